From an optimization exercise on the open Yosys and OpenROAD flow, aimed at small area and a short achievable clock period; shortcuts taken in it are not production practice.
Where RTL was checked, it was by simulation tests only, not by an equivalence proof against the original.
Runs are listed by start time; runs that overlapped did not see each other's results, and the first one shown may already differ from the original design.
Some runs may be left out. An edit can pass the tests and still lose a function that they never use.
The RTL of runs 2 to 4, 6 and 8 to 14 was laid out without a check of its function.
Power and IR drop assume default switching activity.

==> design/flow/design.v <==
module axi_addr #(
        parameter AW = 32,
        parameter DW = 32
    )(
    input  [AW-1 : 0] i_last_addr,
    input  [2 : 0]    i_size,
    input  [1 : 0]    i_burst,
    input  [7 : 0]    i_len,
    output reg [AW-1 : 0] o_next_addr
    );
    localparam DSZ = $clog2(DW) - 3;  
    localparam FIXED     = 2'b00,
               INCREMENT = 2'b01,
               WRAP      = 2'b10;
    reg [AW-1 : 0] wrap_mask, increment;
    always @(*) begin
        increment = 0;
        if (i_burst != FIXED) begin
            if (DSZ == 0) begin
                increment = 1;
            end
            else if (DSZ == 1) begin
                increment = i_size[0] ? 2 : 1;
            end
            else if (DSZ == 2) begin
                increment = i_size[1] ? 4 : (i_size[0] ? 2 : 1);
            end
            else if (DSZ == 3) begin
                case (i_size[1 : 0])
                    2'b00: increment = 1;
                    2'b01: increment = 2;
                    2'b10: increment = 4;
                    2'b11: increment = 8;
                endcase
            end
            else begin
                increment = (1 << i_size);
            end
        end
    end
    always @(*) begin
        wrap_mask = 'b0;
        if (i_burst == WRAP) begin
            if (i_len == 1) begin
                wrap_mask = (1 << (i_size + 1));
            end
            else if (i_len == 3) begin
                wrap_mask = (1 << (i_size + 2));
            end
            else if (i_len == 7) begin
                wrap_mask = (1 << (i_size + 3));
            end
            else if (i_len == 15) begin
                wrap_mask = (1 << (i_size + 4));
            end
            wrap_mask = wrap_mask - 1;
            if (AW > 12) begin
                wrap_mask[(AW-1) : ((AW >12) ? 12 : (AW-1))] = 'b0;
            end
        end
    end
    always @(*) begin
        o_next_addr = i_last_addr + increment;
        if (i_burst != FIXED) begin
            if (DSZ < 2) begin
                o_next_addr = i_size[0];
            end
            else if (DSZ < 4) begin
                case(i_size[1 : 0]) 
                    2'b00: o_next_addr        = o_next_addr;
                    2'b01: o_next_addr[0]     = 1'b0;
                    2'b10: o_next_addr[1 : 0] = 'b0;
                    2'b11: o_next_addr[2 : 0] = 'b0;
                endcase
            end
            else begin
                case(i_size) 
                    3'b000: o_next_addr        = o_next_addr;
                    3'b001: o_next_addr[0]     = 1'b0;
                    3'b010: o_next_addr[1 : 0] = 'b0;
                    3'b011: o_next_addr[2 : 0] = 'b0;
                    3'b100: o_next_addr[3 : 0] = 'b0;
                    3'b101: o_next_addr[4 : 0] = 'b0;
                    3'b110: o_next_addr[5 : 0] = 'b0;
                    3'b111: o_next_addr[6 : 0] = 'b0;
                endcase
            end
        end
        if (i_burst[1]) begin
            o_next_addr = (i_last_addr & ~wrap_mask) | (o_next_addr & wrap_mask);
        end
        if (AW > 12) begin
            o_next_addr[(AW-1) : ((AW >12) ? 12 : (AW-1))] = i_last_addr[(AW-1) : ((AW >12) ? 12 : (AW-1))];
        end
    end
endmodule
module axi_slave #(
    parameter AXI_ID_WD   = 2,
    parameter AXI_DATA_WD = 32,
    parameter AXI_ADDR_WD = 32,
    parameter AXI_STRB_WD = 4
    )(
    input                      S_AXI_ACLK,
    input                      S_AXI_ARESETN,
    input  [AXI_ADDR_WD-1 : 0] S_AXI_AWADDR,
    input  [AXI_ID_WD-1   : 0] S_AXI_AWID,
    input  [1 : 0]             S_AXI_AWBURST,
    input  [2 : 0]             S_AXI_AWSIZE,
    input  [7 : 0]             S_AXI_AWLEN,
    input                      S_AXI_AWVALID,
    output                     S_AXI_AWREADY,
    input  [AXI_DATA_WD-1 : 0] S_AXI_WDATA,
    input  [AXI_STRB_WD-1 : 0] S_AXI_WSTRB,
    input                      S_AXI_WLAST,
    input                      S_AXI_WVALID,
    output                     S_AXI_WREADY,
    output [AXI_ID_WD-1   : 0] S_AXI_BID,
    output [1 : 0]             S_AXI_BRESP,
    output                     S_AXI_BVALID,
    input                      S_AXI_BREADY,
    input  [AXI_ADDR_WD-1 : 0] S_AXI_ARADDR,
    input  [AXI_ID_WD-1   : 0] S_AXI_ARID,
    input  [1 : 0]             S_AXI_ARBURST,
    input  [2 : 0]             S_AXI_ARSIZE,
    input  [7 : 0]             S_AXI_ARLEN,
    input                      S_AXI_ARVALID,
    output                     S_AXI_ARREADY,
    output [AXI_DATA_WD-1 : 0] S_AXI_RDATA,
    output                     S_AXI_RLAST,
    output [AXI_ID_WD-1   : 0] S_AXI_RID,
    output [1 : 0]             S_AXI_RRESP,
    output                     S_AXI_RVALID,
    input                      S_AXI_RREADY
    );
    localparam IW = AXI_ID_WD,
               DW = AXI_DATA_WD,
               AW = AXI_ADDR_WD,
               SW = AXI_STRB_WD;
    localparam DW_BYTE = DW >> 3;
    localparam DEPTH   = 1 << 8;
    reg [7 : 0] bank0 [63 : 0];
    reg [7 : 0] bank1 [63 : 0];
    reg [7 : 0] bank2 [63 : 0];
    reg [7 : 0] bank3 [63 : 0];
    reg [AW-1 : 0] awaddr;
    reg [IW-1 : 0] awid;
    reg [1 : 0]    awburst;
    reg [2 : 0]    awsize;
    reg [7 : 0]    awlen;
    reg [AW-1 : 0] araddr;
    reg [IW-1 : 0] arid;
    reg [1 : 0]    arburst;
    reg [2 : 0]    arsize;
    reg [7 : 0]    arlen;
    reg            axi_awready;
    reg            axi_wready;
    reg [IW-1 : 0] axi_bid;
    reg            axi_bvalid;
    reg            axi_arready;
    reg [DW-1 : 0] axi_rdata;
    reg            axi_rlast;
    reg [IW-1 : 0] axi_rid;
    reg            axi_rvalid;
    reg         bvalid_r;
    reg [7 : 0] cur_rlen;
    wire [AW-1 : 0] next_wr_addr;
    wire [AW-1 : 0] next_rd_addr;
    wire awfire = S_AXI_AWVALID  && S_AXI_AWREADY;
    wire wfire  = S_AXI_WVALID   && S_AXI_WREADY;
    wire arfire = S_AXI_ARVALID  && S_AXI_ARREADY;
    wire rfire  = S_AXI_RVALID   && S_AXI_RREADY;
    wire b_pend = S_AXI_BVALID   && !S_AXI_BREADY;
    wire r_pend = S_AXI_RVALID   && !S_AXI_RREADY;
    always @(posedge S_AXI_ACLK) begin
        if (S_AXI_AWREADY) begin
            awaddr  <= S_AXI_AWADDR;
            awid    <= S_AXI_AWID;
            awburst <= S_AXI_AWBURST;
            awlen   <= S_AXI_AWLEN;
            awsize  <= S_AXI_AWSIZE;
        end
        else if (wfire) begin
            awaddr <= next_wr_addr;
        end
    end
    always @(posedge S_AXI_ACLK) begin
        if (!S_AXI_ARESETN) begin
            axi_awready <= 1'b1;
            axi_wready  <= 1'b0;
        end
        else if (awfire) begin
            axi_awready <= 1'b0;
            axi_wready  <= 1'b1;
        end
        else if (wfire) begin
            axi_awready <= S_AXI_WLAST && !b_pend;
            axi_wready  <= !S_AXI_WLAST;
        end
        else if (!S_AXI_AWREADY) begin
            if (axi_wready) begin
                axi_awready <= 1'b0;
            end
            else if (b_pend) begin
                axi_awready <= 1'b0;
            end
            else begin
                axi_awready <= 1'b1;
            end
        end
    end
    always @(posedge S_AXI_ACLK) begin
        if (!b_pend) begin
            axi_bid <= awid;
        end
    end
    always @(posedge S_AXI_ACLK) begin
        if (!S_AXI_ARESETN) begin
            axi_bvalid <= 1'b0;
        end
        else if (wfire && S_AXI_WLAST) begin
            axi_bvalid <= 1'b1;
        end
        else if (S_AXI_BREADY) begin
            axi_bvalid <= bvalid_r;
        end
    end
    always @(posedge S_AXI_ACLK) begin
        if (!S_AXI_ARESETN) begin
            bvalid_r <= 1'b0;
        end
        else if (b_pend && wfire && S_AXI_WLAST) begin
            bvalid_r <= 1'b1;
        end
        else if (S_AXI_BREADY) begin
            bvalid_r <= 1'b0;
        end
    end
    wire [1 : 0] wl0 = 2'd0 - awaddr[1 : 0];
    wire [1 : 0] wl1 = 2'd1 - awaddr[1 : 0];
    wire [1 : 0] wl2 = 2'd2 - awaddr[1 : 0];
    wire [1 : 0] wl3 = 2'd3 - awaddr[1 : 0];
    wire [5 : 0] wrow = awaddr[7 : 2];
    wire [5 : 0] wr0 = wrow + (awaddr[1 : 0] > 2'd0);
    wire [5 : 0] wr1 = wrow + (awaddr[1 : 0] > 2'd1);
    wire [5 : 0] wr2 = wrow + (awaddr[1 : 0] > 2'd2);
    wire [5 : 0] wr3 = wrow;
    always @(posedge S_AXI_ACLK) begin
        if (wfire && S_AXI_WSTRB[wl0]) bank0[wr0] <= S_AXI_WDATA[{wl0, 3'b000} +: 8];
        if (wfire && S_AXI_WSTRB[wl1]) bank1[wr1] <= S_AXI_WDATA[{wl1, 3'b000} +: 8];
        if (wfire && S_AXI_WSTRB[wl2]) bank2[wr2] <= S_AXI_WDATA[{wl2, 3'b000} +: 8];
        if (wfire && S_AXI_WSTRB[wl3]) bank3[wr3] <= S_AXI_WDATA[{wl3, 3'b000} +: 8];
    end
    axi_addr #( 
        .AW(AW),
        .DW(DW)
    ) get_next_wr_addr(
        .i_last_addr(awaddr),
        .i_burst(awburst),
        .i_size(awsize),
        .i_len(awlen),
        .o_next_addr(next_wr_addr)
    );
    assign S_AXI_AWREADY = axi_awready;
    assign S_AXI_WREADY  = axi_wready;
    assign S_AXI_BRESP   = 2'b00;
    assign S_AXI_BVALID  = axi_bvalid;
    assign S_AXI_BID     = axi_bid;
    always @(posedge S_AXI_ACLK) begin
        if (arfire) begin
            araddr  <= S_AXI_ARADDR;
            arid    <= S_AXI_ARID;
            arburst <= S_AXI_ARBURST;
            arlen   <= S_AXI_ARLEN;
            arsize  <= S_AXI_ARSIZE;
        end
        else if (rfire) begin
            araddr <= next_rd_addr;
        end
    end
    always @(posedge S_AXI_ACLK) begin
        if (!S_AXI_ARESETN) begin
            cur_rlen <= 'b0;
        end
        else if (arfire) begin
            cur_rlen <= S_AXI_ARLEN;
        end
        else if (rfire) begin
            cur_rlen <= cur_rlen - 1'b1;
        end
    end
    always @(posedge S_AXI_ACLK) begin
        if (!S_AXI_ARESETN) begin
            axi_arready <= 1'b1;
        end
        else if (arfire) begin
            axi_arready <= 1'b0;
        end
        else if (rfire) begin
            axi_arready <= (cur_rlen == 0);
        end
    end
    always @(posedge S_AXI_ACLK) begin
        if (!S_AXI_ARESETN) begin
            axi_rvalid <= 1'b0;
        end
        else if (arfire) begin
            axi_rvalid <= 1'b1;
        end
        else if (rfire) begin
            axi_rvalid <= (cur_rlen > 0);
        end
    end
    always @(posedge S_AXI_ACLK) begin
        if (!S_AXI_ARESETN) begin
            axi_rlast <= 1'b0;
        end
        else if (arfire) begin
            axi_rlast <= (S_AXI_ARLEN == 'b0);
        end
        else if (rfire) begin
            axi_rlast <= (cur_rlen == 'b1);
        end
    end
    always @(posedge S_AXI_ACLK) begin
        if (arfire) begin
            axi_rid <= S_AXI_ARID;
        end
    end
    axi_addr #( 
        .AW(AW),
        .DW(DW)
    ) get_next_rd_addr(
        .i_last_addr(araddr),
        .i_burst(arburst),
        .i_size(arsize),
        .i_len(arlen),
        .o_next_addr(next_rd_addr)
    );
    wire [5 : 0] rrow = araddr[7 : 2];
    wire [7 : 0] rb0 = bank0[rrow + (araddr[1 : 0] > 2'd0)];
    wire [7 : 0] rb1 = bank1[rrow + (araddr[1 : 0] > 2'd1)];
    wire [7 : 0] rb2 = bank2[rrow + (araddr[1 : 0] > 2'd2)];
    wire [7 : 0] rb3 = bank3[rrow];
    wire [31 : 0] rall = {rb3, rb2, rb1, rb0};
    wire [63 : 0] rdup = {rall, rall};
    always @(*) begin
        axi_rdata = rdup[{araddr[1 : 0], 3'b000} +: 32];
    end
    assign S_AXI_ARREADY = axi_arready;
    assign S_AXI_RVALID  = axi_rvalid;
    assign S_AXI_RDATA   = axi_rdata;
    assign S_AXI_RLAST   = axi_rlast;
    assign S_AXI_RID     = axi_rid;
    assign S_AXI_RRESP   = 2'b00;
endmodule
==> design/flow/run.sh <==
#!/bin/bash
# synth_recipe.tcl (not shown) runs the flow's synth.tcl, then flattens the netlist and writes it again
# the make line also repeats each setting of config.mk as NAME=value (left out here)
make -C /OpenROAD-flow-scripts/flow DESIGN_CONFIG=/design/flow/config.mk WORK_HOME=/design/flow/orfs CLKGATE_MAP_FILE= SYNTH_SCRIPT=/design/flow/synth_recipe.tcl finish
==> design/flow/config.mk <==
export PLATFORM = sky130hd
export DESIGN_NAME = axi_slave
export DESIGN_NICKNAME = axi_slave
export VERILOG_FILES = /design/flow/design.v
export SDC_FILE = /design/flow/constraint.sdc
export NUM_CORES = 4
export LEC_CHECK = 0
export CAP_MARGIN = 20
export CELL_PAD_IN_SITES_DETAIL_PLACEMENT = 2
export CELL_PAD_IN_SITES_GLOBAL_PLACEMENT = 4
export CORE_MARGIN = 2
export CORE_UTILIZATION = 30
export PLACE_DENSITY = 0.5
export SLEW_MARGIN = 20
==> design/flow/constraint.sdc <==
create_clock -name core_clock -period 10.0 [get_ports {S_AXI_ACLK}]
set_input_delay 2.0000 -clock core_clock [delete_from_list [all_inputs] [get_ports {S_AXI_ACLK}]]
set_output_delay 2.0000 -clock core_clock [all_outputs]
set_load 0.01 [all_outputs]
==> results of run 1 <==
==> worst paths after layout <==
| path | endpoint | cells after the start |
|---|---|---|
| max reg2reg | bank2[58][1] | 7 |
| min reg2reg | axi_bid[1] | 0 |
| max | S_AXI_RDATA[25] | 13 |
| min | axi_bid[1] | 0 |
==> worst reg2reg max path, delay by kind of cell (launching register included) <==
family / cells / cell delay, ps
AND/OR/NAND/NOR: 3 / 2200
AO/OA/AOI/OAI: 1 / 450
buffers and inverters: 2 / 650
adder cells (fa/ha/maj): 1 / 970
flip-flops: 1 / 320
==> sequential cells by signal, indices dropped and copies added, names as in the netlist, 3 cells and up, named ones only <==
register,cells
bank1,512
awlen,8
bank2,512
arlen,8
bank3,512
bank0,512
arsize,3
awsize,3
cur_rlen,8
araddr,6
==> cells in the mapped netlist (3+ instances only) <==
| cell | n | area [um^2] |
|---|---|---|
| edfxtp_1 | 2096 | 62900 |
| mux4_2 | 688 | 15500 |
| nor2_1 | 339 | 1270 |
| clkbuf_1 | 131 | 492 |
| nand2_1 | 110 | 413 |
| a21oi_1 | 63 | 315 |
| mux2i_1 | 60 | 601 |
| nand3_1 | 41 | 205 |
| buf_2 | 40 | 200 |
| ha_1 | 32 | 400 |
| inv_1 | 32 | 120 |
| buf_1 | 30 | 113 |
| xnor2_1 | 28 | 245 |
| o21ai_0 | 27 | 135 |
| nor3_1 | 24 | 120 |
| dfxtp_1 | 21 | 420 |
| xor2_1 | 20 | 175 |
| a22oi_1 | 17 | 128 |
| mux2_2 | 14 | 158 |
| nor2b_1 | 13 | 81.3 |
| nand3b_1 | 11 | 82.6 |
| a21o_1 | 9 | 67.6 |
| and3_1 | 9 | 56.3 |
| nand2b_1 | 9 | 56.3 |
| or3_1 | 9 | 56.3 |
| a31oi_1 | 8 | 50.1 |
| a211oi_1 | 7 | 52.6 |
| nand4_1 | 7 | 43.8 |
| nor4_1 | 7 | 43.8 |
| o211ai_1 | 7 | 52.6 |
| a311oi_1 | 5 | 43.8 |
| or2_2 | 5 | 31.3 |
| and4_1 | 4 | 35.0 |
| buf_4 | 4 | 30.0 |
| nor3b_1 | 4 | 30.0 |
| o31ai_1 | 4 | 30.0 |
| o32a_1 | 4 | 40.0 |
| a32oi_1 | 3 | 26.3 |
| inv_2 | 3 | 11.3 |
| nor4_2 | 3 | 37.5 |
| o22ai_1 | 3 | 18.8 |
| o32ai_1 | 3 | 26.3 |
==> metal layers <==
| metal | GRT usage (%) | vias to the layer above | share of wire (%) |
|---|---|---|---|
| met1 | 25.8 | 22700 | 46 |
| met5 | 0 | - | 0.0049 |
| met4 | 3.95 | 2 | 2.0 |
| li1 | - | 17400 | - |
| met3 | 2.14 | 279 | 2.8 |
| met2 | 30.7 | 592 | 49 |
==> layout make-up <==
class	instances	area (um^2)	share of cell area, %
sequential	2117	63400	63.7
multi-input combinational	1641	21200	21.4
clock buffer	314	6390	6.42
tap	3743	4680	4.71
timing repair buffer	254	2460	2.47
clock inverter	133	1190	1.20
inverter	36	135	0.136
antenna	3	7.51	0.00755
==> through the flow <==
step / cells / hold WS, ps / setup WS, ps
floorplan: 4000 / 400 / 4030
global placement: 7791 / 402 / 2150
detailed placement: 7791 / 406 / 2180
CTS: 8238 / 425 / 1160
global route: 8240 / 437 / 1080
finish: 8241 / 422 / 1210
==> logic make-up (layout without fill, tap and decap cells) <==
logic type                 after synthesis  count (layout)  synth area share [%]
buffers and inverters                  242             737                  1.15
and+or+nand+nor                        612             612                  3.20
other                                    1               7               0.00439
xor gates and xnor gates                48              48                 0.492
muxes                                  762             762                  19.0
adders and majority gates               34              34                 0.516
AOI/OAI and AO/OA                      181             181                  1.40
DFF                                   2117            2117                  74.2
==> power by group through the flow <==
stage / Combinational [mW] / Sequential [mW] / Clock [mW]
CTS: 5.29 / 10.4 / 8.97
floorplan: 2.82 / 10.5 / 0
global route: 5.41 / 10.4 / 9.29
global placement: 5.23 / 10.5 / 0
detailed placement: 5.29 / 10.5 / 0
finish: 5.07 / 10.4 / 8.67
==> impl_metrics.toml, run 1 <==
[status]
status = "timing/DRC/antenna clean"

[sta]
max_freq_ghz = 0.114
final-max-slew-violation-count = 0
finalHoldViolations = 0
worstMarginPinSlew_ps = 1110
fin_crit_sh_pct = 87.9
tns_ps = 0
setup-violations-final = 0
fin_crit_ps = 8790
skew_ps = 25.1
slew-limit-headroom_pct = 25.5
rsz0062_at_grt = "no"

[power_and_ir_drop]
p_int_mw = 17.2
power.share.clock_pct = 36.0
p_per_area_nw_per_um2 = 242
pwr-share-seq_pct = 43.0
leakage_nw = 30.4
p_switching_mw = 6.85
totalPowerFinal_mw = 24.1
netSwitchingFraction_pct = 28.4
ir_drop_uv = 131
comb_power_share_pct = 21.0

[drt]
drtIter0Drc = 3126
drc = 0
viasPerCell = 4.97
drt-total-wl_um = 264000
postRouteAntennaNets = 0
vias = 41000
routedWlPerCell_um = 32.1
dr.pass1.iters = 5

[synthesis]
ys_ff_latch = 2117
ys.flop_type = "edfxtp_1"
yosysSeqAreaShare_pct = 74.2
syn_area_per_cell_um2 = 21.4
synthArstFlopShare_pct = 0
netlist_instances = 3997
synth_edf_count = 2096
synth_warnings = 2
yosys.cell_types.count = 74
syn_area_um2 = 85400

[final_layout]
area_growth_pct = 16.5
nets = 4467
postLayoutCoreUtil_pct = 35.2
fin_area_um2 = 99500
final_cell_mix = "edfxtp_1, mux4_2, nor2_1"
mostFrequentLayoutCell = "edfxtp_1"
post_route_cells_drive_above_1_share_pct = 26.5
fillCellCount = 27100

[global_route]
antenna_found_initial = 21
grt.overflow.total = 0
grt_max_degree = 65
grt_pass1_vias = 45400
grt_usage_pct = 18.4
grt_first_pass_wirelength_um = 373000

[clocking]
holdBufCountCts = 0
cts_made_buffers = 245
clk_latency_ps = 900
cts_setup_buffers = 0
cts_root_buf = "clkbuf_16"
cts_tree = "yes"
path_clk_slew_ps = 60
cts_sinks = 2117
clk_path_buf_depth = 4
htree_levels = 4
cts_resized = 0

[worst_setup_path]
critPathMaxFanout = 33
cp_top_family = "multiplexers"
r2r_slack_ps = 5020
worstSetupEndpointType = "output port"
start_kind = "flop"
path_class = "flop to output port"
arrival_ps = 6790
slowest_stage = "mux2i_1"
crit_required_ps = 8000
max_stage_delay_ps = 810
path_cells = "buf_4 -> inv_2 -> buf_4 -> nor2_1 -> ha_4 -> buf_12 -> buf_12 -> mux4_2 -> mux4_2 -> mux4_2 -> mux2i_1 -> a21oi_1 -> clkdlybuf4s50_1"
crit_buf_inv = 6
cpMostUsedCell = "mux4_2"

[placed_design]
gp_congestion = 0.721
io_buffers = 131
dpl-instance-area_um2 = 91900
hpwl_um = 171000

[flow_run]
cap_violations = 0

[floorplan]
rows = 195
initial_core_util_pct = 30.2
coreArea_um2 = 283000
fp.dieW_um = 537
ios = 184
dieArea_um2 = 289000
die_h_um = 537

[min_path]
hold_path_class = "flop to flop"
hold_start = "awid[1]"
==> inputs of run 2 (changes only) <==
==> design/flow/design.v (replaced) <==
module axi_addr (
    input      [7 : 0] i_last_addr,
    input      [2 : 0] i_size,
    input      [1 : 0] i_burst,
    input      [7 : 0] i_len,
    output reg [7 : 0] o_next_addr
    );
    localparam FIXED = 2'b00,
               WRAP  = 2'b10;
    reg [7 : 0] wrap_mask, increment;
    always @(*) begin
        increment = 8'd0;
        if (i_burst != FIXED)
            increment = i_size[1] ? 8'd4 : (i_size[0] ? 8'd2 : 8'd1);
    end
    always @(*) begin
        wrap_mask = 8'd0;
        if (i_burst == WRAP) begin
            if (i_len == 1)       wrap_mask = (1 << (i_size + 1));
            else if (i_len == 3)  wrap_mask = (1 << (i_size + 2));
            else if (i_len == 7)  wrap_mask = (1 << (i_size + 3));
            else if (i_len == 15) wrap_mask = (1 << (i_size + 4));
            wrap_mask = wrap_mask - 1'b1;
        end
    end
    always @(*) begin
        o_next_addr = i_last_addr + increment;
        if (i_burst != FIXED) begin
            case (i_size[1 : 0])
                2'b00: o_next_addr        = o_next_addr;
                2'b01: o_next_addr[0]     = 1'b0;
                2'b10: o_next_addr[1 : 0] = 2'b0;
                2'b11: o_next_addr[2 : 0] = 3'b0;
            endcase
        end
        if (i_burst[1])
            o_next_addr = (i_last_addr & ~wrap_mask) | (o_next_addr & wrap_mask);
    end
endmodule
module axi_slave #(
    parameter AXI_ID_WD   = 2,
    parameter AXI_DATA_WD = 32,
    parameter AXI_ADDR_WD = 32,
    parameter AXI_STRB_WD = 4
    )(
    input                      S_AXI_ACLK,
    input                      S_AXI_ARESETN,
    input  [AXI_ADDR_WD-1 : 0] S_AXI_AWADDR,
    input  [AXI_ID_WD-1   : 0] S_AXI_AWID,
    input  [1 : 0]             S_AXI_AWBURST,
    input  [2 : 0]             S_AXI_AWSIZE,
    input  [7 : 0]             S_AXI_AWLEN,
    input                      S_AXI_AWVALID,
    output                     S_AXI_AWREADY,
    input  [AXI_DATA_WD-1 : 0] S_AXI_WDATA,
    input  [AXI_STRB_WD-1 : 0] S_AXI_WSTRB,
    input                      S_AXI_WLAST,
    input                      S_AXI_WVALID,
    output                     S_AXI_WREADY,
    output [AXI_ID_WD-1   : 0] S_AXI_BID,
    output [1 : 0]             S_AXI_BRESP,
    output                     S_AXI_BVALID,
    input                      S_AXI_BREADY,
    input  [AXI_ADDR_WD-1 : 0] S_AXI_ARADDR,
    input  [AXI_ID_WD-1   : 0] S_AXI_ARID,
    input  [1 : 0]             S_AXI_ARBURST,
    input  [2 : 0]             S_AXI_ARSIZE,
    input  [7 : 0]             S_AXI_ARLEN,
    input                      S_AXI_ARVALID,
    output                     S_AXI_ARREADY,
    output [AXI_DATA_WD-1 : 0] S_AXI_RDATA,
    output                     S_AXI_RLAST,
    output [AXI_ID_WD-1   : 0] S_AXI_RID,
    output [1 : 0]             S_AXI_RRESP,
    output                     S_AXI_RVALID,
    input                      S_AXI_RREADY
    );
    localparam IW = AXI_ID_WD;
    reg [7 : 0] awaddr;
    reg [IW-1 : 0] awid;
    reg [1 : 0] awburst;
    reg [2 : 0] awsize;
    reg [7 : 0] awlen;
    reg [7 : 0] araddr;
    reg [1 : 0] arburst;
    reg [2 : 0] arsize;
    reg [7 : 0] arlen;
    reg            axi_awready;
    reg            axi_wready;
    reg [IW-1 : 0] axi_bid;
    reg            axi_bvalid;
    reg            bvalid_r;
    reg            axi_arready;
    reg [31 : 0]   axi_rdata;
    reg            axi_rlast;
    reg [IW-1 : 0] axi_rid;
    reg            axi_rvalid;
    reg [7 : 0]    cur_rlen;
    wire [7 : 0] next_wr_addr;
    wire [7 : 0] next_rd_addr;
    wire awfire = S_AXI_AWVALID && axi_awready;
    wire wfire  = S_AXI_WVALID  && axi_wready;
    wire arfire = S_AXI_ARVALID && axi_arready;
    wire rfire  = axi_rvalid    && S_AXI_RREADY;
    wire b_pend = axi_bvalid    && !S_AXI_BREADY;
    always @(posedge S_AXI_ACLK) begin
        if (axi_awready) begin
            awaddr  <= S_AXI_AWADDR[7 : 0];
            awid    <= S_AXI_AWID;
            awburst <= S_AXI_AWBURST;
            awlen   <= S_AXI_AWLEN;
            awsize  <= S_AXI_AWSIZE;
        end
        else if (wfire) begin
            awaddr <= next_wr_addr;
        end
    end
    always @(posedge S_AXI_ACLK) begin
        if (!S_AXI_ARESETN) begin
            axi_awready <= 1'b1;
            axi_wready  <= 1'b0;
        end
        else if (awfire) begin
            axi_awready <= 1'b0;
            axi_wready  <= 1'b1;
        end
        else if (wfire) begin
            axi_awready <= S_AXI_WLAST && !b_pend;
            axi_wready  <= !S_AXI_WLAST;
        end
        else if (!axi_awready) begin
            axi_awready <= !axi_wready && !b_pend;
        end
    end
    always @(posedge S_AXI_ACLK) begin
        if (!b_pend)
            axi_bid <= awid;
    end
    always @(posedge S_AXI_ACLK) begin
        if (!S_AXI_ARESETN)
            axi_bvalid <= 1'b0;
        else if (wfire && S_AXI_WLAST)
            axi_bvalid <= 1'b1;
        else if (S_AXI_BREADY)
            axi_bvalid <= bvalid_r;
    end
    always @(posedge S_AXI_ACLK) begin
        if (!S_AXI_ARESETN)
            bvalid_r <= 1'b0;
        else if (b_pend && wfire && S_AXI_WLAST)
            bvalid_r <= 1'b1;
        else if (S_AXI_BREADY)
            bvalid_r <= 1'b0;
    end
    axi_addr get_next_wr_addr (
        .i_last_addr(awaddr),
        .i_burst(awburst),
        .i_size(awsize),
        .i_len(awlen),
        .o_next_addr(next_wr_addr)
    );
    assign S_AXI_AWREADY = axi_awready;
    assign S_AXI_WREADY  = axi_wready;
    assign S_AXI_BRESP   = 2'b00;
    assign S_AXI_BVALID  = axi_bvalid;
    assign S_AXI_BID     = axi_bid;
    always @(posedge S_AXI_ACLK) begin
        if (arfire) begin
            arburst <= S_AXI_ARBURST;
            arlen   <= S_AXI_ARLEN;
            arsize  <= S_AXI_ARSIZE;
        end
    end
    always @(posedge S_AXI_ACLK) begin
        if (arfire)
            axi_rid <= S_AXI_ARID;
    end
    always @(posedge S_AXI_ACLK) begin
        if (!S_AXI_ARESETN)
            cur_rlen <= 8'd0;
        else if (arfire)
            cur_rlen <= S_AXI_ARLEN;
        else if (rfire)
            cur_rlen <= cur_rlen - 1'b1;
    end
    always @(posedge S_AXI_ACLK) begin
        if (!S_AXI_ARESETN)
            axi_arready <= 1'b1;
        else if (arfire)
            axi_arready <= 1'b0;
        else if (rfire)
            axi_arready <= (cur_rlen == 8'd0);
    end
    always @(posedge S_AXI_ACLK) begin
        if (!S_AXI_ARESETN)
            axi_rvalid <= 1'b0;
        else if (arfire)
            axi_rvalid <= 1'b1;
        else if (rfire)
            axi_rvalid <= (cur_rlen != 8'd0);
    end
    always @(posedge S_AXI_ACLK) begin
        if (!S_AXI_ARESETN)
            axi_rlast <= 1'b0;
        else if (arfire)
            axi_rlast <= (S_AXI_ARLEN == 8'd0);
        else if (rfire)
            axi_rlast <= (cur_rlen == 8'd1);
    end
    axi_addr get_next_rd_addr (
        .i_last_addr(araddr),
        .i_burst(arburst),
        .i_size(arsize),
        .i_len(arlen),
        .o_next_addr(next_rd_addr)
    );
    wire [7 : 0] araddr_nx = arfire ? S_AXI_ARADDR[7 : 0] :
                             rfire  ? next_rd_addr : araddr;
    always @(posedge S_AXI_ACLK) begin
        araddr <= araddr_nx;
    end
    wire [5 : 0] ar_row_in  = S_AXI_ARADDR[7 : 2];
    wire [5 : 0] ar_row_in1 = S_AXI_ARADDR[7 : 2] + 1'b1;
    wire [7 : 0] ar_int     = rfire ? next_rd_addr : araddr;
    wire [5 : 0] ar_row_int1 = ar_int[7 : 2] + 1'b1;
    wire [31 : 0] bank_nx;
    genvar b, r;
    generate
        for (b = 0; b < 4; b = b + 1) begin : g_bank
            wire [1 : 0] wl   = b - awaddr[1 : 0];
            wire [5 : 0] wrow = awaddr[7 : 2] + (awaddr[1 : 0] > b);
            wire         wen  = wfire && S_AXI_WSTRB[wl];
            wire [7 : 0] wdat = S_AXI_WDATA[{wl, 3'b000} +: 8];
            wire [5 : 0] rrow = arfire ? ((S_AXI_ARADDR[1 : 0] > b) ? ar_row_in1 : ar_row_in)
                                       : ((ar_int[1 : 0] > b) ? ar_row_int1 : ar_int[7 : 2]);
            wire [511 : 0] q;
            reg  [7 : 0]   rd;
            integer k;
            for (r = 0; r < 64; r = r + 1) begin : g_row
                reg [7 : 0] m;
                always @(posedge S_AXI_ACLK) begin
                    if (wen && wrow == r)
                        m <= wdat;
                end
                assign q[r*8 +: 8] = m;
            end
            always @(*) begin
                rd = 8'd0;
                for (k = 0; k < 64; k = k + 1)
                    rd = rd | (q[k*8 +: 8] & {8{rrow == k}});
            end
            assign bank_nx[b*8 +: 8] = (wen && wrow == rrow) ? wdat : rd;
        end
    endgenerate
    wire [1 : 0]  rsh  = araddr_nx[1 : 0];
    wire [63 : 0] bdup = {bank_nx, bank_nx};
    always @(posedge S_AXI_ACLK) begin
        axi_rdata <= bdup[{rsh, 3'b000} +: 32];
    end
    assign S_AXI_ARREADY = axi_arready;
    assign S_AXI_RVALID  = axi_rvalid;
    assign S_AXI_RDATA   = axi_rdata;
    assign S_AXI_RLAST   = axi_rlast;
    assign S_AXI_RID     = axi_rid;
    assign S_AXI_RRESP   = 2'b00;
endmodule
==> run 2 against run 1 <==
- synthesized cell count grew 50%
- die area rose by 3.4%
- critical path depth increased by 13
- register-to-register slack got worse by 3900 ps
- final area rose by 5.6%
- clock power rose by 1%
- critical path type is now flop to flop
- global-route usage up 9.8 points
- via count rose by 49%
- first-iteration DRC count grew 97%
- largest cell class unchanged
==> impl_metrics.toml, run 2 <==
[clocking]
htree_levels = 4
cts_root_buf = "clkbuf_16"
cts_setup_buffers = 0
cts_resized = 0
path_clk_slew_ps = 60
clk_path_buf_depth = 4
cts_tree = "yes"
holdBufCountCts = 0
clk_latency_ps = 930
cts_sinks = 2143
cts_made_buffers = 245

[synthesis]
synthTopCellsByArea = "edfxtp_1, a22oi_1, nor2_1, nand2_1, a222oi_1"
ys.flop_type = "edfxtp_1"
syn_area_per_cell_um2 = 14.8
yosys.cell_types.count = 119
netlist_instances = 5977
yosys.area_share.adder_pct = 0.470
synth_edf_count = 2088
ys_ff_latch = 2143
synth_warnings = 2
yosysSeqAreaShare_pct = 72.3
synth-xor-area-share_pct = 1.03
syn_area_um2 = 88300
synth_compound_area_share_pct = 13.7
yosysMostFrequentCell = "edfxtp_1"
synthArstFlopShare_pct = 0
synth_top_family_by_area = "compound AO/OA/AOI/OAI gates"
synth_commonest_cells = "edfxtp_1, nor2_1, nand2_1"
synthSimpleGateAreaFrac_pct = 8.54
yosys.area.top_type = "edfxtp_1"
synth_mux_area_share_pct = 2.00
netlist.area_leader.share_pct = 71.0

[placed_design]
post-place-ws_ps = 669
dp.cells = 10100
gp_congestion = 0.840
hpwl_um = 288000
io_buffers = 131

[power_and_ir_drop]
leakage_nw = 32.9
p_per_area_nw_per_um2 = 239
ir_drop_uv = 164

[final_layout]
postLayoutCoreUtil_pct = 35.8
regArea_um2 = 63800
mostFrequentLayoutCell = "edfxtp_1"
fillCellCount = 29600
final_cell_mix = "edfxtp_1, buf_4, nand2_1"
regMostFlops = "g_bank.g_row.m"
largest_reg_flops = 2048
post_route_cells_drive_above_1_share_pct = 16.1
area_growth_pct = 19.0
multi_input_area_um2 = 23700
reg_top3 = "g_bank.g_row.m (2048), axi_rdata (32)"
instances_no_fill = 10600
nets = 6607

[sta]
tns_ps = 0
slew-limit-headroom_pct = 21.2
skew_ps = 62.0
whs_ps = 422
rsz0062_at_grt = "no"
max_freq_ghz = 0.112
finalHoldViolations = 0
fin_crit_ps = 8900
worstMarginPinSlew_ps = 1180
worst_slack_ps = 1100
fin_crit_sh_pct = 89.0
setup-violations-final = 0
final-max-slew-violation-count = 0

[worst_setup_path]
critPathMaxFanout = 14
crit_required_ps = 10770
cpMostUsedCell = "buf_4"
worstSetupEndpointType = "flop"
start_kind = "flop"
max_stage_delay_ps = 770
slowest_stage = "a2111oi_0"
path_class = "flop to flop"
arrival_ps = 9660

[flow_run]
cap_violations = 0

[global_route]
grt_usage_pct = 28.1
grt.overflow.total = 0
grt_first_pass_wirelength_um = 580000
grt_max_degree = 68
grt_pass1_vias = 63500
antenna_found_initial = 18

[floorplan]
rows = 199
dieArea_um2 = 299000
initial_core_util_pct = 30.1
die_h_um = 546
coreArea_um2 = 293000
fp.dieW_um = 546
ios = 184

[min_path]
hold_path_class = "flop to flop"

[drt]
viasPerCell = 5.80
drtIter0Drc = 6150
drt-total-wl_um = 429000
routedWlPerCell_um = 40.7
drc = 0
postRouteAntennaNets = 0
dr.pass1.iters = 9
vias = 61200

[status]
status = "timing/DRC/antenna clean"
[run 2: cell count changes after synthesis, sizes merged, moves of 143 or more]
cell | previous run | this run
nand2 | 110 | 426
mux4 | 688 | 32
a22oi | 17 | 297
a21oi | 63 | 206
a222oi | 0 | 156
nand3 | 41 | 231
[run 2: cells by family (layout without fill, tap and decap cells)]
kind of cell,after synthesis,in the layout
muxes,131,131
DFF,2143,2143
AOI/OAI and AO/OA,1572,1572
other,1,10
adders and majority gates,32,32
and+or+nand+nor,1581,1581
buffers and inverters,417,1072
xor gates and xnor gates,100,100
[run 2: worst max-delay path: cells and delay by family (launching register included)]
family	cells	cell delay (ps)
AO/OA/AOI/OAI	11	4450
adder cells (fa/ha/maj)	2	770
buffers and inverters	4	950
flip-flops	1	530
multiplexers	1	120
AND/OR/NAND/NOR	8	1890
[run 2: cell type report]
class / count / area share, %
tap: 3919 / 4.67
inverter: 43 / 0.156
antenna: 6 / 0.0143
multi-input combinational: 3420 / 22.6
sequential: 2143 / 60.7
clock buffer: 307 / 6.10
clock inverter: 138 / 1.07
timing repair buffer: 584 / 4.68
[run 2: layer usage]
layer | routed length [um] | GRT usage (%) | up-vias
met1 | 189000 | 38.2 | 33800
met5 | 0 | 0 | -
met3 | 17200 | 2.50 | 442
li1 | - | - | 25300
met2 | 212000 | 48.3 | 1683
met4 | 10900 | 6.87 | 0
[run 2: power by group]
part           total, mW  switching (mW)  leakage (nW)  internal [mW]
combinational       5.83            4.34          9.98           1.49
clock               8.77            3.85          3.67           4.92
sequential          10.5          0.0754          19.3           10.4
[run 2: path summary, 6_finish.rpt]
kind,from,to,slack (ps),cells past startpoint
max,arsize[1],axi_rdata[18],1100,26
min,awid[0],axi_bid[0],420,0
max reg2reg,arsize[1],axi_rdata[18],1100,26
min reg2reg,awid[0],axi_bid[0],420,0
[run 2: metrics by stage]
stage | area (um^2) | power (mW)
after detailed placement | 97500 | 16.5
after CTS | 105000 | 25.3
after global routing | 105000 | 25.8
final | 105000 | 25.1
after global placement | 97300 | 16.5
after floorplan | 88300 | 13.1
==> inputs of run 3 (changes only) <==
--- a/design/flow/design.v
+++ b/design/flow/design.v
@@ -1,3 +1,2 @@
-module axi_addr (
-    input      [7 : 0] i_last_addr,
+module axi_addr_mask (
     input      [2 : 0] i_size,
@@ -5,35 +4,46 @@
     input      [7 : 0] i_len,
-    output reg [7 : 0] o_next_addr
+    output             o_nf,
+    output     [1 : 0] o_sz,
+    output reg [7 : 0] o_mask
     );
-    localparam FIXED = 2'b00,
-               WRAP  = 2'b10;
-    reg [7 : 0] wrap_mask, increment;
+    reg [7 : 0] wrap_mask;
     always @(*) begin
-        increment = 8'd0;
-        if (i_burst != FIXED)
-            increment = i_size[1] ? 8'd4 : (i_size[0] ? 8'd2 : 8'd1);
+        wrap_mask = 8'd0;
+        if (i_len == 1)       wrap_mask = (1 << (i_size + 1));
+        else if (i_len == 3)  wrap_mask = (1 << (i_size + 2));
+        else if (i_len == 7)  wrap_mask = (1 << (i_size + 3));
+        else if (i_len == 15) wrap_mask = (1 << (i_size + 4));
+        wrap_mask = wrap_mask - 1'b1;
     end
     always @(*) begin
-        wrap_mask = 8'd0;
-        if (i_burst == WRAP) begin
-            if (i_len == 1)       wrap_mask = (1 << (i_size + 1));
-            else if (i_len == 3)  wrap_mask = (1 << (i_size + 2));
-            else if (i_len == 7)  wrap_mask = (1 << (i_size + 3));
-            else if (i_len == 15) wrap_mask = (1 << (i_size + 4));
-            wrap_mask = wrap_mask - 1'b1;
-        end
+        case (i_burst)
+            2'b10:   o_mask = wrap_mask;
+            2'b11:   o_mask = 8'h00;
+            default: o_mask = 8'hff;
+        endcase
     end
+    assign o_nf = (i_burst != 2'b00);
+    assign o_sz = i_size[1 : 0];
+endmodule
+module axi_addr (
+    input      [7 : 0] i_last_addr,
+    input              i_nf,
+    input      [1 : 0] i_sz,
+    input      [7 : 0] i_mask,
+    output     [7 : 0] o_next_addr
+    );
+    wire [7 : 0] inc = !i_nf ? 8'd0 : i_sz[1] ? 8'd4 : i_sz[0] ? 8'd2 : 8'd1;
+    reg  [7 : 0] sum;
     always @(*) begin
-        o_next_addr = i_last_addr + increment;
-        if (i_burst != FIXED) begin
-            case (i_size[1 : 0])
-                2'b00: o_next_addr        = o_next_addr;
-                2'b01: o_next_addr[0]     = 1'b0;
-                2'b10: o_next_addr[1 : 0] = 2'b0;
-                2'b11: o_next_addr[2 : 0] = 3'b0;
+        sum = i_last_addr + inc;
+        if (i_nf) begin
+            case (i_sz)
+                2'b00: sum        = sum;
+                2'b01: sum[0]     = 1'b0;
+                2'b10: sum[1 : 0] = 2'b0;
+                2'b11: sum[2 : 0] = 3'b0;
             endcase
         end
-        if (i_burst[1])
-            o_next_addr = (i_last_addr & ~wrap_mask) | (o_next_addr & wrap_mask);
     end
+    assign o_next_addr = (i_last_addr & ~i_mask) | (sum & i_mask);
 endmodule
@@ -78,11 +88,2 @@
     localparam IW = AXI_ID_WD;
-    reg [7 : 0] awaddr;
-    reg [IW-1 : 0] awid;
-    reg [1 : 0] awburst;
-    reg [2 : 0] awsize;
-    reg [7 : 0] awlen;
-    reg [7 : 0] araddr;
-    reg [1 : 0] arburst;
-    reg [2 : 0] arsize;
-    reg [7 : 0] arlen;
     reg            axi_awready;
@@ -98,4 +99,2 @@
     reg [7 : 0]    cur_rlen;
-    wire [7 : 0] next_wr_addr;
-    wire [7 : 0] next_rd_addr;
     wire awfire = S_AXI_AWVALID && axi_awready;
@@ -105,2 +104,26 @@
     wire b_pend = axi_bvalid    && !S_AXI_BREADY;
+    reg [7 : 0]    awaddr;
+    reg [IW-1 : 0] awid;
+    reg            aw_nf;
+    reg [1 : 0]    aw_sz;
+    reg [7 : 0]    aw_mask;
+    wire           aw_nf_in;
+    wire [1 : 0]   aw_sz_in;
+    wire [7 : 0]   aw_mask_in;
+    wire [7 : 0]   next_wr_addr;
+    axi_addr_mask get_wr_mask (
+        .i_size(S_AXI_AWSIZE),
+        .i_burst(S_AXI_AWBURST),
+        .i_len(S_AXI_AWLEN),
+        .o_nf(aw_nf_in),
+        .o_sz(aw_sz_in),
+        .o_mask(aw_mask_in)
+    );
+    axi_addr get_next_wr_addr (
+        .i_last_addr(awaddr),
+        .i_nf(aw_nf),
+        .i_sz(aw_sz),
+        .i_mask(aw_mask),
+        .o_next_addr(next_wr_addr)
+    );
     always @(posedge S_AXI_ACLK) begin
@@ -109,5 +132,5 @@
             awid    <= S_AXI_AWID;
-            awburst <= S_AXI_AWBURST;
-            awlen   <= S_AXI_AWLEN;
-            awsize  <= S_AXI_AWSIZE;
+            aw_nf   <= aw_nf_in;
+            aw_sz   <= aw_sz_in;
+            aw_mask <= aw_mask_in;
         end
@@ -154,9 +177,2 @@
     end
-    axi_addr get_next_wr_addr (
-        .i_last_addr(awaddr),
-        .i_burst(awburst),
-        .i_size(awsize),
-        .i_len(awlen),
-        .o_next_addr(next_wr_addr)
-    );
     assign S_AXI_AWREADY = axi_awready;
@@ -166,7 +182,40 @@
     assign S_AXI_BID     = axi_bid;
+    reg [7 : 0]  araddr;
+    reg [7 : 0]  rnext;
+    reg          ar_nf;
+    reg [1 : 0]  ar_sz;
+    reg [7 : 0]  ar_mask;
+    wire         ar_nf_in;
+    wire [1 : 0] ar_sz_in;
+    wire [7 : 0] ar_mask_in;
+    wire [7 : 0] rnext_in;
+    wire [7 : 0] rnext_nx;
+    axi_addr_mask get_rd_mask (
+        .i_size(S_AXI_ARSIZE),
+        .i_burst(S_AXI_ARBURST),
+        .i_len(S_AXI_ARLEN),
+        .o_nf(ar_nf_in),
+        .o_sz(ar_sz_in),
+        .o_mask(ar_mask_in)
+    );
+    axi_addr get_next_rd_addr_in (
+        .i_last_addr(S_AXI_ARADDR[7 : 0]),
+        .i_nf(ar_nf_in),
+        .i_sz(ar_sz_in),
+        .i_mask(ar_mask_in),
+        .o_next_addr(rnext_in)
+    );
+    axi_addr get_next_rd_addr (
+        .i_last_addr(rnext),
+        .i_nf(ar_nf),
+        .i_sz(ar_sz),
+        .i_mask(ar_mask),
+        .o_next_addr(rnext_nx)
+    );
     always @(posedge S_AXI_ACLK) begin
         if (arfire) begin
-            arburst <= S_AXI_ARBURST;
-            arlen   <= S_AXI_ARLEN;
-            arsize  <= S_AXI_ARSIZE;
+            ar_nf   <= ar_nf_in;
+            ar_sz   <= ar_sz_in;
+            ar_mask <= ar_mask_in;
+            axi_rid <= S_AXI_ARID;
         end
@@ -174,4 +223,10 @@
     always @(posedge S_AXI_ACLK) begin
-        if (arfire)
-            axi_rid <= S_AXI_ARID;
+        if (arfire) begin
+            araddr <= S_AXI_ARADDR[7 : 0];
+            rnext  <= rnext_in;
+        end
+        else if (rfire) begin
+            araddr <= rnext;
+            rnext  <= rnext_nx;
+        end
     end
@@ -209,20 +264,11 @@
     end
-    axi_addr get_next_rd_addr (
-        .i_last_addr(araddr),
-        .i_burst(arburst),
-        .i_size(arsize),
-        .i_len(arlen),
-        .o_next_addr(next_rd_addr)
-    );
-    wire [7 : 0] araddr_nx = arfire ? S_AXI_ARADDR[7 : 0] :
-                             rfire  ? next_rd_addr : araddr;
-    always @(posedge S_AXI_ACLK) begin
-        araddr <= araddr_nx;
-    end
-    wire [5 : 0] ar_row_in  = S_AXI_ARADDR[7 : 2];
-    wire [5 : 0] ar_row_in1 = S_AXI_ARADDR[7 : 2] + 1'b1;
-    wire [7 : 0] ar_int     = rfire ? next_rd_addr : araddr;
-    wire [5 : 0] ar_row_int1 = ar_int[7 : 2] + 1'b1;
+    wire [5 : 0] row_in  = S_AXI_ARADDR[7 : 2];
+    wire [5 : 0] row_in1 = S_AXI_ARADDR[7 : 2] + 1'b1;
+    wire [5 : 0] row_a   = araddr[7 : 2];
+    wire [5 : 0] row_a1  = araddr[7 : 2] + 1'b1;
+    wire [5 : 0] row_n   = rnext[7 : 2];
+    wire [5 : 0] row_n1  = rnext[7 : 2] + 1'b1;
+    wire [1 : 0] rsh = arfire ? S_AXI_ARADDR[1 : 0] : rfire ? rnext[1 : 0] : araddr[1 : 0];
     wire [31 : 0] bank_nx;
-    genvar b, r;
+    genvar b, r, j;
     generate
@@ -233,7 +279,11 @@
             wire [7 : 0] wdat = S_AXI_WDATA[{wl, 3'b000} +: 8];
-            wire [5 : 0] rrow = arfire ? ((S_AXI_ARADDR[1 : 0] > b) ? ar_row_in1 : ar_row_in)
-                                       : ((ar_int[1 : 0] > b) ? ar_row_int1 : ar_int[7 : 2]);
+            wire [5 : 0] rrow = arfire ? ((S_AXI_ARADDR[1 : 0] > b) ? row_in1 : row_in)
+                              : rfire  ? ((rnext[1 : 0] > b) ? row_n1 : row_n)
+                                       : ((araddr[1 : 0] > b) ? row_a1 : row_a);
+            wire [7 : 0] whi = 8'd1 << wrow[5 : 3];
+            wire [7 : 0] wlo = 8'd1 << wrow[2 : 0];
+            wire [7 : 0] rhi = 8'd1 << rrow[5 : 3];
+            wire [7 : 0] rlo = 8'd1 << rrow[2 : 0];
+            wire [63 : 0] rsel;
             wire [511 : 0] q;
-            reg  [7 : 0]   rd;
-            integer k;
             for (r = 0; r < 64; r = r + 1) begin : g_row
@@ -241,3 +291,3 @@
                 always @(posedge S_AXI_ACLK) begin
-                    if (wen && wrow == r)
+                    if (wen && whi[r / 8] && wlo[r % 8])
                         m <= wdat;
@@ -245,12 +295,16 @@
                 assign q[r*8 +: 8] = m;
+                assign rsel[r] = rhi[r / 8] & rlo[r % 8];
             end
-            always @(*) begin
-                rd = 8'd0;
-                for (k = 0; k < 64; k = k + 1)
-                    rd = rd | (q[k*8 +: 8] & {8{rrow == k}});
+            wire [7 : 0] rd;
+            for (j = 0; j < 8; j = j + 1) begin : g_bit
+                wire [63 : 0] col;
+                for (r = 0; r < 64; r = r + 1) begin : g_col
+                    assign col[r] = q[r*8 + j];
+                end
+                mux64_oh u_mux (.d(col), .s(rsel), .y(rd[j]));
             end
-            assign bank_nx[b*8 +: 8] = (wen && wrow == rrow) ? wdat : rd;
+            wire hit = wen && (wrow == rrow);
+            assign bank_nx[b*8 +: 8] = hit ? wdat : rd;
         end
     endgenerate
-    wire [1 : 0]  rsh  = araddr_nx[1 : 0];
     wire [63 : 0] bdup = {bank_nx, bank_nx};
@@ -266 +320,52 @@
 endmodule
+module mux64_oh (
+    input  [63 : 0] d,
+    input  [63 : 0] s,
+    output          y
+    );
+    wire [21 : 0] g;
+    genvar i;
+    generate
+        for (i = 0; i < 21; i = i + 1) begin : g_aoi
+            aoi222 u (.a(d[3*i +: 3]), .s(s[3*i +: 3]), .y(g[i]));
+        end
+    endgenerate
+    nand2_c u_l (.a(d[63]), .b(s[63]), .y(g[21]));
+    wire [5 : 0] h;
+    nand4_c u_h0 (.a(g[3 : 0]),   .y(h[0]));
+    nand4_c u_h1 (.a(g[7 : 4]),   .y(h[1]));
+    nand4_c u_h2 (.a(g[11 : 8]),  .y(h[2]));
+    nand4_c u_h3 (.a(g[15 : 12]), .y(h[3]));
+    nand4_c u_h4 (.a(g[19 : 16]), .y(h[4]));
+    nand2_c u_h5 (.a(g[20]), .b(g[21]), .y(h[5]));
+    wire [1 : 0] k;
+    nor3_c u_k0 (.a(h[2 : 0]), .y(k[0]));
+    nor3_c u_k1 (.a(h[5 : 3]), .y(k[1]));
+    nand2_c u_y (.a(k[0]), .b(k[1]), .y(y));
+endmodule
+module aoi222 (
+    input  [2 : 0] a,
+    input  [2 : 0] s,
+    output         y
+    );
+    assign y = !((a[0] & s[0]) | (a[1] & s[1]) | (a[2] & s[2]));
+endmodule
+module nand2_c (
+    input  a,
+    input  b,
+    output y
+    );
+    assign y = !(a & b);
+endmodule
+module nand4_c (
+    input  [3 : 0] a,
+    output         y
+    );
+    assign y = !(&a);
+endmodule
+module nor3_c (
+    input  [2 : 0] a,
+    output         y
+    );
+    assign y = !(|a);
+endmodule
--- a/design/flow/config.mk
+++ b/design/flow/config.mk
@@ -11,4 +11,7 @@
 export CORE_MARGIN = 2
-export CORE_UTILIZATION = 30
-export PLACE_DENSITY = 0.5
+export CORE_UTILIZATION = 40
+export PLACE_DENSITY = 0.6
+export SETUP_SLACK_MARGIN = 5
 export SLEW_MARGIN = 20
+export SYNTH_HIERARCHICAL = 1
+export SYNTH_MINIMUM_KEEP_SIZE = 0
==> run 3 against run 2 <==
- still clean
- combinational power is 29% lower
- first-iteration DRC count rose by 3.7%
- synthesized area is 5.0% lower
- via count is 14% lower
- critical endpoint is now axi_rdata[8]
==> impl_metrics.toml, run 3 <==
[worst_setup_path]
slowest_stage = "a222oi_1"
critPathMaxFanout = 7
cpMostUsedCell = "nand3_4"
crit_required_ps = 10720
max_stage_delay_ps = 580
start_kind = "input pin"
path_cells = "clkdlybuf4s15_1 -> buf_6 -> nand2_4 -> or4_4 -> nand3_4 -> nand3_4 -> and2_4 -> nand2b_4 -> nor2_4 -> a222oi_1 -> nand4_1 -> nor3_4 -> nand2_2 -> nand2b_1 -> o221ai_1 -> o22ai_1"
arrival_ps = 5900
crit_buf_inv = 2
rr_endpoint = "axi_rdata[21]"
timing.rr.start = "araddr[4]"
r2r_slack_ps = 5120
ff2ff_path_depth = 14
path_class = "input pin to flop"
cp_top_family = "simple AND/OR/NAND/NOR gates"
worstSetupEndpointType = "flop"

[global_route]
grt_usage_pct = 26.9
grt_max_degree = 68
grt_first_pass_wirelength_um = 413000
antenna_found_initial = 9
top_usage_layer = "met2"
grt_use_met1_pct = 35.3
grt_use_met2_pct = 47.2
grt_pass1_vias = 55500
grt.overflow.total = 0
use_met3_pct = 3.46

[power_and_ir_drop]
power.share.clock_pct = 36.0
netSwitchingFraction_pct = 29.4
p_per_area_nw_per_um2 = 233
leakage_nw = 31.3
pwr-share-seq_pct = 46.2
p_switching_mw = 6.84
ir_drop_uv = 195
p_int_mw = 16.5
comb_power_share_pct = 17.8

[drt]
viasPerCell = 6.24
dr.pass1.iters = 10
vias = 52900
postRouteAntennaNets = 0
routedWlPerCell_um = 34.4
drtIter0Drc = 6377
drt-total-wl_um = 292000
drc = 0

[clocking]
cts_tree = "yes"
cts_root_buf = "clkbuf_16"
clk_latency_ps = 890
htree_levels = 4
path_clk_slew_ps = 60
cts_made_buffers = 225
cts_sinks = 2147
clk_path_buf_depth = 3

[synthesis]
netlist_instances = 5009
yosysMostFrequentCell = "edfxtp_1"
synthTopCellsByArea = "edfxtp_1, a222oi_1, nor2_1, nand4_1, nand2_1"
netlist.area_leader.share_pct = 75.2
synth_compound_area_share_pct = 10.8
synth_warnings = 9
synthSimpleGateAreaFrac_pct = 9.04
synthArstFlopShare_pct = 0
yosys.area_share.adder_pct = 0.579
synth_top_family_by_area = "compound AO/OA/AOI/OAI gates"
synth-xor-area-share_pct = 0.895
synth_edf_count = 2100
synth_mux_area_share_pct = 1.44
ys.flop_type = "edfxtp_1"
syn_area_um2 = 83900
yosys.cell_types.count = 92
synth_commonest_cells = "edfxtp_1, a222oi_1, nor2_1"
yosysSeqAreaShare_pct = 76.3
syn_area_per_cell_um2 = 16.8
yosys.area.top_type = "edfxtp_1"
ys_ff_latch = 2147

[final_layout]
nets = 5646
postLayoutCoreUtil_pct = 47.8
reg_top3 = "g_bank.g_row.m (2048), axi_rdata (32)"
fillCellCount = 19100
largest_reg_flops = 2048
area_growth_pct = 19.2
post_route_cells_drive_above_1_share_pct = 19.6
mostFrequentLayoutCell = "edfxtp_1"
final_cell_mix = "edfxtp_1, a222oi_1, nor2_1"
regMostFlops = "g_bank.g_row.m"
regArea_um2 = 64000
multi_input_area_um2 = 21400

[sta]
tns_ps = 0
finalHoldViolations = 0
slew-limit-headroom_pct = 25.0
max_freq_ghz = 0.193
worstMarginPinSlew_ps = 1120
fin_crit_ps = 5180
skew_ps = 50.7
fin_crit_sh_pct = 51.8
final-max-slew-violation-count = 0
setup-violations-final = 0
rsz0062_at_grt = "yes"

[placed_design]
hpwl_um = 186000
io_buffers = 131
gp_congestion = 0.781

[floorplan]
ios = 184
fp.dieW_um = 462
initial_core_util_pct = 40.1
die_h_um = 462
coreArea_um2 = 209000
dieArea_um2 = 213000
rows = 168

[min_path]
hold_start = "awid[0]"
hold_path_class = "flop to flop"
min_to = "axi_bid[0]"
hold_depth = 0

[status]
status = "timing/DRC/antenna clean"

[flow_run]
cap_violations = 0
==> run 3: cell types whose count changed after synthesis, sizes merged, moves of 105 or more <==
| cell | change |
|---|---|
| a21oi | -188 |
| a222oi | +516 |
| a22o | -105 |
| a22oi | -295 |
| clkbuf | -191 |
| nand2 | -135 |
| nand3 | -140 |
| nand4 | +138 |
| nor2 | +163 |
==> run 3: area by class of cell <==
cell class,instances,area share [%]
Clock inverter,163,1.62
Antenna cell,2,0.00500
Inverter,39,0.171
Tap cell,2805,3.51
Multi-Input combinational cell,2705,21.4
Clock buffer,261,5.77
Sequential cell,2147,64.0
Timing Repair inverter,3,0.0263
Timing Repair Buffer,350,3.53
==> run 3: Yosys stat by module, one instance, submodules excluded, excerpt <==
module	flip-flops and latches	cells	copies in the design	cell area, um^2
nor3_c	0	1	64	10.0
axi_addr_mask	0	108	2	781
nand4_c	0	1	160	6.26
axi_slave	2147	3693	1	72800
axi_addr	0	36	3	275
nand2_c	0	1	96	3.75
aoi222	0	1	672	10.0
==> run 3: routing by layer <==
metal | share of wire [%] | vias up
li1 | - | 22500
met1 | 40 | 28300
met2 | 51 | 1709
met3 | 5.6 | 380
met4 | 2.6 | 6
met5 | 0.012 | -
==> run 3: worst register-to-register path, stage by stage, from the launching register on <==
cell,delay (ps)
edfxtp_1,690
nand3_1,370
or4_1,650
a21oi_4,290
or3_4,240
nor2_4,50
nand3_4,190
nor2_4,110
a222oi_1,590
nand4_1,380
nor3_4,320
nand2_2,160
a311o_1,300
o2111a_2,160
mux2_4,270
==> run 3: cell families (layout without fill, tap and decap cells) <==
kind of cell    Yosys count  in the layout
flops                  2147           2147
fa+ha+maj                37             37
compound gates          985            985
other cells               1              6
xor+xnor                 84             84
buf+inv                 160            816
simple gates           1522           1522
mux                      73             73
==> run 3: worst max path at each step <==
stage	slack, ps	start	cells past startpoint	to
after floorplan	5000	S_AXI_ARADDR[4]	17	axi_rdata[20]
final	4820	S_AXI_ARADDR[5]	16	axi_rdata[8]
after global routing	4840	S_AXI_ARADDR[2]	16	axi_rdata[3]
after global placement	1610	S_AXI_ARVALID	16	axi_rdata[3]
after CTS	4910	S_AXI_ARADDR[3]	18	axi_rdata[19]
after detailed placement	1630	S_AXI_RREADY	15	axi_rdata[21]
==> run 3: repair_timing <==
item / 4_1_cts / 5_1_grt
hold buffers: 0 / 0
pin swaps: 187 / 159
setup buffers: 93 / 50
endpoints found under the setup margin: 68 / 40
endpoints found under the hold margin: 0 / 0
gates resized for setup: 461 / 195
cloned: 6 / 2
==> run 3: power groups by stage <==
| stage | logic [mW] | clock network (mW) | registers [mW] |
|---|---|---|---|
| final | 4.16 | 8.38 | 10.8 |
| after CTS | 4.03 | 8.55 | 10.8 |
| after global placement | 3.49 | 0 | 11.0 |
| after detailed placement | 3.60 | 0 | 11.0 |
| after global routing | 4.37 | 8.83 | 10.8 |
| after floorplan | 1.67 | 0 | 10.8 |
==> run 3: per-stage QoR <==
stage	cells	hold WS [ps]	setup slack, ps	power (mW)	instance area [um^2]
6_report	8475	426	4820	23.3	100000
3_3_place_gp	7897	401	1610	14.5	88700
4_1_cts	8421	422	4910	23.3	98800
2_1_floorplan	5012	400	5000	12.5	83900
5_1_grt	8474	437	4840	24.0	100000
3_5_place_dp	7898	407	1630	14.6	88700
==> inputs of run 4 (changes only) <==
--- a/design/flow/config.mk
+++ b/design/flow/config.mk
@@ -13,3 +13,2 @@
 export PLACE_DENSITY = 0.6
-export SETUP_SLACK_MARGIN = 5
 export SLEW_MARGIN = 20
==> run 4 against run 3 <==
- synthesized area stayed put
- utilization shrank 2.0 points
- still clean on timing, DRC and antenna
- global-route usage fell by 0.36 points
- highest routed layer unchanged
==> impl_metrics.toml, run 4 <==
[placed_design]
post-place-ws_ps = 1340
gp_congestion = 0.796
io_buffers = 131
hpwl_um = 186000

[drt]
drt-total-wl_um = 287000
drtIter0Drc = 6370
postRouteAntennaNets = 0
wl_met3_um = 12800
routedWlPerCell_um = 34.6
wirelength_met1_um = 119000
dr.pass1.iters = 14
vias = 51500
viasPerCell = 6.20
drc = 0
top_layer = "met5"
routed-wl-met2_um = 148000

[sta]
rsz0062_at_grt = "no"
final-max-slew-violation-count = 0
worstMarginPinSlew_ps = 1120
worst_slack_ps = 2280
finalHoldViolations = 0
tns_ps = 0
max_freq_ghz = 0.129
fin_crit_sh_pct = 77.2
skew_ps = 62.7
slew-limit-headroom_pct = 25.1
setup-violations-final = 0
whs_ps = 425
fin_crit_ps = 7720

[final_layout]
area_growth_pct = 14.1
reg_top3 = "g_bank.g_row.m (2048), axi_rdata (32)"
largest_reg_flops = 2048
mostFrequentLayoutCell = "edfxtp_1"
final_cell_mix = "edfxtp_1, a222oi_1, nor2_1"
regMostFlops = "g_bank.g_row.m"
nets = 5492
post_route_cells_drive_above_1_share_pct = 10.1

[floorplan]
rows = 168
coreArea_um2 = 209000
die_h_um = 462
dieArea_um2 = 213000
fp.dieW_um = 462
initial_core_util_pct = 40.1
ios = 184

[worst_setup_path]
path_class = "input pin to flop"
start_kind = "input pin"
arrival_ps = 8460
crit_required_ps = 10740
critPathMaxFanout = 29
worstSetupEndpointType = "flop"
ff2ff_path_depth = 16

[min_path]
hold_path_class = "flop to flop"
hold_depth = 0

[synthesis]
yosysSeqAreaShare_pct = 76.3
syn_area_um2 = 83900
synth_compound_area_share_pct = 10.8
synth_mux_area_share_pct = 1.44
ys_ff_latch = 2147
syn_area_per_cell_um2 = 16.8
yosys.cell_types.count = 92
ys.flop_type = "edfxtp_1"
synthSimpleGateAreaFrac_pct = 9.04
synthTopCellsByArea = "edfxtp_1, a222oi_1, nor2_1, nand4_1, nand2_1"
netlist_instances = 5009
synth_warnings = 9
synth-xor-area-share_pct = 0.895
synthArstFlopShare_pct = 0
synth_commonest_cells = "edfxtp_1, a222oi_1, nor2_1"
yosys.area.top_type = "edfxtp_1"
synth_top_family_by_area = "compound AO/OA/AOI/OAI gates"
yosys.area_share.adder_pct = 0.579
yosysMostFrequentCell = "edfxtp_1"
synth_edf_count = 2100
netlist.area_leader.share_pct = 75.2

[global_route]
antenna_found_initial = 11
grt.overflow.total = 0
grt_pass1_vias = 54700
grt_usage_pct = 26.6
grt_max_degree = 68
grt_first_pass_wirelength_um = 407000

[flow_run]
cap_violations = 0

[clocking]
clk_latency_ps = 870
path_clk_slew_ps = 60
holdBufCountCts = 0
cts_made_buffers = 223
cts_tree = "yes"
cts_sinks = 2147
clk_path_buf_depth = 3
htree_levels = 4
cts_setup_buffers = 0
cts_resized = 0
cts_root_buf = "clkbuf_16"

[power_and_ir_drop]
ir_drop_uv = 182
p_per_area_nw_per_um2 = 235
leakage_nw = 29.6

[status]
status = "timing/DRC/antenna clean"
-- run 4: cell counts after synthesis --
Identical to the previous run, type by type.
-- run 4: layout make-up --
class | count | area, um^2
multi-input combinational | 2705 | 19200
clock buffer | 272 | 5820
tap | 2805 | 3510
sequential | 2147 | 64000
fill | 19500 | 113000
antenna | 3 | 7.51
clock inverter | 137 | 1290
inverter | 39 | 151
timing repair buffer | 201 | 1840
-- run 4: modules after synthesis, one instance, submodules excluded, excerpt --
module / cells / copies in the design / cell area [um^2] / flip-flops and latches
axi_addr: 36 / 3 / 275 / 0
nor3_c: 1 / 64 / 10.0 / 0
axi_addr_mask: 108 / 2 / 781 / 0
nand2_c: 1 / 96 / 3.75 / 0
nand4_c: 1 / 160 / 6.26 / 0
axi_slave: 3693 / 1 / 72800 / 2147
-- run 4: kinds of logic after synthesis --
kind of cell             after synthesis
AO/OA/AOI/OAI                        985
adder cells (fa/ha/maj)               37
multiplexers                          73
other                                  1
XOR/XNOR                              84
buffers and inverters                160
flip-flops                          2147
AND/OR/NAND/NOR                     1522
-- run 4: per-stage QoR --
stage               total power [mW]  cells  utilization (%)  instance area (um^2)
finish                          22.5   8309             45.8                 95800
global route                    23.1   8308             45.8                 95800
CTS                             22.7   8306             45.8                 95800
detailed placement              14.6   7897             42.4                 88700
global placement                14.5   7897             42.4                 88700
floorplan                       12.5   5012                -                 83900
-- run 4: path summary, 6_finish.rpt --
kind | from | endpoint | slack [ps]
max reg2reg | axi_arready | axi_rdata[5] | 3470
min reg2reg | awid[1] | axi_bid[1] | 430
min | awid[1] | axi_bid[1] | 430
max | S_AXI_ARVALID | axi_rdata[5] | 2280
-- run 4: power breakdown --
group	internal, mW	leakage, nW	switching, mW	total [mW]
logic	0.843	6.87	2.76	3.60
clock network	4.62	3.46	3.55	8.17
registers	10.6	19.3	0.173	10.7
total	16.0	29.6	6.48	22.5
-- run 4: worst max-delay path, cell delays in order --
cell and delay, ps:
clkdlybuf4s50_1 680, nand2_2 110, inv_2 500, nor2_1 310, buf_4 270, a221oi_1 880
nor2_1 190, nand2_1 710, nor2_1 370, a222oi_1 590, nand4_1 370, nor3_2 560
nand2_1 190, nor2_1 140, o31ai_1 90, o211a_1 170, mux2_2 280
-- run 4: layer usage --
layer,vias to the layer above,GRT usage [%]
li1,22200,-
met1,27500,34.6
met2,1483,46.9
met3,341,3.34
met4,8,6.57
met5,-,0
==> inputs of run 5 (changes only) <==
--- a/design/flow/design.v
+++ b/design/flow/design.v
@@ -8,17 +8,9 @@
     );
-    reg [7 : 0] wrap_mask;
+    wire len_ok = (i_len[7 : 4] == 4'd0) && i_len[0] &&
+                  (i_len[1] || !i_len[2]) && (i_len[2] || !i_len[3]);
+    wire [3 : 0] p = i_size + i_len[0] + i_len[1] + i_len[2] + i_len[3];
+    integer i;
     always @(*) begin
-        wrap_mask = 8'd0;
-        if (i_len == 1)       wrap_mask = (1 << (i_size + 1));
-        else if (i_len == 3)  wrap_mask = (1 << (i_size + 2));
-        else if (i_len == 7)  wrap_mask = (1 << (i_size + 3));
-        else if (i_len == 15) wrap_mask = (1 << (i_size + 4));
-        wrap_mask = wrap_mask - 1'b1;
-    end
-    always @(*) begin
-        case (i_burst)
-            2'b10:   o_mask = wrap_mask;
-            2'b11:   o_mask = 8'h00;
-            default: o_mask = 8'hff;
-        endcase
+        for (i = 0; i < 8; i = i + 1)
+            o_mask[i] = (i_burst == 2'b10) ? (!len_ok || p > i) : !i_burst[0] ? 1'b1 : !i_burst[1];
     end
@@ -215,3 +207,3 @@
     always @(posedge S_AXI_ACLK) begin
-        if (arfire) begin
+        if (axi_arready) begin
             ar_nf   <= ar_nf_in;
@@ -223,3 +215,3 @@
     always @(posedge S_AXI_ACLK) begin
-        if (arfire) begin
+        if (axi_arready) begin
             araddr <= S_AXI_ARADDR[7 : 0];
@@ -227,3 +219,3 @@
         end
-        else if (rfire) begin
+        else if (S_AXI_RREADY) begin
             araddr <= rnext;
@@ -235,3 +227,3 @@
             cur_rlen <= 8'd0;
-        else if (arfire)
+        else if (axi_arready)
             cur_rlen <= S_AXI_ARLEN;
@@ -259,3 +251,3 @@
             axi_rlast <= 1'b0;
-        else if (arfire)
+        else if (axi_arready)
             axi_rlast <= (S_AXI_ARLEN == 8'd0);
@@ -270,3 +262,3 @@
     wire [5 : 0] row_n1  = rnext[7 : 2] + 1'b1;
-    wire [1 : 0] rsh = arfire ? S_AXI_ARADDR[1 : 0] : rfire ? rnext[1 : 0] : araddr[1 : 0];
+    wire [1 : 0] rsh = axi_arready ? S_AXI_ARADDR[1 : 0] : S_AXI_RREADY ? rnext[1 : 0] : araddr[1 : 0];
     wire [31 : 0] bank_nx;
@@ -279,4 +271,4 @@
             wire [7 : 0] wdat = S_AXI_WDATA[{wl, 3'b000} +: 8];
-            wire [5 : 0] rrow = arfire ? ((S_AXI_ARADDR[1 : 0] > b) ? row_in1 : row_in)
-                              : rfire  ? ((rnext[1 : 0] > b) ? row_n1 : row_n)
+            wire [5 : 0] rrow = axi_arready  ? ((S_AXI_ARADDR[1 : 0] > b) ? row_in1 : row_in)
+                              : S_AXI_RREADY ? ((rnext[1 : 0] > b) ? row_n1 : row_n)
                                        : ((araddr[1 : 0] > b) ? row_a1 : row_a);
--- a/design/flow/config.mk
+++ b/design/flow/config.mk
@@ -13,2 +13,3 @@
 export PLACE_DENSITY = 0.6
+export SETUP_SLACK_MARGIN = 5
 export SLEW_MARGIN = 20
==> run 5 against run 4 <==
- non-clock buffer count up 167
- clock skew fell by 7.2 ps
- via count is 1.6% lower
- routed wire length increased by 0.17%
- synthesized cell count down 4.9%
- critical path depth did not move
- total power is 1.9% higher
- die area down 1.6%
- clock power shrank 2%
- largest power group unchanged
==> impl_metrics.toml, run 5 <==
[power_and_ir_drop]
pwr-share-seq_pct = 47.0
p_per_area_nw_per_um2 = 233
p_int_mw = 16.2
leakage_nw = 30.6
netSwitchingFraction_pct = 29.2
comb_power_share_pct = 18.0
p_switching_mw = 6.69
power.share.clock_pct = 35.0
ir_drop_uv = 183

[drt]
drtIter0Drc = 6575
routedWlPerCell_um = 35.3
drc = 0
drt-total-wl_um = 288000
postRouteAntennaNets = 0
dr.pass1.iters = 13
vias = 50700
viasPerCell = 6.23

[global_route]
grt_pass1_vias = 53700
grt_usage_pct = 26.8
grt_max_degree = 78
grt.overflow.total = 0
grt_first_pass_wirelength_um = 404000
antenna_found_initial = 8

[floorplan]
initial_core_util_pct = 40.3
ios = 184
rows = 166
die_h_um = 458
fp.dieW_um = 458
dieArea_um2 = 210000
coreArea_um2 = 205000

[clocking]
cts_tree = "yes"
cts_root_buf = "clkbuf_16"
cts_sinks = 2147
cts_made_buffers = 224
clk_path_buf_depth = 3
path_clk_slew_ps = 60
clk_latency_ps = 860
holdBufCountCts = 0
htree_levels = 4

[final_layout]
fin_area_um2 = 98300
post_route_cells_drive_above_1_share_pct = 19.7
reg_top3 = "g_bank.g_row.m (2048), axi_rdata (32)"
mostFrequentLayoutCell = "edfxtp_1"
nets = 5432
regMostFlops = "g_bank.g_row.m"
regArea_um2 = 64000
final_cell_mix = "edfxtp_1, a222oi_1, nor2_1"
area_growth_pct = 19.1
multi_input_area_um2 = 20000
largest_reg_flops = 2048
fillCellCount = 18700

[worst_setup_path]
arrival_ps = 6100
start_kind = "input pin"
path_class = "input pin to flop"
ff2ff_path_depth = 15
r2r_slack_ps = 4700
critPathMaxFanout = 5
rr_endpoint = "axi_rdata[29]"
crit_required_ps = 10720
timing.rr.start = "rnext[4]"
worstSetupEndpointType = "flop"

[sta]
rsz0062_at_grt = "yes"
fin_crit_sh_pct = 53.8
max_freq_ghz = 0.186
final-max-slew-violation-count = 0
fin_crit_ps = 5380
tns_ps = 0
setup-violations-final = 0
slew-limit-headroom_pct = 21.6
finalHoldViolations = 0
skew_ps = 55.5
worstMarginPinSlew_ps = 1170

[placed_design]
io_buffers = 131
gp_congestion = 0.790
dpl-instance-area_um2 = 87300
hpwl_um = 185000

[synthesis]
ys.flop_type = "edfxtp_1"
synthTopCellsByArea = "edfxtp_1, a222oi_1, nor2_1, nand4_1, dfxtp_1"
ys_ff_latch = 2147
netlist.area_leader.share_pct = 76.4
synthArstFlopShare_pct = 0
yosys.cell_types.count = 81
netlist_instances = 4764
syn_area_per_cell_um2 = 17.3
syn_area_um2 = 82500
synth_commonest_cells = "edfxtp_1, a222oi_1, nor2_1"
synth_edf_count = 2100
yosysSeqAreaShare_pct = 77.5
yosys.area.top_type = "edfxtp_1"
synth_warnings = 9
yosysMostFrequentCell = "edfxtp_1"

[min_path]
hold_path_class = "flop to flop"
hold_start = "awid[1]"
min_to = "axi_bid[1]"
hold_depth = 0

[flow_run]
cap_violations = 0

[status]
status = "timing/DRC/antenna clean"
==> run 5: cell count changes after synthesis, moves of 14 or more <==
cell	change
inv_1	+17
mux2i_1	+31
o311a_1	+14
nand4_1	-44
buf_2	-14
o22ai_1	-16
o31ai_1	-20
nand3_1	-31
xor2_1	-19
and3_1	-18
nor2_1	-59
nand2_1	-43
a21oi_1	+29
==> run 5: area by class of cell <==
type / instances / area share, %
clock buffers: 291 / 6.08
multi-input cells: 2461 / 20.4
flip-flops and latches: 2147 / 65.1
inverters: 59 / 0.238
diodes: 7 / 0.0178
clock inverters: 122 / 1.03
repair buffers: 368 / 3.69
well taps: 2688 / 3.42
==> run 5: cell families (layout without fill, tap and decap cells) <==
group,after synthesis,in the layout,share of synthesized area (%)
simple gates,1282,1282,7.58
other cells,1,11,0.00454
buf+inv,159,840,0.896
fa+ha+maj,33,33,0.582
flops,2147,2147,77.5
xor+xnor,76,76,0.806
compound gates,952,952,10.7
mux,114,114,1.92
==> run 5: layer usage <==
| layer | share of wire [%] | GRT usage, % |
|---|---|---|
| met4 | 2.8 | 7.60 |
| met3 | 4.5 | 2.95 |
| met5 | 0 | 0 |
| met2 | 51 | 47.1 |
| met1 | 41 | 35.2 |
==> run 5: worst max-delay path by stage <==
stage | slack [ps] | from | to | depth (start not counted)
finish | 4620 | S_AXI_ARADDR[2] | axi_rdata[29] | 17
global route | 4670 | S_AXI_ARADDR[2] | axi_rdata[12] | 19
CTS | 4800 | S_AXI_ARADDR[2] | axi_rdata[14] | 18
detailed placement | 1860 | S_AXI_RREADY | axi_rdata[1] | 13
global placement | 1860 | S_AXI_RREADY | axi_rdata[6] | 13
floorplan | 5000 | S_AXI_RREADY | axi_rdata[7] | 14
==> run 5: what timing repair did <==
item	CTS	global route
endpoints found under the setup margin	32	32
gates resized for setup	514	139
buffers inserted	113	55
gates cloned	2	0
pin swaps	207	111
==> run 5: Yosys stat by module (local to each module, per instance), a selection <==
module | flip-flops and latches | copies in the design | cell area [um^2] | cells inside
axi_addr_mask | 0 | 2 | 273 | 36
nor3_c | 0 | 64 | 10.0 | 1
axi_addr | 0 | 3 | 275 | 36
nand2_c | 0 | 96 | 3.75 | 1
axi_slave | 2147 | 1 | 72400 | 3592
aoi222 | 0 | 672 | 10.0 | 1
nand4_c | 0 | 160 | 6.26 | 1
==> run 5: power by group through the flow <==
stage / sequential, mW / combinational, mW / clock [mW]
finish: 10.8 / 4.13 / 8.03
global route: 10.8 / 4.31 / 8.47
CTS: 10.8 / 3.97 / 8.18
detailed placement: 11.0 / 3.50 / 0
global placement: 11.0 / 3.41 / 0
floorplan: 10.9 / 1.58 / 0
==> run 5: critical path: stages <==
cell,delay (ps)
buf_8,70
buf_12,120
nand3_4,130
nor3_4,160
mux2i_2,300
a211oi_4,80
buf_12,160
buf_6,120
or3b_4,330
nor2_4,90
a222oi_1,570
nand4_1,470
nor3_4,520
nand2_2,140
o31a_1,210
o311a_1,330
a221o_1,270
==> run 5: per-stage QoR <==
| stage | total power, mW | hold WS, ps | setup slack, ps | util, % | instances |
|---|---|---|---|---|---|
| after floorplan | 12.4 | 400 | 5000 | - | 4767 |
| final | 22.9 | 432 | 4620 | 48.0 | 8143 |
| after detailed placement | 14.5 | 416 | 1860 | 42.6 | 7551 |
| after global routing | 23.5 | 439 | 4670 | 48.0 | 8139 |
| after global placement | 14.4 | 402 | 1860 | 42.6 | 7551 |
| after CTS | 22.9 | 430 | 4800 | 47.5 | 8079 |
==> inputs of run 6 (changes only) <==
--- a/design/flow/design.v
+++ b/design/flow/design.v
@@ -256,11 +256,17 @@
     end
-    wire [5 : 0] row_in  = S_AXI_ARADDR[7 : 2];
-    wire [5 : 0] row_in1 = S_AXI_ARADDR[7 : 2] + 1'b1;
-    wire [5 : 0] row_a   = araddr[7 : 2];
-    wire [5 : 0] row_a1  = araddr[7 : 2] + 1'b1;
-    wire [5 : 0] row_n   = rnext[7 : 2];
-    wire [5 : 0] row_n1  = rnext[7 : 2] + 1'b1;
-    wire [1 : 0] rsh = axi_arready ? S_AXI_ARADDR[1 : 0] : S_AXI_RREADY ? rnext[1 : 0] : araddr[1 : 0];
-    wire [31 : 0] bank_nx;
-    genvar b, r, j;
+    wire [3 : 0] sh_in, sh_a, sh_n;
+    wire [3 : 0] sh = axi_arready ? sh_in : S_AXI_RREADY ? sh_n : sh_a;
+    assign sh_in = 4'd1 << S_AXI_ARADDR[1 : 0];
+    assign sh_a  = 4'd1 << araddr[1 : 0];
+    assign sh_n  = 4'd1 << rnext[1 : 0];
+    wire [31 : 0] rd_all;
+    wire [3 : 0]  hit;
+    wire [31 : 0] wdat_all;
+    wire [31 : 0] i_hi, i_lo;
+    row_dec u_idec (.a(S_AXI_ARADDR[7 : 0]), .hi(i_hi), .lo(i_lo));
+    wire [23 : 0] w_rows, a_rows, n_rows;
+    bank_rows u_wrows (.a(awaddr), .rows(w_rows));
+    bank_rows u_arows (.a(araddr), .rows(a_rows));
+    bank_rows u_nrows (.a(rnext),  .rows(n_rows));
+    genvar b, r, j, i;
     generate
@@ -268,12 +274,12 @@
             wire [1 : 0] wl   = b - awaddr[1 : 0];
-            wire [5 : 0] wrow = awaddr[7 : 2] + (awaddr[1 : 0] > b);
             wire         wen  = wfire && S_AXI_WSTRB[wl];
             wire [7 : 0] wdat = S_AXI_WDATA[{wl, 3'b000} +: 8];
-            wire [5 : 0] rrow = axi_arready  ? ((S_AXI_ARADDR[1 : 0] > b) ? row_in1 : row_in)
-                              : S_AXI_RREADY ? ((rnext[1 : 0] > b) ? row_n1 : row_n)
-                                       : ((araddr[1 : 0] > b) ? row_a1 : row_a);
-            wire [7 : 0] whi = 8'd1 << wrow[5 : 3];
-            wire [7 : 0] wlo = 8'd1 << wrow[2 : 0];
-            wire [7 : 0] rhi = 8'd1 << rrow[5 : 3];
-            wire [7 : 0] rlo = 8'd1 << rrow[2 : 0];
+            wire [5 : 0] wrow  = w_rows[b*6 +: 6];
+            wire [5 : 0] irow  = S_AXI_RREADY ? n_rows[b*6 +: 6] : a_rows[b*6 +: 6];
+            wire [7 : 0] whi   = 8'd1 << wrow[5 : 3];
+            wire [7 : 0] wlo   = 8'd1 << wrow[2 : 0];
+            wire [7 : 0] hi_r  = 8'd1 << irow[5 : 3];
+            wire [7 : 0] lo_r  = 8'd1 << irow[2 : 0];
+            wire [7 : 0] rhi = axi_arready ? i_hi[b*8 +: 8] : hi_r;
+            wire [7 : 0] rlo = axi_arready ? i_lo[b*8 +: 8] : lo_r;
             wire [63 : 0] rsel;
@@ -289,3 +295,2 @@
             end
-            wire [7 : 0] rd;
             for (j = 0; j < 8; j = j + 1) begin : g_bit
@@ -295,12 +300,25 @@
                 end
-                mux64_oh u_mux (.d(col), .s(rsel), .y(rd[j]));
+                mux64_oh u_mux (.d(col), .s(rsel), .y(rd_all[b*8 + j]));
+            end
+            assign hit[b] = wen && (|(whi & rhi)) && (|(wlo & rlo));
+            assign wdat_all[b*8 +: 8] = wdat;
+        end
+        for (i = 0; i < 4; i = i + 1) begin : g_lane
+            wire [3 : 0] rot;
+            for (b = 0; b < 4; b = b + 1) begin : g_rot
+                assign rot[b] = sh[(b - i) & 3];
+            end
+            wire [3 : 0] gm = rot & ~hit;
+            wire [3 : 0] gw = rot & hit;
+            for (j = 0; j < 8; j = j + 1) begin : g_bit
+                wire wb = |(gw & {wdat_all[24 + j], wdat_all[16 + j], wdat_all[8 + j], wdat_all[j]});
+                wire y;
+                lane_sel u_sel (.g(gm), .d({rd_all[24 + j], rd_all[16 + j], rd_all[8 + j], rd_all[j]}),
+                                .wb_n(!wb), .y(y));
+                always @(posedge S_AXI_ACLK) begin
+                    axi_rdata[i*8 + j] <= y;
+                end
             end
-            wire hit = wen && (wrow == rrow);
-            assign bank_nx[b*8 +: 8] = hit ? wdat : rd;
         end
     endgenerate
-    wire [63 : 0] bdup = {bank_nx, bank_nx};
-    always @(posedge S_AXI_ACLK) begin
-        axi_rdata <= bdup[{rsh, 3'b000} +: 32];
-    end
     assign S_AXI_ARREADY = axi_arready;
@@ -312,2 +330,56 @@
 endmodule
+module row_dec (
+    input  [7 : 0]  a,
+    output [31 : 0] hi,
+    output [31 : 0] lo
+    );
+    wire [7 : 0] lo0 = 8'd1 << a[4 : 2];
+    wire [7 : 0] hi0 = 8'd1 << a[7 : 5];
+    wire [7 : 0] lo1 = {lo0[6 : 0], lo0[7]};
+    wire [7 : 0] hi1 = {hi0[6 : 0], hi0[7]};
+    genvar b;
+    generate
+        for (b = 0; b < 4; b = b + 1) begin : g_b
+            wire c     = (a[1 : 0] > b);
+            wire carry = c && lo0[7];
+            assign lo[b*8 +: 8] = c     ? lo1 : lo0;
+            assign hi[b*8 +: 8] = carry ? hi1 : hi0;
+        end
+    endgenerate
+endmodule
+module bank_rows (
+    input  [7 : 0]  a,
+    output [23 : 0] rows
+    );
+    genvar b;
+    generate
+        for (b = 0; b < 4; b = b + 1) begin : g_b
+            assign rows[b*6 +: 6] = a[7 : 2] + (a[1 : 0] > b);
+        end
+    endgenerate
+endmodule
+module lane_sel (
+    input  [3 : 0] g,
+    input  [3 : 0] d,
+    input          wb_n,
+    output         y
+    );
+    wire n0, n1;
+    aoi22 u0 (.a(d[1 : 0]), .s(g[1 : 0]), .y(n0));
+    aoi22 u1 (.a(d[3 : 2]), .s(g[3 : 2]), .y(n1));
+    nand3_c u2 (.a({n0, n1, wb_n}), .y(y));
+endmodule
+module aoi22 (
+    input  [1 : 0] a,
+    input  [1 : 0] s,
+    output         y
+    );
+    assign y = !((a[0] & s[0]) | (a[1] & s[1]));
+endmodule
+module nand3_c (
+    input  [2 : 0] a,
+    output         y
+    );
+    assign y = !(&a);
+endmodule
 module mux64_oh (
==> design/flow/flow/run.sh (new file) <==
#!/bin/bash
set -euo pipefail
bash standard.sh SETUP_SLACK_MARGIN=6.5 finish > flow_make.log 2>&1
==> design/flow/standard.sh (new file) <==
#!/bin/bash
# synth_recipe.tcl (not shown) runs the flow's synth.tcl, then flattens the netlist and writes it again
# the make line also repeats each setting of config.mk as NAME=value (left out here)
make -C /OpenROAD-flow-scripts/flow DESIGN_CONFIG=/design/flow/config.mk WORK_HOME=/design/flow/orfs CLKGATE_MAP_FILE= SYNTH_SCRIPT=/design/flow/synth_recipe.tcl "${@:-finish}"
removed: design/flow/run.sh
==> run 6 against run 5 <==
- non-clock buffer count increased by 197
- sequential share of layout area decreased by 4.2 points
- register-to-register slack better by 820 ps
- critical path depth shrank 2
- final area grew 7.0%
- synthesized area increased by 2.8%
- clock power down 1%
- clock skew grew 10 ps
- combinational power barely moved
- critical path type unchanged
==> impl_metrics.toml, run 6 <==
[drt]
postRouteAntennaNets = 0
wl_met3_um = 16600
routedWlPerCell_um = 35.3
viasPerCell = 6.27
routed-wl-met2_um = 157000
vias = 55100
drc = 0
wirelength_met1_um = 130000
top_layer = "met4"
drtIter0Drc = 7399
dr.pass1.iters = 10
drt-total-wl_um = 310000

[worst_setup_path]
crit_buf_inv = 4
start_kind = "input pin"
worstSetupEndpointType = "flop"
path_cells = "buf_12 -> buf_12 -> o2111ai_4 -> xor2_2 -> buf_4 -> nor2_4 -> a22oi_2 -> buf_6 -> nor2_2 -> a222oi_1 -> nand4_1 -> nor3_4 -> nand2_4 -> a22oi_2 -> nand3_2"
path_class = "input pin to flop"
max_stage_delay_ps = 570
critPathMaxFanout = 8
crit_required_ps = 10680
slowest_stage = "a222oi_1"
cp_top_family = "compound AO/OA/AOI/OAI gates"
arrival_ps = 5290

[power_and_ir_drop]
power.share.clock_pct = 34.9
comb_power_share_pct = 18.1
ir_drop_uv = 191
p_int_mw = 16.0
pwr-share-seq_pct = 47.0
p_per_area_nw_per_um2 = 216
p_switching_mw = 6.75
leakage_nw = 32.8
netSwitchingFraction_pct = 29.7

[synthesis]
synth_commonest_cells = "edfxtp_1, a222oi_1, nor2_1"
synth_edf_count = 2100
synthTopCellsByArea = "edfxtp_1, a222oi_1, nor2_1, nand4_1, dfxtp_1"
syn_area_um2 = 84800
yosys.area.top_type = "edfxtp_1"
syn_area_per_cell_um2 = 16.6
synth-xor-area-share_pct = 0.898
yosysMostFrequentCell = "edfxtp_1"
ys_ff_latch = 2147
yosys.cell_types.count = 107
netlist.area_leader.share_pct = 74.3
synth_mux_area_share_pct = 1.59
synth_top_family_by_area = "compound AO/OA/AOI/OAI gates"
synthSimpleGateAreaFrac_pct = 8.16
synth_warnings = 9
ys.flop_type = "edfxtp_1"
yosysSeqAreaShare_pct = 75.5
yosys.area_share.adder_pct = 0.670
synth_compound_area_share_pct = 11.9
netlist_instances = 5120
synthArstFlopShare_pct = 0

[sta]
skew_ps = 65.7
tns_ps = 0
final-max-slew-violation-count = 0
rsz0062_at_grt = "yes"
fin_crit_ps = 4610
finalHoldViolations = 0
setup-violations-final = 0
fin_crit_sh_pct = 46.1
max_freq_ghz = 0.217
worstMarginPinSlew_ps = 1360
slew-limit-headroom_pct = 9.07
whs_ps = 432

[final_layout]
largest_reg_flops = 2048
postLayoutCoreUtil_pct = 49.7
final_cell_mix = "edfxtp_1, a222oi_1, nor2_4"
fillCellCount = 19100
reg_top3 = "g_bank.g_row.m (2048), axi_rdata (32)"
nets = 5955
post_route_cells_drive_above_1_share_pct = 29.4
mostFrequentLayoutCell = "edfxtp_1"
instances_no_fill = 8788
area_growth_pct = 24.0
regMostFlops = "g_bank.g_row.m"

[floorplan]
fp.dieW_um = 464
coreArea_um2 = 211000
dieArea_um2 = 216000
ios = 184
die_h_um = 464
rows = 169
initial_core_util_pct = 40.1

[placed_design]
gp_congestion = 0.800
io_buffers = 131
dp.cells = 8051
hpwl_um = 195000

[clocking]
clk_latency_ps = 870
htree_levels = 4
path_clk_slew_ps = 60
cts_root_buf = "clkbuf_16"
cts_sinks = 2147
cts_tree = "yes"
holdBufCountCts = 0
clk_path_buf_depth = 3
cts_made_buffers = 223

[status]
status = "timing/DRC/antenna clean"

[flow_run]
cap_violations = 0

[global_route]
grt_first_pass_wirelength_um = 441000
antenna_found_initial = 13
grt_max_degree = 112
grt_usage_pct = 28.3
grt.overflow.total = 0
grt_pass1_vias = 58100

[min_path]
hold_path_class = "flop to flop"
## run 6: cell types whose count changed after synthesis, moves of 16 or more
cell / delta
mux2_2: +17
inv_1: +34
o32ai_1: +22
nand3_1: +47
buf_4: +23
nor2_1: +31
o221ai_1: -17
o22ai_1: +27
mux4_2: -24
a22oi_2: +64
nand3b_1: +19
a22oi_1: +51
a221oi_1: +16
## run 6: layer usage
layer / vias to the layer above / track usage, %
li1: 23300 / -
met1: 29500 / 38.7
met4: 0 / 6.01
met5: - / 0
met2: 1903 / 48.6
met3: 377 / 3.24
## run 6: repair_timing
action                      CTS  global route
setup endpoints to repair  2415          1409
cloned                       11             1
setup buffers               259            49
pin swaps                   349           138
resized for setup          1094           120
## run 6: path summary, 6_finish.rpt
check                                startpoint            end  slack, ps  cells after the start
worst max register to register         rnext[1]  axi_rdata[21]       5520                     17
worst min register to register          awid[1]     axi_bid[1]        430                      0
worst max-delay path            S_AXI_ARADDR[1]  axi_rdata[21]       5390                     15
worst min-delay path                    awid[1]     axi_bid[1]        430                      0
## run 6: layout make-up
cell class              instances  area, um^2  area share (%)
inverters                      97         429           0.408
flip-flops and latches       2147       64100            61.0
clock buffers                 284        5890            5.60
clock inverters               126         938           0.892
well taps                    2821        3530            3.36
diodes                          5        12.5          0.0119
multi-input cells            2743       24200            23.1
repair buffers                565        6000            5.70
## run 6: per-stage QoR
stage	setup slack (ps)	power, mW	area [um^2]
finish	5390	22.7	105000
detailed placement	2230	14.3	91000
global placement	2330	14.2	91000
global route	5370	23.3	105000
floorplan	5480	12.5	86100
CTS	5510	22.8	104000
## run 6: cells by family (layout without fill, tap and decap cells)
family                     count (synthesis)  in the layout
muxes                                    118            118
adders and majority gates                 40             40
buffers and inverters                    235           1072
and+or+nand+nor                         1397           1397
other                                      1              9
DFF                                     2147           2147
xor gates and xnor gates                  87             87
AOI/OAI and AO/OA                       1095           1097
## run 6: per-module statistics from Yosys (local to each module, per instance), excerpt
module	cell area, um^2	cells	flops+latches	times used
axi_slave	72000	3602	2147	1
row_dec	793	133	0	1
bank_rows	313	39	0	3
axi_addr	275	36	0	3
axi_addr_mask	273	36	0	2
aoi22	12.5	1	0	64
aoi222	10.0	1	0	672
nor3_c	10.0	1	0	64
nand4_c	6.26	1	0	160
nand3_c	5.00	1	0	32
nand2_c	3.75	1	0	96
## run 6: power groups by stage
| stage | Combinational, mW | Sequential (mW) | Clock [mW] |
|---|---|---|---|
| floorplan | 1.72 | 10.7 | 0 |
| global placement | 3.41 | 10.8 | 0 |
| detailed placement | 3.51 | 10.8 | 0 |
| CTS | 4.05 | 10.7 | 8.06 |
| global route | 4.31 | 10.7 | 8.38 |
| finish | 4.11 | 10.7 | 7.92 |
==> inputs of run 7 (changes only) <==
--- a/design/flow/design.v
+++ b/design/flow/design.v
@@ -284,3 +284,2 @@
             wire [7 : 0] rlo = axi_arready ? i_lo[b*8 +: 8] : lo_r;
-            wire [63 : 0] rsel;
             wire [511 : 0] q;
@@ -293,3 +292,2 @@
                 assign q[r*8 +: 8] = m;
-                assign rsel[r] = rhi[r / 8] & rlo[r % 8];
             end
@@ -300,3 +298,3 @@
                 end
-                mux64_oh u_mux (.d(col), .s(rsel), .y(rd_all[b*8 + j]));
+                mux64_oh u_mux (.d(col), .hi(rhi), .lo(rlo), .y(rd_all[b*8 + j]));
             end
@@ -366,19 +364,3 @@
     );
-    wire n0, n1;
-    aoi22 u0 (.a(d[1 : 0]), .s(g[1 : 0]), .y(n0));
-    aoi22 u1 (.a(d[3 : 2]), .s(g[3 : 2]), .y(n1));
-    nand3_c u2 (.a({n0, n1, wb_n}), .y(y));
-endmodule
-module aoi22 (
-    input  [1 : 0] a,
-    input  [1 : 0] s,
-    output         y
-    );
-    assign y = !((a[0] & s[0]) | (a[1] & s[1]));
-endmodule
-module nand3_c (
-    input  [2 : 0] a,
-    output         y
-    );
-    assign y = !(&a);
+    assign y = (|(g & d)) | !wb_n;
 endmodule
@@ -386,50 +368,21 @@
     input  [63 : 0] d,
-    input  [63 : 0] s,
+    input  [7 : 0]  hi,
+    input  [7 : 0]  lo,
     output          y
     );
-    wire [21 : 0] g;
+    wire [7 : 0] g;
     genvar i;
     generate
-        for (i = 0; i < 21; i = i + 1) begin : g_aoi
-            aoi222 u (.a(d[3*i +: 3]), .s(s[3*i +: 3]), .y(g[i]));
+        for (i = 0; i < 8; i = i + 1) begin : g_grp
+            mux8_oh u (.d(d[8*i +: 8]), .s(lo), .y(g[i]));
         end
     endgenerate
-    nand2_c u_l (.a(d[63]), .b(s[63]), .y(g[21]));
-    wire [5 : 0] h;
-    nand4_c u_h0 (.a(g[3 : 0]),   .y(h[0]));
-    nand4_c u_h1 (.a(g[7 : 4]),   .y(h[1]));
-    nand4_c u_h2 (.a(g[11 : 8]),  .y(h[2]));
-    nand4_c u_h3 (.a(g[15 : 12]), .y(h[3]));
-    nand4_c u_h4 (.a(g[19 : 16]), .y(h[4]));
-    nand2_c u_h5 (.a(g[20]), .b(g[21]), .y(h[5]));
-    wire [1 : 0] k;
-    nor3_c u_k0 (.a(h[2 : 0]), .y(k[0]));
-    nor3_c u_k1 (.a(h[5 : 3]), .y(k[1]));
-    nand2_c u_y (.a(k[0]), .b(k[1]), .y(y));
-endmodule
-module aoi222 (
-    input  [2 : 0] a,
-    input  [2 : 0] s,
-    output         y
-    );
-    assign y = !((a[0] & s[0]) | (a[1] & s[1]) | (a[2] & s[2]));
-endmodule
-module nand2_c (
-    input  a,
-    input  b,
-    output y
-    );
-    assign y = !(a & b);
-endmodule
-module nand4_c (
-    input  [3 : 0] a,
-    output         y
-    );
-    assign y = !(&a);
+    mux8_oh u_hi (.d(g), .s(hi), .y(y));
 endmodule
-module nor3_c (
-    input  [2 : 0] a,
+module mux8_oh (
+    input  [7 : 0] d,
+    input  [7 : 0] s,
     output         y
     );
-    assign y = !(|a);
+    assign y = |(d & s);
 endmodule
--- a/design/flow/config.mk
+++ b/design/flow/config.mk
@@ -17 +17,2 @@
 export SYNTH_MINIMUM_KEEP_SIZE = 0
+export TNS_END_PERCENT = 20
==> run 7 against run 6 <==
- worst setup slack better by 210 ps
- still clean
- total power is 6.4% higher
- highest routed layer unchanged
- clock power is 4.8% higher
- sequential cell count stayed put
- sequential share of layout area is 1.7 points lower
==> impl_metrics.toml, run 7 <==
[synthesis]
netlist_instances = 5341
syn_area_per_cell_um2 = 16.0
synth_warnings = 9
yosys.area.top_type = "edfxtp_1"
ys.flop_type = "edfxtp_1"
synthTopCellsByArea = "edfxtp_1, a22oi_1, nand4_1, nor2_1, dfxtp_1"
synthArstFlopShare_pct = 0
syn_area_um2 = 85400
netlist.area_leader.share_pct = 73.9
synth_commonest_cells = "edfxtp_1, a22oi_1, nor2_1"
synth_edf_count = 2100
ys_ff_latch = 2147
yosys.cell_types.count = 97
yosysMostFrequentCell = "edfxtp_1"
yosysSeqAreaShare_pct = 75.0

[worst_setup_path]
path_class = "input pin to flop"
rr_endpoint = "axi_rdata[2]"
crit_required_ps = 10720
worstSetupEndpointType = "flop"
slowest_stage = "a222oi_1"
ff2ff_path_depth = 18
start_kind = "input pin"
timing.rr.start = "rnext[1]"
path_cells = "buf_16 -> nand3b_1 -> buf_4 -> o21ai_4 -> nand2_2 -> o31ai_4 -> buf_12 -> buf_4 -> buf_16 -> a22oi_2 -> nand4_1 -> a22oi_2 -> nand4_1 -> buf_6 -> a222oi_1 -> nand3_2"
arrival_ps = 5120
critPathMaxFanout = 14
max_stage_delay_ps = 400
r2r_slack_ps = 5670

[final_layout]
reg_top3 = "g_bank.g_row.m (2048), axi_rdata (32)"
fillCellCount = 19000
largest_reg_flops = 2048
final_cell_mix = "edfxtp_1, a22oi_1, nand4_1"
mostFrequentLayoutCell = "edfxtp_1"
multi_input_area_um2 = 25400
regArea_um2 = 64000
area_growth_pct = 26.4
post_route_cells_drive_above_1_share_pct = 27.0
nets = 6222
regMostFlops = "g_bank.g_row.m"

[global_route]
grt_first_pass_wirelength_um = 465000
grt_max_degree = 69
grt_usage_pct = 30.0
grt_pass1_vias = 59900
antenna_found_initial = 3
grt.overflow.total = 0

[floorplan]
dieArea_um2 = 217000
coreArea_um2 = 212000
rows = 169
initial_core_util_pct = 40.3
fp.dieW_um = 466
die_h_um = 466
ios = 184

[flow_run]
cap_violations = 0

[sta]
whs_ps = 419
fin_crit_ps = 4400
finalHoldViolations = 0
fin_crit_sh_pct = 44.0
tns_ps = 0
max_freq_ghz = 0.227
final-max-slew-violation-count = 0
slew-limit-headroom_pct = 16.8
skew_ps = 36.6
rsz0062_at_grt = "yes"
setup-violations-final = 0
worstMarginPinSlew_ps = 1250

[drt]
routedWlPerCell_um = 37.9
postRouteAntennaNets = 0
viasPerCell = 6.33
vias = 57400
dr.pass1.iters = 8
drc = 0
drt-total-wl_um = 343000
drtIter0Drc = 5591

[clocking]
clk_latency_ps = 880
path_clk_slew_ps = 60
htree_levels = 4
cts_tree = "yes"
cts_sinks = 2147
cts_root_buf = "clkbuf_16"
holdBufCountCts = 0
cts_made_buffers = 225
clk_path_buf_depth = 3

[power_and_ir_drop]
leakage_nw = 33.2
p_per_area_nw_per_um2 = 224
ir_drop_uv = 201

[min_path]
hold_path_class = "flop to flop"
min_to = "axi_bid[0]"
hold_start = "awid[0]"
hold_depth = 0

[placed_design]
hpwl_um = 188000
io_buffers = 131
gp_congestion = 0.820

[status]
status = "timing/DRC/antenna clean"
[run 7: worst max path at each step]
stage,cells past startpoint,to,startpoint
3_3_place_gp,14,axi_rdata[2],S_AXI_ARADDR[2]
3_5_place_dp,14,axi_rdata[2],S_AXI_ARADDR[4]
6_report,16,axi_rdata[2],S_AXI_ARADDR[3]
4_1_cts,14,axi_rdata[5],S_AXI_ARADDR[1]
2_1_floorplan,15,axi_rdata[26],S_AXI_ARADDR[2]
5_1_grt,17,axi_rdata[2],S_AXI_ARADDR[4]
[run 7: critical path: cells and delay by family]
kind            cells  cell delay (ps)
simple gates        5              880
buf+inv             6             1060
compound gates      5             1140
[run 7: modules after synthesis, one instance, submodules excluded, a selection]
module	flip-flops and latches	cell area, um^2	cells	times used
mux8_oh	0	36.3	5	288
axi_slave	2147	71200	3375	1
bank_rows	0	313	39	3
row_dec	0	793	133	1
axi_addr	0	275	36	3
lane_sel	0	18.8	3	32
axi_addr_mask	0	273	36	2
[run 7: cells by family (layout without fill, tap and decap cells)]
family,after synthesis,in the layout,share of synthesized area (%)
compound gates,1548,1558,13.6
flops,2147,2147,75.0
mux,105,105,1.45
fa+ha+maj,40,40,0.665
other cells,1,9,0.00439
xor+xnor,83,83,0.851
simple gates,1193,1196,7.19
buf+inv,224,1100,1.25
[run 7: per-stage QoR]
stage,instances,worst slack (ps),area (um^2),utilization [%],total power [mW]
2_1_floorplan,5344,5170,85700,-,12.7
3_3_place_gp,8267,2640,90700,42.7,14.7
3_5_place_dp,8267,2590,90700,42.7,14.8
4_1_cts,8930,5800,105000,49.4,23.8
5_1_grt,9055,5570,108000,50.9,24.8
6_report,9059,5600,108000,50.9,24.2
[run 7: repair_timing]
item                                    4_1_cts  5_1_grt
cloned                                       45       23
resized for setup                          1022      342
pin swaps                                   235      181
setup buffers                               202       99
endpoints found under the setup margin     2239     2401
[run 7: where the power goes]
| group | switching (mW) | internal, mW | total, mW |
|---|---|---|---|
| sequential | 0.0877 | 10.5 | 10.6 |
| combinational | 3.71 | 1.59 | 5.30 |
| clock | 3.67 | 4.64 | 8.30 |
| total | 7.46 | 16.7 | 24.2 |
[run 7: metal layers]
layer / vias to the layer above / wire (um) / part of all wire (%) / global-route usage, %
met4: 0 / 14500 / 4.2 / 10.3
met5: - / 0 / 0 / 0
met2: 2040 / 172000 / 50 / 51.5
met3: 557 / 18800 / 5.5 / 3.60
li1: 23900 / - / - / -
met1: 30900 / 138000 / 40 / 39.3
[run 7: area by class of cell]
cell class                 instances  share of cell area, %
antenna                            5                 0.0116
tap                             2821                   3.27
multi-input combinational       2986                   23.5
timing repair buffer             602                   7.05
sequential                      2147                   59.3
clock buffer                     291                   5.55
clock inverter                   125                   1.00
inverter                          82                  0.320
==> inputs of run 8 (changes only) <==
--- a/design/flow/design.v
+++ b/design/flow/design.v
@@ -174,3 +174,3 @@
     assign S_AXI_BID     = axi_bid;
-    reg [7 : 0]  araddr;
+    reg [7 : 0]  araddr;    
     reg [7 : 0]  rnext;
@@ -214,2 +214,7 @@
     end
+    wire [23 : 0] in_rows, nin_rows, nnx_rows;
+    reg  [23 : 0] arow, nrow;
+    bank_rows u_in_rows  (.a(S_AXI_ARADDR[7 : 0]), .rows(in_rows));
+    bank_rows u_nin_rows (.a(rnext_in),            .rows(nin_rows));
+    bank_rows u_nnx_rows (.a(rnext_nx),            .rows(nnx_rows));
     always @(posedge S_AXI_ACLK) begin
@@ -218,2 +223,4 @@
             rnext  <= rnext_in;
+            arow   <= in_rows;
+            nrow   <= nin_rows;
         end
@@ -222,2 +229,4 @@
             rnext  <= rnext_nx;
+            arow   <= nrow;
+            nrow   <= nnx_rows;
         end
@@ -264,8 +273,6 @@
     wire [31 : 0] wdat_all;
-    wire [31 : 0] i_hi, i_lo;
-    row_dec u_idec (.a(S_AXI_ARADDR[7 : 0]), .hi(i_hi), .lo(i_lo));
-    wire [23 : 0] w_rows, a_rows, n_rows;
+    wire [7 : 0] in_p = axi_arready ? 8'd1 << S_AXI_ARADDR[4 : 2] : 8'd0;
+    wire [7 : 0] in_q = axi_arready ? 8'd1 << S_AXI_ARADDR[7 : 5] : 8'd0;
+    wire [23 : 0] w_rows;
     bank_rows u_wrows (.a(awaddr), .rows(w_rows));
-    bank_rows u_arows (.a(araddr), .rows(a_rows));
-    bank_rows u_nrows (.a(rnext),  .rows(n_rows));
     genvar b, r, j, i;
@@ -277,9 +284,12 @@
             wire [5 : 0] wrow  = w_rows[b*6 +: 6];
-            wire [5 : 0] irow  = S_AXI_RREADY ? n_rows[b*6 +: 6] : a_rows[b*6 +: 6];
+            wire [5 : 0] irow  = S_AXI_RREADY ? nrow[b*6 +: 6] : arow[b*6 +: 6];
             wire [7 : 0] whi   = 8'd1 << wrow[5 : 3];
             wire [7 : 0] wlo   = 8'd1 << wrow[2 : 0];
-            wire [7 : 0] hi_r  = 8'd1 << irow[5 : 3];
-            wire [7 : 0] lo_r  = 8'd1 << irow[2 : 0];
-            wire [7 : 0] rhi = axi_arready ? i_hi[b*8 +: 8] : hi_r;
-            wire [7 : 0] rlo = axi_arready ? i_lo[b*8 +: 8] : lo_r;
+            wire [7 : 0] hi_r  = axi_arready ? 8'd0 : 8'd1 << irow[5 : 3];
+            wire [7 : 0] lo_r  = axi_arready ? 8'd0 : 8'd1 << irow[2 : 0];
+            wire [7 : 0] rhi, rlo;
+            line_sel #(.B(b)) u_lines (
+                .a_lo(S_AXI_ARADDR[1 : 0]), .p(in_p), .q(in_q),
+                .lo_r(lo_r), .hi_r(hi_r), .lo(rlo), .hi(rhi)
+            );
             wire [511 : 0] q;
@@ -328,21 +338,2 @@
 endmodule
-module row_dec (
-    input  [7 : 0]  a,
-    output [31 : 0] hi,
-    output [31 : 0] lo
-    );
-    wire [7 : 0] lo0 = 8'd1 << a[4 : 2];
-    wire [7 : 0] hi0 = 8'd1 << a[7 : 5];
-    wire [7 : 0] lo1 = {lo0[6 : 0], lo0[7]};
-    wire [7 : 0] hi1 = {hi0[6 : 0], hi0[7]};
-    genvar b;
-    generate
-        for (b = 0; b < 4; b = b + 1) begin : g_b
-            wire c     = (a[1 : 0] > b);
-            wire carry = c && lo0[7];
-            assign lo[b*8 +: 8] = c     ? lo1 : lo0;
-            assign hi[b*8 +: 8] = carry ? hi1 : hi0;
-        end
-    endgenerate
-endmodule
 module bank_rows (
@@ -364,3 +355,31 @@
     );
-    assign y = (|(g & d)) | !wb_n;
+    wire n0, n1;
+    aoi22 u0 (.a(d[1 : 0]), .s(g[1 : 0]), .y(n0));
+    aoi22 u1 (.a(d[3 : 2]), .s(g[3 : 2]), .y(n1));
+    assign y = !(n0 & n1 & wb_n);
+endmodule
+module aoi22 (
+    input  [1 : 0] a,
+    input  [1 : 0] s,
+    output         y
+    );
+    assign y = !((a[0] & s[0]) | (a[1] & s[1]));
+endmodule
+module line_sel #(
+    parameter B = 0
+    )(
+    input  [1 : 0] a_lo,
+    input  [7 : 0] p,
+    input  [7 : 0] q,
+    input  [7 : 0] lo_r,
+    input  [7 : 0] hi_r,
+    output [7 : 0] lo,
+    output [7 : 0] hi
+    );
+    wire c     = (a_lo > B);
+    wire carry = c && p[7];
+    wire [7 : 0] lo_in = c     ? {p[6 : 0], p[7]} : p;
+    wire [7 : 0] hi_in = carry ? {q[6 : 0], q[7]} : q;
+    assign lo = lo_in | lo_r;
+    assign hi = hi_in | hi_r;
 endmodule
==> run 8 against run 7 <==
- still clean on timing, DRC and antenna
- via count grew 0.30%
- count of clock-buffer cells in the layout grew 6
- die area grew 1.4%
- critical endpoint is now nrow[17]
- largest power group unchanged
==> impl_metrics.toml, run 8 <==
[final_layout]
area_growth_pct = 28.7
final_cell_mix = "edfxtp_1, a22oi_1, a22oi_2"
multi_input_area_um2 = 25600
regArea_um2 = 65300
regMostFlops = "g_bank.g_row.m"
post_route_cells_drive_above_1_share_pct = 29.8
largest_reg_flops = 2048
mostFrequentLayoutCell = "edfxtp_1"
fin_area_um2 = 111000
nets = 6355
fillCellCount = 19200
instances_no_fill = 9212
reg_top3 = "g_bank.g_row.m (2048), axi_rdata (32)"
postLayoutCoreUtil_pct = 51.9

[sta]
fin_crit_sh_pct = 46.0
max_freq_ghz = 0.218
rsz0062_at_grt = "yes"
whs_ps = 428
setup-violations-final = 0
slew-limit-headroom_pct = 24.9
skew_ps = 80.7
finalHoldViolations = 0
fin_crit_ps = 4600
final-max-slew-violation-count = 0
worst_slack_ps = 5400
worstMarginPinSlew_ps = 1130
tns_ps = 0

[placed_design]
io_buffers = 131
hpwl_um = 191000
post-place-ws_ps = 2650
dpl-instance-area_um2 = 92400
gp_congestion = 0.796
dp.cells = 8312

[global_route]
grt_max_degree = 69
grt.overflow.total = 0
grt_first_pass_wirelength_um = 477000
grt_pass1_vias = 60800
antenna_found_initial = 7
grt_usage_pct = 30.3

[floorplan]
dieArea_um2 = 220000
ios = 184
rows = 170
die_h_um = 469
initial_core_util_pct = 40.3
coreArea_um2 = 215000
fp.dieW_um = 469

[clocking]
cts_tree = "yes"
htree_levels = 4
cts_root_buf = "clkbuf_16"
holdBufCountCts = 0
cts_sinks = 2189
cts_made_buffers = 231
clk_path_buf_depth = 3
clk_latency_ps = 900
path_clk_slew_ps = 70

[synthesis]
synth_commonest_cells = "edfxtp_1, a22oi_1, nor2_1"
netlist.area_leader.share_pct = 74.3
netlist_instances = 5329
syn_area_um2 = 86600
ys.flop_type = "edfxtp_1"
synth_edf_count = 2142
synth_warnings = 9
syn_area_per_cell_um2 = 16.3
yosys.cell_types.count = 79
synthArstFlopShare_pct = 0
synthTopCellsByArea = "edfxtp_1, a22oi_1, nand4_1, nor2_1, dfxtp_1"
yosysMostFrequentCell = "edfxtp_1"
ys_ff_latch = 2189
yosys.area.top_type = "edfxtp_1"
yosysSeqAreaShare_pct = 75.3

[worst_setup_path]
arrival_ps = 5200
path_class = "input pin to flop"
crit_required_ps = 10600
critPathMaxFanout = 4
worstSetupEndpointType = "flop"
start_kind = "input pin"

[drt]
viasPerCell = 6.25
vias = 57600
routedWlPerCell_um = 37.4
drc = 0
dr.pass1.iters = 5
drtIter0Drc = 5116
drt-total-wl_um = 345000
postRouteAntennaNets = 0

[power_and_ir_drop]
leakage_nw = 34.9
ir_drop_uv = 184
totalPowerFinal_mw = 24.1
p_per_area_nw_per_um2 = 216

[status]
status = "timing/DRC/antenna clean"

[flow_run]
cap_violations = 0

[min_path]
hold_path_class = "flop to flop"
[run 8: cell count changes after synthesis, sizes merged, moves of 32 or more]
cell,previous run,this run
a222oi,32,0
nor2,354,425
edfxtp,2100,2142
a22o,47,1
nand2,218,140
a22oi,1155,1219
[run 8: path summary, 6_finish.rpt]
check                   from       endpoint  slack, ps  depth (start not counted)
min reg2reg          awid[0]     axi_bid[0]        430                          0
min                  awid[0]     axi_bid[0]        430                          0
max          S_AXI_ARSIZE[0]       nrow[17]       5400                         16
max reg2reg        awaddr[2]  axi_rdata[15]       5680                         14
[run 8: cell type report]
| type | instances | share of cell area, % |
|---|---|---|
| multi-input cells | 2951 | 23.0 |
| inverters | 80 | 0.269 |
| repair buffers | 718 | 8.42 |
| diodes | 3 | 0.00673 |
| clock buffers | 297 | 5.52 |
| well taps | 2838 | 3.19 |
| flip-flops and latches | 2189 | 58.6 |
| clock inverters | 136 | 1.07 |
[run 8: Yosys stat by module, one instance, submodules excluded, a selection]
module,cells,flops+latches,cell area [um^2],copies in the design
mux8_oh,5,0,36.3,288
aoi22,1,0,12.5,64
axi_addr_mask,36,0,273,2
lane_sel,1,0,5.00,32
axi_slave,3312,2189,71600,1
bank_rows,40,0,314,4
axi_addr,36,0,275,3
[run 8: kinds of logic (layout without fill, tap and decap cells)]
group	after synthesis	count (layout)	synth area share, %
mux	122	122	1.76
compound gates	1516	1524	13.3
fa+ha+maj	46	46	0.742
buf+inv	203	1231	1.17
xor+xnor	73	73	0.738
flops	2189	2189	75.3
simple gates	1179	1182	6.90
other cells	1	7	0.00433
[run 8: critical path, stage by stage]
cell     delay, ps
buf_12         100
fa_1           540
inv_2           40
fa_2           330
inv_2           80
fa_2           250
xor2_4         240
nand3_2        130
a31oi_4        210
and4_4         240
o21ai_4         70
xnor2_4        250
and3_4         240
nand3_4         70
xnor2_2        140
mux2_4         260
[run 8: power breakdown]
group          switching (mW)  internal (mW)
registers               0.241           10.6
logic                    3.18           1.54
clock network            3.76           4.72
[run 8: per-layer routing]
layer  up-vias  wire [um]  GRT usage (%)
li1      24000          -              -
met2      1781     175000           52.6
met3       463      16300           3.52
met4         0      11800           8.85
met5         -          0              0
met1     31300     142000           39.9
[run 8: what timing repair did]
action	in CTS	in global routing
cloned	62	13
gates resized for setup	988	355
setup endpoints to repair	2273	2136
pin swaps	361	273
buffers inserted	297	89
==> inputs of run 9 (changes only) <==
==> design/flow/flow/run.sh (replaced) <==
#!/bin/bash
set -euo pipefail
bash standard.sh SETUP_SLACK_MARGIN=6.5 "BUFFER_PORTS_ARGS=-buffer_cell sky130_fd_sc_hd__buf_2" finish > flow_make.log 2>&1
--- a/design/flow/config.mk
+++ b/design/flow/config.mk
@@ -12,2 +12,4 @@
 export CORE_UTILIZATION = 40
+export CTS_CLUSTER_DIAMETER = 70
+export CTS_CLUSTER_SIZE = 24
 export PLACE_DENSITY = 0.6
==> run 9 against run 8 <==
- fmax decreased by 0.31%
- count of clock-buffer cells in the layout shrank 143
- non-clock buffer count down 59
- via count shrank 2.7%
- global-route usage is 0.67 points lower
- utilization shrank 2.1 points
- synthesized cell count unchanged
- largest cell class unchanged
==> impl_metrics.toml, run 9 <==
[status]
status = "timing/DRC/antenna clean"

[synthesis]
yosys.area.top_type = "edfxtp_1"
synth_mux_area_share_pct = 1.76
ys.flop_type = "edfxtp_1"
synth_commonest_cells = "edfxtp_1, a22oi_1, nor2_1"
syn_area_per_cell_um2 = 16.3
synthTopCellsByArea = "edfxtp_1, a22oi_1, nand4_1, nor2_1, dfxtp_1"
yosysMostFrequentCell = "edfxtp_1"
synthArstFlopShare_pct = 0
ys_ff_latch = 2189
syn_area_um2 = 86600
synth_top_family_by_area = "compound AO/OA/AOI/OAI gates"
synth_warnings = 9
yosys.cell_types.count = 79
netlist.area_leader.share_pct = 74.3
synth-xor-area-share_pct = 0.738
synth_compound_area_share_pct = 13.3
synthSimpleGateAreaFrac_pct = 6.90
synth_edf_count = 2142
netlist_instances = 5329
yosysSeqAreaShare_pct = 75.3
yosys.area_share.adder_pct = 0.742

[clocking]
cts_made_buffers = 144
clk_latency_ps = 860
holdBufCountCts = 0
cts_root_buf = "clkbuf_16"
cts_sinks = 2189
htree_levels = 4
clk_path_buf_depth = 3
cts_tree = "yes"
path_clk_slew_ps = 70

[min_path]
hold_depth = 0
hold_start = "awid[1]"
hold_path_class = "flop to flop"
min_to = "axi_bid[1]"

[final_layout]
nets = 6217
largest_reg_flops = 2048
mostFrequentLayoutCell = "edfxtp_1"
reg_top3 = "g_bank.g_row.m (2048), axi_rdata (32)"
area_growth_pct = 23.4
post_route_cells_drive_above_1_share_pct = 28.9
final_cell_mix = "edfxtp_1, a22oi_1, nand4_1"
regMostFlops = "g_bank.g_row.m"

[drt]
routedWlPerCell_um = 37.0
postRouteAntennaNets = 0
vias = 56000
drc = 0
drt-total-wl_um = 333000
dr.pass1.iters = 5
viasPerCell = 6.23
drtIter0Drc = 5275

[floorplan]
ios = 184
rows = 170
fp.dieW_um = 469
initial_core_util_pct = 40.3
coreArea_um2 = 215000
dieArea_um2 = 220000
die_h_um = 469

[flow_run]
cap_violations = 0

[worst_setup_path]
critPathMaxFanout = 4
rr_endpoint = "axi_rdata[20]"
slowest_stage = "fa_2"
cpMostUsedCell = "fa_2"
timing.rr.start = "axi_arready"
path_cells = "buf_12 -> fa_2 -> inv_2 -> fa_2 -> inv_2 -> fa_2 -> xor2_4 -> nor2_4 -> a31oi_4 -> nand2b_1 -> o22ai_4 -> and2_4 -> ha_4 -> ha_4 -> nand2_2 -> xnor2_1 -> mux2_4"
r2r_slack_ps = 5850
max_stage_delay_ps = 570
worstSetupEndpointType = "flop"
path_class = "input pin to flop"
arrival_ps = 5190
ff2ff_path_depth = 13
crit_required_ps = 10580
start_kind = "input pin"

[sta]
tns_ps = 0
finalHoldViolations = 0
fin_crit_sh_pct = 46.1
worstMarginPinSlew_ps = 1360
setup-violations-final = 0
rsz0062_at_grt = "yes"
final-max-slew-violation-count = 0
fin_crit_ps = 4610
max_freq_ghz = 0.217
slew-limit-headroom_pct = 9.24
skew_ps = 50.0
worst_slack_ps = 5390

[placed_design]
post-place-ws_ps = 2620
gp_congestion = 0.785
hpwl_um = 190000
io_buffers = 131

[global_route]
grt_usage_pct = 29.6
grt_max_degree = 69
grt.overflow.total = 0
antenna_found_initial = 15
grt_first_pass_wirelength_um = 466000
grt_pass1_vias = 59000

[power_and_ir_drop]
p_per_area_nw_per_um2 = 205
ir_drop_uv = 206
leakage_nw = 33.3
[run 9: cell families (layout without fill, tap and decap cells)]
kind of cell,count (synthesis),count (layout)
AO/OA/AOI/OAI,1516,1530
adder cells (fa/ha/maj),46,46
AND/OR/NAND/NOR,1179,1184
buffers and inverters,203,999
other,1,6
XOR/XNOR,73,73
multiplexers,122,122
flip-flops,2189,2189
[run 9: layout make-up]
cell class              count  area, um^2
diodes                      2        5.00
well taps                2838        3550
clock inverters           106        1160
multi-input cells        2959       25100
inverters                  80         300
fillers                 19500      108000
flip-flops and latches   2189       65300
repair buffers            659        7810
clock buffers             154        3700
[run 9: worst max path at each step]
stage | from | depth (start not counted) | to
2_1_floorplan | S_AXI_RREADY | 13 | axi_rdata[25]
3_3_place_gp | S_AXI_RREADY | 14 | axi_rdata[31]
4_1_cts | S_AXI_ARLEN[0] | 17 | nrow[17]
6_report | S_AXI_ARSIZE[0] | 17 | nrow[16]
3_5_place_dp | S_AXI_RREADY | 14 | axi_rdata[7]
5_1_grt | S_AXI_ARSIZE[0] | 17 | nrow[5]
[run 9: critical path, delay by kind of cell]
kind                       cells  cell delay (ps)
adders and majority gates      5             1450
and+or+nand+nor                4              490
AOI/OAI and AO/OA              2              420
xor gates and xnor gates       2              360
muxes                          1              250
buffers and inverters          3              220
[run 9: layer usage]
layer	wire length, um	GRT usage, %
met5	0	0
met4	9690	7.95
met3	15300	3.14
met2	170000	51.7
met1	138000	39.3
[run 9: timing repair]
item	4_1_cts	5_1_grt
resized for setup	865	276
endpoints found under the hold margin	0	0
buffers inserted	275	72
gates cloned	69	1
pin swaps	328	202
setup endpoints to repair	2187	2143
[run 9: modules after synthesis, one instance, submodules excluded, a selection]
module,flops+latches,cell area (um^2)
axi_slave,2189,71600
bank_rows,0,314
axi_addr,0,275
axi_addr_mask,0,273
mux8_oh,0,36.3
aoi22,0,12.5
lane_sel,0,5.00
[run 9: power breakdown]
part / internal [mW] / total (mW) / switching (mW)
clock network: 2.98 / 6.52 / 3.53
registers: 10.6 / 10.9 / 0.248
logic: 1.41 / 4.50 / 3.08
[run 9: stage by stage]
stage	utilization (%)	hold slack, ps	total power [mW]	cells	instance area (um^2)
6_report	49.7	433	21.9	8987	107000
5_1_grt	49.7	449	22.5	8987	107000
4_1_cts	48.7	434	21.8	8911	105000
3_5_place_dp	42.7	412	14.6	8307	91600
3_3_place_gp	42.7	401	14.4	8307	91600
2_1_floorplan	-	400	12.7	5332	87100
==> inputs of run 10 (changes only) <==
--- a/design/flow/design.v
+++ b/design/flow/design.v
@@ -10,7 +10,9 @@
                   (i_len[1] || !i_len[2]) && (i_len[2] || !i_len[3]);
-    wire [3 : 0] p = i_size + i_len[0] + i_len[1] + i_len[2] + i_len[3];
-    integer i;
+    wire [7 : 0] wrap = ({4'd0, i_len[3 : 0]} << i_size) | ~(8'hff << i_size);
     always @(*) begin
-        for (i = 0; i < 8; i = i + 1)
-            o_mask[i] = (i_burst == 2'b10) ? (!len_ok || p > i) : !i_burst[0] ? 1'b1 : !i_burst[1];
+        case (i_burst)
+            2'b10:   o_mask = len_ok ? wrap : 8'hff;
+            2'b11:   o_mask = 8'h00;
+            default: o_mask = 8'hff;
+        endcase
     end
@@ -275,2 +277,4 @@
     wire [7 : 0] in_q = axi_arready ? 8'd1 << S_AXI_ARADDR[7 : 5] : 8'd0;
+    wire sel_a = !axi_arready && !S_AXI_RREADY;
+    wire sel_n = !axi_arready && S_AXI_RREADY;
     wire [23 : 0] w_rows;
@@ -284,7 +288,10 @@
             wire [5 : 0] wrow  = w_rows[b*6 +: 6];
-            wire [5 : 0] irow  = S_AXI_RREADY ? nrow[b*6 +: 6] : arow[b*6 +: 6];
+            wire [5 : 0] arow_b = arow[b*6 +: 6];
+            wire [5 : 0] nrow_b = nrow[b*6 +: 6];
             wire [7 : 0] whi   = 8'd1 << wrow[5 : 3];
             wire [7 : 0] wlo   = 8'd1 << wrow[2 : 0];
-            wire [7 : 0] hi_r  = axi_arready ? 8'd0 : 8'd1 << irow[5 : 3];
-            wire [7 : 0] lo_r  = axi_arready ? 8'd0 : 8'd1 << irow[2 : 0];
+            wire [7 : 0] hi_a  = 8'd1 << arow_b[5 : 3];
+            wire [7 : 0] lo_a  = 8'd1 << arow_b[2 : 0];
+            wire [7 : 0] hi_n  = 8'd1 << nrow_b[5 : 3];
+            wire [7 : 0] lo_n  = 8'd1 << nrow_b[2 : 0];
             wire [7 : 0] rhi, rlo;
@@ -292,3 +299,5 @@
                 .a_lo(S_AXI_ARADDR[1 : 0]), .p(in_p), .q(in_q),
-                .lo_r(lo_r), .hi_r(hi_r), .lo(rlo), .hi(rhi)
+                .sel_a(sel_a), .lo_a(lo_a), .hi_a(hi_a),
+                .sel_n(sel_n), .lo_n(lo_n), .hi_n(hi_n),
+                .lo(rlo), .hi(rhi)
             );
@@ -373,4 +382,8 @@
     input  [7 : 0] q,
-    input  [7 : 0] lo_r,
-    input  [7 : 0] hi_r,
+    input          sel_a,
+    input  [7 : 0] lo_a,
+    input  [7 : 0] hi_a,
+    input          sel_n,
+    input  [7 : 0] lo_n,
+    input  [7 : 0] hi_n,
     output [7 : 0] lo,
@@ -382,4 +395,4 @@
     wire [7 : 0] hi_in = carry ? {q[6 : 0], q[7]} : q;
-    assign lo = lo_in | lo_r;
-    assign hi = hi_in | hi_r;
+    assign lo = lo_in | (lo_a & {8{sel_a}}) | (lo_n & {8{sel_n}});
+    assign hi = hi_in | (hi_a & {8{sel_a}}) | (hi_n & {8{sel_n}});
 endmodule
==> run 10 against run 9 <==
- still clean
- routed wire length is 1.7% higher
- synthesized cell count down 0.73%
- non-clock buffer count shrank 35
- global-route usage hardly changed
- sequential share of layout area rose by 0.25 points
- fmax increased by 5.8%
- sequential power hardly changed
- critical path type unchanged
==> impl_metrics.toml, run 10 <==
[global_route]
grt.overflow.total = 0
grt_pass1_vias = 59600
grt_max_degree = 66
use_met3_pct = 4.30
grt_usage_pct = 29.6
grt_use_met1_pct = 41.2
top_usage_layer = "met2"
grt_first_pass_wirelength_um = 470000
antenna_found_initial = 25
grt_use_met2_pct = 48.6

[drt]
drt-total-wl_um = 338000
vias = 57400
postRouteAntennaNets = 0
viasPerCell = 6.43
dr.pass1.iters = 6
drtIter0Drc = 5959
routedWlPerCell_um = 37.9
drc = 0

[final_layout]
nets = 6123
post_route_cells_drive_above_1_share_pct = 28.0
mostFrequentLayoutCell = "edfxtp_1"
fillCellCount = 19700
reg_top3 = "g_bank.g_row.m (2048), axi_rdata (32)"
instances_no_fill = 8923
largest_reg_flops = 2048
area_growth_pct = 21.5
final_cell_mix = "edfxtp_1, a22oi_1, nand4_1"
regMostFlops = "g_bank.g_row.m"
postLayoutCoreUtil_pct = 49.0

[worst_setup_path]
slowest_stage = "a211o_4"
start_kind = "input pin"
arrival_ps = 5030
max_stage_delay_ps = 380
cp_top_family = "compound AO/OA/AOI/OAI gates"
r2r_slack_ps = 5970
rr_endpoint = "axi_rdata[14]"
cpMostUsedCell = "buf_6"
timing.rr.start = "axi_arready"
worstSetupEndpointType = "flop"
crit_required_ps = 10670
critPathMaxFanout = 7
path_class = "input pin to flop"
crit_buf_inv = 7
path_cells = "buf_6 -> buf_12 -> nand2_8 -> nor3_4 -> buf_6 -> buf_6 -> and3_4 -> a211o_4 -> buf_12 -> buf_16 -> a22oi_1 -> nand4_1 -> a22oi_2 -> nand4_1 -> buf_6 -> a22oi_2 -> nand3_1"
ff2ff_path_depth = 15

[power_and_ir_drop]
totalPowerFinal_mw = 22.1
p_per_area_nw_per_um2 = 207
leakage_nw = 33.1
ir_drop_uv = 182

[floorplan]
ios = 184
rows = 171
die_h_um = 472
initial_core_util_pct = 40.3
dieArea_um2 = 223000
fp.dieW_um = 472
coreArea_um2 = 217000

[synthesis]
synthArstFlopShare_pct = 0
netlist_instances = 5290
synth_warnings = 9
yosys.cell_types.count = 84
ys.flop_type = "edfxtp_1"
yosys.area.top_type = "edfxtp_1"
netlist.area_leader.share_pct = 73.5
synth_commonest_cells = "edfxtp_1, a22oi_1, nor2_1"
syn_area_um2 = 87600
yosysMostFrequentCell = "edfxtp_1"
syn_area_per_cell_um2 = 16.6
ys_ff_latch = 2189
synth_edf_count = 2142
synthTopCellsByArea = "edfxtp_1, a22oi_1, nand4_1, nor2_1, dfxtp_1"
yosysSeqAreaShare_pct = 74.5

[clocking]
cts_sinks = 2189
cts_root_buf = "clkbuf_16"
htree_levels = 4
path_clk_slew_ps = 80
cts_made_buffers = 144
clk_latency_ps = 840
cts_tree = "yes"
clk_path_buf_depth = 3

[placed_design]
dp.cells = 8258
io_buffers = 131
gp_congestion = 0.793
hpwl_um = 188000

[sta]
slew-limit-headroom_pct = 26.6
final-max-slew-violation-count = 0
fin_crit_sh_pct = 43.6
fin_crit_ps = 4360
rsz0062_at_grt = "yes"
max_freq_ghz = 0.229
finalHoldViolations = 0
skew_ps = 48.4
tns_ps = 0
setup-violations-final = 0
worstMarginPinSlew_ps = 1100

[status]
status = "timing/DRC/antenna clean"

[flow_run]
cap_violations = 0

[min_path]
min_to = "axi_bid[0]"
hold_path_class = "flop to flop"
hold_depth = 0
hold_start = "awid[0]"
-- run 10: cell count changes in the layout (fill, tap and decap cells not counted), sizes merged, moves of 26 or more --
cell	previous run	this run
buf	634	594
a22oi	1219	1252
inv	125	89
a31oi	43	12
a211o	46	20
and3b	0	36
nor3b	12	51
nand2	140	102
nor2	425	335
-- run 10: layout make-up --
cell class,instances,area [um^2],area share [%]
Sequential cell,2189,65300,61.3
Multi-Input combinational cell,2938,25300,23.8
Timing Repair Buffer,624,7010,6.58
Clock buffer,157,3760,3.53
Tap cell,2854,3570,3.36
Clock inverter,103,1240,1.17
Inverter,45,185,0.174
Timing Repair inverter,5,57.6,0.0541
Antenna cell,8,20.0,0.0188
-- run 10: per-stage QoR --
stage	hold WS (ps)	worst slack, ps	area (um^2)
detailed placement	406	2530	92900
global route	448	5630	106000
CTS	425	5810	105000
finish	423	5640	106000
floorplan	400	4730	88800
global placement	405	2590	92900
-- run 10: timing repair --
item / in CTS / in global routing
resized for setup: 652 / 182
endpoints found under the setup margin: 1833 / 1901
pin swaps: 240 / 119
setup buffers: 275 / 52
cloned: 59 / 11
hold buffers: 0 / 0
-- run 10: worst max path at each step --
stage / start / endpoint / slack (ps) / depth (start not counted)
4_1_cts: S_AXI_RREADY / axi_rdata[5] / 5810 / 17
2_1_floorplan: S_AXI_RREADY / axi_rdata[24] / 4730 / 15
5_1_grt: S_AXI_RREADY / axi_rdata[8] / 5630 / 16
3_3_place_gp: S_AXI_RREADY / axi_rdata[6] / 2590 / 13
3_5_place_dp: S_AXI_RREADY / axi_rdata[3] / 2530 / 12
6_report: S_AXI_ARADDR[4] / axi_rdata[14] / 5640 / 17
-- run 10: Yosys stat by module, one instance, submodules excluded, excerpt --
module / copies in the design / area (um^2) / cells inside / flops+latches
mux8_oh: 288 / 36.3 / 5 / 0
lane_sel: 32 / 5.00 / 1 / 0
aoi22: 64 / 12.5 / 1 / 0
axi_addr: 3 / 275 / 36 / 0
axi_slave: 1 / 71900 / 3205 / 2189
axi_addr_mask: 2 / 284 / 37 / 0
bank_rows: 4 / 309 / 38 / 0
-- run 10: cells by family after synthesis --
| logic type | count (synthesis) | share of synthesized area (%) |
|---|---|---|
| other | 1 | 0.00428 |
| adders and majority gates | 38 | 0.569 |
| and+or+nand+nor | 1136 | 7.03 |
| DFF | 2189 | 74.5 |
| muxes | 150 | 2.43 |
| xor gates and xnor gates | 72 | 0.720 |
| AOI/OAI and AO/OA | 1516 | 13.4 |
| buffers and inverters | 188 | 1.26 |
-- run 10: power by group --
part,leakage [nW],total (mW),internal (mW),switching (mW)
Sequential,19.7,10.9,10.6,0.271
Clock,2.41,6.64,3.12,3.52
Combinational,10.9,4.55,1.43,3.11
-- run 10: metal layers --
metal  wire length [um]  vias up  share of wire, %
li1                   -    23800                 -
met1             145000    31300                43
met2             163000     1935                48
met3              19300      441               5.7
met4              10100       22               3.0
met5                138        -             0.041
==> inputs of run 11 (changes only) <==
--- a/design/flow/design.v
+++ b/design/flow/design.v
@@ -319,3 +319,8 @@
             end
-            assign hit[b] = wen && (|(whi & rhi)) && (|(wlo & rlo));
+            wire [5 : 0] wrow_m1 = wrow - 1'b1;
+            wire         c_in    = (S_AXI_ARADDR[1 : 0] > b);
+            wire         eq_in   = (S_AXI_ARADDR[7 : 2] == (c_in ? wrow_m1 : wrow));
+            wire         eq_a    = (arow_b == wrow);
+            wire         eq_n    = (nrow_b == wrow);
+            assign hit[b] = wen && (axi_arready ? eq_in : S_AXI_RREADY ? eq_n : eq_a);
             assign wdat_all[b*8 +: 8] = wdat;
==> run 11 against run 10 <==
- register-to-register slack worse by 190 ps
- sequential power about the same
- final area increased by 0.63%
- final cell count is 4.1% higher
- fmax decreased by 0.73%
- clock skew up 2.0 ps
- die area increased by 2.2%
==> impl_metrics.toml, run 11 <==
[final_layout]
regArea_um2 = 65300
mostFrequentLayoutCell = "edfxtp_1"
regMostFlops = "g_bank.g_row.m"
final_cell_mix = "edfxtp_1, a22oi_1, nand4_1"
nets = 6399
reg_top3 = "g_bank.g_row.m (2048), axi_rdata (32)"
fillCellCount = 20500
postLayoutCoreUtil_pct = 48.2
area_growth_pct = 19.7
largest_reg_flops = 2048
multi_input_area_um2 = 26300
post_route_cells_drive_above_1_share_pct = 25.0
instances_no_fill = 9289

[worst_setup_path]
rr_endpoint = "axi_rdata[20]"
ff2ff_path_depth = 16
r2r_slack_ps = 5780
crit_path_start = "S_AXI_RREADY"
arrival_ps = 5060
start_kind = "input pin"
crit_required_ps = 10670
timing.rr.start = "awaddr[0]"
worstSetupEndpointType = "flop"
crit_end = "axi_rdata[10]"
path_class = "input pin to flop"
critPathMaxFanout = 11

[clocking]
cts_sinks = 2189
htree_levels = 4
cts_root_buf = "clkbuf_16"
cts_made_buffers = 140
path_clk_slew_ps = 80
holdBufCountCts = 0
cts_tree = "yes"
clk_path_buf_depth = 3
clk_latency_ps = 850

[synthesis]
netlist.area_leader.share_pct = 71.9
yosys.area.top_type = "edfxtp_1"
yosys.cell_types.count = 99
yosysSeqAreaShare_pct = 72.9
netlist_instances = 5664
synthTopCellsByArea = "edfxtp_1, a22oi_1, nand4_1, nor2_1, mux2_2"
syn_area_um2 = 89500
synth_warnings = 9
synth_edf_count = 2142
syn_area_per_cell_um2 = 15.8
yosysMostFrequentCell = "edfxtp_1"
synth_commonest_cells = "edfxtp_1, a22oi_1, nor2_1"
ys.flop_type = "edfxtp_1"
ys_ff_latch = 2189
synthArstFlopShare_pct = 0

[global_route]
grt_usage_pct = 29.2
grt.overflow.total = 0
grt_max_degree = 82
antenna_found_initial = 7
grt_pass1_vias = 61200
grt_first_pass_wirelength_um = 477000

[sta]
finalHoldViolations = 0
max_freq_ghz = 0.228
setup-violations-final = 0
tns_ps = 0
final-max-slew-violation-count = 0
fin_crit_sh_pct = 43.9
rsz0062_at_grt = "yes"
skew_ps = 50.4
whs_ps = 435
slew-limit-headroom_pct = 18.9
fin_crit_ps = 4390
worstMarginPinSlew_ps = 1200

[power_and_ir_drop]
ir_drop_uv = 181
p_per_area_nw_per_um2 = 207
leakage_nw = 33.5

[drt]
drc = 0
drtIter0Drc = 5336
viasPerCell = 6.27
postRouteAntennaNets = 0
vias = 58200
dr.pass1.iters = 5
routedWlPerCell_um = 36.6
drt-total-wl_um = 340000

[floorplan]
rows = 173
ios = 184
initial_core_util_pct = 40.3
die_h_um = 477
coreArea_um2 = 222000
fp.dieW_um = 477
dieArea_um2 = 228000

[flow_run]
cap_violations = 0

[placed_design]
dp.cells = 8709
io_buffers = 131
gp_congestion = 0.803
hpwl_um = 197000

[status]
status = "timing/DRC/antenna clean"

[min_path]
hold_path_class = "flop to flop"
==> run 11: kinds of logic after synthesis <==
group           count (synthesis)  synth area share (%)
buf+inv                       286                  1.70
mux                           166                  2.04
other cells                     1               0.00419
flops                        2189                  72.9
compound gates               1577                  13.8
xor+xnor                      133                  1.30
fa+ha+maj                      56                 0.808
simple gates                 1256                  7.47
==> run 11: area by class of cell <==
cell class / instances / share of cell area [%]
well taps: 2975 / 3.48
repair buffers: 580 / 6.22
inverters: 82 / 0.300
flip-flops and latches: 2189 / 60.9
diodes: 5 / 0.0117
multi-input cells: 3212 / 24.6
clock inverters: 96 / 1.10
clock buffers: 150 / 3.39
==> run 11: how the worst min path moves through the flow <==
stage               startpoint          to  slack [ps]  depth (start not counted)
global placement       awid[0]  axi_bid[0]         400                          0
global route           awid[0]  axi_bid[0]         450                          0
finish                 awid[1]  axi_bid[1]         440                          0
CTS                    awid[1]  axi_bid[1]         440                          0
detailed placement     awid[1]  axi_bid[1]         420                          0
floorplan              awid[0]  axi_bid[0]         400                          0
==> run 11: metal layers <==
layer,part of all wire [%],global-route usage (%)
met5,0.0038,0
met4,3.2,8.62
met3,4.6,3.33
met2,51,50.3
met1,42,38.7
==> run 11: per-module statistics from Yosys (local to each module, per instance), a selection <==
module / flip-flops and latches / cells inside / copies in the design
mux8_oh: 0 / 5 / 288
lane_sel: 0 / 1 / 32
axi_slave: 2189 / 3557 / 1
axi_addr: 0 / 36 / 3
bank_rows: 0 / 43 / 4
axi_addr_mask: 0 / 38 / 2
aoi22: 0 / 1 / 64
==> run 11: worst max-delay path, stage by stage <==
cell	delay, ps
buf_12	110
buf_12	130
nor2b_4	170
clkbuf_16	190
a22o_4	220
a211o_4	410
buf_16	200
a22oi_2	250
nand4_1	320
a22oi_1	300
nand4_1	150
buf_6	180
a22oi_2	220
nand3_1	150
==> run 11: per-stage QoR <==
stage	instance area (um^2)	worst slack, ps	power [mW]
global route	107000	5630	22.8
floorplan	90000	4800	13.2
detailed placement	94300	2940	15.1
finish	107000	5610	22.2
CTS	106000	5720	22.2
global placement	94300	2970	15.0
==> run 11: where the power goes <==
part           switching [mW]  internal, mW
Combinational            3.42          1.48
Clock                    3.46          2.98
Sequential              0.196          10.7
==> run 11: repair_timing <==
action,in CTS,in global routing
cloned,57,6
pin swaps,234,129
setup endpoints to repair,2094,2059
gates resized for setup,667,212
buffers inserted,222,43
==> inputs of run 12 (changes only) <==
--- a/design/flow/config.mk
+++ b/design/flow/config.mk
@@ -11,6 +11,6 @@
 export CORE_MARGIN = 2
-export CORE_UTILIZATION = 40
+export CORE_UTILIZATION = 50
 export CTS_CLUSTER_DIAMETER = 70
 export CTS_CLUSTER_SIZE = 24
-export PLACE_DENSITY = 0.6
+export PLACE_DENSITY = 0.68
 export SETUP_SLACK_MARGIN = 5
==> run 12 against run 11 <==
- the run now fails in detailed placement
- synthesized cell count unchanged
- synthesized area unchanged
==> impl_metrics.toml, run 12 <==
[status]
status = "did not finish"
haltStage = "detailed placement"
error = "[ERROR DPL-0033] detailed placement checks failed during check placement."

[placed_design]
io_buffers = 131
gp_congestion = 0.829
hpwl_um = 221000

[synthesis]
synth_edf_count = 2142
synthArstFlopShare_pct = 0
netlist_instances = 5664
yosysMostFrequentCell = "edfxtp_1"
yosysSeqAreaShare_pct = 72.9
synthTopCellsByArea = "edfxtp_1, a22oi_1, nand4_1, nor2_1, mux2_2"
yosys.area.top_type = "edfxtp_1"
ys_ff_latch = 2189
yosys.cell_types.count = 99
ys.flop_type = "edfxtp_1"
syn_area_um2 = 89500
syn_area_per_cell_um2 = 15.8
synth_warnings = 9
synth_commonest_cells = "edfxtp_1, a22oi_1, nor2_1"
netlist.area_leader.share_pct = 71.9

[floorplan]
ios = 184
fp.dieW_um = 427
initial_core_util_pct = 50.2
rows = 155
die_h_um = 427
-- run 12: Yosys stat by module, one instance, submodules excluded, excerpt --
module         flops+latches  times used
aoi22                      0          64
mux8_oh                    0         288
bank_rows                  0           4
axi_addr                   0           3
lane_sel                   0          32
axi_slave               2189           1
axi_addr_mask              0           2
-- run 12: worst max path at each step --
stage                   depth (start not counted)  slack, ps       endpoint
after floorplan                                15       4800   axi_rdata[0]
after global placement                         13       2880  axi_rdata[31]
-- run 12: power by group through the flow --
stage          clock network, mW  registers (mW)  logic [mW]
2_1_floorplan                  0            11.0        2.19
3_3_place_gp                   0            11.1        3.72
-- run 12: cell families after synthesis --
kind of cell,Yosys count,synth area share (%)
buf+inv,286,1.70
fa+ha+maj,56,0.808
simple gates,1256,7.47
other cells,1,0.00419
xor+xnor,133,1.30
flops,2189,72.9
mux,166,2.04
compound gates,1577,13.8
-- run 12: per-stage QoR --
stage	setup slack [ps]	total power [mW]	cell area, um^2	hold slack [ps]	instances
floorplan	4800	13.2	90000	400	5667
global placement	2880	14.8	93300	417	8065
==> inputs of run 13 (changes only) <==
--- a/design/flow/design.v
+++ b/design/flow/design.v
@@ -319,8 +319,3 @@
             end
-            wire [5 : 0] wrow_m1 = wrow - 1'b1;
-            wire         c_in    = (S_AXI_ARADDR[1 : 0] > b);
-            wire         eq_in   = (S_AXI_ARADDR[7 : 2] == (c_in ? wrow_m1 : wrow));
-            wire         eq_a    = (arow_b == wrow);
-            wire         eq_n    = (nrow_b == wrow);
-            assign hit[b] = wen && (axi_arready ? eq_in : S_AXI_RREADY ? eq_n : eq_a);
+            assign hit[b] = wen && (|(whi & rhi)) && (|(wlo & rlo));
             assign wdat_all[b*8 +: 8] = wdat;
--- a/design/flow/config.mk
+++ b/design/flow/config.mk
@@ -11,6 +11,6 @@
 export CORE_MARGIN = 2
-export CORE_UTILIZATION = 50
+export CORE_UTILIZATION = 40
 export CTS_CLUSTER_DIAMETER = 70
 export CTS_CLUSTER_SIZE = 24
-export PLACE_DENSITY = 0.68
+export PLACE_DENSITY = 0.6
 export SETUP_SLACK_MARGIN = 5
@@ -19,2 +19,2 @@
 export SYNTH_MINIMUM_KEEP_SIZE = 0
-export TNS_END_PERCENT = 20
+export TNS_END_PERCENT = 5
==> run 13 against run 12 <==
- now clean on timing, DRC and antenna
- synthesized area shrank 2.2%
- synthesized cell count is 6.6% lower
==> impl_metrics.toml, run 13 <==
[status]
status = "timing/DRC/antenna clean"

[worst_setup_path]
arrival_ps = 5100
crit_end = "axi_rdata[29]"
path_class = "input pin to flop"
worstSetupEndpointType = "flop"
crit_required_ps = 10650
timing.rr.start = "axi_arready"
rr_endpoint = "axi_rdata[5]"
start_kind = "input pin"
critPathMaxFanout = 7
r2r_slack_ps = 5770
crit_path_start = "S_AXI_RREADY"
ff2ff_path_depth = 15

[final_layout]
regMostFlops = "g_bank.g_row.m"
nets = 6032
reg_top3 = "g_bank.g_row.m (2048), axi_rdata (32)"
mostFrequentLayoutCell = "edfxtp_1"
fillCellCount = 19900
post_route_cells_drive_above_1_share_pct = 24.4
area_growth_pct = 19.0
final_cell_mix = "edfxtp_1, a22oi_1, nand4_1"
largest_reg_flops = 2048

[drt]
drc = 0
drt-total-wl_um = 334000
viasPerCell = 6.42
postRouteAntennaNets = 0
vias = 56700
drtIter0Drc = 6038
dr.pass1.iters = 5
routedWlPerCell_um = 37.9

[min_path]
hold_path_class = "flop to flop"
hold_depth = 0

[clocking]
cts_made_buffers = 146
clk_latency_ps = 840
clk_path_buf_depth = 3
cts_tree = "yes"
htree_levels = 4
cts_root_buf = "clkbuf_16"
cts_sinks = 2189
path_clk_slew_ps = 80

[synthesis]
yosys.area.top_type = "edfxtp_1"
synth_warnings = 9
synthTopCellsByArea = "edfxtp_1, a22oi_1, nand4_1, nor2_1, dfxtp_1"
yosysMostFrequentCell = "edfxtp_1"
yosys.cell_types.count = 84
ys_ff_latch = 2189
synth_commonest_cells = "edfxtp_1, a22oi_1, nor2_1"
syn_area_um2 = 87600
netlist.area_leader.share_pct = 73.5
yosysSeqAreaShare_pct = 74.5
ys.flop_type = "edfxtp_1"
syn_area_per_cell_um2 = 16.6
synth_edf_count = 2142
netlist_instances = 5290
synthArstFlopShare_pct = 0

[flow_run]
cap_violations = 0

[sta]
fin_crit_ps = 4450
worstMarginPinSlew_ps = 1200
slew-limit-headroom_pct = 20.1
finalHoldViolations = 0
worst_slack_ps = 5550
max_freq_ghz = 0.225
tns_ps = 0
rsz0062_at_grt = "yes"
fin_crit_sh_pct = 44.5
setup-violations-final = 0
skew_ps = 55.4
final-max-slew-violation-count = 0

[floorplan]
initial_core_util_pct = 40.3
ios = 184
dieArea_um2 = 223000
fp.dieW_um = 472
die_h_um = 472
rows = 171
coreArea_um2 = 217000

[global_route]
grt_max_degree = 66
antenna_found_initial = 19
grt_first_pass_wirelength_um = 469000
grt.overflow.total = 0
grt_usage_pct = 29.6
grt_pass1_vias = 59100

[power_and_ir_drop]
ir_drop_uv = 183
p_per_area_nw_per_um2 = 208
leakage_nw = 32.5

[placed_design]
post-place-ws_ps = 2970
gp_congestion = 0.779
hpwl_um = 190000
io_buffers = 131
-- run 13: kinds of logic after synthesis --
logic type                 count (synthesis)  synth area share, %
and+or+nand+nor                         1136                 7.03
muxes                                    150                 2.43
DFF                                     2189                 74.5
xor gates and xnor gates                  72                0.720
adders and majority gates                 38                0.569
buffers and inverters                    188                 1.26
other                                      1              0.00428
AOI/OAI and AO/OA                       1516                 13.4
-- run 13: stage by stage --
step	cell area (um^2)	util (%)	power [mW]	cells	hold slack (ps)
after floorplan	88500	-	12.8	5293	400
after global placement	92700	42.7	14.5	8258	403
after detailed placement	92700	42.7	14.6	8259	412
after CTS	104000	47.7	21.7	8795	430
after global routing	104000	47.9	22.3	8824	437
final	104000	47.9	21.7	8827	433
-- run 13: power breakdown --
group          leakage, nW  switching [mW]  internal (mW)  total, mW
Sequential            19.7           0.256           10.6       10.9
Clock                 2.38            3.53           3.04       6.56
Combinational         10.3            2.94           1.30       4.23
Total                 32.5            6.72           15.0       21.7
-- run 13: timing repair --
action                                   CTS  global route
gates cloned                              59             1
setup buffers                            217            25
hold buffers                               0             0
endpoints found under the setup margin  2119          2078
hold endpoints to repair                   0             0
resized for setup                        586            59
pin swaps                                186            47
-- run 13: worst min-delay path by stage --
stage             from    endpoint  slack (ps)
2_1_floorplan  awid[0]  axi_bid[0]         400
3_3_place_gp   awid[1]  axi_bid[1]         400
3_5_place_dp   awid[0]  axi_bid[0]         410
4_1_cts        awid[0]  axi_bid[0]         430
5_1_grt        awid[0]  axi_bid[0]         440
6_report       awid[1]  axi_bid[1]         430
-- run 13: final cells by class --
| cell class | count | area [um^2] | area share (%) |
|---|---|---|---|
| Clock buffer | 166 | 3880 | 3.72 |
| Antenna cell | 5 | 12.5 | 0.0120 |
| Timing Repair Buffer | 529 | 5700 | 5.47 |
| Tap cell | 2854 | 3570 | 3.43 |
| Sequential cell | 2189 | 65300 | 62.6 |
| Multi-Input combinational cell | 2942 | 24500 | 23.5 |
| Inverter | 45 | 185 | 0.178 |
| Clock inverter | 94 | 1080 | 1.03 |
| Timing Repair inverter | 3 | 45.0 | 0.0432 |
-- run 13: modules after synthesis (local to each module, per instance), a selection --
module	cell area, um^2	cells	copies in the design
mux8_oh	36.3	5	288
bank_rows	309	38	4
axi_addr	275	36	3
lane_sel	5.00	1	32
aoi22	12.5	1	64
axi_slave	71900	3205	1
axi_addr_mask	284	37	2
-- run 13: metal layers --
metal | up-vias | wire (um) | global-route usage (%)
met4 | 16 | 10100 | 8.33
met1 | 30800 | 144000 | 41.0
met3 | 434 | 18800 | 4.04
met2 | 1889 | 162000 | 48.8
met5 | - | 99 | 0
li1 | 23600 | - | -
-- run 13: worst max-delay path: stages --
cell	delay [ps]
buf_12	120
nor2b_4	210
buf_12	210
a22o_4	230
a211o_4	360
buf_16	170
mux4_2	460
mux2_4	300
o31ai_4	70
buf_12	190
buf_12	120
buf_16	130
nor3_4	50
a211oi_2	280
nand3_1	160
==> inputs of run 14 (changes only) <==
==> design/flow/config.mk (replaced) <==
export PLATFORM = sky130hd
export DESIGN_NAME = axi_slave
export DESIGN_NICKNAME = axi_slave
export VERILOG_FILES = /design/flow/design.v
export SDC_FILE = /design/flow/constraint.sdc
export NUM_CORES = 4
export LEC_CHECK = 0
export CAP_MARGIN = 20
export CELL_PAD_IN_SITES_DETAIL_PLACEMENT = 1
export CELL_PAD_IN_SITES_GLOBAL_PLACEMENT = 2
export CORE_MARGIN = 2
export CORE_UTILIZATION = 50
export CTS_CLUSTER_DIAMETER = 70
export CTS_CLUSTER_SIZE = 24
export PLACE_DENSITY = 0.66
export SETUP_SLACK_MARGIN = 5
export SLEW_MARGIN = 20
export SYNTH_HIERARCHICAL = 1
export SYNTH_MINIMUM_KEEP_SIZE = 0
export TNS_END_PERCENT = 20
==> run 14 against run 13 <==
- still clean
- sequential share of layout area fell by 0.41 points
- sequential cell count stayed put
- synthesized cell count unchanged
- first-iteration DRC count is 20% higher
- routed wire length is 9.3% lower
- fmax rose by 5.2%
- utilization increased by 12 points
- total power decreased by 1.3%
- critical path type unchanged
==> impl_metrics.toml, run 14 <==
[status]
status = "timing/DRC/antenna clean"

[worst_setup_path]
cp_top_family = "compound AO/OA/AOI/OAI gates"
arrival_ps = 4920
max_stage_delay_ps = 330
path_class = "input pin to flop"
crit_buf_inv = 6
path_cells = "buf_12 -> or2_4 -> buf_12 -> clkinv_16 -> buf_4 -> a22oi_1 -> o211ai_1 -> and4_1 -> a31o_2 -> o31ai_4 -> buf_12 -> bufbuf_16 -> nor3_1 -> a211oi_2 -> nand3_1"
timing.rr.start = "awaddr[1]"
rr_endpoint = "axi_rdata[19]"
worst-path-stages = 15
slowest_stage = "a211oi_2"
r2r_slack_ps = 6060
ff2ff_path_depth = 15
cpMostUsedCell = "buf_12"
crit_required_ps = 10700
critPathMaxFanout = 12
worstSetupEndpointType = "flop"
start_kind = "input pin"

[global_route]
grt.overflow.total = 0
grt_max_degree = 66
grt_pass1_vias = 56400
antenna_found_initial = 10
grt_first_pass_wirelength_um = 425000
grt_usage_pct = 33.3

[sta]
fin_crit_ps = 4230
setup-violations-final = 0
skew_ps = 32.4
max_freq_ghz = 0.237
finalHoldViolations = 0
tns_ps = 0
rsz0062_at_grt = "yes"
fin_crit_sh_pct = 42.3
slew-limit-headroom_pct = 27.5
final-max-slew-violation-count = 0
worstMarginPinSlew_ps = 1090

[min_path]
hold_path_class = "flop to flop"
min_to = "axi_bid[0]"
hold_start = "awid[0]"
hold_depth = 0

[flow_run]
cap_violations = 0

[clocking]
clk_latency_ps = 820
cts_sinks = 2189
path_clk_slew_ps = 90
cts_tree = "yes"
clk_path_buf_depth = 3
holdBufCountCts = 0
cts_root_buf = "clkbuf_16"
cts_made_buffers = 134
htree_levels = 4

[synthesis]
netlist.area_leader.share_pct = 73.5
synth_edf_count = 2142
yosys.cell_types.count = 84
synth_commonest_cells = "edfxtp_1, a22oi_1, nor2_1"
synthArstFlopShare_pct = 0
syn_area_um2 = 87600
yosysSeqAreaShare_pct = 74.5
yosys.area.top_type = "edfxtp_1"
netlist_instances = 5290
yosysMostFrequentCell = "edfxtp_1"
syn_area_per_cell_um2 = 16.6
synth_warnings = 9
synthTopCellsByArea = "edfxtp_1, a22oi_1, nand4_1, nor2_1, dfxtp_1"
ys.flop_type = "edfxtp_1"
ys_ff_latch = 2189

[power_and_ir_drop]
comb_power_share_pct = 20.3
netSwitchingFraction_pct = 30.2
ir_drop_uv = 216
power.share.clock_pct = 28.8
totalPowerFinal_mw = 21.4
p_int_mw = 14.9
p_switching_mw = 6.45
leakage_nw = 32.7
p_per_area_nw_per_um2 = 204
pwr-share-seq_pct = 50.8

[final_layout]
area_growth_pct = 19.8
fillCellCount = 15300
largest_reg_flops = 2048
mostFrequentLayoutCell = "edfxtp_1"
nets = 6068
regMostFlops = "g_bank.g_row.m"
post_route_cells_drive_above_1_share_pct = 26.9
final_cell_mix = "edfxtp_1, a22oi_1, nand4_1"
reg_top3 = "g_bank.g_row.m (2048), axi_rdata (32)"

[floorplan]
rows = 153
ios = 184
die_h_um = 422
coreArea_um2 = 174000
fp.dieW_um = 422
initial_core_util_pct = 50.3
dieArea_um2 = 178000

[placed_design]
io_buffers = 131
hpwl_um = 159000
gp_congestion = 0.833

[drt]
vias = 57100
dr.pass1.iters = 8
routedWlPerCell_um = 36.5
postRouteAntennaNets = 0
drc = 0
drt-total-wl_um = 303000
viasPerCell = 6.87
drtIter0Drc = 7232
[run 14: cell counts after synthesis]
No cell type changed its count.
[run 14: power by group through the flow]
stage | clock, mW | sequential [mW] | combinational (mW)
6_report | 6.17 | 10.9 | 4.35
5_1_grt | 6.50 | 10.9 | 4.50
4_1_cts | 6.21 | 10.9 | 4.13
3_5_place_dp | 0 | 11.1 | 3.36
3_3_place_gp | 0 | 11.1 | 3.29
2_1_floorplan | 0 | 11.0 | 1.88
[run 14: routing by layer]
layer,routed length [um],track usage [%]
met4,12300,12.0
met5,103,0
met2,142000,52.2
met1,124000,47.2
met3,25400,5.71
[run 14: metrics by stage]
step                      cells  worst slack [ps]  instance area (um^2)  utilization (%)  hold slack, ps
after detailed placement   7700              3200                 92100             52.9             413
after global routing       8312              5730                105000             60.3             454
after global placement     7699              3290                 92100             52.9             402
final                      8315              5770                105000             60.3             433
after floorplan            5293              4730                 88800                -             400
after CTS                  8259              5930                103000             59.4             435
[run 14: modules after synthesis, one instance, submodules excluded, a selection]
module / area [um^2] / copies in the design / cells
aoi22: 12.5 / 64 / 1
bank_rows: 309 / 4 / 38
axi_addr: 275 / 3 / 36
axi_addr_mask: 284 / 2 / 37
axi_slave: 71900 / 1 / 3205
mux8_oh: 36.3 / 288 / 5
lane_sel: 5.00 / 32 / 1
[run 14: worst reg2reg max path, delay by kind of cell, from the launching register on]
family,cells,cell delay (ps)
buf+inv,4,1050
mux,1,360
compound gates,3,780
simple gates,4,520
flops,1,460
fa+ha+maj,2,470
xor+xnor,1,170
[run 14: how the worst max path moves through the flow]
stage / slack, ps / start / end
6_report: 5770 / S_AXI_RREADY / axi_rdata[19]
5_1_grt: 5730 / S_AXI_RREADY / axi_rdata[19]
4_1_cts: 5930 / S_AXI_RREADY / axi_rdata[19]
3_5_place_dp: 3200 / S_AXI_ARADDR[3] / axi_rdata[3]
3_3_place_gp: 3290 / S_AXI_ARADDR[3] / axi_rdata[3]
2_1_floorplan: 4730 / S_AXI_RREADY / axi_rdata[24]
[run 14: area by class of cell]
| class | count | area, um^2 | share of cell area, % |
|---|---|---|---|
| antenna | 5 | 12.5 | 0.0119 |
| sequential | 2189 | 65300 | 62.2 |
| tap | 2325 | 2910 | 2.77 |
| clock inverter | 78 | 940 | 0.896 |
| clock buffer | 151 | 3610 | 3.44 |
| timing repair buffer | 561 | 6280 | 5.99 |
| inverter | 45 | 185 | 0.177 |
| timing repair inverter | 3 | 57.6 | 0.0549 |
| multi-input combinational | 2958 | 25600 | 24.4 |
[run 14: cell families (layout without fill, tap and decap cells)]
group                      Yosys count  after routing  share of synthesized area, %
muxes                              150            151                          2.43
AOI/OAI and AO/OA                 1516           1539                          13.4
other                                1              9                       0.00428
and+or+nand+nor                   1136           1154                          7.03
DFF                               2189           2189                          74.5
xor gates and xnor gates            72             72                         0.720
adders and majority gates           38             38                         0.569
buffers and inverters              188            838                          1.26
[run 14: repair_timing]
item                                    in CTS  in global routing
cloned                                      70                  8
gates resized for setup                    610                200
pin swaps                                  227                122
buffers inserted                           260                 43
endpoints found under the setup margin    1780               1834
==> inputs of run 15 (changes only) <==
--- a/design/flow/design.v
+++ b/design/flow/design.v
@@ -88,3 +88,2 @@
     reg            axi_arready;
-    reg [31 : 0]   axi_rdata;
     reg            axi_rlast;
@@ -272,2 +271,7 @@
     assign sh_n  = 4'd1 << rnext[1 : 0];
+    reg  [3 : 0]  sh_q;      
+    reg  [31 : 0] rd_q;      
+    always @(posedge S_AXI_ACLK) begin
+        sh_q <= sh;
+    end
     wire [31 : 0] rd_all;
@@ -322,2 +326,7 @@
         end
+        for (b = 0; b < 4; b = b + 1) begin : g_bq
+            always @(posedge S_AXI_ACLK) begin
+                rd_q[b*8 +: 8] <= hit[b] ? wdat_all[b*8 +: 8] : rd_all[b*8 +: 8];
+            end
+        end
         for (i = 0; i < 4; i = i + 1) begin : g_lane
@@ -325,14 +334,6 @@
             for (b = 0; b < 4; b = b + 1) begin : g_rot
-                assign rot[b] = sh[(b - i) & 3];
+                assign rot[b] = sh_q[(b - i) & 3];
             end
-            wire [3 : 0] gm = rot & ~hit;
-            wire [3 : 0] gw = rot & hit;
             for (j = 0; j < 8; j = j + 1) begin : g_bit
-                wire wb = |(gw & {wdat_all[24 + j], wdat_all[16 + j], wdat_all[8 + j], wdat_all[j]});
-                wire y;
-                lane_sel u_sel (.g(gm), .d({rd_all[24 + j], rd_all[16 + j], rd_all[8 + j], rd_all[j]}),
-                                .wb_n(!wb), .y(y));
-                always @(posedge S_AXI_ACLK) begin
-                    axi_rdata[i*8 + j] <= y;
-                end
+                assign S_AXI_RDATA[i*8 + j] = |(rot & {rd_q[24 + j], rd_q[16 + j], rd_q[8 + j], rd_q[j]});
             end
@@ -342,3 +343,2 @@
     assign S_AXI_RVALID  = axi_rvalid;
-    assign S_AXI_RDATA   = axi_rdata;
     assign S_AXI_RLAST   = axi_rlast;
@@ -358,20 +358,2 @@
 endmodule
-module lane_sel (
-    input  [3 : 0] g,
-    input  [3 : 0] d,
-    input          wb_n,
-    output         y
-    );
-    wire n0, n1;
-    aoi22 u0 (.a(d[1 : 0]), .s(g[1 : 0]), .y(n0));
-    aoi22 u1 (.a(d[3 : 2]), .s(g[3 : 2]), .y(n1));
-    assign y = !(n0 & n1 & wb_n);
-endmodule
-module aoi22 (
-    input  [1 : 0] a,
-    input  [1 : 0] s,
-    output         y
-    );
-    assign y = !((a[0] & s[0]) | (a[1] & s[1]));
-endmodule
 module line_sel #(
--- a/design/flow/config.mk
+++ b/design/flow/config.mk
@@ -8,9 +8,9 @@
 export CAP_MARGIN = 20
-export CELL_PAD_IN_SITES_DETAIL_PLACEMENT = 1
-export CELL_PAD_IN_SITES_GLOBAL_PLACEMENT = 2
+export CELL_PAD_IN_SITES_DETAIL_PLACEMENT = 2
+export CELL_PAD_IN_SITES_GLOBAL_PLACEMENT = 4
 export CORE_MARGIN = 2
-export CORE_UTILIZATION = 50
+export CORE_UTILIZATION = 40
 export CTS_CLUSTER_DIAMETER = 70
 export CTS_CLUSTER_SIZE = 24
-export PLACE_DENSITY = 0.66
+export PLACE_DENSITY = 0.6
 export SETUP_SLACK_MARGIN = 5
==> run 15 against run 14 <==
- largest cell class unchanged
- clock skew increased by 5.3 ps
- die area rose by 23%
- combinational power grew 3%
- sequential share of layout area fell by 1.1 points
- worst hold slack worse by 1.8 ps
- first-iteration DRC count decreased by 24%
==> impl_metrics.toml, run 15 <==
[worst_setup_path]
slowest_stage = "a221o_4"
rr_endpoint = "rd_q[13]"
cp_top_family = "compound AO/OA/AOI/OAI gates"
crit_end = "rd_q[31]"
worst-path-stages = 13
crit_required_ps = 10700
critPathMaxFanout = 21
arrival_ps = 4860
path_class = "input pin to flop"
path_cells = "buf_16 -> nand2_8 -> nor3_4 -> buf_12 -> buf_12 -> buf_4 -> a221o_4 -> buf_16 -> a22oi_2 -> nand4_1 -> a22oi_2 -> nand4_1 -> mux2_4"
worstSetupEndpointType = "flop"
r2r_slack_ps = 6030
max_stage_delay_ps = 390
crit_path_start = "S_AXI_ARADDR[4]"
ff2ff_path_depth = 14
crit_buf_inv = 5
timing.rr.start = "axi_arready"
start_kind = "input pin"

[floorplan]
ios = 184
coreArea_um2 = 215000
fp.dieW_um = 469
dieArea_um2 = 220000
rows = 170
die_h_um = 469
initial_core_util_pct = 40.3

[synthesis]
netlist.area_leader.share_pct = 74.3
synth_warnings = 9
yosysSeqAreaShare_pct = 75.5
synthSimpleGateAreaFrac_pct = 6.47
yosys.area_share.adder_pct = 0.575
synthTopCellsByArea = "edfxtp_1, a22oi_1, nand4_1, nor2_1, mux2_2"
synth_edf_count = 2142
yosys.area.top_type = "edfxtp_1"
netlist_instances = 5156
yosysMostFrequentCell = "edfxtp_1"
ys_ff_latch = 2193
ys.flop_type = "edfxtp_1"
syn_area_per_cell_um2 = 16.8
synth_mux_area_share_pct = 2.88
synth_compound_area_share_pct = 12.6
syn_area_um2 = 86500
synth_top_family_by_area = "compound AO/OA/AOI/OAI gates"
yosys.cell_types.count = 79
synthArstFlopShare_pct = 0
synth_commonest_cells = "edfxtp_1, a22oi_1, nor2_1"
synth-xor-area-share_pct = 0.739

[power_and_ir_drop]
p_switching_mw = 6.81
p_int_mw = 15.3
pwr-share-seq_pct = 49.6
p_per_area_nw_per_um2 = 207
netSwitchingFraction_pct = 30.8
ir_drop_uv = 191
leakage_nw = 33.3
power.share.clock_pct = 30.1
comb_power_share_pct = 20.2

[placed_design]
io_buffers = 131
hpwl_um = 174000
gp_congestion = 0.780

[global_route]
grt_max_degree = 66
grt_pass1_vias = 56900
grt_usage_pct = 28.7
grt_first_pass_wirelength_um = 448000
antenna_found_initial = 11
grt.overflow.total = 0

[drt]
drt-total-wl_um = 329000
viasPerCell = 6.32
postRouteAntennaNets = 0
routedWlPerCell_um = 37.7
drc = 0
drtIter0Drc = 5497
vias = 55300
dr.pass1.iters = 6

[status]
status = "timing/DRC/antenna clean"

[sta]
fin_crit_ps = 4150
final-max-slew-violation-count = 0
worstMarginPinSlew_ps = 1080
tns_ps = 0
fin_crit_sh_pct = 41.5
whs_ps = 431
finalHoldViolations = 0
rsz0062_at_grt = "yes"
slew-limit-headroom_pct = 28.0
skew_ps = 37.7
setup-violations-final = 0
max_freq_ghz = 0.241

[clocking]
clk_path_buf_depth = 3
htree_levels = 4
cts_made_buffers = 145
clk_latency_ps = 840
cts_tree = "yes"
holdBufCountCts = 0
cts_root_buf = "clkbuf_16"
cts_sinks = 2193
path_clk_slew_ps = 80

[final_layout]
final_cell_mix = "edfxtp_1, a22oi_1, a22oi_2"
mostFrequentLayoutCell = "edfxtp_1"
area_growth_pct = 23.6
fillCellCount = 19200
largest_reg_flops = 2048
post_route_cells_drive_above_1_share_pct = 31.5
reg_top3 = "g_bank.g_row.m (2048), rd_q (32)"
multi_input_area_um2 = 25200
regArea_um2 = 65400
regMostFlops = "g_bank.g_row.m"
nets = 5963

[min_path]
hold_path_class = "flop to flop"
hold_start = "awid[1]"

[flow_run]
cap_violations = 0
-- run 15: cell type report --
type	instances	share of cell area, %
flip-flops and latches	2193	61.1
well taps	2838	3.32
clock inverters	97	1.09
diodes	4	0.00936
inverters	38	0.133
multi-input cells	2806	23.5
repair buffers	603	7.16
clock buffers	168	3.65
-- run 15: kinds of logic (layout without fill, tap and decap cells) --
group / after synthesis / after routing
buffers and inverters: 184 / 906
xor gates and xnor gates: 73 / 73
other: 1 / 8
adders and majority gates: 38 / 38
and+or+nand+nor: 1041 / 1051
DFF: 2193 / 2193
AOI/OAI and AO/OA: 1444 / 1458
muxes: 182 / 182
-- run 15: stage by stage --
| stage | std cells | util (%) | area (um^2) | power [mW] | worst slack, ps |
|---|---|---|---|---|---|
| 2_1_floorplan | 5159 | - | 87400 | 12.7 | 4870 |
| 3_3_place_gp | 8094 | 42.6 | 91600 | 14.4 | 3430 |
| 3_5_place_dp | 8094 | 42.6 | 91600 | 14.5 | 3390 |
| 4_1_cts | 8604 | 48.1 | 103000 | 21.8 | 5970 |
| 5_1_grt | 8744 | 49.8 | 107000 | 22.7 | 5850 |
| 6_report | 8747 | 49.8 | 107000 | 22.2 | 5850 |
-- run 15: worst min path at each step --
stage / to / slack, ps / depth (start not counted)
floorplan: axi_bid[0] / 400 / 0
global placement: axi_bid[0] / 410 / 0
finish: axi_bid[1] / 430 / 0
detailed placement: axi_bid[1] / 410 / 0
CTS: axi_bid[1] / 430 / 0
global route: axi_bid[0] / 460 / 0
-- run 15: repair_timing --
action                                   CTS  global route
endpoints found under the setup margin  1831          1941
pin swaps                                208           224
resized for setup                        774           441
buffers inserted                         178           109
cloned                                    67            30
-- run 15: power groups by stage --
| stage | logic, mW | registers, mW | clock network [mW] |
|---|---|---|---|
| after floorplan | 1.79 | 11.0 | 0 |
| after global placement | 3.23 | 11.1 | 0 |
| after detailed placement | 3.32 | 11.1 | 0 |
| after CTS | 4.05 | 10.9 | 6.77 |
| after global routing | 4.68 | 11.0 | 7.04 |
| final | 4.48 | 11.0 | 6.67 |
-- run 15: modules after synthesis, one instance, submodules excluded, a selection --
module / flip-flops and latches / times used / cells / area [um^2]
bank_rows: 0 / 4 / 38 / 305
axi_addr: 0 / 3 / 36 / 275
axi_addr_mask: 0 / 2 / 37 / 284
mux8_oh: 0 / 288 / 5 / 36.3
axi_slave: 2193 / 1 / 3167 / 71800
-- run 15: metal layers --
metal,vias to the layer above,track usage [%],share of wire [%]
li1,23100,-,-
met1,30000,39.3,43
met2,1709,48.4,49
met3,389,3.35,5.0
met4,4,7.76,3.1
met5,-,0,0.0082
==> inputs of run 16 (changes only) <==
--- a/design/flow/config.mk
+++ b/design/flow/config.mk
@@ -8,9 +8,9 @@
 export CAP_MARGIN = 20
-export CELL_PAD_IN_SITES_DETAIL_PLACEMENT = 2
-export CELL_PAD_IN_SITES_GLOBAL_PLACEMENT = 4
+export CELL_PAD_IN_SITES_DETAIL_PLACEMENT = 1
+export CELL_PAD_IN_SITES_GLOBAL_PLACEMENT = 2
 export CORE_MARGIN = 2
-export CORE_UTILIZATION = 40
+export CORE_UTILIZATION = 50
 export CTS_CLUSTER_DIAMETER = 70
 export CTS_CLUSTER_SIZE = 24
-export PLACE_DENSITY = 0.6
+export PLACE_DENSITY = 0.66
 export SETUP_SLACK_MARGIN = 5
==> run 16 against run 15 <==
- synthesized cell count is the same
- highest routed layer is now met4
- first-iteration DRC count increased by 0.47%
- final cell count shrank 7.5%
- critical path type unchanged
- combinational power is 12% lower
- sequential power barely moved
- via count decreased by 2.0%
==> impl_metrics.toml, run 16 <==
[floorplan]
initial_core_util_pct = 50.4
die_h_um = 420
dieArea_um2 = 176000
rows = 152
coreArea_um2 = 172000
ios = 184
fp.dieW_um = 420

[synthesis]
syn_area_um2 = 86500
synthArstFlopShare_pct = 0
yosysSeqAreaShare_pct = 75.5
ys_ff_latch = 2193
yosys.cell_types.count = 79
yosys.area.top_type = "edfxtp_1"
synth_commonest_cells = "edfxtp_1, a22oi_1, nor2_1"
yosysMostFrequentCell = "edfxtp_1"
synthTopCellsByArea = "edfxtp_1, a22oi_1, nand4_1, nor2_1, mux2_2"
ys.flop_type = "edfxtp_1"
syn_area_per_cell_um2 = 16.8
netlist.area_leader.share_pct = 74.3
synth_warnings = 9
netlist_instances = 5156
synth_edf_count = 2142

[clocking]
cts_tree = "yes"
htree_levels = 4
holdBufCountCts = 0
path_clk_slew_ps = 100
cts_sinks = 2193
cts_made_buffers = 136
cts_root_buf = "clkbuf_16"
clk_latency_ps = 820
clk_path_buf_depth = 3

[worst_setup_path]
crit_end = "rd_q[20]"
critPathMaxFanout = 31
start_kind = "input pin"
crit_buf_inv = 5
arrival_ps = 4930
path_cells = "buf_6 -> buf_12 -> nand2_4 -> nor2_4 -> buf_12 -> and3_4 -> a211o_4 -> buf_12 -> buf_4 -> a22oi_2 -> nand4_1 -> a22oi_2 -> nand4_1 -> mux2_4"
cpMostUsedCell = "buf_12"
max_stage_delay_ps = 360
timing.rr.start = "awaddr[1]"
rr_endpoint = "g_bank[1].g_row[44].m[1]"
slowest_stage = "mux2_4"
r2r_slack_ps = 6240
ff2ff_path_depth = 6
crit_path_start = "S_AXI_ARADDR[4]"
worst-path-stages = 14
crit_required_ps = 10700
cp_top_family = "simple AND/OR/NAND/NOR gates"
worstSetupEndpointType = "flop"
path_class = "input pin to flop"

[drt]
postRouteAntennaNets = 0
routedWlPerCell_um = 35.2
dr.pass1.iters = 6
viasPerCell = 6.69
vias = 54100
drc = 0
drt-total-wl_um = 285000
drtIter0Drc = 5523

[placed_design]
post-place-ws_ps = 3580
io_buffers = 131
dpl-instance-area_um2 = 90800
dp.cells = 7549
gp_congestion = 0.823
hpwl_um = 155000

[sta]
skew_ps = 36.3
fin_crit_sh_pct = 42.2
slew-limit-headroom_pct = 20.6
worstMarginPinSlew_ps = 1180
finalHoldViolations = 0
setup-violations-final = 0
final-max-slew-violation-count = 0
fin_crit_ps = 4220
worst_slack_ps = 5780
rsz0062_at_grt = "yes"
tns_ps = 0
max_freq_ghz = 0.237

[final_layout]
area_growth_pct = 19.2
instances_no_fill = 8094
fin_area_um2 = 103000
fillCellCount = 15100
largest_reg_flops = 2048
final_cell_mix = "edfxtp_1, a22oi_1, nand4_1"
reg_top3 = "g_bank.g_row.m (2048), rd_q (32)"
regMostFlops = "g_bank.g_row.m"
post_route_cells_drive_above_1_share_pct = 26.3
n_antenna_cell = 0
mostFrequentLayoutCell = "edfxtp_1"
nets = 5867

[global_route]
grt_usage_pct = 31.8
grt_first_pass_wirelength_um = 399000
grt.overflow.total = 0
grt_max_degree = 66
antenna_found_initial = 2
grt_pass1_vias = 54000

[power_and_ir_drop]
ir_drop_uv = 232
leakage_nw = 32.3
p_per_area_nw_per_um2 = 205
totalPowerFinal_mw = 21.1

[min_path]
hold_start = "bvalid_r"
hold_path_class = "flop to flop"

[status]
status = "timing/DRC/antenna clean"

[flow_run]
cap_violations = 0
[run 16: cell counts after synthesis]
No cell type changed its count.
[run 16: worst min-delay path by stage]
stage                       endpoint  slack (ps)  cells past startpoint
after global routing      axi_bvalid         550                      2
after floorplan           axi_bid[0]         400                      0
final                     axi_bvalid         510                      2
after detailed placement  axi_bvalid         490                      2
after global placement    axi_bvalid         470                      2
after CTS                 axi_bvalid         500                      2
[run 16: timing repair]
item,CTS,global route
setup endpoints to repair,2148,1727
cloned,65,8
resized for setup,650,220
pin swaps,213,123
buffers inserted,186,55
[run 16: per-module statistics from Yosys, one instance, submodules excluded, excerpt]
module,times used,flops+latches,cells,area [um^2]
axi_slave,1,2193,3167,71800
axi_addr,3,0,36,275
mux8_oh,288,0,5,36.3
axi_addr_mask,2,0,37,284
bank_rows,4,0,38,305
[run 16: final cells by class]
type	count	area, um^2	area share, %
multi-input cells	2804	24100	23.4
repair buffers	518	6070	5.89
clock buffers	154	3560	3.46
clock inverters	77	962	0.933
inverters	38	143	0.138
well taps	2310	2890	2.80
flip-flops and latches	2193	65400	63.4
[run 16: worst reg2reg max path, cell delays in order (launching register included)]
cell and delay (ps):
edfxtp_1 510, buf_8 360, ha_1 300, ha_1 200, xor2_1 520, or3b_2 740, nor2_1 750
[run 16: logic make-up after synthesis]
logic type	after synthesis	synth area share (%)
other	1	0.00433
XOR/XNOR	73	0.739
AO/OA/AOI/OAI	1444	12.6
adder cells (fa/ha/maj)	38	0.575
multiplexers	182	2.88
flip-flops	2193	75.5
buffers and inverters	184	1.20
AND/OR/NAND/NOR	1041	6.47
[run 16: metrics by stage]
step,hold slack [ps],utilization [%]
CTS,504,59.1
global placement,475,52.9
global route,548,60.0
detailed placement,491,52.9
floorplan,400,-
finish,509,60.0
[run 16: layer usage]
metal / share of wire (%) / vias to the layer above / track usage [%]
met5: 0 / - / 0
met4: 4.6 / 0 / 13.1
met3: 6.2 / 521 / 4.13
met2: 49 / 2011 / 52.3
met1: 40 / 28700 / 42.9
li1: - / 22900 / -
[run 16: where the power goes]
part | internal [mW] | total (mW) | switching, mW
Sequential | 10.6 | 11.0 | 0.359
Clock | 2.96 | 6.18 | 3.22
Combinational | 1.34 | 3.96 | 2.62
Total | 14.9 | 21.1 | 6.20
==> inputs of run 17 (changes only) <==
--- a/design/flow/config.mk
+++ b/design/flow/config.mk
@@ -11,6 +11,6 @@
 export CORE_MARGIN = 2
-export CORE_UTILIZATION = 50
+export CORE_UTILIZATION = 58
 export CTS_CLUSTER_DIAMETER = 70
 export CTS_CLUSTER_SIZE = 24
-export PLACE_DENSITY = 0.66
+export PLACE_DENSITY = 0.74
 export SETUP_SLACK_MARGIN = 5
==> run 17 against run 16 <==
- largest power group unchanged
- final area rose by 0.39%
- total power increased by 2.0%
- still clean on timing, DRC and antenna
- via count rose by 3.7%
- synthesized cell count unchanged
- clock skew increased by 17 ps
- sequential power hardly changed
==> impl_metrics.toml, run 17 <==
[flow_run]
cap_violations = 0

[clocking]
cts_made_buffers = 137
clk_latency_ps = 810
cts_tree = "yes"
cts_sinks = 2193
path_clk_slew_ps = 90
clk_path_buf_depth = 3
cts_root_buf = "clkbuf_16"
htree_levels = 4

[floorplan]
dieArea_um2 = 152000
rows = 141
die_h_um = 390
initial_core_util_pct = 58.5
coreArea_um2 = 148000
fp.dieW_um = 390
ios = 184

[synthesis]
synth_top_family_by_area = "compound AO/OA/AOI/OAI gates"
synthSimpleGateAreaFrac_pct = 6.47
synth_edf_count = 2142
netlist_instances = 5156
yosys.area.top_type = "edfxtp_1"
yosys.area_share.adder_pct = 0.575
synth-xor-area-share_pct = 0.739
ys.flop_type = "edfxtp_1"
synth_commonest_cells = "edfxtp_1, a22oi_1, nor2_1"
ys_ff_latch = 2193
yosysSeqAreaShare_pct = 75.5
synthArstFlopShare_pct = 0
synth_warnings = 9
yosysMostFrequentCell = "edfxtp_1"
syn_area_um2 = 86500
netlist.area_leader.share_pct = 74.3
synthTopCellsByArea = "edfxtp_1, a22oi_1, nand4_1, nor2_1, mux2_2"
yosys.cell_types.count = 79
synth_compound_area_share_pct = 12.6
synth_mux_area_share_pct = 2.88
syn_area_per_cell_um2 = 16.8

[final_layout]
fillCellCount = 12100
mostFrequentLayoutCell = "edfxtp_1"
reg_top3 = "g_bank.g_row.m (2048), rd_q (32)"
final_cell_mix = "edfxtp_1, a22oi_1, a22oi_2"
area_growth_pct = 19.6
postLayoutCoreUtil_pct = 69.9
regMostFlops = "g_bank.g_row.m"
largest_reg_flops = 2048
instances_no_fill = 7706
post_route_cells_drive_above_1_share_pct = 28.2
fin_area_um2 = 104000
regArea_um2 = 65400
nets = 5843
multi_input_area_um2 = 24400

[drt]
drc = 0
viasPerCell = 7.29
vias = 56200
routedWlPerCell_um = 38.0
dr.pass1.iters = 6
drtIter0Drc = 7065
postRouteAntennaNets = 0
drt-total-wl_um = 293000

[sta]
worstMarginPinSlew_ps = 1160
final-max-slew-violation-count = 0
rsz0062_at_grt = "yes"
fin_crit_sh_pct = 41.2
fin_crit_ps = 4120
setup-violations-final = 0
tns_ps = 0
skew_ps = 53.3
finalHoldViolations = 0
max_freq_ghz = 0.243
slew-limit-headroom_pct = 21.9

[power_and_ir_drop]
power.share.clock_pct = 30.1
comb_power_share_pct = 18.8
p_int_mw = 15.2
leakage_nw = 32.4
netSwitchingFraction_pct = 29.5
pwr-share-seq_pct = 51.1
p_per_area_nw_per_um2 = 208
ir_drop_uv = 208
p_switching_mw = 6.35

[global_route]
grt_pass1_vias = 55800
antenna_found_initial = 9
grt_max_degree = 66
grt.overflow.total = 0
grt_first_pass_wirelength_um = 404000
grt_usage_pct = 37.1

[worst_setup_path]
critPathMaxFanout = 12
path_class = "input pin to flop"
arrival_ps = 4800
start_kind = "input pin"
crit_required_ps = 10680
worstSetupEndpointType = "flop"

[placed_design]
dp.cells = 7169
dpl-instance-area_um2 = 90400
io_buffers = 131
hpwl_um = 158000
gp_congestion = 0.934

[status]
status = "timing/DRC/antenna clean"

[min_path]
hold_path_class = "flop to flop"
==> run 17: cell counts after synthesis <==
No cell type changed its count.
==> run 17: Yosys stat by module (local to each module, per instance), a selection <==
module / area [um^2] / cells
axi_slave: 71800 / 3167
bank_rows: 305 / 38
axi_addr_mask: 284 / 37
axi_addr: 275 / 36
mux8_oh: 36.3 / 5
==> run 17: repair_timing <==
item	in CTS	in global routing
hold buffers	0	0
buffers inserted	161	59
pin swaps	210	194
resized for setup	641	333
cloned	54	15
endpoints found under the setup margin	1590	1900
==> run 17: area by class of cell <==
cell class              instances  share of cell area [%]
flip-flops and latches       2193                    63.2
multi-input cells            2790                    23.5
repair buffers                507                    6.07
clock buffers                 156                    3.60
well taps                    1930                    2.33
clock inverters                90                    1.14
inverters                      38                   0.138
diodes                          2                 0.00483
==> run 17: kinds of logic (layout without fill, tap and decap cells) <==
logic type      count (synthesis)  in the layout
mux                           182            182
flops                        2193           2193
xor+xnor                       73             73
fa+ha+maj                      38             38
simple gates                 1041           1044
buf+inv                       184            791
compound gates               1444           1449
other cells                     1              6
==> run 17: path summary, 6_finish.rpt <==
path | end | from | cells past startpoint | slack, ps
hold / removal | axi_bid[1] | awid[1] | 0 | 430
setup reg to reg | g_bank[0].g_row[48].m[4] | awaddr[3] | 7 | 6120
hold reg to reg | axi_bid[1] | awid[1] | 0 | 430
setup / recovery | rd_q[18] | S_AXI_ARADDR[4] | 13 | 5880
==> run 17: per-layer routing <==
layer	part of all wire, %	global-route usage, %	vias up
met5	0.030	0	-
met4	4.5	14.6	12
met3	11	8.21	668
met2	47	57.9	3494
met1	37	51.5	29200
li1	-	-	22800
==> run 17: critical path, cell delays in order <==
cell     delay [ps]
buf_16          120
nand2_8          80
buf_4           120
nor3_4           50
buf_6           130
and3_2          300
a211o_4         360
buf_4           220
a22oi_1         350
nand4_1         220
a22oi_2         360
nand4_1         170
mux2_2          300
==> run 17: through the flow <==
step | total power [mW] | worst slack (ps) | hold slack (ps)
floorplan | 12.7 | 4870 | 400
global placement | 14.1 | 3730 | 403
detailed placement | 14.2 | 3590 | 415
CTS | 21.1 | 5990 | 431
global route | 22.0 | 5910 | 452
finish | 21.6 | 5880 | 429
==> run 17: power groups by stage <==
stage	Combinational (mW)	Sequential [mW]	Clock [mW]
finish	4.06	11.0	6.50
global route	4.18	11.0	6.77
CTS	3.64	11.0	6.46
detailed placement	3.04	11.2	0
global placement	2.93	11.2	0
floorplan	1.79	11.0	0
==> inputs of run 18 (changes only) <==
==> design/flow/flow/run.sh (replaced) <==
#!/bin/bash
set -euo pipefail
bash standard.sh SETUP_SLACK_MARGIN=6.0 "BUFFER_PORTS_ARGS=-buffer_cell sky130_fd_sc_hd__buf_2" finish > flow_make.log 2>&1
--- a/design/flow/config.mk
+++ b/design/flow/config.mk
@@ -11,6 +11,6 @@
 export CORE_MARGIN = 2
-export CORE_UTILIZATION = 58
+export CORE_UTILIZATION = 50
 export CTS_CLUSTER_DIAMETER = 70
 export CTS_CLUSTER_SIZE = 24
-export PLACE_DENSITY = 0.74
+export PLACE_DENSITY = 0.66
 export SETUP_SLACK_MARGIN = 5
==> run 18 against run 17 <==
- sequential share of layout area up 3.3 points
- final cell count up 2.8%
- die area up 16%
- largest cell class unchanged
- critical path type unchanged
- count of clock-buffer cells in the layout down 1
- synthesized area unchanged
==> impl_metrics.toml, run 18 <==
[clocking]
holdBufCountCts = 0
clk_path_buf_depth = 3
path_clk_slew_ps = 80
clk_latency_ps = 840
cts_made_buffers = 138
htree_levels = 4
cts_sinks = 2193
cts_tree = "yes"
cts_root_buf = "clkbuf_16"

[sta]
fin_crit_sh_pct = 40.9
setup-violations-final = 0
worstMarginPinSlew_ps = 1050
final-max-slew-violation-count = 0
tns_ps = 0
fin_crit_ps = 4090
skew_ps = 40.2
max_freq_ghz = 0.244
rsz0062_at_grt = "yes"
slew-limit-headroom_pct = 28.9
finalHoldViolations = 0

[worst_setup_path]
cpMostUsedCell = "nand4_1"
timing.rr.start = "awaddr[1]"
crit_end = "rd_q[4]"
path_class = "input pin to flop"
crit_path_start = "S_AXI_ARADDR[1]"
crit_buf_inv = 4
worst-path-stages = 11
ff2ff_path_depth = 6
critPathMaxFanout = 26
crit_required_ps = 10710
slowest_stage = "a22oi_2"
path_cells = "buf_6 -> buf_16 -> o21ai_4 -> o311ai_4 -> buf_4 -> bufbuf_16 -> a22oi_1 -> nand4_1 -> a22oi_2 -> nand4_1 -> mux2_2"
worstSetupEndpointType = "flop"
cp_top_family = "compound AO/OA/AOI/OAI gates"
start_kind = "input pin"
r2r_slack_ps = 6060
rr_endpoint = "g_bank[0].g_row[63].m[0]"
arrival_ps = 4800
max_stage_delay_ps = 350

[flow_run]
cap_violations = 0

[floorplan]
die_h_um = 420
coreArea_um2 = 172000
dieArea_um2 = 176000
fp.dieW_um = 420
rows = 152
initial_core_util_pct = 50.4
ios = 184

[drt]
routedWlPerCell_um = 33.6
dr.pass1.iters = 5
viasPerCell = 6.60
vias = 52300
drc = 0
postRouteAntennaNets = 0
drtIter0Drc = 5480
drt-total-wl_um = 266000

[final_layout]
final_cell_mix = "edfxtp_1, a22oi_1, nand4_1"
post_route_cells_drive_above_1_share_pct = 18.5
reg_top3 = "g_bank.g_row.m (2048), rd_q (32)"
nets = 5703
regMostFlops = "g_bank.g_row.m"
mostFrequentLayoutCell = "edfxtp_1"
instances_no_fill = 7925
area_growth_pct = 13.6
fin_area_um2 = 98300
largest_reg_flops = 2048

[placed_design]
dp.cells = 7554
dpl-instance-area_um2 = 90200
io_buffers = 131
hpwl_um = 151000
gp_congestion = 0.812

[synthesis]
syn_area_um2 = 86500
synthTopCellsByArea = "edfxtp_1, a22oi_1, nand4_1, nor2_1, mux2_2"
ys_ff_latch = 2193
yosysMostFrequentCell = "edfxtp_1"
synth_warnings = 9
synth_commonest_cells = "edfxtp_1, a22oi_1, nor2_1"
netlist.area_leader.share_pct = 74.3
synthArstFlopShare_pct = 0
netlist_instances = 5156
yosysSeqAreaShare_pct = 75.5
yosys.cell_types.count = 79
syn_area_per_cell_um2 = 16.8
synth_edf_count = 2142
yosys.area.top_type = "edfxtp_1"
ys.flop_type = "edfxtp_1"

[global_route]
antenna_found_initial = 8
grt_max_degree = 66
grt_first_pass_wirelength_um = 374000
grt_pass1_vias = 52200
grt_usage_pct = 29.5
grt.overflow.total = 0

[min_path]
hold_path_class = "flop to flop"

[power_and_ir_drop]
leakage_nw = 30.6
p_per_area_nw_per_um2 = 208
ir_drop_uv = 202

[status]
status = "timing/DRC/antenna clean"
## run 18: worst reg2reg max path, stage by stage (launching register included)
cell	delay, ps
edfxtp_1	520
or2_2	370
ha_1	240
ha_1	230
xor2_1	520
nand3_1	870
nor2_2	810
## run 18: repair_timing
action | in CTS | in global routing
pin swaps | 60 | 56
endpoints found under the setup margin | 1288 | 1280
endpoints found under the hold margin | 0 | 0
buffers inserted | 66 | 37
resized for setup | 303 | 113
cloned | 27 | 13
## run 18: modules after synthesis (local to each module, per instance), excerpt
module	area, um^2	cells	copies in the design	flops+latches
axi_addr	275	36	3	0
axi_addr_mask	284	37	2	0
axi_slave	71800	3167	1	2193
bank_rows	305	38	4	0
mux8_oh	36.3	5	288	0
## run 18: how the worst min path moves through the flow
stage / slack [ps] / endpoint / depth (start not counted) / from
detailed placement: 430 / axi_bid[1] / 0 / awid[1]
global placement: 400 / axi_bid[1] / 0 / awid[1]
finish: 440 / axi_bid[0] / 0 / awid[0]
global route: 450 / axi_bid[1] / 0 / awid[1]
CTS: 440 / axi_bid[0] / 0 / awid[0]
floorplan: 400 / axi_bid[0] / 0 / awid[0]
## run 18: final cells by class
class,instances,area [um^2]
clock inverters,72,848
inverters,38,143
clock buffers,155,3620
diodes,1,2.50
repair buffers,362,3770
flip-flops and latches,2193,65400
well taps,2310,2890
multi-input cells,2794,21700
fillers,15300,73400
## run 18: stage by stage
stage | utilization (%) | hold slack (ps) | setup slack (ps) | total power [mW]
after detailed placement | 52.5 | 428 | 3680 | 14.2
after global routing | 57.3 | 450 | 5870 | 21.1
after CTS | 56.6 | 442 | 5750 | 20.5
after global placement | 52.5 | 404 | 3770 | 14.1
final | 57.3 | 437 | 5910 | 20.5
after floorplan | - | 400 | 4870 | 12.7
## run 18: per-layer routing
layer	track usage (%)	up-vias	part of all wire, %
li1	-	22500	-
met1	39.9	27900	41
met2	49.9	1572	50
met3	3.82	359	5.1
met4	9.11	6	3.1
met5	0	-	0.015
## run 18: logic make-up after synthesis
kind of cell,Yosys count,share of synthesized area (%)
DFF,2193,75.5
AOI/OAI and AO/OA,1444,12.6
and+or+nand+nor,1041,6.47
buffers and inverters,184,1.20
muxes,182,2.88
xor gates and xnor gates,73,0.739
adders and majority gates,38,0.575
other,1,0.00433
## run 18: report_power, final
group,leakage [nW],internal [mW],switching (mW)
registers,19.8,10.6,0.336
clock network,2.17,2.87,3.22
logic,8.61,1.09,2.35
==> inputs of run 19 (changes only) <==
==> design/flow/flow/run.sh (replaced) <==
#!/bin/bash
set -euo pipefail
bash standard.sh SETUP_SLACK_MARGIN=5.8 "BUFFER_PORTS_ARGS=-buffer_cell sky130_fd_sc_hd__buf_2" finish > flow_make.log 2>&1
==> run 19 against run 18 <==
- utilization is 0.87 points lower
- count of clock-buffer cells in the layout stayed put
- clock skew shrank 6.3 ps
- sequential power about the same
- fmax is 6.2% lower
- die area did not move
- global-route usage shrank 0.70 points
- routed wire length shrank 2.7%
- sequential share of layout area is 1.0 points higher
- total power fell by 0.97%
- worst hold slack gained 2.8 ps
- largest cell class unchanged
==> impl_metrics.toml, run 19 <==
[synthesis]
synth_warnings = 9
synthArstFlopShare_pct = 0
synthTopCellsByArea = "edfxtp_1, a22oi_1, nand4_1, nor2_1, mux2_2"
synth_edf_count = 2142
yosysSeqAreaShare_pct = 75.5
yosys.area.top_type = "edfxtp_1"
synth_commonest_cells = "edfxtp_1, a22oi_1, nor2_1"
ys.flop_type = "edfxtp_1"
syn_area_um2 = 86500
syn_area_per_cell_um2 = 16.8
yosysMostFrequentCell = "edfxtp_1"
ys_ff_latch = 2193
yosys.cell_types.count = 79
netlist_instances = 5156
netlist.area_leader.share_pct = 74.3

[drt]
drc = 0
drt-total-wl_um = 259000
postRouteAntennaNets = 0
dr.pass1.iters = 5
top_layer = "met4"
wirelength_met1_um = 107000
routed-wl-met2_um = 130000
vias = 51600
wl_met3_um = 12800
drtIter0Drc = 5276
routedWlPerCell_um = 32.9
viasPerCell = 6.56

[worst_setup_path]
start_kind = "input pin"
max_stage_delay_ps = 530
crit_required_ps = 10680
critPathMaxFanout = 43
crit_buf_inv = 4
slowest_stage = "a221o_4"
arrival_ps = 5050
cpMostUsedCell = "nand4_1"
path_cells = "clkbuf_4 -> nor2b_4 -> buf_12 -> clkbuf_16 -> a221o_4 -> buf_8 -> a22oi_1 -> nand4_1 -> a22oi_2 -> nand4_1 -> mux2_2"
path_class = "input pin to flop"
worstSetupEndpointType = "flop"
cp_top_family = "compound AO/OA/AOI/OAI gates"

[global_route]
grt_usage_pct = 28.8
grt_max_degree = 66
grt.overflow.total = 0
grt_pass1_vias = 51900
antenna_found_initial = 5
grt_first_pass_wirelength_um = 367000

[final_layout]
area_growth_pct = 11.9
nets = 5639
regArea_um2 = 65400
reg_top3 = "g_bank.g_row.m (2048), rd_q (32)"
largest_reg_flops = 2048
fin_area_um2 = 96800
multi_input_area_um2 = 21300
post_route_cells_drive_above_1_share_pct = 15.9
mostFrequentLayoutCell = "edfxtp_1"
regMostFlops = "g_bank.g_row.m"
final_cell_mix = "edfxtp_1, a22oi_1, nand4_1"
fillCellCount = 15400

[clocking]
cts_root_buf = "clkbuf_16"
cts_tree = "yes"
clk_latency_ps = 830
clk_path_buf_depth = 3
cts_sinks = 2193
path_clk_slew_ps = 60
cts_made_buffers = 138
htree_levels = 4

[power_and_ir_drop]
pwr-share-seq_pct = 54.0
netSwitchingFraction_pct = 28.6
p_per_area_nw_per_um2 = 210
leakage_nw = 30.0
ir_drop_uv = 193
p_int_mw = 14.5
comb_power_share_pct = 16.0
power.share.clock_pct = 29.9
p_switching_mw = 5.81

[sta]
slew-limit-headroom_pct = 31.6
skew_ps = 33.8
fin_crit_ps = 4360
worstMarginPinSlew_ps = 1020
rsz0062_at_grt = "yes"
max_freq_ghz = 0.229
final-max-slew-violation-count = 0
finalHoldViolations = 0
tns_ps = 0
setup-violations-final = 0
fin_crit_sh_pct = 43.6

[floorplan]
rows = 152
dieArea_um2 = 176000
initial_core_util_pct = 50.4
coreArea_um2 = 172000
die_h_um = 420
ios = 184
fp.dieW_um = 420

[placed_design]
dpl-instance-area_um2 = 90200
io_buffers = 131
hpwl_um = 151000
gp_congestion = 0.812

[min_path]
hold_path_class = "flop to flop"

[status]
status = "timing/DRC/antenna clean"

[flow_run]
cap_violations = 0
## run 19: cell counts after synthesis
No cell type changed its count.
## run 19: power by group through the flow
stage | Combinational, mW | Sequential [mW] | Clock (mW)
floorplan | 1.75 | 11.0 | 0
global placement | 2.96 | 11.2 | 0
detailed placement | 3.03 | 11.2 | 0
CTS | 3.19 | 11.0 | 6.17
global route | 3.46 | 11.0 | 6.44
finish | 3.26 | 11.0 | 6.07
## run 19: worst paths after layout
| path | slack [ps] | startpoint | depth (start not counted) | end |
|---|---|---|---|---|
| worst max-delay path | 5640 | S_AXI_RREADY | 11 | rd_q[26] |
| worst min-delay path | 440 | awid[0] | 0 | axi_bid[0] |
| worst max register to register | 5740 | awaddr[2] | 6 | g_bank[0].g_row[31].m[0] |
| worst min register to register | 440 | awid[0] | 0 | axi_bid[0] |
## run 19: what timing repair did
action	in CTS	in global routing
pin swaps	35	24
setup buffers	34	19
endpoints found under the setup margin	437	1065
gates cloned	16	10
gates resized for setup	187	77
hold buffers	0	0
## run 19: worst reg2reg max path: stages (launching register included)
cell and delay [ps]:
edfxtp_1 970, ha_1 350, ha_1 220, nand3_1 100
xnor2_1 760, nand3_1 610, nor2_1 870
## run 19: cell families (layout without fill, tap and decap cells)
family                   Yosys count  count (layout)  synth area share (%)
other                              1               5               0.00433
AO/OA/AOI/OAI                   1444            1449                  12.6
adder cells (fa/ha/maj)           38              38                 0.575
XOR/XNOR                          73              73                 0.739
buffers and inverters            184             564                  1.20
flip-flops                      2193            2193                  75.5
AND/OR/NAND/NOR                 1041            1047                  6.47
multiplexers                     182             182                  2.88
## run 19: modules after synthesis (local to each module, per instance), a selection
| module | copies in the design | area (um^2) | cells inside | flip-flops and latches |
|---|---|---|---|---|
| axi_addr | 3 | 275 | 36 | 0 |
| axi_addr_mask | 2 | 284 | 37 | 0 |
| axi_slave | 1 | 71800 | 3167 | 2193 |
| bank_rows | 4 | 305 | 38 | 0 |
| mux8_oh | 288 | 36.3 | 5 | 0 |
## run 19: stage by stage
stage / power [mW] / util (%) / setup WS, ps / hold slack [ps] / instances
floorplan: 12.7 / - / 4870 / 400 / 5159
global placement: 14.1 / 52.5 / 3770 / 404 / 7554
detailed placement: 14.2 / 52.5 / 3680 / 428 / 7554
CTS: 20.3 / 56.0 / 5650 / 442 / 7831
global route: 20.9 / 56.4 / 5590 / 449 / 7860
finish: 20.3 / 56.4 / 5640 / 440 / 7861
## run 19: layer usage
metal / up-vias / track usage [%]
met5: - / 0
met4: 0 / 8.97
met3: 344 / 3.48
met2: 1499 / 48.8
met1: 27400 / 39.1
li1: 22300 / -
## run 19: cell type report
class                           count  area share, %
Inverter                           38          0.147
Clock buffer                      155           3.74
Multi-Input combinational cell   2793           22.0
Sequential cell                  2193           67.5
Antenna cell                        1        0.00258
Tap cell                         2310           2.98
Timing Repair Buffer              299           2.82
Clock inverter                     72          0.876
==> inputs of run 20 (changes only) <==
==> design/flow/flow/run.sh (replaced) <==
#!/bin/bash
set -euo pipefail
bash standard.sh SETUP_SLACK_MARGIN=6.0 "BUFFER_PORTS_ARGS=-buffer_cell sky130_fd_sc_hd__buf_2" finish > flow_make.log 2>&1
--- a/design/flow/config.mk
+++ b/design/flow/config.mk
@@ -11,6 +11,6 @@
 export CORE_MARGIN = 2
-export CORE_UTILIZATION = 50
+export CORE_UTILIZATION = 58
 export CTS_CLUSTER_DIAMETER = 70
 export CTS_CLUSTER_SIZE = 24
-export PLACE_DENSITY = 0.66
+export PLACE_DENSITY = 0.74
 export SETUP_SLACK_MARGIN = 5
==> run 20 against run 19 <==
- still clean
- register-to-register slack gained 180 ps
- count of clock-buffer cells in the layout is 4 lower
- worst setup slack better by 100 ps
- synthesized cell count unchanged
- global-route usage rose by 5.9 points
- first-iteration DRC count is 23% higher
- fmax grew 2.5%
- critical path depth is 2 higher
- synthesized area unchanged
- final cell count fell by 4.1%
- clock power is 1% higher
- sequential share of layout area decreased by 0.38 points
- critical path type unchanged
- highest routed layer is now met5
==> impl_metrics.toml, run 20 <==
[clocking]
cts_made_buffers = 133
clk_path_buf_depth = 3
cts_root_buf = "clkbuf_16"
cts_tree = "yes"
path_clk_slew_ps = 80
clk_latency_ps = 800
htree_levels = 4
cts_sinks = 2193

[synthesis]
yosysSeqAreaShare_pct = 75.5
yosys.area.top_type = "edfxtp_1"
yosysMostFrequentCell = "edfxtp_1"
synth_edf_count = 2142
yosys.cell_types.count = 79
netlist_instances = 5156
synthTopCellsByArea = "edfxtp_1, a22oi_1, nand4_1, nor2_1, mux2_2"
synth_commonest_cells = "edfxtp_1, a22oi_1, nor2_1"
netlist.area_leader.share_pct = 74.3
syn_area_per_cell_um2 = 16.8
synthArstFlopShare_pct = 0
ys_ff_latch = 2193
syn_area_um2 = 86500
synth_warnings = 9
ys.flop_type = "edfxtp_1"

[sta]
finalHoldViolations = 0
worst_slack_ps = 5740
skew_ps = 31.2
worstMarginPinSlew_ps = 1120
rsz0062_at_grt = "yes"
setup-violations-final = 0
max_freq_ghz = 0.235
tns_ps = 0
fin_crit_ps = 4260
fin_crit_sh_pct = 42.6
slew-limit-headroom_pct = 25.2
final-max-slew-violation-count = 0

[global_route]
grt.overflow.total = 0
antenna_found_initial = 9
grt_pass1_vias = 54500
grt_usage_pct = 34.7
grt_max_degree = 70
grt_first_pass_wirelength_um = 382000

[worst_setup_path]
worstSetupEndpointType = "flop"
crit_required_ps = 10680
slowest_stage = "mux2_2"
max_stage_delay_ps = 350
timing.rr.start = "awaddr[0]"
arrival_ps = 4940
ff2ff_path_depth = 7
critPathMaxFanout = 17
r2r_slack_ps = 5920
path_class = "input pin to flop"
rr_endpoint = "g_bank[0].g_row[39].m[6]"
path_cells = "buf_8 -> nand2b_4 -> nor3_4 -> buf_4 -> o21ai_0 -> o311ai_4 -> buf_4 -> buf_16 -> a22oi_1 -> nand4_1 -> a22oi_2 -> nand4_1 -> mux2_2"
start_kind = "input pin"

[final_layout]
reg_top3 = "g_bank.g_row.m (2048), rd_q (32)"
nets = 5681
final_cell_mix = "edfxtp_1, a22oi_1, nand4_1"
mostFrequentLayoutCell = "edfxtp_1"
post_route_cells_drive_above_1_share_pct = 18.0
area_growth_pct = 12.5
fin_area_um2 = 97400
regMostFlops = "g_bank.g_row.m"
largest_reg_flops = 2048
regArea_um2 = 65300
fillCellCount = 12700
multi_input_area_um2 = 21700

[min_path]
min_to = "axi_bid[0]"
hold_start = "awid[0]"
hold_path_class = "flop to flop"
hold_depth = 0

[power_and_ir_drop]
ir_drop_uv = 201
totalPowerFinal_mw = 20.5
leakage_nw = 30.4
p_per_area_nw_per_um2 = 211

[drt]
postRouteAntennaNets = 0
vias = 53800
dr.pass1.iters = 6
drc = 0
routedWlPerCell_um = 35.2
viasPerCell = 7.14
drtIter0Drc = 6497
drt-total-wl_um = 265000

[floorplan]
initial_core_util_pct = 58.5
fp.dieW_um = 390
die_h_um = 390
rows = 141
dieArea_um2 = 152000
ios = 184
coreArea_um2 = 148000

[placed_design]
gp_congestion = 0.826
io_buffers = 131
hpwl_um = 152000
post-place-ws_ps = 3550
dpl-instance-area_um2 = 89700

[flow_run]
cap_violations = 0

[status]
status = "timing/DRC/antenna clean"
[run 20: worst max-delay path by stage]
stage | slack, ps | from | endpoint | depth (start not counted)
2_1_floorplan | 4870 | S_AXI_ARADDR[4] | rd_q[0] | 9
3_3_place_gp | 3720 | S_AXI_ARADDR[4] | rd_q[3] | 10
3_5_place_dp | 3550 | S_AXI_ARADDR[4] | rd_q[1] | 10
4_1_cts | 5850 | awaddr[0] | g_bank[2].g_row[53].m[1] | 7
5_1_grt | 5760 | S_AXI_ARADDR[4] | rd_q[4] | 13
6_report | 5740 | S_AXI_ARADDR[4] | rd_q[7] | 13
[run 20: final cells by class]
cell class / count / area share [%]
inverter: 38 / 0.146
timing repair buffer: 341 / 3.27
clock inverter: 83 / 1.07
antenna: 2 / 0.00514
clock buffer: 151 / 3.64
sequential: 2193 / 67.1
tap: 1930 / 2.48
multi-input combinational: 2798 / 22.3
[run 20: metrics by stage]
step	utilization, %	hold slack, ps	cells
2_1_floorplan	-	400	5159
3_3_place_gp	60.6	403	7173
3_5_place_dp	60.6	406	7174
4_1_cts	65.7	423	7533
5_1_grt	65.8	445	7535
6_report	65.8	422	7536
[run 20: layer usage]
layer | routed length (um) | part of all wire (%) | up-vias | GRT usage, %
met1 | 101000 | 38 | 28100 | 46.9
met3 | 23500 | 8.9 | 498 | 5.86
met2 | 131000 | 49 | 2751 | 57.3
met4 | 10400 | 3.9 | 10 | 12.4
met5 | 54 | 0.020 | - | 0
li1 | - | - | 22400 | -
[run 20: modules after synthesis (local to each module, per instance), a selection]
module | times used | cells inside | flops+latches
axi_addr_mask | 2 | 37 | 0
mux8_oh | 288 | 5 | 0
axi_addr | 3 | 36 | 0
axi_slave | 1 | 3167 | 2193
bank_rows | 4 | 38 | 0
[run 20: cell families (layout without fill, tap and decap cells)]
| family | after synthesis | after routing | share of synthesized area, % |
|---|---|---|---|
| compound gates | 1444 | 1454 | 12.6 |
| xor+xnor | 73 | 73 | 0.739 |
| fa+ha+maj | 38 | 38 | 0.575 |
| buf+inv | 184 | 613 | 1.20 |
| flops | 2193 | 2193 | 75.5 |
| mux | 182 | 182 | 2.88 |
| other cells | 1 | 6 | 0.00433 |
| simple gates | 1041 | 1047 | 6.47 |
[run 20: worst max-delay path: cells and delay by family]
family / cells / cell delay, ps
AOI/OAI and AO/OA: 4 / 920
buffers and inverters: 4 / 780
muxes: 1 / 350
and+or+nand+nor: 4 / 850
[run 20: what timing repair did]
item | 4_1_cts | 5_1_grt
resized for setup | 314 | 54
pin swaps | 92 | 1
buffers inserted | 96 | 1
gates cloned | 29 | 0
endpoints found under the setup margin | 266 | 1235
hold buffers | 0 | 0
[run 20: power by group]
group / total [mW] / switching [mW] / internal [mW] / leakage [nW]
logic: 3.46 / 2.42 / 1.04 / 8.39
registers: 10.9 / 0.289 / 10.6 / 19.8
clock network: 6.16 / 3.20 / 2.96 / 2.23
==> inputs of run 21 (changes only) <==
==> design/flow/flow/run.sh (replaced) <==
#!/bin/bash
set -euo pipefail
bash standard.sh SETUP_SLACK_MARGIN=6.2 "BUFFER_PORTS_ARGS=-buffer_cell sky130_fd_sc_hd__buf_2" finish > flow_make.log 2>&1
--- a/design/flow/config.mk
+++ b/design/flow/config.mk
@@ -11,6 +11,6 @@
 export CORE_MARGIN = 2
-export CORE_UTILIZATION = 58
+export CORE_UTILIZATION = 50
 export CTS_CLUSTER_DIAMETER = 70
 export CTS_CLUSTER_SIZE = 24
-export PLACE_DENSITY = 0.74
+export PLACE_DENSITY = 0.66
 export SETUP_SLACK_MARGIN = 5
==> run 21 against run 20 <==
- sequential cell count is the same
- sequential share of layout area shrank 2.8 points
- register-to-register slack gained 130 ps
- synthesized cell count is the same
==> impl_metrics.toml, run 21 <==
[worst_setup_path]
critPathMaxFanout = 12
path_class = "input pin to flop"
path_cells = "buf_2 -> and2_2 -> and2_1 -> nor2b_1 -> nand2_1 -> nor2_1"
start_kind = "input pin"
max_stage_delay_ps = 800
cp_top_family = "simple AND/OR/NAND/NOR gates"
crit_required_ps = 10460
crit_path_start = "S_AXI_WVALID"
r2r_slack_ps = 6050
slowest_stage = "nor2_1"
arrival_ps = 4560
worstSetupEndpointType = "flop"
crit_buf_inv = 1
timing.rr.start = "awaddr[1]"

[clocking]
cts_sinks = 2193
path_clk_slew_ps = 90
clk_latency_ps = 840
cts_made_buffers = 138
cts_tree = "yes"
holdBufCountCts = 0
clk_path_buf_depth = 3
htree_levels = 4
cts_root_buf = "clkbuf_16"

[synthesis]
netlist_instances = 5156
ys.flop_type = "edfxtp_1"
yosys.area.top_type = "edfxtp_1"
yosysMostFrequentCell = "edfxtp_1"
syn_area_um2 = 86500
synthTopCellsByArea = "edfxtp_1, a22oi_1, nand4_1, nor2_1, mux2_2"
synth_warnings = 9
yosysSeqAreaShare_pct = 75.5
syn_area_per_cell_um2 = 16.8
yosys.cell_types.count = 79
synthArstFlopShare_pct = 0
netlist.area_leader.share_pct = 74.3
synth_edf_count = 2142
synth_commonest_cells = "edfxtp_1, a22oi_1, nor2_1"
ys_ff_latch = 2193

[final_layout]
largest_reg_flops = 2048
reg_top3 = "g_bank.g_row.m (2048), rd_q (32)"
post_route_cells_drive_above_1_share_pct = 23.8
mostFrequentLayoutCell = "edfxtp_1"
fin_area_um2 = 102000
area_growth_pct = 17.5
final_cell_mix = "edfxtp_1, a22oi_1, nand4_1"
regMostFlops = "g_bank.g_row.m"
nets = 5838

[drt]
drc = 0
viasPerCell = 6.66
drtIter0Drc = 5744
drt-total-wl_um = 280000
postRouteAntennaNets = 0
dr.pass1.iters = 6
routedWlPerCell_um = 34.8
vias = 53700

[sta]
finalHoldViolations = 0
fin_crit_sh_pct = 41.0
setup-violations-final = 0
fin_crit_ps = 4100
worstMarginPinSlew_ps = 1130
max_freq_ghz = 0.244
final-max-slew-violation-count = 0
skew_ps = 33.1
tns_ps = 0
rsz0062_at_grt = "yes"
slew-limit-headroom_pct = 24.1

[placed_design]
hpwl_um = 151000
dpl-instance-area_um2 = 90200
gp_congestion = 0.812
io_buffers = 131

[floorplan]
rows = 152
coreArea_um2 = 172000
initial_core_util_pct = 50.4
ios = 184
die_h_um = 420
fp.dieW_um = 420
dieArea_um2 = 176000

[power_and_ir_drop]
p_per_area_nw_per_um2 = 206
leakage_nw = 31.8
ir_drop_uv = 204

[global_route]
grt_max_degree = 66
grt_first_pass_wirelength_um = 393000
grt.overflow.total = 0
antenna_found_initial = 8
grt_pass1_vias = 53700
grt_usage_pct = 31.2

[min_path]
hold_start = "awid[0]"
hold_path_class = "flop to flop"

[status]
status = "timing/DRC/antenna clean"

[flow_run]
cap_violations = 0
## run 21: changes by cell type in the layout (fill, tap and decap cells not counted), sizes merged, moves of 2 or more
cell	change
buf	+133
bufinv	-5
bufbuf	+10
clkinvlp	+2
nand2	-2
clkinv	-8
clkbuf	+16
a211o	-5
a221o	+2
## run 21: final cells by class
cell class                      instances  area (um^2)
Antenna cell                            1         2.50
Clock buffer                          155         3620
Clock inverter                         72          848
Fill cell                           15100        70100
Inverter                               38          143
Multi-Input combinational cell       2795        22800
Sequential cell                      2193        65400
Tap cell                             2310         2890
Timing Repair Buffer                  496         5920
## run 21: per-layer routing
layer / vias up / share of wire, % / track usage (%)
met1: 28600 / 40 / 41.9
met2: 1909 / 50 / 52.5
met5: - / 0.0046 / 0
met3: 405 / 5.7 / 3.92
li1: 22800 / - / -
met4: 2 / 3.6 / 10.8
## run 21: cells by family after synthesis
kind of cell	count (synthesis)	synth area share (%)
adders and majority gates	38	0.575
buffers and inverters	184	1.20
AOI/OAI and AO/OA	1444	12.6
muxes	182	2.88
other	1	0.00433
xor gates and xnor gates	73	0.739
and+or+nand+nor	1041	6.47
DFF	2193	75.5
## run 21: through the flow
step	setup WS [ps]	hold slack, ps	power, mW	instances	util [%]
after floorplan	4870	400	12.7	5159	-
after global placement	3770	404	14.1	7554	52.5
after detailed placement	3680	428	14.2	7554	52.5
after CTS	6020	442	20.9	8005	58.6
after global routing	5910	449	21.5	8060	59.2
final	5900	438	20.9	8060	59.2
## run 21: worst reg2reg max path, delay by kind of cell (launching register included)
family / cells / cell delay [ps]
xor gates and xnor gates: 1 / 480
adders and majority gates: 2 / 460
DFF: 1 / 520
and+or+nand+nor: 3 / 2120
## run 21: path summary, 6_finish.rpt
path,endpoint,depth (start not counted)
max reg2reg,g_bank[2].g_row[30].m[7],6
max,g_bank[3].g_row[0].m[1],6
min,axi_bid[0],0
min reg2reg,axi_bid[0],0
## run 21: Yosys stat by module, one instance, submodules excluded, excerpt
module | area [um^2] | cells inside | copies in the design
axi_addr_mask | 284 | 37 | 2
mux8_oh | 36.3 | 5 | 288
axi_slave | 71800 | 3167 | 1
axi_addr | 275 | 36 | 3
bank_rows | 305 | 38 | 4
## run 21: repair_timing
action                     in CTS  in global routing
setup buffers                 161                 42
pin swaps                     200                 70
setup endpoints to repair    2069               1265
resized for setup             674                 75
hold endpoints to repair        0                  0
gates cloned                   63                 11
## run 21: report_power, final
group          switching (mW)  total [mW]  internal, mW
sequential              0.343        11.0          10.6
combinational            2.53        3.84          1.31
clock                    3.23        6.11          2.87
total                    6.11        20.9          14.8
==> inputs of run 22 (changes only) <==
==> design/flow/flow/run.sh (replaced) <==
#!/bin/bash
set -euo pipefail
bash standard.sh SETUP_SLACK_MARGIN=6.0 "BUFFER_PORTS_ARGS=-buffer_cell sky130_fd_sc_hd__buf_2" finish > flow_make.log 2>&1
--- a/design/flow/config.mk
+++ b/design/flow/config.mk
@@ -19,2 +19,2 @@
 export SYNTH_MINIMUM_KEEP_SIZE = 0
-export TNS_END_PERCENT = 20
+export TNS_END_PERCENT = 5
==> run 22 against run 21 <==
- non-clock buffer count decreased by 102
- worst hold slack worse by 32 ps
- first-iteration DRC count grew 0.37%
- synthesized area unchanged
- register-to-register slack got worse by 210 ps
- clock power rose by 4.7%
- worst setup slack lost 150 ps
- synthesized cell count is the same
- count of clock-buffer cells in the layout shrank 5
- die area did not move
- critical path type unchanged
- critical endpoint is now rd_q[18]
==> impl_metrics.toml, run 22 <==
[status]
status = "timing/DRC/antenna clean"

[global_route]
grt_max_degree = 66
grt_first_pass_wirelength_um = 394000
grt_pass1_vias = 53300
grt.overflow.total = 0
antenna_found_initial = 6
grt_usage_pct = 31.4

[placed_design]
dp.cells = 7564
io_buffers = 131
gp_congestion = 0.809
hpwl_um = 153000
post-place-ws_ps = 3580

[synthesis]
synthTopCellsByArea = "edfxtp_1, a22oi_1, nand4_1, nor2_1, mux2_2"
syn_area_um2 = 86500
yosysMostFrequentCell = "edfxtp_1"
syn_area_per_cell_um2 = 16.8
synth_top_family_by_area = "compound AO/OA/AOI/OAI gates"
netlist.area_leader.share_pct = 74.3
synthArstFlopShare_pct = 0
synth_compound_area_share_pct = 12.6
ys.flop_type = "edfxtp_1"
yosys.cell_types.count = 79
synth_commonest_cells = "edfxtp_1, a22oi_1, nor2_1"
yosys.area.top_type = "edfxtp_1"
netlist_instances = 5156
synth-xor-area-share_pct = 0.739
yosys.area_share.adder_pct = 0.575
ys_ff_latch = 2193
synth_mux_area_share_pct = 2.88
synth_edf_count = 2142
synthSimpleGateAreaFrac_pct = 6.47
synth_warnings = 9
yosysSeqAreaShare_pct = 75.5

[sta]
tns_ps = 0
skew_ps = 34.1
fin_crit_ps = 4250
final-max-slew-violation-count = 0
setup-violations-final = 0
finalHoldViolations = 0
worst_slack_ps = 5750
rsz0062_at_grt = "yes"
max_freq_ghz = 0.235
slew-limit-headroom_pct = 30.7
fin_crit_sh_pct = 42.5
worstMarginPinSlew_ps = 1040

[worst_setup_path]
cpMostUsedCell = "buf_12"
slowest_stage = "a22oi_2"
arrival_ps = 4950
worstSetupEndpointType = "flop"
worst-path-stages = 15
path_class = "input pin to flop"
cp_top_family = "buffers and inverters"
path_cells = "buf_6 -> buf_12 -> buf_12 -> nand2_8 -> nor2_4 -> buf_12 -> buf_4 -> buf_4 -> a211o_4 -> buf_6 -> a22oi_2 -> nand4_1 -> a22oi_2 -> nand4_1 -> mux2_4"
max_stage_delay_ps = 370
crit_buf_inv = 7
ff2ff_path_depth = 9
start_kind = "input pin"
r2r_slack_ps = 5840
crit_required_ps = 10700
critPathMaxFanout = 16

[clocking]
cts_sinks = 2193
clk_latency_ps = 840
cts_root_buf = "clkbuf_16"
path_clk_slew_ps = 80
htree_levels = 4
clk_path_buf_depth = 3
cts_tree = "yes"
cts_made_buffers = 140

[final_layout]
mostFrequentLayoutCell = "edfxtp_1"
nets = 5750
area_growth_pct = 15.2
fillCellCount = 15400
post_route_cells_drive_above_1_share_pct = 20.4
regMostFlops = "g_bank.g_row.m"
instances_no_fill = 7982
reg_top3 = "g_bank.g_row.m (2048), rd_q (32)"
final_cell_mix = "edfxtp_1, a22oi_1, nand4_1"
largest_reg_flops = 2048

[drt]
routedWlPerCell_um = 34.6
vias = 53000
drt-total-wl_um = 276000
postRouteAntennaNets = 0
viasPerCell = 6.64
drtIter0Drc = 5765
dr.pass1.iters = 6
drc = 0

[floorplan]
die_h_um = 420
initial_core_util_pct = 50.4
ios = 184
coreArea_um2 = 172000
fp.dieW_um = 420
rows = 152
dieArea_um2 = 176000

[power_and_ir_drop]
p_per_area_nw_per_um2 = 210
leakage_nw = 31.1
ir_drop_uv = 205

[min_path]
hold_depth = 0
hold_path_class = "flop to flop"

[flow_run]
cap_violations = 0
## run 22: cell counts after synthesis
No cell type changed its count.
## run 22: what timing repair did
action / 4_1_cts / 5_1_grt
gates cloned: 56 / 0
hold buffers: 0 / 0
endpoints found under the setup margin: 885 / 1299
gates resized for setup: 449 / 61
pin swaps: 138 / 2
setup buffers: 118 / 4
## run 22: cell type report
type                    count  area, um^2  share of cell area, %
inverters                  38         143                  0.143
diodes                      1        2.50                0.00251
clock buffers             150        3650                   3.66
flip-flops and latches   2193       65300                   65.5
multi-input cells        2807       22300                   22.3
clock inverters            89        1170                   1.17
well taps                2310        2890                   2.90
repair buffers            394        4240                   4.25
## run 22: where the power goes
| part | total (mW) | internal (mW) | switching [mW] |
|---|---|---|---|
| combinational | 3.65 | 1.14 | 2.51 |
| sequential | 10.9 | 10.6 | 0.304 |
| clock | 6.40 | 3.11 | 3.29 |
## run 22: routing by layer
layer | vias up | GRT usage (%) | routed length, um
li1 | 22600 | - | -
met1 | 28000 | 42.1 | 112000
met2 | 1939 | 52.4 | 137000
met3 | 412 | 4.05 | 16400
met4 | 4 | 12.0 | 11400
met5 | - | 0 | 34
## run 22: worst paths after layout
| kind | from | end |
|---|---|---|
| max | S_AXI_ARADDR[4] | rd_q[18] |
| min | awid[1] | axi_bid[1] |
| max reg2reg | awaddr[0] | g_bank[2].g_row[26].m[5] |
| min reg2reg | awid[1] | axi_bid[1] |
## run 22: worst reg2reg max path, delay by kind of cell (launching register included)
| family | cells | cell delay, ps |
|---|---|---|
| AND/OR/NAND/NOR | 5 | 2040 |
| flip-flops | 1 | 470 |
| adder cells (fa/ha/maj) | 2 | 450 |
| XOR/XNOR | 1 | 410 |
| buffers and inverters | 1 | 400 |
## run 22: Yosys stat by module, one instance, submodules excluded, excerpt
module | cell area (um^2) | cells inside | flip-flops and latches
bank_rows | 305 | 38 | 0
mux8_oh | 36.3 | 5 | 0
axi_addr_mask | 284 | 37 | 0
axi_slave | 71800 | 3167 | 2193
axi_addr | 275 | 36 | 0
## run 22: kinds of logic after synthesis
family	Yosys count
flops	2193
compound gates	1444
buf+inv	184
xor+xnor	73
simple gates	1041
mux	182
other cells	1
fa+ha+maj	38
## run 22: per-stage QoR
step | utilization, % | area [um^2] | hold WS, ps | total power, mW
final | 58.1 | 99700 | 406 | 21.0
after global placement | 52.6 | 90300 | 405 | 14.2
after CTS | 57.9 | 99500 | 406 | 21.0
after global routing | 58.1 | 99700 | 412 | 21.5
after floorplan | - | 86800 | 400 | 12.7
after detailed placement | 52.6 | 90300 | 411 | 14.3
==> inputs of run 23 (changes only) <==
--- a/design/flow/config.mk
+++ b/design/flow/config.mk
@@ -12,4 +12,4 @@
 export CORE_UTILIZATION = 50
-export CTS_CLUSTER_DIAMETER = 70
-export CTS_CLUSTER_SIZE = 24
+export CTS_CLUSTER_DIAMETER = 80
+export CTS_CLUSTER_SIZE = 30
 export PLACE_DENSITY = 0.66
@@ -19,2 +19,2 @@
 export SYNTH_MINIMUM_KEEP_SIZE = 0
-export TNS_END_PERCENT = 5
+export TNS_END_PERCENT = 20
==> run 23 against run 22 <==
- largest cell class unchanged
- highest routed layer is now met4
- still clean
- combinational power shrank 5%
- clock skew shrank 0.58 ps
- critical path type unchanged
- routed wire length shrank 3.2%
==> impl_metrics.toml, run 23 <==
[clocking]
cts_tree = "yes"
cts_root_buf = "clkbuf_16"
cts_made_buffers = 118
clk_latency_ps = 830
cts_sinks = 2193
htree_levels = 3
clk_path_buf_depth = 3
holdBufCountCts = 0
path_clk_slew_ps = 100

[global_route]
antenna_found_initial = 9
grt_pass1_vias = 52000
grt.overflow.total = 0
grt_usage_pct = 29.4
grt_first_pass_wirelength_um = 373000
grt_max_degree = 66

[min_path]
hold_depth = 0
hold_path_class = "flop to flop"
hold_start = "awid[1]"

[synthesis]
synthTopCellsByArea = "edfxtp_1, a22oi_1, nand4_1, nor2_1, mux2_2"
yosysSeqAreaShare_pct = 75.5
synthArstFlopShare_pct = 0
synth_warnings = 9
yosysMostFrequentCell = "edfxtp_1"
netlist_instances = 5156
ys_ff_latch = 2193
netlist.area_leader.share_pct = 74.3
ys.flop_type = "edfxtp_1"
yosys.area.top_type = "edfxtp_1"
syn_area_um2 = 86500
synth_commonest_cells = "edfxtp_1, a22oi_1, nor2_1"
yosys.cell_types.count = 79
syn_area_per_cell_um2 = 16.8
synth_edf_count = 2142

[power_and_ir_drop]
netSwitchingFraction_pct = 30.0
pwr-share-seq_pct = 53.6
p_int_mw = 14.3
leakage_nw = 30.6
p_per_area_nw_per_um2 = 208
ir_drop_uv = 224
p_switching_mw = 6.14
power.share.clock_pct = 29.6
comb_power_share_pct = 16.9
totalPowerFinal_mw = 20.5

[drt]
drt-total-wl_um = 268000
viasPerCell = 6.59
drtIter0Drc = 5288
routedWlPerCell_um = 33.8
postRouteAntennaNets = 0
vias = 52300
drc = 0
dr.pass1.iters = 6

[worst_setup_path]
path_class = "input pin to flop"
ff2ff_path_depth = 8
cpMostUsedCell = "nand4_1"
start_kind = "input pin"
worstSetupEndpointType = "flop"
crit_path_start = "S_AXI_RREADY"
path_cells = "buf_6 -> nor2b_4 -> buf_12 -> a221o_2 -> clkbuf_8 -> a22oi_1 -> nand4_1 -> a22oi_2 -> nand4_1 -> mux2_2"
max_stage_delay_ps = 380
critPathMaxFanout = 65
crit_required_ps = 10700
slowest_stage = "a221o_2"
arrival_ps = 4820
timing.rr.start = "awaddr[1]"

[sta]
finalHoldViolations = 0
tns_ps = 0
rsz0062_at_grt = "yes"
fin_crit_ps = 4110
fin_crit_sh_pct = 41.1
final-max-slew-violation-count = 0
slew-limit-headroom_pct = 26.5
skew_ps = 33.5
worstMarginPinSlew_ps = 1100
setup-violations-final = 0
max_freq_ghz = 0.243

[final_layout]
nets = 5695
mostFrequentLayoutCell = "edfxtp_1"
largest_reg_flops = 2048
reg_top3 = "g_bank.g_row.m (2048), rd_q (32)"
post_route_cells_drive_above_1_share_pct = 18.3
area_growth_pct = 13.7
regMostFlops = "g_bank.g_row.m"
fin_area_um2 = 98400
final_cell_mix = "edfxtp_1, a22oi_1, nand4_1"

[status]
status = "timing/DRC/antenna clean"

[placed_design]
dpl-instance-area_um2 = 90200
io_buffers = 131
gp_congestion = 0.812
hpwl_um = 151000

[floorplan]
coreArea_um2 = 172000
fp.dieW_um = 420
initial_core_util_pct = 50.4
rows = 152
dieArea_um2 = 176000
die_h_um = 420
ios = 184

[flow_run]
cap_violations = 0
run 23: cell counts after synthesis:
No cell type changed its count.
run 23: kinds of logic after synthesis:
| logic type | count (synthesis) | share of synthesized area, % |
|---|---|---|
| DFF | 2193 | 75.5 |
| AOI/OAI and AO/OA | 1444 | 12.6 |
| and+or+nand+nor | 1041 | 6.47 |
| buffers and inverters | 184 | 1.20 |
| muxes | 182 | 2.88 |
| xor gates and xnor gates | 73 | 0.739 |
| adders and majority gates | 38 | 0.575 |
| other | 1 | 0.00433 |
run 23: per-module statistics from Yosys (local to each module, per instance), a selection:
module,copies in the design,flip-flops and latches,area [um^2]
bank_rows,4,0,305
axi_addr,3,0,275
axi_addr_mask,2,0,284
mux8_oh,288,0,36.3
axi_slave,1,2193,71800
run 23: per-stage QoR:
stage | setup WS [ps] | hold WS (ps) | instances | util, %
after detailed placement | 3680 | 428 | 7554 | 52.5
after global routing | 5810 | 436 | 7929 | 57.3
final | 5890 | 433 | 7929 | 57.3
after global placement | 3770 | 404 | 7554 | 52.5
after floorplan | 4870 | 400 | 5159 | -
after CTS | 5870 | 433 | 7861 | 56.6
run 23: what timing repair did:
item	CTS	global route
pin swaps	57	54
setup buffers	61	50
setup endpoints to repair	1319	394
gates cloned	28	16
resized for setup	306	93
run 23: power by group through the flow:
stage | combinational [mW] | clock, mW | sequential [mW]
global placement | 2.96 | 0 | 11.2
floorplan | 1.75 | 0 | 11.0
CTS | 3.32 | 6.13 | 11.0
detailed placement | 3.03 | 0 | 11.2
global route | 3.65 | 6.40 | 11.0
finish | 3.46 | 6.06 | 11.0
run 23: routing by layer:
metal	global-route usage (%)	routed length [um]	vias up
met4	8.64	8240	0
met1	39.9	109000	27800
met2	49.8	136000	1650
met3	3.53	14300	355
li1	-	-	22500
met5	0	0	-
run 23: final timing paths:
path	end	slack [ps]
setup / recovery	rd_q[24]	5890
setup reg to reg	g_bank[2].g_row[56].m[0]	6040
hold / removal	axi_bid[1]	430
hold reg to reg	axi_bid[1]	430
run 23: critical path: cells and delay by family:
| family | cells | cell delay, ps |
|---|---|---|
| buf+inv | 3 | 690 |
| compound gates | 3 | 1010 |
| mux | 1 | 360 |
| simple gates | 3 | 630 |
run 23: area by class of cell:
class                      count  area, um^2
fill                       15300       73300
sequential                  2193       65400
multi-input combinational   2794       21600
timing repair buffer         374        3940
clock buffer                 118        2950
tap                         2310        2890
clock inverter               100        1490
inverter                      38         145
antenna                        2        5.00
==> inputs of run 24 (changes only) <==
--- a/design/flow/config.mk
+++ b/design/flow/config.mk
@@ -11,6 +11,6 @@
 export CORE_MARGIN = 2
-export CORE_UTILIZATION = 50
-export CTS_CLUSTER_DIAMETER = 80
-export CTS_CLUSTER_SIZE = 30
-export PLACE_DENSITY = 0.66
+export CORE_UTILIZATION = 45
+export CTS_CLUSTER_DIAMETER = 70
+export CTS_CLUSTER_SIZE = 24
+export PLACE_DENSITY = 0.62
 export SETUP_SLACK_MARGIN = 5
==> run 24 against run 23 <==
- critical path depth up 3
- clock skew up 4.3 ps
- non-clock buffer count up 44
- worst setup slack worse by 150 ps
- synthesized cell count unchanged
- via count up 0.57%
- die area up 11%
- still clean
- final area up 2.0%
- total power up 3.0%
==> impl_metrics.toml, run 24 <==
[final_layout]
regMostFlops = "g_bank.g_row.m"
area_growth_pct = 15.9
instances_no_fill = 8215
mostFrequentLayoutCell = "edfxtp_1"
largest_reg_flops = 2048
post_route_cells_drive_above_1_share_pct = 20.5
nets = 5763
reg_top3 = "g_bank.g_row.m (2048), rd_q (32)"
fillCellCount = 17500
final_cell_mix = "edfxtp_1, a22oi_1, nand4_1"

[clocking]
path_clk_slew_ps = 80
cts_made_buffers = 140
holdBufCountCts = 0
clk_latency_ps = 830
cts_tree = "yes"
cts_root_buf = "clkbuf_16"
cts_sinks = 2193
clk_path_buf_depth = 3
htree_levels = 4

[worst_setup_path]
path_class = "input pin to flop"
crit_required_ps = 10690
slowest_stage = "a211o_4"
critPathMaxFanout = 6
max_stage_delay_ps = 370
arrival_ps = 4950
path_cells = "buf_12 -> nor2b_4 -> buf_12 -> buf_12 -> buf_6 -> a22o_1 -> a211o_4 -> bufbuf_16 -> a22oi_1 -> nand4_1 -> a22oi_2 -> nand4_1 -> mux2_2"
start_kind = "input pin"
cpMostUsedCell = "buf_12"
worstSetupEndpointType = "flop"

[drt]
vias = 52600
drtIter0Drc = 5278
dr.pass1.iters = 5
drt-total-wl_um = 280000
viasPerCell = 6.40
routedWlPerCell_um = 34.0
postRouteAntennaNets = 0
drc = 0

[sta]
max_freq_ghz = 0.235
fin_crit_sh_pct = 42.6
skew_ps = 37.8
rsz0062_at_grt = "yes"
setup-violations-final = 0
tns_ps = 0
final-max-slew-violation-count = 0
slew-limit-headroom_pct = 28.0
worstMarginPinSlew_ps = 1080
fin_crit_ps = 4260
finalHoldViolations = 0

[global_route]
grt_max_degree = 66
grt.overflow.total = 0
grt_pass1_vias = 53100
grt_first_pass_wirelength_um = 399000
antenna_found_initial = 11
grt_usage_pct = 28.2

[synthesis]
synth_compound_area_share_pct = 12.6
netlist_instances = 5156
ys_ff_latch = 2193
yosys.cell_types.count = 79
yosys.area.top_type = "edfxtp_1"
synthArstFlopShare_pct = 0
yosys.area_share.adder_pct = 0.575
synth_commonest_cells = "edfxtp_1, a22oi_1, nor2_1"
synth_warnings = 9
synth_mux_area_share_pct = 2.88
syn_area_per_cell_um2 = 16.8
syn_area_um2 = 86500
ys.flop_type = "edfxtp_1"
synthTopCellsByArea = "edfxtp_1, a22oi_1, nand4_1, nor2_1, mux2_2"
synth_edf_count = 2142
synthSimpleGateAreaFrac_pct = 6.47
synth-xor-area-share_pct = 0.739
synth_top_family_by_area = "compound AO/OA/AOI/OAI gates"
yosysSeqAreaShare_pct = 75.5
netlist.area_leader.share_pct = 74.3
yosysMostFrequentCell = "edfxtp_1"

[floorplan]
coreArea_um2 = 191000
ios = 184
die_h_um = 443
rows = 160
dieArea_um2 = 196000
fp.dieW_um = 443
initial_core_util_pct = 45.4

[min_path]
hold_path_class = "flop to flop"

[status]
status = "timing/DRC/antenna clean"

[placed_design]
dp.cells = 7772
gp_congestion = 0.795
hpwl_um = 159000
io_buffers = 131

[power_and_ir_drop]
ir_drop_uv = 170
p_per_area_nw_per_um2 = 210
leakage_nw = 31.3

[flow_run]
cap_violations = 0
-- run 24: worst max-delay path, delay by kind of cell --
| kind | cells | cell delay, ps |
|---|---|---|
| mux | 1 | 320 |
| simple gates | 3 | 570 |
| buf+inv | 5 | 850 |
| compound gates | 4 | 1140 |
-- run 24: path summary, 6_finish.rpt --
check                                   from  cells past startpoint                        to  slack (ps)
worst max-delay path            S_AXI_RREADY                     13                  rd_q[19]        5740
worst min-delay path                 awid[0]                      0                axi_bid[0]         430
worst max register to register     awaddr[1]                      9  g_bank[2].g_row[63].m[3]        5970
worst min register to register       awid[0]                      0                axi_bid[0]         430
-- run 24: timing repair --
item | 4_1_cts | 5_1_grt
gates resized for setup | 421 | 106
pin swaps | 109 | 28
setup endpoints to repair | 757 | 1283
gates cloned | 45 | 1
hold endpoints to repair | 0 | 0
buffers inserted | 110 | 28
-- run 24: layout make-up --
cell class,count,area (um^2),area share (%)
multi-input combinational,2796,22100,22.1
clock buffer,158,3800,3.79
inverter,38,143,0.142
sequential,2193,65400,65.1
tap,2511,3140,3.13
clock inverter,95,1080,1.07
antenna,6,15.0,0.0150
timing repair buffer,418,4650,4.64
-- run 24: cell families (layout without fill, tap and decap cells) --
family / count (synthesis) / count (layout)
other: 1 / 10
AND/OR/NAND/NOR: 1041 / 1050
adder cells (fa/ha/maj): 38 / 38
buffers and inverters: 184 / 709
multiplexers: 182 / 182
XOR/XNOR: 73 / 73
AO/OA/AOI/OAI: 1444 / 1449
flip-flops: 2193 / 2193
-- run 24: where the power goes --
part	leakage (nW)	internal, mW	switching, mW
clock	2.35	3.07	3.40
sequential	19.8	10.6	0.297
combinational	9.14	1.18	2.53
total	31.3	14.9	6.23
-- run 24: stage by stage --
step | cell area, um^2 | hold slack (ps) | util [%] | worst slack [ps] | power (mW)
after floorplan | 86800 | 400 | - | 4870 | 12.7
after global routing | 100000 | 451 | 52.6 | 5810 | 21.7
after detailed placement | 90600 | 406 | 47.5 | 3620 | 14.3
after CTS | 99600 | 430 | 52.3 | 5750 | 21.1
final | 100000 | 430 | 52.6 | 5740 | 21.1
after global placement | 90600 | 401 | 47.5 | 3700 | 14.2
-- run 24: per-module statistics from Yosys, one instance, submodules excluded, a selection --
module | area, um^2 | flops+latches | times used | cells
axi_addr | 275 | 0 | 3 | 36
axi_addr_mask | 284 | 0 | 2 | 37
axi_slave | 71800 | 2193 | 1 | 3167
bank_rows | 305 | 0 | 4 | 38
mux8_oh | 36.3 | 0 | 288 | 5
-- run 24: routing by layer --
| layer | routed length [um] | GRT usage, % |
|---|---|---|
| met4 | 9260 | 9.18 |
| met5 | 13 | 0 |
| met1 | 119000 | 38.9 |
| met3 | 13800 | 3.31 |
| met2 | 138000 | 46.7 |
==> inputs of run 25 (changes only) <==
==> design/flow/flow/run.sh (replaced) <==
#!/bin/bash
set -euo pipefail
bash standard.sh SETUP_SLACK_MARGIN=6.1 "BUFFER_PORTS_ARGS=-buffer_cell sky130_fd_sc_hd__buf_2" finish > flow_make.log 2>&1
--- a/design/flow/config.mk
+++ b/design/flow/config.mk
@@ -11,6 +11,6 @@
 export CORE_MARGIN = 2
-export CORE_UTILIZATION = 45
+export CORE_UTILIZATION = 50
 export CTS_CLUSTER_DIAMETER = 70
 export CTS_CLUSTER_SIZE = 24
-export PLACE_DENSITY = 0.62
+export PLACE_DENSITY = 0.66
 export SETUP_SLACK_MARGIN = 5
==> run 25 against run 24 <==
- clock power down 5.7%
- clock skew is 3.3 ps lower
- count of clock-buffer cells in the layout decreased by 3
==> impl_metrics.toml, run 25 <==
[status]
status = "timing/DRC/antenna clean"

[synthesis]
synth_edf_count = 2142
synth_warnings = 9
yosys.area.top_type = "edfxtp_1"
syn_area_per_cell_um2 = 16.8
yosysSeqAreaShare_pct = 75.5
ys.flop_type = "edfxtp_1"
synthTopCellsByArea = "edfxtp_1, a22oi_1, nand4_1, nor2_1, mux2_2"
netlist_instances = 5156
synthArstFlopShare_pct = 0
ys_ff_latch = 2193
netlist.area_leader.share_pct = 74.3
yosysMostFrequentCell = "edfxtp_1"
synth_commonest_cells = "edfxtp_1, a22oi_1, nor2_1"
syn_area_um2 = 86500
yosys.cell_types.count = 79

[sta]
max_freq_ghz = 0.241
whs_ps = 439
rsz0062_at_grt = "yes"
slew-limit-headroom_pct = 29.7
setup-violations-final = 0
final-max-slew-violation-count = 0
tns_ps = 0
skew_ps = 34.5
fin_crit_sh_pct = 41.6
fin_crit_ps = 4160
finalHoldViolations = 0
worstMarginPinSlew_ps = 1050
worst_slack_ps = 5840

[global_route]
grt_pass1_vias = 53500
grt_use_met1_pct = 42.3
grt_use_met2_pct = 52.7
use_met3_pct = 4.25
grt_usage_pct = 31.4
grt_first_pass_wirelength_um = 395000
grt.overflow.total = 0
top_usage_layer = "met2"
grt_max_degree = 66
antenna_found_initial = 7

[drt]
viasPerCell = 6.67
vias = 53900
drc = 0
drt-total-wl_um = 285000
routedWlPerCell_um = 35.4
drtIter0Drc = 5631
dr.pass1.iters = 5
postRouteAntennaNets = 0

[worst_setup_path]
critPathMaxFanout = 16
path_class = "input pin to flop"
slowest_stage = "a22oi_2"
start_kind = "input pin"
arrival_ps = 4870
cp_top_family = "buffers and inverters"
path_cells = "buf_12 -> nor2b_4 -> buf_6 -> buf_12 -> buf_8 -> buf_4 -> a22oi_2 -> nand2_4 -> buf_4 -> a22oi_1 -> nand4_1 -> a22oi_2 -> nand4_1 -> mux2_4"
crit_required_ps = 10720
worstSetupEndpointType = "flop"
crit_buf_inv = 6
max_stage_delay_ps = 360

[clocking]
cts_root_buf = "clkbuf_16"
clk_latency_ps = 840
clk_path_buf_depth = 3
cts_made_buffers = 138
holdBufCountCts = 0
cts_tree = "yes"
cts_sinks = 2193
htree_levels = 4
path_clk_slew_ps = 80

[floorplan]
coreArea_um2 = 172000
ios = 184
dieArea_um2 = 176000
rows = 152
fp.dieW_um = 420
initial_core_util_pct = 50.4
die_h_um = 420

[placed_design]
dp.cells = 7554
hpwl_um = 151000
io_buffers = 131
gp_congestion = 0.812
post-place-ws_ps = 3680

[power_and_ir_drop]
ir_drop_uv = 200
p_per_area_nw_per_um2 = 206
leakage_nw = 32.0

[final_layout]
post_route_cells_drive_above_1_share_pct = 23.1
reg_top3 = "g_bank.g_row.m (2048), rd_q (32)"
area_growth_pct = 17.6
instances_no_fill = 8070
final_cell_mix = "edfxtp_1, a22oi_1, nand4_1"
regArea_um2 = 65400
mostFrequentLayoutCell = "edfxtp_1"
regMostFlops = "g_bank.g_row.m"
nets = 5847
multi_input_area_um2 = 22600
fillCellCount = 15100
largest_reg_flops = 2048

[min_path]
hold_path_class = "flop to flop"

[flow_run]
cap_violations = 0
==> run 25: stage by stage <==
stage	utilization, %	power, mW	instance area (um^2)
final	59.3	20.9	102000
after global routing	59.3	21.5	102000
after CTS	58.3	20.8	100000
after detailed placement	52.5	14.2	90200
after global placement	52.5	14.1	90200
after floorplan	-	12.7	86800
==> run 25: cells by family after synthesis <==
| logic type | count (synthesis) | share of synthesized area, % |
|---|---|---|
| AOI/OAI and AO/OA | 1444 | 12.6 |
| xor gates and xnor gates | 73 | 0.739 |
| adders and majority gates | 38 | 0.575 |
| buffers and inverters | 184 | 1.20 |
| DFF | 2193 | 75.5 |
| muxes | 182 | 2.88 |
| other | 1 | 0.00433 |
| and+or+nand+nor | 1041 | 6.47 |
==> run 25: metal layers <==
metal	vias to the layer above	wire length (um)
met5	-	27
met4	4	11000
met3	458	17800
met2	2015	142000
met1	28600	115000
li1	22800	-
==> run 25: path summary, 6_finish.rpt <==
check / endpoint / start / cells past startpoint / slack, ps
worst min register to register: axi_bid[0] / awid[0] / 0 / 440
worst max register to register: g_bank[0].g_row[28].m[6] / awaddr[1] / 7 / 6080
worst min-delay path: axi_bid[0] / awid[0] / 0 / 440
worst max-delay path: rd_q[11] / S_AXI_RREADY / 14 / 5840
==> run 25: per-module statistics from Yosys (local to each module, per instance), excerpt <==
module / cells inside / flip-flops and latches
axi_addr: 36 / 0
axi_slave: 3167 / 2193
bank_rows: 38 / 0
axi_addr_mask: 37 / 0
mux8_oh: 5 / 0
==> run 25: what timing repair did <==
| action | in CTS | in global routing |
|---|---|---|
| pin swaps | 155 | 102 |
| gates cloned | 68 | 22 |
| buffers inserted | 130 | 67 |
| setup endpoints to repair | 1721 | 742 |
| gates resized for setup | 548 | 135 |
==> run 25: area by class of cell <==
| type | instances | share of cell area (%) |
|---|---|---|
| antenna | 2 | 0.00492 |
| tap | 2310 | 2.84 |
| clock inverter | 72 | 0.833 |
| sequential | 2193 | 64.2 |
| timing repair buffer | 506 | 6.20 |
| multi-input combinational | 2794 | 22.2 |
| inverter | 38 | 0.140 |
| clock buffer | 155 | 3.56 |
==> run 25: power by group <==
| part | switching, mW | total [mW] | internal [mW] |
|---|---|---|---|
| logic | 2.53 | 3.85 | 1.31 |
| registers | 0.341 | 11.0 | 10.6 |
| clock network | 3.23 | 6.11 | 2.87 |
==> inputs of run 26 (changes only) <==
==> design/flow/flow/run.sh (replaced) <==
#!/bin/bash
set -euo pipefail
bash standard.sh SETUP_SLACK_MARGIN=6.0 "BUFFER_PORTS_ARGS=-buffer_cell sky130_fd_sc_hd__buf_2" finish > flow_make.log 2>&1
--- a/design/flow/config.mk
+++ b/design/flow/config.mk
@@ -19,2 +19,2 @@
 export SYNTH_MINIMUM_KEEP_SIZE = 0
-export TNS_END_PERCENT = 20
+export TNS_END_PERCENT = 50
==> run 26 against run 25 <==
- final cell count down 0.46%
- sequential share of layout area up 0.86 points
- combinational power down 3%
- still clean on timing, DRC and antenna
- clock skew down 6.2 ps
- sequential power about the same
- fmax down 0.45%
- routed wire length down 2.9%
- register-to-register slack worse by 250 ps
- synthesized cell count unchanged
- largest cell class unchanged
- die area unchanged
- non-clock buffer count down 73
- clock power up 4.1%
- critical endpoint is now g_bank[2].g_row[34].m[5]
==> impl_metrics.toml, run 26 <==
[clocking]
cts_sinks = 2193
clk_path_buf_depth = 3
holdBufCountCts = 0
htree_levels = 4
path_clk_slew_ps = 90
cts_made_buffers = 139
cts_tree = "yes"
cts_root_buf = "clkbuf_16"
clk_latency_ps = 840

[sta]
fin_crit_ps = 4170
rsz0062_at_grt = "yes"
finalHoldViolations = 0
final-max-slew-violation-count = 0
worstMarginPinSlew_ps = 1150
setup-violations-final = 0
max_freq_ghz = 0.240
worst_slack_ps = 5830
whs_ps = 425
tns_ps = 0
skew_ps = 28.3
fin_crit_sh_pct = 41.7
slew-limit-headroom_pct = 22.9

[final_layout]
regMostFlops = "g_bank.g_row.m"
post_route_cells_drive_above_1_share_pct = 22.2
mostFrequentLayoutCell = "edfxtp_1"
instances_no_fill = 8033
postLayoutCoreUtil_pct = 58.5
final_cell_mix = "edfxtp_1, a22oi_1, nand4_1"
largest_reg_flops = 2048
regArea_um2 = 65400
nets = 5790
reg_top3 = "g_bank.g_row.m (2048), rd_q (32)"
area_growth_pct = 16.0
multi_input_area_um2 = 22700
fin_area_um2 = 100000
fillCellCount = 15300

[power_and_ir_drop]
totalPowerFinal_mw = 21.0
ir_drop_uv = 203
leakage_nw = 31.3
p_per_area_nw_per_um2 = 209

[worst_setup_path]
critPathMaxFanout = 39
worstSetupEndpointType = "flop"
ff2ff_path_depth = 9
crit_required_ps = 10460
timing.rr.start = "awaddr[0]"
worst-path-stages = 9
start_kind = "flop"
max_stage_delay_ps = 740
arrival_ps = 4640
path_cells = "buf_6 -> and2_1 -> ha_1 -> ha_1 -> nand3_1 -> xnor2_2 -> nor2_1 -> nand2_1 -> nor2_1"
crit_buf_inv = 1
crit_path_start = "awaddr[0]"
slowest_stage = "nor2_1"
path_class = "flop to flop"
cp_top_family = "simple AND/OR/NAND/NOR gates"

[drt]
dr.pass1.iters = 6
vias = 53300
postRouteAntennaNets = 0
routedWlPerCell_um = 34.5
drt-total-wl_um = 277000
drc = 0
drtIter0Drc = 5635
viasPerCell = 6.64

[placed_design]
io_buffers = 131
dpl-instance-area_um2 = 90300
post-place-ws_ps = 3660
gp_congestion = 0.835
hpwl_um = 151000
dp.cells = 7551

[synthesis]
yosysSeqAreaShare_pct = 75.5
netlist_instances = 5156
yosys.area.top_type = "edfxtp_1"
synth_edf_count = 2142
synthTopCellsByArea = "edfxtp_1, a22oi_1, nand4_1, nor2_1, mux2_2"
yosysMostFrequentCell = "edfxtp_1"
yosys.cell_types.count = 79
syn_area_um2 = 86500
ys.flop_type = "edfxtp_1"
synth_commonest_cells = "edfxtp_1, a22oi_1, nor2_1"
synthArstFlopShare_pct = 0
synth_warnings = 9
netlist.area_leader.share_pct = 74.3
ys_ff_latch = 2193
syn_area_per_cell_um2 = 16.8

[global_route]
grt.overflow.total = 0
grt_max_degree = 66
antenna_found_initial = 9
grt_pass1_vias = 52500
grt_usage_pct = 29.9
grt_first_pass_wirelength_um = 380000

[min_path]
hold_path_class = "flop to flop"
hold_start = "awid[0]"
hold_depth = 0

[floorplan]
initial_core_util_pct = 50.4
fp.dieW_um = 420
ios = 184
die_h_um = 420
coreArea_um2 = 172000
dieArea_um2 = 176000
rows = 152

[status]
status = "timing/DRC/antenna clean"

[flow_run]
cap_violations = 0
run 26: logic make-up after synthesis:
kind of cell / share of synthesized area [%]
muxes: 2.88
and+or+nand+nor: 6.47
xor gates and xnor gates: 0.739
AOI/OAI and AO/OA: 12.6
buffers and inverters: 1.20
DFF: 75.5
other: 0.00433
adders and majority gates: 0.575
run 26: worst register-to-register path, delay by kind of cell (launching register included):
| family | cells | cell delay (ps) |
|---|---|---|
| simple gates | 5 | 2230 |
| fa+ha+maj | 2 | 470 |
| flops | 1 | 440 |
| buf+inv | 1 | 400 |
| xor+xnor | 1 | 270 |
run 26: what timing repair did:
item | CTS | global route
gates resized for setup | 360 | 236
endpoints found under the setup margin | 908 | 1182
gates cloned | 30 | 25
setup buffers | 92 | 85
pin swaps | 70 | 90
run 26: worst paths after layout:
kind	to	slack (ps)
worst max-delay path	g_bank[2].g_row[34].m[5]	5830
worst min-delay path	axi_bid[0]	420
worst max register to register	g_bank[2].g_row[34].m[5]	5830
worst min register to register	axi_bid[0]	420
run 26: layer usage:
metal  wire length [um]  vias to the layer above  global-route usage, %
met3              17000                      417                   3.60
met1             112000                    28200                   40.9
li1                   -                    22700                      -
met2             138000                     1951                   50.0
met4              10100                        4                   10.1
met5                 26                        -                      0
run 26: final cells by class:
cell class | count | share of cell area [%]
diodes | 6 | 0.0150
clock buffers | 159 | 3.72
clock inverters | 85 | 1.06
inverters | 38 | 0.145
multi-input cells | 2809 | 22.6
flip-flops and latches | 2193 | 65.1
well taps | 2310 | 2.88
repair buffers | 433 | 4.46
run 26: Yosys stat by module, one instance, submodules excluded, excerpt:
module | flip-flops and latches | cell area (um^2)
axi_slave | 2193 | 71800
bank_rows | 0 | 305
axi_addr_mask | 0 | 284
axi_addr | 0 | 275
mux8_oh | 0 | 36.3
run 26: power breakdown:
group | internal, mW | switching, mW
clock | 3.05 | 3.30
sequential | 10.6 | 0.312
combinational | 1.16 | 2.57

==> re-timing with driven ports <==
The results above use ideal ports. As a check the final layouts listed here were re-extracted and re-timed, cells and wires unchanged.
Step 1: set_driving_cell puts a clkbuf_16 on S_AXI_ACLK and a buf_2 on each other input, an assumption about the parent block.
Step 2, shift: input delay + t, output delay - t, t = (earliest + latest rising clock arrival at the registers) / 2. This alone moves slack from input paths to output paths.
Slacks: ideal / step 1 / step 2; pairs: ideal / step 1.
run | t (ns) | setup slack, ns | worst setup path at the end | worst data-port slew with drivers (ns)
run 1 | 0.979 | 1.208 / 1.120 / 2.099 | register to output | 0.21
run 2 | 0.996 | 1.105 / 1.105 / 0.577 | input to register | 0.15
run 3 | 0.945 | 4.817 / 4.795 / 3.850 | input to register | 0.27
run 4 | 0.930 | 2.277 / 2.187 / 1.257 | input to register | 0.18
run 5 | 0.945 | 4.619 / 4.660 / 3.715 | input to register | 0.20
run 6 | 0.942 | 5.393 / 5.312 / 4.371 | input to register | 0.29
run 7 | 0.970 | 5.601 / 5.415 / 4.445 | input to register | 0.32
run 8 | 0.941 | 5.405 / 5.448 / 4.507 | input to register | 0.20
run 9 | 0.930 | 5.390 / 5.430 / 4.500 | input to register | 0.18
run 10 | 0.907 | 5.641 / 5.677 / 4.770 | input to register | 0.14
run 11 | 0.914 | 5.609 / 5.604 / 4.689 | input to register | 0.19
run 13 | 0.917 | 5.552 / 5.605 / 4.688 | input to register | 0.09
run 14 | 0.909 | 5.772 / 5.786 / 4.877 | input to register | 0.19
run 15 | 0.907 | 5.846 / 5.780 / 4.872 | input to register | 0.31
run 16 | 0.886 | 5.776 / 5.814 / 4.928 | input to register | 0.09
run 17 | 0.863 | 5.878 / 5.790 / 4.927 | input to register | 0.34
run 18 | 0.904 | 5.908 / 5.900 / 4.996 | input to register | 0.11
run 19 | 0.897 | 5.636 / 5.698 / 4.800 | input to register | 0.10
run 20 | 0.877 | 5.741 / 5.775 / 4.898 | input to register | 0.20
run 21 | 0.906 | 5.899 / 5.943 / 5.037 | input to register | 0.11
run 22 | 0.907 | 5.751 / 5.717 / 4.890 | input to register | 0.10
run 23 | 0.905 | 5.889 / 5.940 / 5.035 | input to register | 0.11
run 24 | 0.905 | 5.743 / 5.789 / 4.883 | input to register | 0.11
run 25 | 0.909 | 5.845 / 5.884 / 4.976 | input to register | 0.11
run 26 | 0.911 | 5.826 / 5.826 / 4.975 | input to register | 0.09
After both steps setup and hold are still met in every run listed. For run 7, which loses most, drivers alone change the setup slack by -0.186 ns; drivers and shift together by -1.156 ns.
